This design comes from an exercise in tuning for small area on the open sky130 flow, not from production work. RTL that was checked went through simulation tests only; none was proved equivalent to the original. Runs are listed by start time; runs that overlapped did not see each other's results, and the first one shown may already differ from the original design. The series may have gaps, and a smaller design here may also do less where the tests do not look. The RTL of runs 1 and 4 was laid out without a check of its function. Power figures rest on the tool's default switching activity, not on a simulated workload.

$ cat design/flow/config.mk
export PLATFORM = sky130hd
export DESIGN_NAME = Tetris_top
export DESIGN_NICKNAME = Tetris_top
export VERILOG_FILES = /design/flow/design.v
export SDC_FILE = /design/flow/constraint.sdc
export NUM_CORES = 8
export LEC_CHECK = 0
export CAP_MARGIN = 20
export CORE_MARGIN = 2
export CORE_UTILIZATION = 40
export PLACE_DENSITY = 0.6
export SLEW_MARGIN = 20
$ cat design/flow/constraint.sdc
create_clock -name core_clock -period 12.0 [get_ports {clk}]
set_input_delay 2.4000 -clock core_clock [delete_from_list [all_inputs] [get_ports {clk}]]
set_output_delay 2.4000 -clock core_clock [all_outputs]
set_load 0.01 [all_outputs]
$ cat design/flow/design.v
module tetris_main(clk, rst, Btn_Left, Btn_Right, Btn_Down, Btn_Spin, GridS, GridA, Score);
	reg [199:0] Grid_Settled;
	reg [229:0] Grid_Active;
	input clk, rst, Btn_Left, Btn_Right, Btn_Down, Btn_Spin;
	output wire [199:0] GridS;
	output wire [199:0] GridA;
	output reg [12:0] Score;
	assign GridS = Grid_Settled[199:0];
	assign GridA = Grid_Active[229:30];
	parameter START_SCREEN_SETTLED = 200'b0;
	parameter GAMEOVER_SCREEN_SETTLED = 200'b0;
	parameter ROW_MASK = 10'b11111_11111;
	parameter BEGINNING_SA = 8'd213;
	parameter PS_None = 0,
			  PS_O_1 =  1,
			  PS_I_1 =  2,
			  PS_I_2 =  3,
			  PS_S_1 =  4,
			  PS_S_2 =  5,
			  PS_Z_1 =  6,
			  PS_Z_2 =  7,
			  PS_L_1 =  8,
			  PS_L_2 =  9,
			  PS_L_3 = 10,
			  PS_L_4 = 11,
			  PS_J_1 = 12,
			  PS_J_2 = 13,
			  PS_J_3 = 14,
			  PS_J_4 = 15,
			  PS_T_1 = 16,
			  PS_T_2 = 17,
			  PS_T_3 = 18,
			  PS_T_4 = 19;
	parameter PSd_O_1 = 16'b0110_0110_0000_0000,
			  PSd_I_1 = 16'b0100_0100_0100_0100,
			  PSd_I_2 = 16'b0000_1111_0000_0000,
			  PSd_S_1 = 16'b0000_0110_1100_0000,
			  PSd_S_2 = 16'b0100_0110_0010_0000,
			  PSd_Z_1 = 16'b0000_1100_0110_0000,
			  PSd_Z_2 = 16'b0100_1100_1000_0000,
			  PSd_L_1 = 16'b0100_0100_0110_0000,
			  PSd_L_2 = 16'b0000_1110_1000_0000,
			  PSd_L_3 = 16'b0110_0010_0010_0000,
			  PSd_L_4 = 16'b0010_1110_0000_0000,
			  PSd_J_1 = 16'b0100_0100_1100_0000,
			  PSd_J_2 = 16'b1000_1110_0000_0000,
			  PSd_J_3 = 16'b0110_0100_0100_0000,
			  PSd_J_4 = 16'b0000_1110_0010_0000,
			  PSd_T_1 = 16'b0100_1110_0000_0000,
			  PSd_T_2 = 16'b0100_1100_0100_0000,
			  PSd_T_3 = 16'b0000_1110_0100_0000,
			  PSd_T_4 = 16'b0100_0110_0100_0000;
	parameter S_Start = 0, 				 
			  S_Initialize = 1,			 
			  S_GenerateNewPiece = 2,	 
			  S_Idle = 3,				 
			  S_MoveLeft = 4,			 
			  S_MoveRight = 5,			 
			  S_Spin = 6,				 
			  S_SpinCorrection = 7,		 
			  S_Wait = 8,				 
			  S_Tick = 9,				 
			  S_CleanFullRows = 10,		 
			  S_CleanEmptyRows = 11,	 
			  S_CheckLoss = 12,			 
			  S_GameOver = 13;			 
	reg [199:0] Grid_Mask;
	wire Column_Left = Grid_Active[229] | Grid_Active[219] | Grid_Active[209] | Grid_Active[199] | Grid_Active[189]
					 | Grid_Active[179] | Grid_Active[169] | Grid_Active[159] | Grid_Active[149] | Grid_Active[139]
					 | Grid_Active[129] | Grid_Active[119] | Grid_Active[109] | Grid_Active[099] | Grid_Active[089]
					 | Grid_Active[079] | Grid_Active[069] | Grid_Active[059] | Grid_Active[049] | Grid_Active[039]
					 | Grid_Active[029] | Grid_Active[019] | Grid_Active[009];
	wire Column_Left2 = Grid_Active[228] | Grid_Active[218] | Grid_Active[208] | Grid_Active[198] | Grid_Active[188]
					  | Grid_Active[178] | Grid_Active[168] | Grid_Active[158] | Grid_Active[148] | Grid_Active[138]
					  | Grid_Active[128] | Grid_Active[118] | Grid_Active[108] | Grid_Active[098] | Grid_Active[088]
					  | Grid_Active[078] | Grid_Active[068] | Grid_Active[058] | Grid_Active[048] | Grid_Active[038]
					  | Grid_Active[028] | Grid_Active[018] | Grid_Active[008];
	wire Column_Right = Grid_Active[220] | Grid_Active[210] | Grid_Active[200] | Grid_Active[190] | Grid_Active[180]
					  | Grid_Active[170] | Grid_Active[160] | Grid_Active[150] | Grid_Active[140] | Grid_Active[130]
					  | Grid_Active[120] | Grid_Active[110] | Grid_Active[100] | Grid_Active[090] | Grid_Active[080]
					  | Grid_Active[070] | Grid_Active[060] | Grid_Active[050] | Grid_Active[040] | Grid_Active[030]
					  | Grid_Active[020] | Grid_Active[010] | Grid_Active[000];
	wire Column_Right2 = Grid_Active[221] | Grid_Active[211] | Grid_Active[201] | Grid_Active[191] | Grid_Active[181]
					   | Grid_Active[171] | Grid_Active[161] | Grid_Active[151] | Grid_Active[141] | Grid_Active[131]
					   | Grid_Active[121] | Grid_Active[111] | Grid_Active[101] | Grid_Active[091] | Grid_Active[081]
					   | Grid_Active[071] | Grid_Active[061] | Grid_Active[051] | Grid_Active[041] | Grid_Active[031]
					   | Grid_Active[021] | Grid_Active[011] | Grid_Active[001];
	reg [4:0] AP_State_PS;  
	reg [15:0] AP_State_PSd;  
	reg [7:0] AP_State_SA;  
	reg [4:0] Game_State;
	reg [6:0] Game_State_Counter;
	reg [2:0] Row_Elim_Counter;
	reg [11:0] Game_Clock_Counter;
	reg [13:0] Game_Clock_Acc;
	wire Game_Tick = Game_Clock_Counter[11];
	reg [1:0] clk2_Counter;
	wire clk2_ce = (clk2_Counter == 2'd1);
	reg [2:0] Random_Counter;
	always @(posedge clk) begin
		if (rst) clk2_Counter <= 2'd0;
		else clk2_Counter <= clk2_Counter + 1'b1;
	end
	always @(posedge clk) begin
		if (rst)
			Random_Counter <= 3'b0;
		else if (!clk2_ce)
			Random_Counter <= Random_Counter;
		else if (Random_Counter == 3'b110)
			Random_Counter <= 3'b0;
		else
			Random_Counter <= Random_Counter + 1'b1;
	end
	 always @(posedge clk) begin
		if (rst) Game_Clock_Acc <= 5;
		else if (clk2_ce) Game_Clock_Acc <= 5;
	end
	always @(posedge clk) begin
		if (rst)
			AP_State_PSd <= 16'b0;
		else if (clk2_ce)
		case (AP_State_PS)
			PS_O_1: AP_State_PSd <= PSd_O_1;
			PS_I_1: AP_State_PSd <= PSd_I_1;
			PS_I_2: AP_State_PSd <= PSd_I_2;
			PS_S_1: AP_State_PSd <= PSd_S_1;
			PS_S_2: AP_State_PSd <= PSd_S_2;
			PS_Z_1: AP_State_PSd <= PSd_Z_1;
			PS_Z_2: AP_State_PSd <= PSd_Z_2;
			PS_L_1: AP_State_PSd <= PSd_L_1;
			PS_L_2: AP_State_PSd <= PSd_L_2;
			PS_L_3: AP_State_PSd <= PSd_L_3;
			PS_L_4: AP_State_PSd <= PSd_L_4;
			PS_J_1: AP_State_PSd <= PSd_J_1;
			PS_J_2: AP_State_PSd <= PSd_J_2;
			PS_J_3: AP_State_PSd <= PSd_J_3;
			PS_J_4: AP_State_PSd <= PSd_J_4;
			PS_T_1: AP_State_PSd <= PSd_T_1;
			PS_T_2: AP_State_PSd <= PSd_T_2;
			PS_T_3: AP_State_PSd <= PSd_T_3;
			PS_T_4: AP_State_PSd <= PSd_T_4;
			default: AP_State_PSd <= 16'b0;
		endcase
	end
	always @(posedge clk) begin
		if (rst)
			Grid_Active <= 230'b0;
		else if (clk2_ce)
		Grid_Active <= 230'b0 + (AP_State_PSd[15:12] << (AP_State_SA + 30))
					+ (AP_State_PSd[11:8] << (AP_State_SA + 20))
					+ (AP_State_PSd[7:4] << (AP_State_SA + 10))
					+ (AP_State_PSd[3:0] << (AP_State_SA));
	end
	always @(posedge clk) begin
		if (rst)
			Game_Clock_Counter <= 0;
		else if (!clk2_ce)
			Game_Clock_Counter <= Game_Clock_Counter;
		else if (Game_State == S_Idle)
			Game_Clock_Counter <= Game_Clock_Counter[10:0] + Game_Clock_Acc;
		else if (Game_State == S_Spin)
			Game_Clock_Counter <= 0;
	end
	always @(posedge clk) begin
		if (rst) begin
			Game_State <= S_Start;
			Game_State_Counter <= 0;
			Grid_Settled <= 200'b0;
			Score <= 13'd0;
			AP_State_PS <= PS_None;
			AP_State_SA <= 8'd0;
		end
		else if (clk2_ce)
		case (Game_State)
			S_Start: begin
				Grid_Settled <= START_SCREEN_SETTLED;
				if (Btn_Spin) begin
					Game_State_Counter <= 1'b0;
					Game_State <= S_Initialize;
				end
			end
			S_Initialize: begin
				Score <= 13'd0;
				Grid_Settled <= 200'b0;
				Game_State_Counter <= 1'b0;
				Game_State <= S_GenerateNewPiece;
			end
			S_GenerateNewPiece: begin
				if (Game_State_Counter == 0) begin
					case (Random_Counter)
						0: AP_State_PS <= PS_O_1;
						1: AP_State_PS <= PS_I_1;
						2: AP_State_PS <= PS_S_1;
						3: AP_State_PS <= PS_Z_1;
						4: AP_State_PS <= PS_L_1;
						5: AP_State_PS <= PS_J_1;
						default: AP_State_PS <= PS_T_1;
					endcase
					AP_State_SA <= BEGINNING_SA;
				end
				if (Game_State_Counter < 2)  
					Game_State_Counter <= Game_State_Counter + 1'b1;
				else begin
					Game_State_Counter <= 1'b0;
					Game_State <= S_Idle;
				end
			end
			S_Idle: begin
				if (Btn_Spin) begin
					Game_State_Counter <= 1'b0;
					Game_State <= S_Spin;
				end
				else if (Btn_Left) begin
					if ((Column_Left == 0) && (({1'b0,Grid_Settled[199:1]} & Grid_Active[229:30]) == 0))
						Game_State <= S_MoveLeft;
				end
				else if (Btn_Right) begin
					if ((Column_Right == 0) && (({Grid_Settled[198:0],1'b0} & Grid_Active[229:30]) == 0))
						Game_State <= S_MoveRight;
				end
				else if (Game_Tick || Btn_Down) begin
					Game_State_Counter <= 1'b0;
					Game_State <= S_Tick;
				end
			end
			S_MoveLeft: begin
				AP_State_SA <= AP_State_SA + 1'b1;
				Game_State_Counter <= 1;
				Game_State <= S_Wait;
			end
			S_MoveRight: begin
				AP_State_SA <= AP_State_SA - 1'b1;
				Game_State_Counter <= 1;
				Game_State <= S_Wait;
			end
			S_Spin: begin
				if (Game_State_Counter == 0) begin
					case (AP_State_PS)
						PS_O_1: AP_State_PS <= PS_O_1;
						PS_I_1: AP_State_PS <= PS_I_2;
						PS_I_2: AP_State_PS <= PS_I_1;
						PS_S_1: AP_State_PS <= PS_S_2;
						PS_S_2: AP_State_PS <= PS_S_1;
						PS_Z_1: AP_State_PS <= PS_Z_2;
						PS_Z_2: AP_State_PS <= PS_Z_1;
						PS_L_1: AP_State_PS <= PS_L_2;
						PS_L_2: AP_State_PS <= PS_L_3;
						PS_L_3: AP_State_PS <= PS_L_4;
						PS_L_4: AP_State_PS <= PS_L_1;
						PS_J_1: AP_State_PS <= PS_J_2;
						PS_J_2: AP_State_PS <= PS_J_3;
						PS_J_3: AP_State_PS <= PS_J_4;
						PS_J_4: AP_State_PS <= PS_J_1;
						PS_T_1: AP_State_PS <= PS_T_2;
						PS_T_2: AP_State_PS <= PS_T_3;
						PS_T_3: AP_State_PS <= PS_T_4;
						PS_T_4: AP_State_PS <= PS_T_1;
						default: AP_State_PS <= PS_None;
					endcase
				end
				if (Game_State_Counter < 3)
					Game_State_Counter <= Game_State_Counter + 1'b1;
				else begin
					Game_State_Counter <= 1'b0;
					Game_State <= S_SpinCorrection;
				end
			end
			S_SpinCorrection: begin
				Game_State_Counter <= Game_State_Counter + 1'b1;
				if (Game_State_Counter[0] == 0) begin
					if (Column_Left && Column_Right) begin
						if (Column_Left2 && Column_Right2)  
							AP_State_SA <= AP_State_SA + 2'd2;
						else if (Column_Left2 == 0)
							AP_State_SA <= AP_State_SA + 1'b1;
						else if (Column_Right2 == 0)
							AP_State_SA <= AP_State_SA - 1'b1;
					end
					else if ((Grid_Active[229:30] & Grid_Settled) != 0) begin
						AP_State_SA <= AP_State_SA + 4'd10;
					end
					else begin
						Game_State_Counter <= 1;
						Game_State <= S_Wait;
					end
				end				
			end
			S_Wait: begin
				if (Game_State_Counter != 0)
					Game_State_Counter <= Game_State_Counter + 1'b1;
				else Game_State <= S_Idle;
			end
			S_Tick: begin
				if (Grid_Active[39:30] > 0 || (Grid_Settled[189:0] & Grid_Active[229:40]) > 0) begin
					Grid_Settled <= Grid_Settled | Grid_Active[229:30];
					Game_State <= S_CleanFullRows;
					Game_State_Counter <= 16'b0;
				end
				else begin
					AP_State_SA <= AP_State_SA - 4'd10;
					Game_State_Counter <= 1'b1;
					Game_State <= S_Wait;
				end
			end
			S_CleanFullRows: begin
				if (Game_State_Counter == 0) begin
					Grid_Mask <= {ROW_MASK,190'b0};
					Row_Elim_Counter <= 3'b0;
				end
				else begin
					if ( Grid_Mask != 0 &&(Grid_Mask & Grid_Settled) == Grid_Mask) begin
						Grid_Settled <= Grid_Settled ^ Grid_Mask;
						Row_Elim_Counter <= Row_Elim_Counter + 1'b1;
					end
					Grid_Mask <= Grid_Mask >> 10;
				end
				if (Game_State_Counter > 21) begin
					case (Row_Elim_Counter)
						3'b000: Score <= Score;
						3'b001: Score <= Score + 13'd5;
						3'b010: Score <= Score + 13'd15;
						3'b011: Score <= Score + 13'd25;
						3'b100: Score <= Score + 13'd40;
						default: Score <= Score;
					endcase
					Game_State_Counter <= 16'b0;
					Game_State <= S_CleanEmptyRows;
				end
				else
					Game_State_Counter <= Game_State_Counter + 1'b1;
			end
			S_CleanEmptyRows: begin
				Game_State_Counter <= Game_State_Counter + 1'b1;
				case (Game_State_Counter)
					 0: if (Grid_Settled[189:180] == 0) Grid_Settled <= (Grid_Settled[199:190] << 180) + Grid_Settled[179:0];
					 1: if (Grid_Settled[179:170] == 0) Grid_Settled <= (Grid_Settled[199:180] << 170) + Grid_Settled[169:0];
					 2: if (Grid_Settled[169:160] == 0) Grid_Settled <= (Grid_Settled[199:170] << 160) + Grid_Settled[159:0];
					 3: if (Grid_Settled[159:150] == 0) Grid_Settled <= (Grid_Settled[199:160] << 150) + Grid_Settled[149:0];
					 4: if (Grid_Settled[149:140] == 0) Grid_Settled <= (Grid_Settled[199:150] << 140) + Grid_Settled[139:0];
					 5: if (Grid_Settled[139:130] == 0) Grid_Settled <= (Grid_Settled[199:140] << 130) + Grid_Settled[129:0];
					 6: if (Grid_Settled[129:120] == 0) Grid_Settled <= (Grid_Settled[199:130] << 120) + Grid_Settled[119:0];
					 7: if (Grid_Settled[119:110] == 0) Grid_Settled <= (Grid_Settled[199:120] << 110) + Grid_Settled[109:0];
					 8: if (Grid_Settled[109:100] == 0) Grid_Settled <= (Grid_Settled[199:110] << 100) + Grid_Settled[099:0];
					 9: if (Grid_Settled[099:090] == 0) Grid_Settled <= (Grid_Settled[199:100] <<  90) + Grid_Settled[089:0];
					10: if (Grid_Settled[089:080] == 0) Grid_Settled <= (Grid_Settled[199:090] <<  80) + Grid_Settled[079:0];
					11: if (Grid_Settled[079:070] == 0) Grid_Settled <= (Grid_Settled[199:080] <<  70) + Grid_Settled[069:0];
					12: if (Grid_Settled[069:060] == 0) Grid_Settled <= (Grid_Settled[199:070] <<  60) + Grid_Settled[059:0];
					13: if (Grid_Settled[059:050] == 0) Grid_Settled <= (Grid_Settled[199:060] <<  50) + Grid_Settled[049:0];
					14: if (Grid_Settled[049:040] == 0) Grid_Settled <= (Grid_Settled[199:050] <<  40) + Grid_Settled[039:0];
					15: if (Grid_Settled[039:030] == 0) Grid_Settled <= (Grid_Settled[199:040] <<  30) + Grid_Settled[029:0];
					16: if (Grid_Settled[029:020] == 0) Grid_Settled <= (Grid_Settled[199:030] <<  20) + Grid_Settled[019:0];
					17: if (Grid_Settled[019:010] == 0) Grid_Settled <= (Grid_Settled[199:020] <<  10) + Grid_Settled[009:0];
					18: if (Grid_Settled[009:000] == 0) Grid_Settled <= (Grid_Settled[199:010]);
				endcase
				if (Game_State_Counter < 18)
					Game_State_Counter <= Game_State_Counter + 1'b1;
				else begin
					Game_State_Counter <= 16'b0;
					Game_State <= S_CheckLoss;
				end
			end
			S_CheckLoss: begin
				if (Grid_Settled[199:190] > 0)
					Game_State <= S_GameOver;
				else begin
					Game_State <= S_GenerateNewPiece;
					Game_State_Counter <= 0;
				end
			end
			S_GameOver: begin
				if (Game_State_Counter != 0)
					Game_State_Counter <= Game_State_Counter + 1'b1;
				else if (Btn_Spin)
					Game_State <= S_Initialize;
			end
			default: Game_State <= S_Start;
		endcase
	end
endmodule
`timescale 1ns / 1ps
module tetris_vga2(
	clk, rst,
	GridA, GridB,
	HSync, VSync,
	R, G, B
    );
	input clk;  
	input rst;  
	input [199:0] GridA;  
	input [199:0] GridB;  
	output reg HSync;
	output reg VSync;
	output wire [2:0] R;
	output wire [2:0] G;
	output wire [1:0] B;
	reg [7:0] RGB;
	assign R = RGB[7:5];
	assign G = RGB[4:2];
	assign B = RGB[1:0];
	parameter COLOR_BACKGROUND = 8'b000_000_00,
			  COLOR_BORDER     = 8'b111_111_11,
			  COLOR_GRIDA      = 8'b000_111_11,
			  COLOR_GRIDB      = 8'b011_001_11,
			  COLOR_BOTH       = 8'b111_000_00;
	parameter HPULSE_END  = 96 ,
			  LMARGIN_END = 336,
			  LBORDER_END = 352,
			  RGAME_END   = 512,
			  RBORDER_END = 528;
	parameter VPULSE_END  = 2,
			  TMARGIN_END = 76,
			  TBORDER_END = 92,
			  BGAME_END   = 412,
			  BBORDER_END = 428;
	reg [9:0] HorizontalCounter;
	reg [9:0] VerticalCounter;
	wire [5:0] ShiftedHorizontalCounter = HorizontalCounter[9:4];
	parameter SHIFTED_HGAME_START = 22;  
	reg [199:0] GridA_Buff;
	reg [199:0] GridB_Buff;
	wire [9:0] a = GridA_Buff[199:190];
	wire [9:0] b = GridB_Buff[199:190];
	reg [1:0] clock_divider;
	wire pxl_ce = (clock_divider == 2'd1);
	wire hsync_fall = pxl_ce && (HorizontalCounter < 96) && HSync;
	always @(posedge clk) begin
		if (rst) clock_divider <= 2'd0;
		else clock_divider <= clock_divider + 1'b1;
	end
	always @(posedge clk) begin
		if (rst)
			HorizontalCounter <= 0;
		else if (!pxl_ce)
			HorizontalCounter <= HorizontalCounter;
		else if (HorizontalCounter < 799)
			HorizontalCounter <= HorizontalCounter + 1'b1;
		else
			HorizontalCounter <= 0;
	end
	always @(posedge clk) begin
		if (rst)
			HSync <= 1'b1;
		else if (!pxl_ce)
			HSync <= HSync;
		else if (HorizontalCounter < 96)
			HSync <= 1'b0;
		else
			HSync <= 1'b1;
	end
	always @(posedge clk) begin
		if (rst)
			VerticalCounter <= 0;
		else if (!hsync_fall)
			VerticalCounter <= VerticalCounter;
		else if (VerticalCounter < 524)
			VerticalCounter <= VerticalCounter + 1'b1;
		else
			VerticalCounter <= 0;
	end
	always @(posedge clk) begin
		if (rst)
			VSync <= 1'b0;
		else if (!pxl_ce)
			VSync <= VSync;
		else if (VerticalCounter < 2)
			VSync <= 1'b0;
		else
			VSync <= 1'b1;
	end
	always @(posedge clk) begin
		if (rst)
			RGB <= COLOR_BACKGROUND;
		else if (!pxl_ce)
			RGB <= RGB;
		else if (VerticalCounter < TMARGIN_END)
			RGB <= COLOR_BACKGROUND;
		else if (VerticalCounter < TBORDER_END) begin
			if (HorizontalCounter >= LMARGIN_END && HorizontalCounter < RBORDER_END)
				RGB <= COLOR_BORDER;
			else
				RGB <= COLOR_BACKGROUND;
		end
		else if (VerticalCounter < BGAME_END) begin
			if (HorizontalCounter < LMARGIN_END)
				RGB <= COLOR_BACKGROUND;
			else if (HorizontalCounter < LBORDER_END)
				RGB <= COLOR_BORDER;
			else if (HorizontalCounter < RGAME_END) begin
				case (ShiftedHorizontalCounter)
					SHIFTED_HGAME_START:     RGB <= (a[9] & b[9]) ? COLOR_BOTH : (a[9]) ? COLOR_GRIDA : (b[9]) ? COLOR_GRIDB : COLOR_BACKGROUND;
					SHIFTED_HGAME_START + 1: RGB <= (a[8] & b[8]) ? COLOR_BOTH : (a[8]) ? COLOR_GRIDA : (b[8]) ? COLOR_GRIDB : COLOR_BACKGROUND;
					SHIFTED_HGAME_START + 2: RGB <= (a[7] & b[7]) ? COLOR_BOTH : (a[7]) ? COLOR_GRIDA : (b[7]) ? COLOR_GRIDB : COLOR_BACKGROUND;
					SHIFTED_HGAME_START + 3: RGB <= (a[6] & b[6]) ? COLOR_BOTH : (a[6]) ? COLOR_GRIDA : (b[6]) ? COLOR_GRIDB : COLOR_BACKGROUND;
					SHIFTED_HGAME_START + 4: RGB <= (a[5] & b[5]) ? COLOR_BOTH : (a[5]) ? COLOR_GRIDA : (b[5]) ? COLOR_GRIDB : COLOR_BACKGROUND;
					SHIFTED_HGAME_START + 5: RGB <= (a[4] & b[4]) ? COLOR_BOTH : (a[4]) ? COLOR_GRIDA : (b[4]) ? COLOR_GRIDB : COLOR_BACKGROUND;
					SHIFTED_HGAME_START + 6: RGB <= (a[3] & b[3]) ? COLOR_BOTH : (a[3]) ? COLOR_GRIDA : (b[3]) ? COLOR_GRIDB : COLOR_BACKGROUND;
					SHIFTED_HGAME_START + 7: RGB <= (a[2] & b[2]) ? COLOR_BOTH : (a[2]) ? COLOR_GRIDA : (b[2]) ? COLOR_GRIDB : COLOR_BACKGROUND;
					SHIFTED_HGAME_START + 8: RGB <= (a[1] & b[1]) ? COLOR_BOTH : (a[1]) ? COLOR_GRIDA : (b[1]) ? COLOR_GRIDB : COLOR_BACKGROUND;
					SHIFTED_HGAME_START + 9: RGB <= (a[0] & b[0]) ? COLOR_BOTH : (a[0]) ? COLOR_GRIDA : (b[0]) ? COLOR_GRIDB : COLOR_BACKGROUND;
					default:		         RGB <= COLOR_BACKGROUND;
				endcase
			end
			else if (HorizontalCounter < RBORDER_END)
				RGB <= COLOR_BORDER;
			else
				RGB <= COLOR_BACKGROUND;
		end
		else if (VerticalCounter < BBORDER_END) begin
			if (HorizontalCounter >= LMARGIN_END && HorizontalCounter < RBORDER_END)
				RGB <= COLOR_BORDER;
			else
				RGB <= COLOR_BACKGROUND;
		end
		else
			RGB <= COLOR_BACKGROUND;
	end
	always @(posedge clk) begin
		if (!hsync_fall) begin
			GridA_Buff <= GridA_Buff;
			GridB_Buff <= GridB_Buff;
		end
		else if (VerticalCounter == 0) begin
			GridA_Buff <= GridA;
			GridB_Buff <= GridB;
		end
		else if (VerticalCounter > TBORDER_END 
				&& VerticalCounter[3:0] == TBORDER_END % 16) begin  
			GridA_Buff <= GridA_Buff << 10;
			GridB_Buff <= GridB_Buff << 10;
		end
	end
endmodule
`timescale 1ns / 1ps
module tetris_seg(clk, rst, num, seg, an);
	input clk, rst;
	input [12:0] num;
	output reg [7:0] seg;
	output reg [3:0] an;
	reg [12:0] divider;
	wire scan_ce = (divider == 13'h0FFF);
	reg [15:0] bcd;
	reg [3:0] dec_bcd;
	always @(posedge clk)
		if (rst) divider <= 13'd0;
		else divider <= divider + 1'b1;
	always @(posedge clk) begin
		if (rst) bcd <= 16'd0;
		else if (scan_ce) begin
		bcd[3:0] <= num % 10;
		bcd[7:4] <= (num / 10) % 10;
		bcd[11:8] <= (num / 100) % 10;
		bcd[15:12] <= (num / 1000) % 10;
		end
	end
	always @(posedge clk) begin
		if (rst) begin
			an <= 4'b1111;
			dec_bcd <= 4'd0;
		end
		else if (scan_ce)
		case (an)
			4'b1110: begin
				an <= 4'b1101;
				dec_bcd <= bcd[7:4];
			end
			4'b1101: begin
				an <= 4'b1011;
				dec_bcd <= bcd[11:8];
			end
			4'b1011: begin
				an <= 4'b0111;
				dec_bcd <= bcd[15:12];
			end
			default: begin
				an <= 4'b1110;
				dec_bcd <= bcd[3:0];
			end
		endcase
	end
	always @(dec_bcd) begin
		case (dec_bcd)
			4'h0 : seg = {1'b1,7'b1000000};
			4'h1 : seg = {1'b1,7'b1111001};
			4'h2 : seg = {1'b1,7'b0100100};
			4'h3 : seg = {1'b1,7'b0110000};
			4'h4 : seg = {1'b1,7'b0011001};
			4'h5 : seg = {1'b1,7'b0010010};
			4'h6 : seg = {1'b1,7'b0000010};
			4'h7 : seg = {1'b1,7'b1111000};
			4'h8 : seg = {1'b1,7'b0000000};
			4'h9 : seg = {1'b1,7'b0010000};
			default : seg = {1'b1,7'b1111111};
		endcase
	end
endmodule
`timescale 1ns / 1ps
module Tetris_top(
	clk,
	rst,
	btnL,
	btnR,
	btnD,
	btnS,
	HSync,
	VSync,
	R,
	G,
	B,
	Seg,
	An
    );
	input clk, rst, btnL, btnR, btnD, btnS;
	output HSync, VSync;
	output [2:0] R;
	output [2:0] G;
	output [1:0] B;
	output [7:0] Seg;
	output [3:0] An;
	wire [199:0] gridA;
	wire [199:0] gridB;
	wire [12:0] score;
	tetris_main M_TET(clk, rst, btnL, btnR, btnD, btnS, gridA, gridB, score);
	tetris_vga2 M_VGA(clk, rst, gridA, gridB, HSync, VSync, R, G, B);
	tetris_seg  M_SEG(clk, rst, score, Seg, An);
endmodule
$ cat design/flow/run.sh
#!/bin/bash
# synth_recipe.tcl (not shown) runs the flow's synth.tcl, then flattens the netlist and writes it again
# the make line also repeats each setting of config.mk as NAME=value (left out here)
make -C /OpenROAD-flow-scripts/flow DESIGN_CONFIG=/design/flow/config.mk WORK_HOME=/design/flow/orfs CLKGATE_MAP_FILE= SYNTH_SCRIPT=/design/flow/synth_recipe.tcl finish
==> run_results.csv, run 1 <==
group,metric,value,unit
outcome,outcome,"timing/DRC/antenna clean",
cells_and_area,layout.cells.non_filler,13200,
power_and_ir_drop,leakagePower,38.7,nW
clocking,numCtsBuffers,112,
setup_path,endpoint_kind,"register",
floorplan,start_util,40.3,%
power_and_ir_drop,power.density,90.7,nW/um^2
drt,viasPerCell,6.85,
synthesis,ys_ff_latch,977,
setup_path,cp_slowest_cell,"a2111oi_0",
clocking,cts.clk_slew.worst_paths,60,ps
drt,drt_first_pass_iters,6,
synthesis,ys_seq_area_share,28.1,%
grt,grt_max_degree,191,
cells_and_area,multi_input_area,55800,um^2
synthesis,synth_top_cell_area_share,15.0,%
place,post-dp-hpwl,413000,um
synthesis,synth_largest_area_cell,"edfxtp_1",
cells_and_area,syn2layout_area_growth,11.7,%
setup_path,start_kind,"register",
floorplan,die_h,464,um
drt,ant_nets,0,
sta,fin_crit,11130,ps
grt,track_usage,49.1,%
floorplan,coreArea,210000,um^2
grt,grt_pass1_vias,82900,
setup_path,slowest_delay,790,ps
synthesis,syn_area,84700,um^2
clocking,cts_setup_buffers,0,
power_and_ir_drop,peakVddDrop,0.130,mV
drt,vias,90700,
place,place_inst,12900,
setup_path,cp.required,12750,ps
drt,drt_drc_violations_left,0,
cells_and_area,regArea,23800,um^2
synthesis,ys_types,114,
synthesis,synth-main-ff-cell,"dfxtp_1",
synthesis,async_flop_share,0,%
cells_and_area,fin_util,45.0,%
synthesis,ys_top_cells_by_area,"edfxtp_1, dfxtp_1, fa_1",
sta,max_freq,89.8,MHz
cells_and_area,final_cell_mix,"nor2_1, nand2_1, inv_1",
sta,fin_crit_sh,92.8,%
grt,grt_overflow,0,
clocking,cts_hold_buffers,0,
place,portBuffers,26,
clocking,clock-root-buffer,"clkbuf_16",
place,gp_congestion,1.24,
synthesis,synthCells,10200,
setup_path,worstPathArrival,11880,ps
sta,skew,66.4,ps
synthesis,synth_edf_count,423,
floorplan,dieWidth,464,um
cells_and_area,num-nets-final,11200,
clocking,cts.repair.resized,0,
sta,rsz0062_at_grt,"false",
synthesis,avgSynthCellArea,8.31,um^2
clocking,insertion_delay,820,ps
setup_path,crit_path_frequent_cell,"buf_4",
sta,setup_viol,0,
cells_and_area,mostFrequentLayoutCell,"nor2_1",
floorplan,boundaryPins,28,
drt,drtIter0Drc,14300,
hold_path,hold_class,"register to register",
setup_path,path_max_fanout,33,
clocking,clock_sinks,977,
sta,finalMaxSlewViolations,0,
drt,wl,544000,um
clocking,htree_levels,3,
sta,hold_violations,0,
cells_and_area,drive_gt1_share,10.1,%
floorplan,rows,168,
cells_and_area,nFillCells,20700,
synthesis,synth_warnings,3,
drt,post_drt_wl_per_cell,41.1,um
grt,antenna_found_initial,106,
flow_run,cap_viol_max_count,0,
sta,relSlewSlack,10.1,%
clocking,cts_tree,"built",
floorplan,dieArea,215000,um^2
clocking,clock_path_buffers,3,
sta,tns,0,ps
setup_path,critPathKind,"register to register",
sta,tightest_slew,1350,ps
grt,grt_pass1_wl,726000,um
[Yosys cell counts, types with 70 or more instances]
cell type and number:
nand3_1 297, nor4_1 169, ha_1 515, clkbuf_1 504
a21oi_1 462, nand4_1 170, o21ai_0 632, nor3_1 115
xnor2_1 225, and3_1 77, a221oi_1 87, mux2_2 200
xor2_1 81, nor2_1 1184, dfxtp_1 554, a21o_1 181
a22o_1 70, a22oi_1 286, nand2_1 1141, fa_1 455
edfxtp_1 423, o22ai_1 254, mux2i_1 177, a211oi_1 216
nor2b_1 107, inv_1 801
[through the flow]
stage	hold slack [ps]	worst slack, ps	power, mW	area [um^2]
global placement	407	1180	4.79	90100
global route	461	289	8.75	94300
CTS	421	1140	8.53	94200
detailed placement	413	1170	4.80	90200
floorplan	399	2020	4.44	84700
finish	418	869	8.57	94500
[final cells by class]
type	count	share of cell area [%]
flip-flops and latches	977	25.2
clock buffers	145	3.27
diodes	86	0.228
inverters	811	3.22
well taps	2805	3.71
repair buffers	533	4.43
multi-input cells	7818	59.0
clock inverters	68	0.934
[layer usage]
layer  vias up  track usage [%]  routed length (um)
met4        53             42.2               57700
met1     44500             59.0              199000
met2      7278             68.8              220000
met5         -            0.401                 507
li1      36500                -                   -
met3      2299             17.8               67800
[power by group]
part | leakage [nW] | internal [mW] | total (mW) | switching (mW)
sequential | 8.50 | 3.65 | 3.72 | 0.0720
clock | 1.94 | 2.16 | 3.80 | 1.64
combinational | 28.2 | 0.277 | 1.06 | 0.781
total | 38.7 | 6.08 | 8.57 | 2.49
[registers in the layout, indices dropped and copies added, names as in the netlist, 5 cells and up, named ones only]
| name | flops |
|---|---|
| M_SEG.bcd | 16 |
| M_SEG.divider | 13 |
| M_TET.AP_State_PS | 5 |
| M_TET.AP_State_PSd | 11 |
| M_TET.AP_State_SA | 8 |
| M_TET.Game_Clock_Counter | 12 |
| M_TET.Game_State_Counter | 7 |
| M_TET.Grid_Active | 212 |
| M_TET.Grid_Mask | 20 |
| M_TET.Grid_Settled | 200 |
| M_TET.Score | 13 |
| M_VGA.GridA_Buff | 200 |
| M_VGA.GridB_Buff | 200 |
| M_VGA.HorizontalCounter | 10 |
| M_VGA.VerticalCounter | 10 |
| Seg | 7 |
[worst paths after layout]
check             slack, ps  cells after the start                      to                   start
setup / recovery        870                     39  M_TET.Grid_Active[192]    M_TET.AP_State_SA[1]
hold / removal          420                      1  M_VGA.clock_divider[0]  M_VGA.clock_divider[0]
setup reg to reg        870                     39  M_TET.Grid_Active[192]    M_TET.AP_State_SA[1]
hold reg to reg         420                      1  M_VGA.clock_divider[0]  M_VGA.clock_divider[0]
[cell families (layout without fill, tap and decap cells)]
family | after synthesis | after routing | share of synthesized area [%]
compound gates | 2625 | 2625 | 20.3
xor+xnor | 306 | 306 | 3.17
fa+ha+maj | 978 | 978 | 18.5
buf+inv | 1401 | 1557 | 6.46
flops | 977 | 977 | 28.1
mux | 377 | 377 | 4.75
other cells | 2 | 95 | 0.00887
simple gates | 3523 | 3523 | 18.7
[critical path, delay by kind of cell, from the launching register on]
| kind | cells | cell delay (ps) |
|---|---|---|
| XOR/XNOR | 1 | 460 |
| buffers and inverters | 7 | 1460 |
| AND/OR/NAND/NOR | 4 | 730 |
| AO/OA/AOI/OAI | 23 | 5950 |
| adder cells (fa/ha/maj) | 4 | 1800 |
| flip-flops | 1 | 610 |
==> inputs of run 2 (changes only) <==
==> design/flow/design.v (replaced) <==
module tetris_main(clk, rst, c, Btn_Left, Btn_Right, Btn_Down, Btn_Spin,
                   gs_ent, dirty, g_ps, g_q, g_p, Score);
	input clk, rst;
	input [1:0] c;
	input Btn_Left, Btn_Right, Btn_Down, Btn_Spin;
	output [49:0] gs_ent;      
	output reg dirty;          
	output [4:0] g_ps;         
	output [4:0] g_q;          
	output [3:0] g_p;          
	output reg [15:0] Score;   
	localparam S_Start = 4'd0, S_Initialize = 4'd1, S_GenerateNewPiece = 4'd2, S_Idle = 4'd3,
	           S_MoveLeft = 4'd4, S_MoveRight = 4'd5, S_Spin = 4'd6, S_SpinCorrection = 4'd7,
	           S_Wait = 4'd8, S_Tick = 4'd9, S_CleanFullRows = 4'd10, S_CleanEmptyRows = 4'd11,
	           S_CheckLoss = 4'd12, S_GameOver = 4'd13;
	localparam OP_NONE = 3'd0, OP_CLR = 3'd1, OP_SETTLE = 3'd2, OP_CLRROW = 3'd3, OP_SHIFT = 3'd4;
	wire ce = (c == 2'd1);
	wire [1:0] ge = c ^ 2'd2;    
	reg [3:0] Game_State;
	reg [6:0] Game_State_Counter;
	reg [2:0] Row_Elim_Counter;
	reg [11:0] Game_Clock_Counter;
	reg [2:0] Random_Counter;
	reg [4:0] PS, PS_d2;
	reg [4:0] SA_q, SAd_q;
	reg [3:0] SA_p, SAd_p;
	reg [2:0] op_r;
	reg accL, accR, accT, accS, accF, accE;
	reg [49:0] gW, gA, gB, gC;
	assign gs_ent = gC;
	assign g_ps = PS_d2;
	assign g_q = SAd_q;
	assign g_p = SAd_p;
	wire [15:0] psd;
	assign psd[0] = 1'b0;
	assign psd[1] = 1'b0;
	assign psd[2] = (PS_d2 == 5'd2);
	assign psd[3] = 1'b0;
	assign psd[4] = 1'b0;
	assign psd[5] = (PS_d2 == 5'd5) | (PS_d2 == 5'd6) | (PS_d2 == 5'd8) | (PS_d2 == 5'd10) | (PS_d2 == 5'd15);
	assign psd[6] = (PS_d2 == 5'd2) | (PS_d2 == 5'd4) | (PS_d2 == 5'd6) | (PS_d2 == 5'd8) | (PS_d2 == 5'd12) | (PS_d2 == 5'd14) | (PS_d2 == 5'd17) | (PS_d2 == 5'd18) | (PS_d2 == 5'd19);
	assign psd[7] = (PS_d2 == 5'd4) | (PS_d2 == 5'd7) | (PS_d2 == 5'd9) | (PS_d2 == 5'd12);
	assign psd[8] = (PS_d2 == 5'd3);
	assign psd[9] = (PS_d2 == 5'd1) | (PS_d2 == 5'd3) | (PS_d2 == 5'd4) | (PS_d2 == 5'd5) | (PS_d2 == 5'd9) | (PS_d2 == 5'd10) | (PS_d2 == 5'd11) | (PS_d2 == 5'd13) | (PS_d2 == 5'd15) | (PS_d2 == 5'd16) | (PS_d2 == 5'd18) | (PS_d2 == 5'd19);
	assign psd[10] = (PS_d2 == 5'd1) | (PS_d2 == 5'd2) | (PS_d2 == 5'd3) | (PS_d2 == 5'd4) | (PS_d2 == 5'd5) | (PS_d2 == 5'd6) | (PS_d2 == 5'd7) | (PS_d2 == 5'd8) | (PS_d2 == 5'd9) | (PS_d2 == 5'd11) | (PS_d2 == 5'd12) | (PS_d2 == 5'd13) | (PS_d2 == 5'd14) | (PS_d2 == 5'd15) | (PS_d2 == 5'd16) | (PS_d2 == 5'd17) | (PS_d2 == 5'd18) | (PS_d2 == 5'd19);
	assign psd[11] = (PS_d2 == 5'd3) | (PS_d2 == 5'd6) | (PS_d2 == 5'd7) | (PS_d2 == 5'd9) | (PS_d2 == 5'd11) | (PS_d2 == 5'd13) | (PS_d2 == 5'd15) | (PS_d2 == 5'd16) | (PS_d2 == 5'd17) | (PS_d2 == 5'd18);
	assign psd[12] = 1'b0;
	assign psd[13] = (PS_d2 == 5'd1) | (PS_d2 == 5'd10) | (PS_d2 == 5'd11) | (PS_d2 == 5'd14);
	assign psd[14] = (PS_d2 == 5'd1) | (PS_d2 == 5'd2) | (PS_d2 == 5'd5) | (PS_d2 == 5'd7) | (PS_d2 == 5'd8) | (PS_d2 == 5'd10) | (PS_d2 == 5'd12) | (PS_d2 == 5'd14) | (PS_d2 == 5'd16) | (PS_d2 == 5'd17) | (PS_d2 == 5'd19);
	assign psd[15] = (PS_d2 == 5'd13);
	wire [4:0] ps_spin;
	assign ps_spin[0] = (PS == 5'd1) | (PS == 5'd2) | (PS == 5'd4) | (PS == 5'd6) | (PS == 5'd8) | (PS == 5'd10) | (PS == 5'd12) | (PS == 5'd14) | (PS == 5'd16) | (PS == 5'd18);
	assign ps_spin[1] = (PS == 5'd2) | (PS == 5'd3) | (PS == 5'd6) | (PS == 5'd7) | (PS == 5'd9) | (PS == 5'd10) | (PS == 5'd13) | (PS == 5'd14) | (PS == 5'd17) | (PS == 5'd18);
	assign ps_spin[2] = (PS == 5'd4) | (PS == 5'd5) | (PS == 5'd6) | (PS == 5'd7) | (PS == 5'd12) | (PS == 5'd13) | (PS == 5'd14) | (PS == 5'd15);
	assign ps_spin[3] = (PS == 5'd8) | (PS == 5'd9) | (PS == 5'd10) | (PS == 5'd11) | (PS == 5'd12) | (PS == 5'd13) | (PS == 5'd14) | (PS == 5'd15);
	assign ps_spin[4] = (PS == 5'd16) | (PS == 5'd17) | (PS == 5'd18) | (PS == 5'd19);
	wire [4:0] ps_new;
	assign ps_new[0] = (Random_Counter == 3'd0);
	assign ps_new[1] = (Random_Counter == 3'd1) || (Random_Counter == 3'd3);
	assign ps_new[2] = (Random_Counter == 3'd2) || (Random_Counter == 3'd3) || (Random_Counter == 3'd5);
	assign ps_new[3] = (Random_Counter == 3'd4) || (Random_Counter == 3'd5);
	assign ps_new[4] = (Random_Counter == 3'd6) || (Random_Counter == 3'd7);
	reg [8:0] tdec;
	always @(*) begin : tdecode
		integer i;
		for (i = -4; i <= 4; i = i + 1)
			tdec[i + 4] = (ge == 2'd0 && SAd_q == 3 - i) || (ge == 2'd1 && SAd_q == 8 - i) ||
			              (ge == 2'd2 && SAd_q == 13 - i) || (ge == 2'd3 && SAd_q == 18 - i);
	end
	reg [9:0] pdec;
	always @(*) begin : pdecode
		integer i;
		for (i = 0; i < 10; i = i + 1) pdec[i] = (SAd_p == i);
	end
	reg [3:0] N [0:5];
	always @(*) begin : nibsel
		integer w, m;
		for (w = -1; w <= 4; w = w + 1) begin
			N[w + 1] = 4'b0;
			for (m = 0; m < 4; m = m + 1)
				if (tdec[m - w + 4]) N[w + 1] = N[w + 1] | psd[4 * m +: 4];
		end
	end
	reg [9:0] M [0:4];
	always @(*) begin : geom
		integer w, col, j;
		for (w = 0; w < 5; w = w + 1)
			for (col = 0; col < 10; col = col + 1) begin
				M[w][col] = 1'b0;
				for (j = 0; j < 4; j = j + 1) begin
					if (col - j >= 0) M[w][col] = M[w][col] | (N[w + 1][j] & pdec[col - j]);
					if (col + 10 - j <= 9) M[w][col] = M[w][col] | (N[w][j] & pdec[col + 10 - j]);
				end
			end
	end
	reg [3:0] ok1, ok2;
	always @(*) begin : colprof
		integer m, j;
		for (j = 0; j < 4; j = j + 1) begin
			ok1[j] = 1'b0; ok2[j] = 1'b0;
			for (m = 0; m < 4; m = m + 1) begin
				if (SAd_q <= 22 - m) ok1[j] = ok1[j] | psd[4 * m + j];
				if (SAd_q <= 21 - m) ok2[j] = ok2[j] | psd[4 * m + j];
			end
		end
	end
	wire colL  = (ok1[0] & pdec[9]) | (ok1[1] & pdec[8]) | (ok1[2] & pdec[7]) | (ok1[3] & pdec[6]);
	wire colL2 = (ok1[0] & pdec[8]) | (ok1[1] & pdec[7]) | (ok1[2] & pdec[6]) | (ok1[3] & pdec[5]);
	wire colR  = (ok1[0] & pdec[0]) | (ok2[1] & pdec[9]) | (ok2[2] & pdec[8]) | (ok2[3] & pdec[7]);
	wire colR2 = (ok1[0] & pdec[1]) | (ok1[1] & pdec[0]) | (ok2[2] & pdec[9]) | (ok2[3] & pdec[8]);
	reg [4:0] bsel;
	always @(*) begin
		case (Game_State)
			S_CleanFullRows:  bsel = 5'd21 - Game_State_Counter[4:0];
			S_CleanEmptyRows: bsel = 5'd19 - Game_State_Counter[4:0];
			default:          bsel = 5'd0;
		endcase
	end
	reg [1:0] bg; reg [2:0] bw;
	always @(*) begin
		if (bsel >= 20) begin bg = 2'd0; bw = 3'd5; end    
		else if (bsel >= 15) begin bg = 2'd3; bw = bsel - 5'd15; end
		else if (bsel >= 10) begin bg = 2'd2; bw = bsel - 5'd10; end
		else if (bsel >= 5) begin bg = 2'd1; bw = bsel - 5'd5; end
		else begin bg = 2'd0; bw = bsel[2:0]; end
	end
	wire bsel_top = (bsel >= 20);
	reg [4:0] r_eq, r_ge, r_chk;
	always @(*) begin : rowcmp
		integer w;
		for (w = 0; w < 5; w = w + 1) begin
			r_eq[w] = !bsel_top && (ge == bg) && (bw == w);
			r_ge[w] = !bsel_top && ((ge > bg) || ((ge == bg) && (w >= bw)));
			if (w < 4) r_chk[w] = !bsel_top && (ge == bg) && (bw == w + 1);
			else r_chk[w] = (bsel_top && bsel == 5'd20 && ge == 2'd3) || (!bsel_top && (bg == ge + 2'd1) && (ge != 2'd3) && (bw == 3'd0));
		end
	end
	wire clr_all = rst | dirty | (op_r == OP_CLR);
	wire op_set = !clr_all && (op_r == OP_SETTLE);
	wire op_crow = !clr_all && (op_r == OP_CLRROW);
	wire op_shf = !clr_all && (op_r == OP_SHIFT);
	reg [49:0] T;
	always @(*) begin : xform
		integer w;
		reg [9:0] above;
		reg keep, sh;
		for (w = 0; w < 5; w = w + 1) begin
			if (w < 4) above = gC[10 * (w + 1) +: 10];
			else above = (ge == 2'd3) ? 10'b0 : gB[9:0];
			sh = op_shf & r_ge[w];
			keep = !clr_all & !(op_crow & r_eq[w]) & !sh;
			T[10 * w +: 10] = (gC[10 * w +: 10] & {10{keep}}) | (above & {10{sh}}) | (M[w] & {10{op_set}});
		end
	end
	reg hitL, hitR, hitT, hitS, hitF, hitE;
	always @(*) begin : checks
		integer w;
		reg [9:0] below, tr, pr;
		hitL = 1'b0; hitR = 1'b0; hitT = 1'b0; hitS = 1'b0; hitF = 1'b0; hitE = 1'b0;
		for (w = 0; w < 5; w = w + 1) begin
			tr = T[10 * w +: 10];
			pr = M[w];
			if (w > 0) below = T[10 * (w - 1) +: 10];
			else below = (ge == 2'd0) ? 10'h3ff : gW[49:40];
			hitS = hitS | (|(tr & pr));
			hitT = hitT | (|(below & pr));
			hitL = hitL | (|(tr[9:1] & pr[8:0]));
			hitR = hitR | (|(tr[8:0] & pr[9:1]));
			hitF = hitF | (r_chk[w] & (&tr));
			hitE = hitE | (r_chk[w] & ~(|tr));
		end
	end
	wire row19_ne = |T[49:40];    
	wire fL = accL | hitL, fR = accR | hitR, fT = accT | hitT, fS = accS | hitS;
	wire fF = accF | hitF, fE = accE | hitE;
	always @(posedge clk) begin
		accL <= ((c == 2'd2) ? 1'b0 : accL) | hitL;
		accR <= ((c == 2'd2) ? 1'b0 : accR) | hitR;
		accT <= ((c == 2'd2) ? 1'b0 : accT) | hitT;
		accS <= ((c == 2'd2) ? 1'b0 : accS) | hitS;
		accF <= ((c == 2'd2) ? 1'b0 : accF) | hitF;
		accE <= ((c == 2'd2) ? 1'b0 : accE) | hitE;
	end
	always @(posedge clk) begin
		gW <= T;
		gA <= gW;
		gB <= gA;
		gC <= gB;
	end
	always @(posedge clk)
		if (rst) dirty <= 1'b1;
		else if (c == 2'd2) dirty <= 1'b0;
	reg [15:0] score_next;
	always @(*) begin : bcd
		reg [3:0] o, t, h, th, o2, t2;
		reg c0, c1, c2, wrap;
		reg [4:0] ts;
		reg [2:0] d;
		o = Score[3:0]; t = Score[7:4]; h = Score[11:8]; th = Score[15:12];
		c0 = 1'b0;
		if (Row_Elim_Counter == 3'd1 || Row_Elim_Counter == 3'd2 || Row_Elim_Counter == 3'd3) begin
			c0 = (o >= 4'd5);
			o = c0 ? o - 4'd5 : o + 4'd5;
		end
		d[0] = (Row_Elim_Counter == 3'd2);
		d[1] = (Row_Elim_Counter == 3'd3);
		d[2] = (Row_Elim_Counter == 3'd4);
		ts = t + d + c0;
		c1 = (ts >= 5'd10);
		t = c1 ? ts - 5'd10 : ts[3:0];
		c2 = c1 && (h == 4'd9);
		h = c1 ? ((h == 4'd9) ? 4'd0 : h + 4'd1) : h;
		th = th + c2;
		wrap = (th == 4'd8) && (h[1] || (h[0] && t == 4'd9 && o >= 4'd2));
		if (wrap) begin
			o2 = (o >= 4'd2) ? o - 4'd2 : o + 4'd8;
			t2 = (o >= 4'd2) ? ((t == 4'd9) ? 4'd0 : t + 4'd1) : t;
			score_next = {8'd0, t2, o2};
		end
		else score_next = {th, h, t, o};
	end
	reg [2:0] sa_op;
	reg [3:0] pn; reg [1:0] qop; reg [4:0] qc;
	always @(*) begin
		pn = SA_p; qop = 2'd0; qc = 5'd0;
		case (sa_op)
			3'd1: begin pn = 4'd3; qop = 2'd3; qc = 5'd21; end
			3'd2: if (SA_p == 4'd9) begin pn = 4'd0; qop = 2'd1; end
			      else if (SA_q == 5'd25 && SA_p == 4'd5) begin pn = 4'd0; qop = 2'd3; qc = 5'd0; end
			      else pn = SA_p + 4'd1;
			3'd3: if (SA_p == 4'd0) begin
			          if (SA_q == 5'd0) begin pn = 4'd5; qop = 2'd3; qc = 5'd25; end
			          else begin pn = 4'd9; qop = 2'd2; end
			      end
			      else pn = SA_p - 4'd1;
			3'd4: if (SA_p >= 4'd8) begin pn = SA_p - 4'd8; qop = 2'd1; end
			      else pn = SA_p + 4'd2;
			3'd5: qop = 2'd1;
			3'd6: if (SA_q == 5'd0) begin
			          qop = 2'd3;
			          if (SA_p <= 4'd3) begin pn = SA_p + 4'd6; qc = 5'd24; end
			          else begin pn = SA_p - 4'd4; qc = 5'd25; end
			      end
			      else qop = 2'd2;
			default: ;
		endcase
	end
	reg [2:0] op_n;
	wire ps_hold = ((Game_State == S_GenerateNewPiece) || (Game_State == S_Spin)) && (Game_State_Counter == 7'd1);
	always @(*) begin
		sa_op = 3'd0;
		case (Game_State)
			S_GenerateNewPiece: if (Game_State_Counter == 0) sa_op = 3'd1;
			S_MoveLeft: sa_op = 3'd2;
			S_MoveRight: sa_op = 3'd3;
			S_SpinCorrection:
				if (Game_State_Counter[0] == 0) begin
					if (colL && colR) begin
						if (colL2 && colR2) sa_op = 3'd4;
						else if (!colL2) sa_op = 3'd2;
						else if (!colR2) sa_op = 3'd3;
					end
					else if (fS) sa_op = 3'd5;
				end
			S_Tick: if (!fT) sa_op = 3'd6;
			default: ;
		endcase
	end
	always @(posedge clk) begin
		if (ce) begin
			SA_p <= pn;
			case (qop)
				2'd1: SA_q <= SA_q + 5'd1;
				2'd2: SA_q <= SA_q - 5'd1;
				2'd3: SA_q <= qc;
				default: ;
			endcase
			SAd_q <= SA_q; SAd_p <= SA_p;
			if (!ps_hold) PS_d2 <= PS;
		end
	end
	always @(posedge clk) begin
		if (rst) begin
			Game_State <= S_Start;
			Score <= 16'd0;
			PS <= 5'd0;
			Random_Counter <= 3'd0;
			Game_Clock_Counter <= 12'd0;
		end
		else if (ce) begin
			Random_Counter <= (Random_Counter == 3'b110) ? 3'b0 : Random_Counter + 1'b1;
			if (Game_State == S_Idle)
				Game_Clock_Counter <= Game_Clock_Counter[10:0] + 12'd5;
			else if (Game_State == S_Spin)
				Game_Clock_Counter <= 12'd0;
			case (Game_State)
				S_Start: begin
					if (Btn_Spin) Game_State <= S_Initialize;
				end
				S_Initialize: begin
					Score <= 16'd0;
					Game_State <= S_GenerateNewPiece;
				end
				S_GenerateNewPiece: begin
					if (Game_State_Counter == 0) PS <= ps_new;
					if (Game_State_Counter >= 2) Game_State <= S_Idle;
				end
				S_Idle: begin
					if (Btn_Spin) Game_State <= S_Spin;
					else if (Btn_Left) begin
						if (!colL && !fL) Game_State <= S_MoveLeft;
					end
					else if (Btn_Right) begin
						if (!colR && !fR) Game_State <= S_MoveRight;
					end
					else if (Game_Clock_Counter[11] || Btn_Down) Game_State <= S_Tick;
				end
				S_MoveLeft: Game_State <= S_Wait;
				S_MoveRight: Game_State <= S_Wait;
				S_Spin: begin
					if (Game_State_Counter == 0) PS <= ps_spin;
					if (Game_State_Counter >= 3) Game_State <= S_SpinCorrection;
				end
				S_SpinCorrection: begin
					if (Game_State_Counter[0] == 0 && !(colL && colR) && !fS) Game_State <= S_Wait;
				end
				S_Wait: begin
					if (Game_State_Counter == 0) Game_State <= S_Idle;
				end
				S_Tick: begin
					if (fT) Game_State <= S_CleanFullRows;
					else Game_State <= S_Wait;
				end
				S_CleanFullRows: begin
					if (Game_State_Counter > 21) begin
						Score <= score_next;
						Game_State <= S_CleanEmptyRows;
					end
				end
				S_CleanEmptyRows: begin
					if (Game_State_Counter >= 18) Game_State <= S_CheckLoss;
				end
				S_CheckLoss: begin
					if (row19_ne) Game_State <= S_GameOver;
					else Game_State <= S_GenerateNewPiece;
				end
				S_GameOver: begin
					if (Game_State_Counter == 0 && Btn_Spin) Game_State <= S_Initialize;
				end
				default: Game_State <= S_Start;
			endcase
		end
	end
	always @(posedge clk) begin
		if (ce) begin
			op_n = OP_NONE;
			case (Game_State)
				S_Start: begin
					op_n = OP_CLR;
					if (Btn_Spin) Game_State_Counter <= 7'd0;
				end
				S_Initialize: begin
					op_n = OP_CLR;
					Game_State_Counter <= 7'd0;
				end
				S_GenerateNewPiece: begin
					if (Game_State_Counter < 2) Game_State_Counter <= Game_State_Counter + 1'b1;
					else Game_State_Counter <= 7'd0;
				end
				S_Idle: begin
					if (Btn_Spin || (!Btn_Left && !Btn_Right && (Game_Clock_Counter[11] || Btn_Down)))
						Game_State_Counter <= 7'd0;
				end
				S_MoveLeft, S_MoveRight: Game_State_Counter <= 7'd1;
				S_Spin: begin
					if (Game_State_Counter < 3) Game_State_Counter <= Game_State_Counter + 1'b1;
					else Game_State_Counter <= 7'd0;
				end
				S_SpinCorrection: begin
					if (Game_State_Counter[0] == 0 && !(colL && colR) && !fS) Game_State_Counter <= 7'd1;
					else Game_State_Counter <= Game_State_Counter + 1'b1;
				end
				S_Wait: begin
					if (Game_State_Counter != 0) Game_State_Counter <= Game_State_Counter + 1'b1;
				end
				S_Tick: begin
					if (fT) begin
						op_n = OP_SETTLE;
						Game_State_Counter <= 7'd0;
					end
					else Game_State_Counter <= 7'd1;
				end
				S_CleanFullRows: begin
					if (Game_State_Counter == 0)
						Row_Elim_Counter <= 3'd0;
					else if (Game_State_Counter <= 20 && fF) begin
						op_n = OP_CLRROW;
						Row_Elim_Counter <= Row_Elim_Counter + 1'b1;
					end
					if (Game_State_Counter > 21) Game_State_Counter <= 7'd0;
					else Game_State_Counter <= Game_State_Counter + 1'b1;
				end
				S_CleanEmptyRows: begin
					if (Game_State_Counter <= 18 && fE) op_n = OP_SHIFT;
					if (Game_State_Counter < 18) Game_State_Counter <= Game_State_Counter + 1'b1;
					else Game_State_Counter <= 7'd0;
				end
				S_CheckLoss: begin
					if (!row19_ne) Game_State_Counter <= 7'd0;
				end
				S_GameOver: begin
					if (Game_State_Counter != 0) Game_State_Counter <= Game_State_Counter + 1'b1;
				end
				default: ;
			endcase
			op_r <= op_n;
		end
	end
endmodule
`timescale 1ns / 1ps
module tetris_vga2(
	clk, rst, c, dirty,
	gs_ent, g_ps, g_q, g_p,
	HSync, VSync,
	R, G, B
    );
	input clk;
	input rst;
	input [1:0] c;
	input dirty;
	input [49:0] gs_ent;
	input [4:0] g_ps;
	input [4:0] g_q;
	input [3:0] g_p;
	output reg HSync;
	output reg VSync;
	output wire [2:0] R;
	output wire [2:0] G;
	output wire [1:0] B;
	reg r2, r1, g2, g0;
	assign R = {r2, r1, r1};
	assign G = {g2, g2, g0};
	assign B = {g0, g0};
	reg [9:0] HorizontalCounter;
	reg [9:0] VerticalCounter;
	wire pxl_ce = (c == 2'd1);
	wire hsync_fall = pxl_ce && (HorizontalCounter < 96) && HSync;
	wire frame_start = hsync_fall && (VerticalCounter == 0);
	always @(posedge clk) begin
		if (rst)
			HorizontalCounter <= 0;
		else if (pxl_ce) begin
			if (HorizontalCounter < 799)
				HorizontalCounter <= HorizontalCounter + 1'b1;
			else
				HorizontalCounter <= 0;
		end
	end
	always @(posedge clk) begin
		if (rst)
			HSync <= 1'b1;
		else if (pxl_ce)
			HSync <= !(HorizontalCounter < 96);
	end
	always @(posedge clk) begin
		if (rst)
			VerticalCounter <= 0;
		else if (hsync_fall) begin
			if (VerticalCounter < 524)
				VerticalCounter <= VerticalCounter + 1'b1;
			else
				VerticalCounter <= 0;
		end
	end
	always @(posedge clk) begin
		if (rst)
			VSync <= 1'b0;
		else if (pxl_ce)
			VSync <= !(VerticalCounter < 2);
	end
	reg [49:0] vW, vA, vB, vC;
	reg ld;
	reg blank;
	reg [4:0] s_ps;
	reg [4:0] s_q;
	reg [3:0] s_p;
	always @(posedge clk) begin
		vW <= ld ? gs_ent : vC;
		vA <= vW;
		vB <= vA;
		vC <= vB;
	end
	always @(posedge clk)
		if (pxl_ce) ld <= frame_start;
	always @(posedge clk) begin
		if (rst) blank <= 1'b1;
		else if (frame_start && !dirty) blank <= 1'b0;
	end
	always @(posedge clk)
		if (frame_start) begin
			s_ps <= g_ps;
			s_q <= g_q;
			s_p <= g_p;
		end
	wire [9:0] H = HorizontalCounter;
	wire [9:0] V = VerticalCounter;
	wire [4:0] vq = V[8:4] + (V[3:0] >= 4'd13);
	wire [4:0] drow = (V <= 10'd108) ? 5'd19 : 5'd25 - vq;
	reg [1:0] dgrp; reg [2:0] dw;
	always @(*) begin
		if (drow >= 15) begin dgrp = 2'd3; dw = drow - 5'd15; end
		else if (drow >= 10) begin dgrp = 2'd2; dw = drow - 5'd10; end
		else if (drow >= 5) begin dgrp = 2'd1; dw = drow - 5'd5; end
		else begin dgrp = 2'd0; dw = drow[2:0]; end
	end
	wire [3:0] dcol = ~H[7:4];    
	wire [1:0] wgrp = (c - 2'd1) ^ 2'd2;    
	reg [9:0] vrow;
	always @(*)
		case (dw)
			3'd0: vrow = vW[9:0];
			3'd1: vrow = vW[19:10];
			3'd2: vrow = vW[29:20];
			3'd3: vrow = vW[39:30];
			default: vrow = vW[49:40];
		endcase
	wire vbit = vrow[dcol];
	reg cap;
	always @(posedge clk)
		if (wgrp == dgrp) cap <= vbit;
	wire abit = ((dgrp == 2'd2) ? vbit : cap) & !blank;
	wire [15:0] sd;
	assign sd[0] = 1'b0;
	assign sd[1] = 1'b0;
	assign sd[2] = (s_ps == 5'd2);
	assign sd[3] = 1'b0;
	assign sd[4] = 1'b0;
	assign sd[5] = (s_ps == 5'd5) | (s_ps == 5'd6) | (s_ps == 5'd8) | (s_ps == 5'd10) | (s_ps == 5'd15);
	assign sd[6] = (s_ps == 5'd2) | (s_ps == 5'd4) | (s_ps == 5'd6) | (s_ps == 5'd8) | (s_ps == 5'd12) | (s_ps == 5'd14) | (s_ps == 5'd17) | (s_ps == 5'd18) | (s_ps == 5'd19);
	assign sd[7] = (s_ps == 5'd4) | (s_ps == 5'd7) | (s_ps == 5'd9) | (s_ps == 5'd12);
	assign sd[8] = (s_ps == 5'd3);
	assign sd[9] = (s_ps == 5'd1) | (s_ps == 5'd3) | (s_ps == 5'd4) | (s_ps == 5'd5) | (s_ps == 5'd9) | (s_ps == 5'd10) | (s_ps == 5'd11) | (s_ps == 5'd13) | (s_ps == 5'd15) | (s_ps == 5'd16) | (s_ps == 5'd18) | (s_ps == 5'd19);
	assign sd[10] = (s_ps == 5'd1) | (s_ps == 5'd2) | (s_ps == 5'd3) | (s_ps == 5'd4) | (s_ps == 5'd5) | (s_ps == 5'd6) | (s_ps == 5'd7) | (s_ps == 5'd8) | (s_ps == 5'd9) | (s_ps == 5'd11) | (s_ps == 5'd12) | (s_ps == 5'd13) | (s_ps == 5'd14) | (s_ps == 5'd15) | (s_ps == 5'd16) | (s_ps == 5'd17) | (s_ps == 5'd18) | (s_ps == 5'd19);
	assign sd[11] = (s_ps == 5'd3) | (s_ps == 5'd6) | (s_ps == 5'd7) | (s_ps == 5'd9) | (s_ps == 5'd11) | (s_ps == 5'd13) | (s_ps == 5'd15) | (s_ps == 5'd16) | (s_ps == 5'd17) | (s_ps == 5'd18);
	assign sd[12] = 1'b0;
	assign sd[13] = (s_ps == 5'd1) | (s_ps == 5'd10) | (s_ps == 5'd11) | (s_ps == 5'd14);
	assign sd[14] = (s_ps == 5'd1) | (s_ps == 5'd2) | (s_ps == 5'd5) | (s_ps == 5'd7) | (s_ps == 5'd8) | (s_ps == 5'd10) | (s_ps == 5'd12) | (s_ps == 5'd14) | (s_ps == 5'd16) | (s_ps == 5'd17) | (s_ps == 5'd19);
	assign sd[15] = (s_ps == 5'd13);
	wire [5:0] k = {1'b0, drow} + 6'd3 - {1'b0, s_q};
	reg [3:0] nmain, nwrap;
	always @(*) begin
		case (k)
			6'd0: begin nmain = sd[3:0]; nwrap = 4'b0; end
			6'd1: begin nmain = sd[7:4]; nwrap = sd[3:0]; end
			6'd2: begin nmain = sd[11:8]; nwrap = sd[7:4]; end
			6'd3: begin nmain = sd[15:12]; nwrap = sd[11:8]; end
			6'd4: begin nmain = 4'b0; nwrap = sd[15:12]; end
			default: begin nmain = 4'b0; nwrap = 4'b0; end
		endcase
	end
	wire [4:0] jd = {1'b0, dcol} - {1'b0, s_p};    
	reg bbit0;
	wire bbit = bbit0 & !blank;
	always @(*) begin
		case (jd)
			5'd0: bbit0 = nmain[0];
			5'd1: bbit0 = nmain[1];
			5'd2: bbit0 = nmain[2];
			5'd3: bbit0 = nmain[3];
			5'd22: bbit0 = nwrap[0];    
			5'd23: bbit0 = nwrap[1];    
			5'd24: bbit0 = nwrap[2];    
			5'd25: bbit0 = nwrap[3];    
			default: bbit0 = 1'b0;
		endcase
	end
	always @(posedge clk) begin
		if (rst) begin
			r2 <= 1'b0; r1 <= 1'b0; g2 <= 1'b0; g0 <= 1'b0;
		end
		else if (pxl_ce) begin
			if (V < 76) begin
				r2 <= 1'b0; r1 <= 1'b0; g2 <= 1'b0; g0 <= 1'b0;
			end
			else if (V < 92 || (V >= 412 && V < 428)) begin
				if (H >= 336 && H < 528) begin
					r2 <= 1'b1; r1 <= 1'b1; g2 <= 1'b1; g0 <= 1'b1;
				end
				else begin
					r2 <= 1'b0; r1 <= 1'b0; g2 <= 1'b0; g0 <= 1'b0;
				end
			end
			else if (V < 412) begin
				if (H < 336 || H >= 528) begin
					r2 <= 1'b0; r1 <= 1'b0; g2 <= 1'b0; g0 <= 1'b0;
				end
				else if (H < 352 || H >= 512) begin
					r2 <= 1'b1; r1 <= 1'b1; g2 <= 1'b1; g0 <= 1'b1;
				end
				else begin
					r2 <= abit & bbit;
					r1 <= bbit;
					g2 <= abit & !bbit;
					g0 <= abit ^ bbit;
				end
			end
			else begin
				r2 <= 1'b0; r1 <= 1'b0; g2 <= 1'b0; g0 <= 1'b0;
			end
		end
	end
endmodule
`timescale 1ns / 1ps
module tetris_seg(clk, rst, num, c, seg, an);
	input clk, rst;
	input [15:0] num;        
	output [1:0] c;          
	output [7:0] seg;
	output reg [3:0] an;
	reg [12:0] divider;
	assign c = divider[1:0];
	wire scan_ce = (divider == 13'h0FFF);
	reg [3:0] dec_bcd;
	reg [3:0] pend;
	always @(posedge clk)
		if (rst) divider <= 13'd0;
		else divider <= divider + 1'b1;
	wire [3:0] an_next = {an[2:0], an[3] & ~(&an[2:0])};
	reg [3:0] digit;
	always @(*)
		case (an_next)
			4'b1110: digit = num[7:4];
			4'b1101: digit = num[11:8];
			4'b1011: digit = num[15:12];
			default: digit = num[3:0];
		endcase
	always @(posedge clk) begin
		if (rst) begin
			an <= 4'b1111;
			dec_bcd <= 4'd0;
			pend <= 4'd0;
		end
		else if (scan_ce) begin
			an <= an_next;
			dec_bcd <= pend;
			pend <= digit;
		end
	end
	assign seg[7] = 1'b1;
	assign seg[0] = !((dec_bcd == 4'd0) | (dec_bcd == 4'd2) | (dec_bcd == 4'd3) | (dec_bcd == 4'd5) | (dec_bcd == 4'd6) | (dec_bcd == 4'd7) | (dec_bcd == 4'd8) | (dec_bcd == 4'd9));
	assign seg[1] = !((dec_bcd == 4'd0) | (dec_bcd == 4'd1) | (dec_bcd == 4'd2) | (dec_bcd == 4'd3) | (dec_bcd == 4'd4) | (dec_bcd == 4'd7) | (dec_bcd == 4'd8) | (dec_bcd == 4'd9));
	assign seg[2] = !((dec_bcd == 4'd0) | (dec_bcd == 4'd1) | (dec_bcd == 4'd3) | (dec_bcd == 4'd4) | (dec_bcd == 4'd5) | (dec_bcd == 4'd6) | (dec_bcd == 4'd7) | (dec_bcd == 4'd8) | (dec_bcd == 4'd9));
	assign seg[3] = !((dec_bcd == 4'd0) | (dec_bcd == 4'd2) | (dec_bcd == 4'd3) | (dec_bcd == 4'd5) | (dec_bcd == 4'd6) | (dec_bcd == 4'd8) | (dec_bcd == 4'd9));
	assign seg[4] = !((dec_bcd == 4'd0) | (dec_bcd == 4'd2) | (dec_bcd == 4'd6) | (dec_bcd == 4'd8));
	assign seg[5] = !((dec_bcd == 4'd0) | (dec_bcd == 4'd4) | (dec_bcd == 4'd5) | (dec_bcd == 4'd6) | (dec_bcd == 4'd8) | (dec_bcd == 4'd9));
	assign seg[6] = !((dec_bcd == 4'd2) | (dec_bcd == 4'd3) | (dec_bcd == 4'd4) | (dec_bcd == 4'd5) | (dec_bcd == 4'd6) | (dec_bcd == 4'd8) | (dec_bcd == 4'd9));
endmodule
`timescale 1ns / 1ps
module Tetris_top(
	clk,
	rst,
	btnL,
	btnR,
	btnD,
	btnS,
	HSync,
	VSync,
	R,
	G,
	B,
	Seg,
	An
    );
	input clk, rst, btnL, btnR, btnD, btnS;
	output HSync, VSync;
	output [2:0] R;
	output [2:0] G;
	output [1:0] B;
	output [7:0] Seg;
	output [3:0] An;
	wire [1:0] c;
	wire dirty;
	wire [49:0] gs_ent;
	wire [4:0] g_ps, g_q;
	wire [3:0] g_p;
	wire [15:0] score;
	tetris_main M_TET(.clk(clk), .rst(rst), .c(c), .Btn_Left(btnL), .Btn_Right(btnR), .Btn_Down(btnD),
		.Btn_Spin(btnS), .gs_ent(gs_ent), .dirty(dirty), .g_ps(g_ps), .g_q(g_q), .g_p(g_p), .Score(score));
	tetris_vga2 M_VGA(.clk(clk), .rst(rst), .c(c), .dirty(dirty), .gs_ent(gs_ent), .g_ps(g_ps), .g_q(g_q),
		.g_p(g_p), .HSync(HSync), .VSync(VSync), .R(R), .G(G), .B(B));
	tetris_seg  M_SEG(.clk(clk), .rst(rst), .num(score), .c(c), .seg(Seg), .an(An));
endmodule
--- a/design/flow/config.mk
+++ b/design/flow/config.mk
@@ -5,6 +5,7 @@
 export SDC_FILE = /design/flow/constraint.sdc
 export NUM_CORES = 8
 export LEC_CHECK = 0
+export ABC_AREA = 1
 export CAP_MARGIN = 20
 export CORE_MARGIN = 2
 export CORE_UTILIZATION = 40
==> run_results.csv, run 2 <==
group,metric,value,unit
setup_path,start_kind,"register",
setup_path,cp.required,12430,ps
synthesis,synth_edf_count,52,
place,portBuffers,26,
sta,finalMaxSlewViolations,0,
cells_and_area,syn2layout_area_growth,12.3,%
drt,viasPerCell,5.20,
sta,tns,0,ps
place,gp_congestion,0.996,
cells_and_area,diodes,0,
drt,wl,77100,um
synthesis,synthCells,3358,
setup_path,endpoint_kind,"register",
sta,relSlewSlack,17.3,%
synthesis,ys_seq_area_share,44.3,%
sta,setup_viol,0,
power_and_ir_drop,peakVddDrop,0.127,mV
synthesis,synth_top_cell_area_share,38.3,%
synthesis,synth-main-ff-cell,"dfxtp_1",
cells_and_area,regArea,11600,um^2
cells_and_area,mostFrequentLayoutCell,"nand2_1",
floorplan,die_h,259,um
synthesis,ys_top_cells_by_area,"dfxtp_1, nand2_1, edfxtp_1",
drt,vias,22300,
synthesis,syn_area,26100,um^2
floorplan,dieArea,67200,um^2
synthesis,ys_ff_latch,551,
synthesis,synth_largest_area_cell,"dfxtp_1",
clocking,cts.clk_slew.worst_paths,60,ps
setup_path,slowest_delay,500,ps
drt,ant_nets,0,
cells_and_area,drive_gt1_share,10.9,%
synthesis,avgSynthCellArea,7.76,um^2
grt,grt_max_degree,52,
setup_path,path_max_fanout,10,
grt,antenna_found_initial,2,
synthesis,synth_compound_area_share,9.83,%
floorplan,boundaryPins,28,
sta,fin_crit,7540,ps
drt,drtIter0Drc,1916,
clocking,clock_sinks,551,
synthesis,synth_most_common_cell,"nand2_1",
power_and_ir_drop,swShare,24.5,%
floorplan,start_util,40.4,%
cells_and_area,multi_input_area,12700,um^2
clocking,htree_levels,2,
power_and_ir_drop,power_frac_comb,6.3,%
setup_path,worstPathArrival,7970,ps
clocking,cts_tree,"built",
synthesis,yosys.area_share.simple,30.5,%
sta,timing.hold.ws,272,ps
drt,drt_first_pass_iters,6,
clocking,cts_hold_buffers,0,
sta,tightest_slew,1220,ps
flow_run,cap_viol_max_count,0,
sta,max_freq,133,MHz
power_and_ir_drop,p_int,3.06,mW
power_and_ir_drop,power.density,138,nW/um^2
drt,post_drt_wl_per_cell,18.0,um
power_and_ir_drop,seqPwrFrac,47.0,%
outcome,outcome,"timing/DRC/antenna clean",
setup_path,critPathKind,"register to register",
cells_and_area,num-nets-final,3491,
setup_path,cp_num_buf_inv,5,
grt,grt_overflow,0,
clocking,insertion_delay,680,ps
synthesis,muxShareOfSynthArea,2.16,%
grt,track_usage,22.7,%
synthesis,synth_top_family_by_area,"simple AND/OR/NAND/NOR gates",
grt,grt_pass1_wl,120000,um
hold_path,min-delay-start,"M_TET.gA[23]",
sta,fin_crit_sh,62.8,%
synthesis,synth_xor_area_share,1.14,%
clocking,clock_path_buffers,3,
setup_path,r2r-start,"M_TET.Game_State[1]",
drt,drt_drc_violations_left,0,
cells_and_area,nFillCells,6484,
power_and_ir_drop,p_switching,994,uW
setup_path,crit_path_frequent_cell,"nand2_1",
power_and_ir_drop,clkPwrFrac,46.7,%
setup_path,path_delay_family,"simple AND/OR/NAND/NOR gates",
floorplan,rows,93,
clocking,cts_setup_buffers,0,
hold_path,hold_class,"register to register",
power_and_ir_drop,leakagePower,12.7,nW
clocking,clock-root-buffer,"clkbuf_16",
setup_path,cp_slowest_cell,"dfxtp_1",
power_and_ir_drop,total_power,4.05,mW
setup_path,startpoint,"M_TET.Game_State[1]",
sta,rsz0062_at_grt,"false",
floorplan,coreArea,64500,um^2
sta,skew,89.8,ps
synthesis,synth_common_cells,"nand2_1, dfxtp_1, inv_1",
cells_and_area,final_cell_mix,"nand2_1, dfxtp_1, inv_1",
grt,grt_pass1_vias,20500,
sta,hold_violations,0,
synthesis,synth-adder-area-share,4.90,%
synthesis,synth_warnings,5,
place,post-dp-hpwl,58000,um
synthesis,async_flop_share,0,%
synthesis,ys_types,74,
clocking,cts.repair.resized,0,
floorplan,dieWidth,259,um
clocking,numCtsBuffers,58,
run 2: changes by cell type in the layout (fill, tap and decap cells not counted), sizes merged, moves of 371 or more:
cell    before  now
nor2      1188  338
edfxtp     423   52
o21ai      647  107
buf        507   21
ha         515   94
fa         455    5
inv        817  398
run 2: final timing paths:
kind / depth (start not counted) / to / slack [ps]
max: 39 / M_TET.SA_q[4] / 4460
min: 0 / M_TET.gB[23] / 270
max reg2reg: 39 / M_TET.SA_q[4] / 4460
min reg2reg: 0 / M_TET.gB[23] / 270
run 2: power by group through the flow:
stage          Sequential, mW  Clock, mW  Combinational [mW]
2_1_floorplan            1.93          0               0.183
3_3_place_gp             1.94          0               0.249
3_5_place_dp             1.94          0               0.249
4_1_cts                  1.90       1.93               0.250
5_1_grt                  1.91       2.01               0.282
6_report                 1.90       1.89               0.254
run 2: layout make-up:
class	instances	area share [%]
Inverter	398	5.10
Multi-Input combinational cell	2331	43.3
Clock inverter	30	1.31
Timing Repair Buffer	46	1.38
Tap cell	855	3.65
Clock buffer	79	5.75
Sequential cell	551	39.5
run 2: through the flow:
step           std cells  util [%]  area (um^2)  setup slack [ps]
2_1_floorplan       3358         -        26100              6040
5_1_grt             4290      45.4        29300              3870
3_3_place_gp        4181      42.2        27200              4050
6_report            4290      45.4        29300              4460
4_1_cts             4290      45.4        29300              4600
3_5_place_dp        4181      42.2        27200              3920
run 2: logic make-up (layout without fill, tap and decap cells):
| kind of cell | count (synthesis) | in the layout |
|---|---|---|
| compound gates | 414 | 414 |
| xor+xnor | 34 | 34 |
| fa+ha+maj | 99 | 99 |
| buf+inv | 476 | 553 |
| flops | 551 | 551 |
| mux | 50 | 50 |
| other cells | 1 | 1 |
| simple gates | 1733 | 1733 |
run 2: routing by layer:
layer	wire, um	vias up	global-route usage, %
met5	9	-	0
met4	2290	2	7.52
met3	4210	137	2.85
met2	34800	716	36.0
met1	35900	10400	32.0
li1	-	11100	-
run 2: worst register-to-register path: cells and delay by family (launching register included):
family          cells  cell delay [ps]
buf+inv             5              670
compound gates      5             1070
xor+xnor            1              150
fa+ha+maj           3              970
flops               1              500
simple gates       25             3930
==> inputs of run 3 (changes only) <==
--- a/design/flow/config.mk
+++ b/design/flow/config.mk
@@ -9,5 +9,7 @@
 export CAP_MARGIN = 20
 export CORE_MARGIN = 2
 export CORE_UTILIZATION = 40
+export CTS_BUF_LIST = sky130_fd_sc_hd__clkbuf_4
+export HOLD_SLACK_MARGIN = 0
 export PLACE_DENSITY = 0.6
 export SLEW_MARGIN = 20
==> run_results.csv, run 3 <==
group,metric,value,unit
sta,fin_crit_sh,62.9,%
outcome,outcome,"timing/DRC/antenna clean",
floorplan,rows,93,
drt,drt_drc_violations_left,0,
drt,post_drt_wl_per_cell,17.6,um
clocking,numCtsBuffers,145,
hold_path,min_path_cells,0,
cells_and_area,drive_gt1_share,14.1,%
setup_path,crit_path_frequent_cell,"nand2_1",
floorplan,dieArea,67200,um^2
setup_path,start_kind,"register",
flow_run,cap_viol_max_count,0,
setup_path,cp.required,12750,ps
sta,hold_violations,0,
synthesis,synth_common_cells,"nand2_1, dfxtp_1, inv_1",
sta,tns,0,ps
hold_path,min-delay-start,"M_TET.gW[23]",
setup_path,path_max_fanout,10,
synthesis,syn_area,26100,um^2
power_and_ir_drop,peakVddDrop,0.0770,mV
setup_path,endpoint_kind,"register",
setup_path,slowest_delay,490,ps
setup_path,r2r_cells,39,
cells_and_area,syn2layout_area_growth,11.5,%
floorplan,start_util,40.4,%
floorplan,die_h,259,um
setup_path,cp_slowest_cell,"dfxtp_1",
drt,drtIter0Drc,1855,
drt,ant_nets,0,
synthesis,synth_most_common_cell,"nand2_1",
cells_and_area,mostFrequentLayoutCell,"nand2_1",
setup_path,critPathKind,"register to register",
synthesis,synth_largest_area_cell,"dfxtp_1",
sta,setup_viol,0,
setup_path,r2r-start,"M_TET.Game_State[1]",
sta,skew,89.5,ps
clocking,cts.clk_slew.worst_paths,70,ps
grt,grt_max_degree,52,
synthesis,ys_seq_area_share,44.3,%
power_and_ir_drop,leakagePower,12.8,nW
clocking,cts.repair.resized,0,
drt,vias,22900,
clocking,clock-root-buffer,"clkbuf_4",
synthesis,ys_top_cells_by_area,"dfxtp_1, nand2_1, edfxtp_1",
clocking,insertion_delay,1050,ps
grt,track_usage,23.3,%
grt,grt_pass1_wl,121000,um
synthesis,synth_edf_count,52,
place,post-dp-hpwl,58000,um
grt,grt_pass1_vias,21300,
cells_and_area,num-nets-final,3578,
sta,tightest_slew,1160,ps
synthesis,avgSynthCellArea,7.76,um^2
clocking,cts_tree,"built",
synthesis,async_flop_share,0,%
synthesis,ys_ff_latch,551,
sta,fin_crit,7550,ps
drt,drt_first_pass_iters,6,
sta,max_freq,132,MHz
place,portBuffers,26,
clocking,clock_path_buffers,3,
synthesis,synth_warnings,5,
power_and_ir_drop,total_power,3.79,mW
grt,antenna_found_initial,4,
setup_path,ff2ff_setup_slack,4450,ps
cells_and_area,nFillCells,6570,
drt,viasPerCell,5.16,
drt,wl,78000,um
clocking,htree_levels,4,
hold_path,hold_class,"register to register",
sta,relSlewSlack,21.4,%
floorplan,coreArea,64500,um^2
hold_path,min_to,"M_TET.gA[23]",
clocking,clock_sinks,551,
floorplan,dieWidth,259,um
setup_path,reg2reg_to,"M_TET.SA_q[4]",
grt,grt_overflow,0,
clocking,cts_setup_buffers,0,
place,gp_congestion,0.996,
synthesis,ys_types,74,
clocking,cts_hold_buffers,0,
floorplan,boundaryPins,28,
synthesis,synthCells,3358,
sta,finalMaxSlewViolations,0,
cells_and_area,final_cell_mix,"nand2_1, dfxtp_1, inv_1",
synthesis,synth_top_cell_area_share,38.3,%
setup_path,worstPathArrival,8300,ps
power_and_ir_drop,power.density,130,nW/um^2
sta,rsz0062_at_grt,"false",
synthesis,synth-main-ff-cell,"dfxtp_1",
## run 3: power breakdown
| group | switching [mW] | internal, mW | total, mW |
|---|---|---|---|
| sequential | 0.0241 | 1.88 | 1.90 |
| combinational | 0.180 | 0.0737 | 0.254 |
| clock | 0.811 | 0.820 | 1.63 |
| total | 1.02 | 2.77 | 3.79 |
## run 3: worst max path at each step
| stage | endpoint | slack [ps] | start | depth (start not counted) |
|---|---|---|---|---|
| after floorplan | M_TET.SA_q[4] | 6040 | rst | 28 |
| after global placement | M_TET.SA_q[4] | 4050 | rst | 30 |
| after detailed placement | M_TET.SA_q[4] | 3920 | rst | 30 |
| after CTS | M_TET.SA_q[4] | 4630 | M_TET.Game_State[1] | 39 |
| after global routing | M_TET.SA_q[4] | 3880 | M_TET.Game_State[1] | 39 |
| final | M_TET.SA_q[4] | 4450 | M_TET.Game_State[1] | 39 |
## run 3: cell families (layout without fill, tap and decap cells)
kind of cell	after synthesis	count (layout)	share of synthesized area, %
and+or+nand+nor	1733	1733	30.5
DFF	551	551	44.3
buffers and inverters	476	692	7.18
AOI/OAI and AO/OA	414	414	9.83
adders and majority gates	99	99	4.90
muxes	50	50	2.16
xor gates and xnor gates	34	34	1.14
other	1	7	0.0144
## run 3: area by class of cell
class / instances / area, um^2 / share of cell area, %
antenna: 6 / 15.0 / 0.0517
clock buffer: 210 / 1580 / 5.42
clock inverter: 38 / 262 / 0.900
inverter: 398 / 1490 / 5.14
multi-input combinational: 2331 / 12700 / 43.7
sequential: 551 / 11600 / 39.7
tap: 855 / 1070 / 3.68
timing repair buffer: 46 / 405 / 1.39
## run 3: critical path: cells and delay by family, from the launching register on
kind	cells	cell delay [ps]
AO/OA/AOI/OAI	5	1050
XOR/XNOR	1	150
AND/OR/NAND/NOR	25	3970
adder cells (fa/ha/maj)	3	970
buffers and inverters	5	670
flip-flops	1	490
## run 3: routing by layer
metal | vias up | track usage, % | share of wire, %
met5 | - | 0 | 0.012
met4 | 2 | 9.56 | 3.2
met3 | 160 | 4.95 | 6.2
met2 | 774 | 36.1 | 45
met1 | 10600 | 31.4 | 46
li1 | 11400 | - | -
## run 3: per-stage QoR
| stage | util (%) | instances | setup WS (ps) | hold slack [ps] | area (um^2) |
|---|---|---|---|---|---|
| after CTS | 45.1 | 4429 | 4630 | 256 | 29000 |
| after detailed placement | 42.2 | 4181 | 3920 | 312 | 27200 |
| after global placement | 42.2 | 4181 | 4050 | 310 | 27200 |
| after global routing | 45.1 | 4432 | 3880 | 273 | 29100 |
| final | 45.1 | 4435 | 4450 | 246 | 29100 |
| after floorplan | - | 3358 | 6040 | 310 | 26100 |
==> inputs of run 4 (changes only) <==
--- a/design/flow/design.v
+++ b/design/flow/design.v
@@ -1,5 +1,5 @@
 module tetris_main(clk, rst, c, Btn_Left, Btn_Right, Btn_Down, Btn_Spin,
-                   gs_ent, dirty, g_ps, g_q, g_p, Score);
+                   gs_ent, dirty, g_ps, g_q, g_p, g_o, Score);
 	input clk, rst;
 	input [1:0] c;
 	input Btn_Left, Btn_Right, Btn_Down, Btn_Spin;
@@ -8,6 +8,7 @@
 	output [4:0] g_ps;         
 	output [4:0] g_q;          
 	output [3:0] g_p;          
+	output [3:0] g_o;          
 	output reg [15:0] Score;   
 	localparam S_Start = 4'd0, S_Initialize = 4'd1, S_GenerateNewPiece = 4'd2, S_Idle = 4'd3,
 	           S_MoveLeft = 4'd4, S_MoveRight = 4'd5, S_Spin = 4'd6, S_SpinCorrection = 4'd7,
@@ -25,6 +26,9 @@
 	reg [4:0] SA_q, SAd_q;
 	reg [3:0] SA_p, SAd_p;
 	reg [2:0] op_r;
+	reg [3:0] o;               
+	reg [1:0] dl_r;            
+	assign g_o = o;
 	reg accL, accR, accT, accS, accF, accE;
 	reg [49:0] gW, gA, gB, gC;
 	assign gs_ent = gC;
@@ -81,17 +85,13 @@
 				if (tdec[m - w + 4]) N[w + 1] = N[w + 1] | psd[4 * m +: 4];
 		end
 	end
-	reg [9:0] M [0:4];
+	wire [3:0] wr = {SAd_p >= 4'd7, SAd_p >= 4'd8, SAd_p >= 4'd9, 1'b0};
+	reg [3:0] M [0:4];
 	always @(*) begin : geom
-		integer w, col, j;
+		integer w, j;
 		for (w = 0; w < 5; w = w + 1)
-			for (col = 0; col < 10; col = col + 1) begin
-				M[w][col] = 1'b0;
-				for (j = 0; j < 4; j = j + 1) begin
-					if (col - j >= 0) M[w][col] = M[w][col] | (N[w + 1][j] & pdec[col - j]);
-					if (col + 10 - j <= 9) M[w][col] = M[w][col] | (N[w][j] & pdec[col + 10 - j]);
-				end
-			end
+			for (j = 0; j < 4; j = j + 1)
+				M[w][j] = wr[j] ? N[w][j] : N[w + 1][j];
 	end
 	reg [3:0] ok1, ok2;
 	always @(*) begin : colprof
@@ -142,30 +142,37 @@
 	reg [49:0] T;
 	always @(*) begin : xform
 		integer w;
-		reg [9:0] above;
+		reg [9:0] above, cr, rc;
 		reg keep, sh;
 		for (w = 0; w < 5; w = w + 1) begin
 			if (w < 4) above = gC[10 * (w + 1) +: 10];
 			else above = (ge == 2'd3) ? 10'b0 : gB[9:0];
+			cr = gC[10 * w +: 10];
+			case (dl_r)
+				2'b01: rc = {cr[0], cr[9:1]};
+				2'b10: rc = {cr[8:0], cr[9]};
+				default: rc = cr;
+			endcase
 			sh = op_shf & r_ge[w];
 			keep = !clr_all & !(op_crow & r_eq[w]) & !sh;
-			T[10 * w +: 10] = (gC[10 * w +: 10] & {10{keep}}) | (above & {10{sh}}) | (M[w] & {10{op_set}});
+			T[10 * w +: 10] = (rc & {10{keep}}) | (above & {10{sh}}) | ({6'b0, M[w]} & {10{op_set}});
 		end
 	end
 	reg hitL, hitR, hitT, hitS, hitF, hitE;
 	always @(*) begin : checks
 		integer w;
-		reg [9:0] below, tr, pr;
+		reg [9:0] below, tr;
+		reg [3:0] pr;
 		hitL = 1'b0; hitR = 1'b0; hitT = 1'b0; hitS = 1'b0; hitF = 1'b0; hitE = 1'b0;
 		for (w = 0; w < 5; w = w + 1) begin
 			tr = T[10 * w +: 10];
 			pr = M[w];
 			if (w > 0) below = T[10 * (w - 1) +: 10];
 			else below = (ge == 2'd0) ? 10'h3ff : gW[49:40];
-			hitS = hitS | (|(tr & pr));
-			hitT = hitT | (|(below & pr));
-			hitL = hitL | (|(tr[9:1] & pr[8:0]));
-			hitR = hitR | (|(tr[8:0] & pr[9:1]));
+			hitS = hitS | (|(tr[3:0] & pr));
+			hitT = hitT | (|(below[3:0] & pr));
+			hitL = hitL | (|(tr[4:1] & pr));
+			hitR = hitR | (|({tr[2:0], tr[9]} & pr));
 			hitF = hitF | (r_chk[w] & (&tr));
 			hitE = hitE | (r_chk[w] & ~(|tr));
 		end
@@ -414,13 +421,21 @@
 				default: ;
 			endcase
 			op_r <= op_n;
+			if (op_n == OP_CLR) begin o <= 4'd3; dl_r <= 2'b00; end
+			else if (op_n != OP_NONE) dl_r <= 2'b00;
+			else if (sa_op == 3'd3) begin dl_r <= 2'b10; o <= (o == 4'd0) ? 4'd9 : o - 4'd1; end
+			else if (sa_op == 3'd2 || sa_op == 3'd4 || rot_t != o) begin dl_r <= 2'b01; o <= (o == 4'd9) ? 4'd0 : o + 4'd1; end
+			else dl_r <= 2'b00;
 		end
 	end
+	wire post_settle = (Game_State == S_CleanFullRows) || (Game_State == S_CleanEmptyRows) ||
+	                   (Game_State == S_CheckLoss) || (Game_State == S_GameOver) || (Game_State == S_GenerateNewPiece);
+	wire [3:0] rot_t = post_settle ? 4'd3 : SA_p;
 endmodule
 `timescale 1ns / 1ps
 module tetris_vga2(
 	clk, rst, c, dirty,
-	gs_ent, g_ps, g_q, g_p,
+	gs_ent, g_ps, g_q, g_p, g_o,
 	HSync, VSync,
 	R, G, B
     );
@@ -432,6 +447,7 @@
 	input [4:0] g_ps;
 	input [4:0] g_q;
 	input [3:0] g_p;
+	input [3:0] g_o;
 	output reg HSync;
 	output reg VSync;
 	output wire [2:0] R;
@@ -484,6 +500,7 @@
 	reg [4:0] s_ps;
 	reg [4:0] s_q;
 	reg [3:0] s_p;
+	reg [3:0] s_o;
 	always @(posedge clk) begin
 		vW <= ld ? gs_ent : vC;
 		vA <= vW;
@@ -501,6 +518,7 @@
 			s_ps <= g_ps;
 			s_q <= g_q;
 			s_p <= g_p;
+			s_o <= g_o;
 		end
 	wire [9:0] H = HorizontalCounter;
 	wire [9:0] V = VerticalCounter;
@@ -524,7 +542,8 @@
 			3'd3: vrow = vW[39:30];
 			default: vrow = vW[49:40];
 		endcase
-	wire vbit = vrow[dcol];
+	wire [3:0] scol = (dcol >= s_o) ? dcol - s_o : dcol + 4'd10 - s_o;
+	wire vbit = vrow[scol];
 	reg cap;
 	always @(posedge clk)
 		if (wgrp == dgrp) cap <= vbit;
@@ -682,11 +701,11 @@
 	wire dirty;
 	wire [49:0] gs_ent;
 	wire [4:0] g_ps, g_q;
-	wire [3:0] g_p;
+	wire [3:0] g_p, g_o;
 	wire [15:0] score;
 	tetris_main M_TET(.clk(clk), .rst(rst), .c(c), .Btn_Left(btnL), .Btn_Right(btnR), .Btn_Down(btnD),
-		.Btn_Spin(btnS), .gs_ent(gs_ent), .dirty(dirty), .g_ps(g_ps), .g_q(g_q), .g_p(g_p), .Score(score));
+		.Btn_Spin(btnS), .gs_ent(gs_ent), .dirty(dirty), .g_ps(g_ps), .g_q(g_q), .g_p(g_p), .g_o(g_o), .Score(score));
 	tetris_vga2 M_VGA(.clk(clk), .rst(rst), .c(c), .dirty(dirty), .gs_ent(gs_ent), .g_ps(g_ps), .g_q(g_q),
-		.g_p(g_p), .HSync(HSync), .VSync(VSync), .R(R), .G(G), .B(B));
+		.g_p(g_p), .g_o(g_o), .HSync(HSync), .VSync(VSync), .R(R), .G(G), .B(B));
 	tetris_seg  M_SEG(.clk(clk), .rst(rst), .num(score), .c(c), .seg(Seg), .an(An));
 endmodule
--- a/design/flow/config.mk
+++ b/design/flow/config.mk
@@ -9,7 +9,9 @@
 export CAP_MARGIN = 20
 export CORE_MARGIN = 2
 export CORE_UTILIZATION = 40
-export CTS_BUF_LIST = sky130_fd_sc_hd__clkbuf_4
+export CTS_BUF_LIST = sky130_fd_sc_hd__clkbuf_8 sky130_fd_sc_hd__clkbuf_16
+export CTS_CLUSTER_DIAMETER = 100
+export CTS_CLUSTER_SIZE = 20
 export HOLD_SLACK_MARGIN = 0
 export PLACE_DENSITY = 0.6
 export SLEW_MARGIN = 20
==> run_results.csv, run 4 <==
group,metric,value,unit
setup_path,startpoint,"M_TET.Game_State[1]",
drt,drt_drc_violations_left,0,
synthesis,ys_top_cells_by_area,"dfxtp_1, nand2_1, edfxtp_1",
synthesis,async_flop_share,0,%
sta,relSlewSlack,25.8,%
sta,tns,0,ps
setup_path,reg2reg_to,"M_TET.SA_q[4]",
cells_and_area,mostFrequentLayoutCell,"nand2_1",
sta,setup_viol,0,
clocking,cts_hold_buffers,0,
setup_path,endpoint_kind,"register",
synthesis,synthCells,3165,
clocking,clock-root-buffer,"clkbuf_16",
power_and_ir_drop,peakVddDrop,0.0867,mV
place,post-dp-hpwl,50200,um
floorplan,coreArea,61900,um^2
place,portBuffers,26,
cells_and_area,final_cell_mix,"nand2_1, dfxtp_1, inv_1",
clocking,insertion_delay,590,ps
clocking,cts.repair.resized,0,
cells_and_area,drive_gt1_share,5.12,%
grt,grt_pass1_vias,18900,
hold_path,hold_class,"register to register",
synthesis,synth_largest_area_cell,"dfxtp_1",
synthesis,syn_area,25100,um^2
synthesis,ys_ff_latch,561,
clocking,cts_tree,"built",
place,gp_congestion,0.940,
setup_path,crit_path_frequent_cell,"nand2_1",
floorplan,dieWidth,255,um
grt,track_usage,20.5,%
flow_run,cap_viol_max_count,0,
cells_and_area,nFillCells,6283,
hold_path,min_path_cells,0,
drt,ant_nets,0,
clocking,cts_setup_buffers,0,
cells_and_area,num-nets-final,3283,
floorplan,die_h,255,um
hold_path,min_to,"M_TET.gC[14]",
setup_path,path_max_fanout,14,
sta,skew,33.2,ps
grt,antenna_found_initial,1,
sta,rsz0062_at_grt,"false",
outcome,outcome,"timing/DRC/antenna clean",
hold_path,min-delay-start,"M_TET.gB[14]",
synthesis,synth_warnings,5,
setup_path,ff2ff_setup_slack,4520,ps
clocking,clock_sinks,561,
grt,grt_max_degree,85,
drt,post_drt_wl_per_cell,16.6,um
drt,drtIter0Drc,1850,
drt,viasPerCell,5.13,
grt,grt_pass1_wl,105000,um
floorplan,start_util,40.6,%
synthesis,synth_top_cell_area_share,39.8,%
power_and_ir_drop,total_power,3.70,mW
sta,finalMaxSlewViolations,0,
synthesis,synth_common_cells,"nand2_1, dfxtp_1, inv_1",
sta,tightest_slew,1100,ps
floorplan,dieArea,64800,um^2
sta,fin_crit,7480,ps
setup_path,slowest_delay,510,ps
synthesis,ys_types,67,
sta,fin_crit_sh,62.3,%
clocking,numCtsBuffers,36,
floorplan,rows,91,
setup_path,cp.required,12350,ps
power_and_ir_drop,power.density,136,nW/um^2
setup_path,r2r-start,"M_TET.Game_State[1]",
drt,vias,20600,
grt,grt_overflow,0,
cells_and_area,syn2layout_area_growth,8.53,%
drt,wl,66800,um
setup_path,r2r_cells,45,
setup_path,cp_slowest_cell,"dfxtp_1",
sta,hold_violations,0,
setup_path,critPathKind,"register to register",
drt,drt_first_pass_iters,8,
cells_and_area,diodes,0,
clocking,htree_levels,2,
synthesis,synth_most_common_cell,"nand2_1",
setup_path,start_kind,"register",
synthesis,ys_seq_area_share,47.2,%
power_and_ir_drop,leakagePower,11.3,nW
floorplan,boundaryPins,28,
synthesis,synth_edf_count,62,
sta,max_freq,134,MHz
clocking,clock_path_buffers,3,
synthesis,avgSynthCellArea,7.94,um^2
clocking,cts.clk_slew.worst_paths,80,ps
cells_and_area,fin_util,44.0,%
synthesis,synth-main-ff-cell,"dfxtp_1",
setup_path,worstPathArrival,7830,ps
## run 4: cell types whose count changed in the layout (fill, tap and decap cells not counted), moves of 18 or more
cell	before	now
a21oi_1	151	183
clkbuf_16	0	36
clkbuf_4	210	0
clkinv_1	23	3
inv_1	365	430
mux2_2	50	0
nand2_1	855	606
nand3_1	234	172
nand3_2	38	14
nor2_1	313	331
o211ai_1	18	47
o21ai_0	96	169
o22ai_1	13	56
## run 4: layout make-up
type	instances	area, um^2	area share, %
Multi-Input combinational cell	2089	11300	41.3
Clock inverter	15	165	0.606
Timing Repair Buffer	41	368	1.35
Inverter	439	1650	6.04
Sequential cell	561	11900	43.5
Tap cell	837	1050	3.84
Clock buffer	37	915	3.35
## run 4: worst max-delay path by stage
stage          depth (start not counted)  slack, ps       endpoint
6_report                              45       4520  M_TET.SA_q[4]
5_1_grt                               45       3720  M_TET.SA_q[4]
4_1_cts                               45       4580  M_TET.SA_q[4]
3_5_place_dp                          33       4350  M_TET.SA_q[4]
3_3_place_gp                          33       4400  M_TET.SA_q[4]
2_1_floorplan                         33       5660  M_TET.SA_q[4]
## run 4: metal layers
layer	vias to the layer above	routed length, um	track usage (%)
met1	9421	31500	29.0
met4	2	2400	7.74
met2	634	28900	31.6
met5	-	11	0
li1	10400	-	-
met3	117	3990	3.01
## run 4: kinds of logic after synthesis
family | count (synthesis) | share of synthesized area, %
AOI/OAI and AO/OA | 562 | 13.2
xor gates and xnor gates | 48 | 1.67
adders and majority gates | 109 | 5.67
and+or+nand+nor | 1369 | 24.3
other | 1 | 0.0149
buffers and inverters | 515 | 7.97
DFF | 561 | 47.2
## run 4: report_power, final
| part | internal, mW | switching, mW | total [mW] |
|---|---|---|---|
| Combinational | 0.112 | 0.272 | 0.385 |
| Sequential | 2.02 | 0.0588 | 2.08 |
| Clock | 0.586 | 0.648 | 1.23 |
| Total | 2.72 | 0.979 | 3.70 |
## run 4: worst max-delay path, delay by kind of cell, from the launching register on
family | cells | cell delay (ps)
adders and majority gates | 3 | 860
and+or+nand+nor | 27 | 3620
AOI/OAI and AO/OA | 6 | 810
xor gates and xnor gates | 1 | 140
buffers and inverters | 8 | 1240
DFF | 1 | 510
## run 4: stage by stage
step	hold WS [ps]	setup slack, ps	cell area (um^2)	cells
after global routing	318	3720	27300	4019
after CTS	307	4580	27300	4019
after global placement	310	4400	26200	3967
after floorplan	310	5660	25100	3165
final	304	4520	27300	4019
after detailed placement	312	4350	26200	3967
==> inputs of run 5 (changes only) <==
--- a/design/flow/design.v
+++ b/design/flow/design.v
@@ -29,7 +29,7 @@
 	reg [3:0] o;               
 	reg [1:0] dl_r;            
 	assign g_o = o;
-	reg accL, accR, accT, accS, accF, accE;
+	reg acc1, acc2;
 	reg [49:0] gW, gA, gB, gC;
 	assign gs_ent = gC;
 	assign g_ps = PS_d2;
@@ -178,15 +178,14 @@
 		end
 	end
 	wire row19_ne = |T[49:40];    
-	wire fL = accL | hitL, fR = accR | hitR, fT = accT | hitT, fS = accS | hitS;
-	wire fF = accF | hitF, fE = accE | hitE;
+	wire hit1 = (Game_State == S_SpinCorrection) ? hitS : (Game_State == S_Tick) ? hitT :
+	            (Game_State == S_CleanFullRows) ? hitF : hitL;
+	wire hit2 = (Game_State == S_CleanEmptyRows) ? hitE : hitR;
+	wire f1 = acc1 | hit1, f2 = acc2 | hit2;
+	wire fL = f1, fS = f1, fT = f1, fF = f1, fR = f2, fE = f2;
 	always @(posedge clk) begin
-		accL <= ((c == 2'd2) ? 1'b0 : accL) | hitL;
-		accR <= ((c == 2'd2) ? 1'b0 : accR) | hitR;
-		accT <= ((c == 2'd2) ? 1'b0 : accT) | hitT;
-		accS <= ((c == 2'd2) ? 1'b0 : accS) | hitS;
-		accF <= ((c == 2'd2) ? 1'b0 : accF) | hitF;
-		accE <= ((c == 2'd2) ? 1'b0 : accE) | hitE;
+		acc1 <= ((c == 2'd2) ? 1'b0 : acc1) | hit1;
+		acc2 <= ((c == 2'd2) ? 1'b0 : acc2) | hit2;
 	end
 	always @(posedge clk) begin
 		gW <= T;
@@ -352,7 +351,7 @@
 					else Game_State <= S_GenerateNewPiece;
 				end
 				S_GameOver: begin
-					if (Game_State_Counter == 0 && Btn_Spin) Game_State <= S_Initialize;
+					if (Btn_Spin) Game_State <= S_Initialize;
 				end
 				default: Game_State <= S_Start;
 			endcase
@@ -415,9 +414,6 @@
 				S_CheckLoss: begin
 					if (!row19_ne) Game_State_Counter <= 7'd0;
 				end
-				S_GameOver: begin
-					if (Game_State_Counter != 0) Game_State_Counter <= Game_State_Counter + 1'b1;
-				end
 				default: ;
 			endcase
 			op_r <= op_n;
==> design/flow/config.mk (replaced) <==
export PLATFORM = sky130hd
export DESIGN_NAME = Tetris_top
export DESIGN_NICKNAME = Tetris_top
export VERILOG_FILES = /design/flow/design.v
export SDC_FILE = /design/flow/constraint.sdc
export NUM_CORES = 8
export LEC_CHECK = 0
export ABC_AREA = 1
export CAP_MARGIN = 20
export CORE_MARGIN = 2
export CORE_UTILIZATION = 55
export CTS_BUF_LIST = sky130_fd_sc_hd__clkbuf_8
export CTS_CLUSTER_DIAMETER = 80
export CTS_CLUSTER_SIZE = 16
export HOLD_SLACK_MARGIN = 0
export PLACE_DENSITY = 0.7
export SLEW_MARGIN = 20
==> run_results.csv, run 5 <==
group,metric,value,unit
setup_path,path_max_fanout,18,
synthesis,ys_types,67,
grt,grt_pass1_vias,20100,
sta,fin_crit,8120,ps
synthesis,synth_largest_area_cell,"dfxtp_1",
synthesis,ys_seq_area_share,47.2,%
cells_and_area,design_area,26400,um^2
cells_and_area,final_cell_mix,"nand2_1, dfxtp_1, inv_1",
cells_and_area,mostFrequentLayoutCell,"nand2_1",
setup_path,r2r-start,"M_TET.Game_State[1]",
clocking,numCtsBuffers,42,
clocking,cts_hold_buffers,0,
power_and_ir_drop,leakagePower,10.8,nW
flow_run,cap_viol_max_count,0,
clocking,cts.repair.resized,0,
sta,hold_violations,0,
setup_path,path_delay_family,"simple AND/OR/NAND/NOR gates",
hold_path,min-delay-start,"M_VGA.vB[31]",
clocking,htree_levels,2,
sta,skew,52.5,ps
power_and_ir_drop,total_power,3.34,mW
sta,relSlewSlack,32.6,%
synthesis,ys_ff_latch,557,
drt,wl,69700,um
synthesis,avgSynthCellArea,7.91,um^2
cells_and_area,diodes,0,
outcome,outcome,"timing/DRC/antenna clean",
cells_and_area,multi_input_area,11200,um^2
drt,vias,21200,
setup_path,reg2reg_to,"M_TET.SA_q[4]",
synthesis,synth_top_cell_area_share,39.7,%
floorplan,start_util,55.4,%
synthesis,synthCells,3155,
place,portBuffers,26,
setup_path,r2r_cells,45,
cells_and_area,syn2layout_area_growth,5.82,%
cells_and_area,nFillCells,4138,
hold_path,min_to,"M_VGA.vC[31]",
hold_path,hold_class,"register to register",
setup_path,slowest_delay,650,ps
sta,max_freq,123,MHz
cells_and_area,drive_gt1_share,5.23,%
sta,finalMaxSlewViolations,0,
sta,tns,0,ps
floorplan,die_h,217,um
clocking,cts_tree,"built",
setup_path,ff2ff_setup_slack,3880,ps
floorplan,dieArea,47100,um^2
drt,drtIter0Drc,1814,
clocking,clock-root-buffer,"clkbuf_8",
cells_and_area,layout.cells.non_filler,3777,
setup_path,cp.required,12420,ps
place,gp_congestion,1.00,
grt,track_usage,29.1,%
clocking,clock_path_buffers,3,
floorplan,boundaryPins,28,
cells_and_area,num-nets-final,3278,
sta,rsz0062_at_grt,"false",
cells_and_area,fin_util,58.6,%
clocking,cts.clk_slew.worst_paths,120,ps
grt,grt_max_degree,101,
place,place_inst,3718,
floorplan,coreArea,45100,um^2
drt,drt_first_pass_iters,6,
sta,setup_viol,0,
drt,post_drt_wl_per_cell,18.5,um
place,post-dp-hpwl,52700,um
sta,fin_crit_sh,67.7,%
synthesis,synth_most_common_cell,"nand2_1",
setup_path,worstPathArrival,8550,ps
grt,grt_overflow,0,
floorplan,dieWidth,217,um
power_and_ir_drop,power.density,126,nW/um^2
synthesis,synth-main-ff-cell,"dfxtp_1",
setup_path,start_kind,"register",
synthesis,async_flop_share,0,%
synthesis,ys_top_cells_by_area,"dfxtp_1, nand2_1, edfxtp_1",
synthesis,syn_area,25000,um^2
setup_path,crit_path_frequent_cell,"nand2_1",
clocking,insertion_delay,670,ps
setup_path,critPathKind,"register to register",
grt,antenna_found_initial,0,
grt,grt_pass1_wl,108000,um
place,postPlaceCellArea,25700,um^2
clocking,cts_setup_buffers,0,
sta,tightest_slew,1010,ps
floorplan,rows,78,
setup_path,cp_slowest_cell,"dfxtp_1",
hold_path,min_path_cells,0,
cells_and_area,regArea,11800,um^2
setup_path,cp_num_buf_inv,5,
drt,viasPerCell,5.62,
synthesis,synth_common_cells,"nand2_1, dfxtp_1, inv_1",
clocking,clock_sinks,557,
setup_path,endpoint_kind,"register",
power_and_ir_drop,peakVddDrop,0.128,mV
drt,drt_drc_violations_left,0,
synthesis,synth_warnings,5,
drt,ant_nets,0,
synthesis,synth_edf_count,62,
run 5: final cells by class:
type,count,share of cell area [%]
clock buffers,43,2.24
clock inverters,16,0.360
inverters,437,6.23
multi-input cells,2084,42.4
flip-flops and latches,557,44.6
well taps,600,2.84
repair buffers,40,1.38
run 5: how the worst max path moves through the flow:
stage	from	endpoint	slack (ps)	depth (start not counted)
finish	M_TET.Game_State[1]	M_TET.SA_q[4]	3880	45
global route	M_TET.Game_State[1]	M_TET.SA_q[4]	3280	45
CTS	M_TET.Game_State[1]	M_TET.SA_q[4]	4050	45
detailed placement	rst	M_TET.SA_q[4]	3690	33
global placement	rst	M_TET.SA_q[4]	3850	33
floorplan	rst	M_TET.SA_q[4]	5390	34
run 5: cells by family after synthesis:
family | count (synthesis) | share of synthesized area (%)
AOI/OAI and AO/OA | 571 | 13.5
muxes | 1 | 0.0401
xor gates and xnor gates | 43 | 1.51
buffers and inverters | 514 | 8.03
and+or+nand+nor | 1358 | 24.0
DFF | 557 | 47.2
adders and majority gates | 110 | 5.75
other | 1 | 0.0150
run 5: layer usage:
layer  global-route usage (%)  vias to the layer above  part of all wire [%]
met4                     14.7                        0                   5.4
met5                        0                        -                     0
li1                         -                    10400                     -
met2                     48.8                      794                    47
met3                     3.54                      187                   5.7
met1                     37.0                     9840                    42
run 5: power by group:
group	internal, mW	switching [mW]
registers	1.99	0.0593
logic	0.0999	0.249
clock network	0.336	0.601
run 5: through the flow:
stage | hold slack, ps | setup slack [ps]
global placement | 310 | 3850
floorplan | 310 | 5390
finish | 327 | 3880
CTS | 328 | 4050
global route | 335 | 3280
detailed placement | 312 | 3690
run 5: worst register-to-register path, delay by kind of cell, from the launching register on:
kind	cells	cell delay [ps]
buffers and inverters	5	640
AND/OR/NAND/NOR	31	4640
XOR/XNOR	1	140
adder cells (fa/ha/maj)	3	900
AO/OA/AOI/OAI	5	900
flip-flops	1	650
==> inputs of run 6 (changes only) <==
==> design/flow/flow/run.sh (new file) <==
#!/bin/bash
# Layout flow: the standard flow, with one extra step after the standard
# synthesis.  The combinational logic of the synthesized netlist is mapped a
# second time with a stronger ABC script (flow/remap.tcl, flow/remap.abc);
# the registers of the standard synthesis are kept as they are (same cells,
# same names).  Then the standard flow continues from that netlist.
# Each tool's output goes to a log file of its own in this folder.
set -euo pipefail
HERE=$PWD
RES=$HERE/orfs/results/$FLOW_PLATFORM/Tetris_top/base

# 1. standard synthesis
bash standard.sh "$RES/1_2_yosys.v" > 1_synth_standard.log 2>&1
cp "$RES/1_2_yosys.v" "$HERE/1_2_yosys_standard.v"

# 2. second mapping of the combinational logic
export REMAP_LIB=$FLOW_HOME/platforms/$FLOW_PLATFORM/lib/sky130_fd_sc_hd__tt_025C_1v80.lib
export REMAP_IN=$HERE/1_2_yosys_standard.v
export REMAP_OUT=$HERE/1_2_yosys_remap.v
export REMAP_SCRIPT=$HERE/flow/remap.abc
export REMAP_CONSTR=$HERE/flow/remap.constr
export REMAP_PERIOD_PS=$(awk "BEGIN{print int($FLOW_PERIOD_NS*1000)}")
export REMAP_STAT=$HERE/remap_stat.txt
yosys -c flow/remap.tcl > 2_remap.log 2>&1
cp "$REMAP_OUT" "$RES/1_2_yosys.v"
touch "$RES/1_2_yosys.v"

# 3. the rest of the standard flow, from the re-mapped netlist
bash standard.sh > 3_layout_standard.log 2>&1
==> design/flow/flow/remap.abc (new file) <==
strash
dc2
dch -f
&get -n
&nf -R 1000
&put
mfs
strash
dch -f
&get -n
&nf -R 1000
&put
mfs
strash
dch -f
&get -n
&nf -R 1000
&put
topo
==> design/flow/flow/remap.constr (new file) <==
set_driving_cell sky130_fd_sc_hd__buf_1
set_load 5
==> design/flow/flow/remap.tcl (new file) <==
# Second mapping of the combinational logic of the standard synthesis netlist
# with a stronger ABC script.  The sequential cells (their instances and
# names) are kept as they are; only the logic between them is re-mapped.
yosys -import
set lib $::env(REMAP_LIB)
read_liberty -ignore_miss_func $lib
read_verilog $::env(REMAP_IN)
hierarchy -top Tetris_top
# keep the sequential cells
foreach m [split [string trim [tee -q -s result.string select -list-mod =sky130_fd_sc_hd__*df* =sky130_fd_sc_hd__*dl*]] "\n"] {
  setattr -mod -set keep_hierarchy 1 $m
}
flatten
opt_clean -purge
techmap
opt -fast -purge
# the platform's don't-use cells (platforms/sky130hd/config.mk)
set dont_use {}
foreach c {sky130_fd_sc_hd__probe_p_8 sky130_fd_sc_hd__probec_p_8 sky130_fd_sc_hd__lpflow_bleeder_1
           sky130_fd_sc_hd__lpflow_clkbufkapwr_1 sky130_fd_sc_hd__lpflow_clkbufkapwr_16 sky130_fd_sc_hd__lpflow_clkbufkapwr_2
           sky130_fd_sc_hd__lpflow_clkbufkapwr_4 sky130_fd_sc_hd__lpflow_clkbufkapwr_8 sky130_fd_sc_hd__lpflow_clkinvkapwr_1
           sky130_fd_sc_hd__lpflow_clkinvkapwr_16 sky130_fd_sc_hd__lpflow_clkinvkapwr_2 sky130_fd_sc_hd__lpflow_clkinvkapwr_4
           sky130_fd_sc_hd__lpflow_clkinvkapwr_8 sky130_fd_sc_hd__lpflow_decapkapwr_12 sky130_fd_sc_hd__lpflow_decapkapwr_3
           sky130_fd_sc_hd__lpflow_decapkapwr_4 sky130_fd_sc_hd__lpflow_decapkapwr_6 sky130_fd_sc_hd__lpflow_decapkapwr_8
           sky130_fd_sc_hd__lpflow_inputiso0n_1 sky130_fd_sc_hd__lpflow_inputiso0p_1 sky130_fd_sc_hd__lpflow_inputiso1n_1
           sky130_fd_sc_hd__lpflow_inputiso1p_1 sky130_fd_sc_hd__lpflow_inputisolatch_1 sky130_fd_sc_hd__lpflow_isobufsrc_1
           sky130_fd_sc_hd__lpflow_isobufsrc_16 sky130_fd_sc_hd__lpflow_isobufsrc_2 sky130_fd_sc_hd__lpflow_isobufsrc_4
           sky130_fd_sc_hd__lpflow_isobufsrc_8 sky130_fd_sc_hd__lpflow_isobufsrckapwr_16 sky130_fd_sc_hd__lpflow_lsbuf_lh_hl_isowell_tap_1
           sky130_fd_sc_hd__lpflow_lsbuf_lh_hl_isowell_tap_2 sky130_fd_sc_hd__lpflow_lsbuf_lh_hl_isowell_tap_4
           sky130_fd_sc_hd__lpflow_lsbuf_lh_isowell_4 sky130_fd_sc_hd__lpflow_lsbuf_lh_isowell_tap_1
           sky130_fd_sc_hd__lpflow_lsbuf_lh_isowell_tap_2 sky130_fd_sc_hd__lpflow_lsbuf_lh_isowell_tap_4} {
  lappend dont_use -dont_use $c
}
abc -script $::env(REMAP_SCRIPT) -liberty $lib {*}$dont_use -constr $::env(REMAP_CONSTR) -D $::env(REMAP_PERIOD_PS)
opt_clean -purge
hilomap -singleton -hicell sky130_fd_sc_hd__conb_1 HI -locell sky130_fd_sc_hd__conb_1 LO
insbuf -buf sky130_fd_sc_hd__buf_4 A X
splitnets
opt_clean -purge
foreach m [split [string trim [tee -q -s result.string select -list-mod =sky130_fd_sc_hd__*]] "\n"] {
  blackbox $m
}
tee -o $::env(REMAP_STAT) stat -liberty $lib
write_verilog -noattr -nohex -nodec $::env(REMAP_OUT)
==> design/flow/standard.sh (new file) <==
#!/bin/bash
# synth_recipe.tcl (not shown) runs the flow's synth.tcl, then flattens the netlist and writes it again
# the make line also repeats each setting of config.mk as NAME=value (left out here)
make -C /OpenROAD-flow-scripts/flow DESIGN_CONFIG=/design/flow/config.mk WORK_HOME=/design/flow/orfs CLKGATE_MAP_FILE= SYNTH_SCRIPT=/design/flow/synth_recipe.tcl "${@:-finish}"
removed: design/flow/run.sh
==> run_results.csv, run 6 <==
group,metric,value,unit
outcome,outcome,"timing/DRC/antenna clean",
power_and_ir_drop,total_power,3.01,mW
sta,rsz0062_at_grt,"false",
sta,fin_crit_sh,84.3,%
place,dp_slack,2090,ps
cells_and_area,mostFrequentLayoutCell,"dfxtp_1",
sta,tns,0,ps
power_and_ir_drop,peakVddDrop,0.0935,mV
setup_path,start_kind,"register",
sta,tightest_slew,1090,ps
clocking,clock_path_buffers,3,
grt,antenna_found_initial,2,
place,gp_congestion,1.00,
clocking,clock_sinks,557,
setup_path,path_delay_family,"simple AND/OR/NAND/NOR gates",
sta,hold_violations,0,
setup_path,slowest_delay,740,ps
cells_and_area,num-nets-final,2277,
sta,relSlewSlack,25.6,%
cells_and_area,drive_gt1_share,3.46,%
cells_and_area,diodes,0,
drt,drt_drc_violations_left,0,
clocking,numCtsBuffers,42,
drt,drt_first_pass_iters,7,
floorplan,coreArea,38500,um^2
setup_path,critPathKind,"register to register",
drt,drtIter0Drc,1834,
clocking,cts.clk_slew.worst_paths,110,ps
floorplan,start_util,55.5,%
synthesis,avgSynthCellArea,9.73,um^2
place,post-dp-hpwl,42500,um
setup_path,path_max_fanout,14,
grt,grt_pass1_vias,16200,
setup_path,worstPathArrival,10510,ps
clocking,cts_hold_buffers,0,
clocking,cts.repair.resized,0,
cells_and_area,nFillCells,3276,
sta,layout_setup_ws,1890,ps
floorplan,rows,72,
synthesis,synthCells,2193,
sta,finalMaxSlewViolations,0,
drt,viasPerCell,6.10,
cells_and_area,final_cell_mix,"dfxtp_1, nor2_1, nand2_1",
setup_path,cp_num_buf_inv,0,
drt,post_drt_wl_per_cell,20.5,um
setup_path,cp.required,12400,ps
setup_path,crit_path_frequent_cell,"a21oi_1",
sta,skew,27.9,ps
drt,vias,17100,
setup_path,endpoint_kind,"register",
hold_path,hold_class,"register to register",
floorplan,die_h,201,um
floorplan,dieWidth,201,um
clocking,htree_levels,2,
clocking,cts_tree,"built",
clocking,cts_setup_buffers,0,
drt,ant_nets,0,
cells_and_area,fin_util,59.9,%
floorplan,dieArea,40400,um^2
grt,grt_pass1_wl,90800,um
flow_run,cap_viol_max_count,0,
drt,wl,57500,um
setup_path,cp_slowest_cell,"a21oi_1",
sta,setup_viol,0,
synthesis,syn_area,21300,um^2
power_and_ir_drop,leakagePower,8.31,nW
clocking,insertion_delay,650,ps
floorplan,boundaryPins,28,
grt,track_usage,28.4,%
grt,grt_max_degree,57,
cells_and_area,syn2layout_area_growth,7.98,%
sta,fin_crit,10110,ps
synthesis,synth_warnings,5,
power_and_ir_drop,power.density,131,nW/um^2
sta,max_freq,98.9,MHz
clocking,clock-root-buffer,"clkbuf_8",
place,portBuffers,26,
grt,grt_overflow,0,
==> run 6: area by class of cell <==
cell class / count / area [um^2] / share of cell area [%]
clock buffer: 44 / 606 / 2.63
clock inverter: 14 / 110 / 0.478
inverter: 36 / 135 / 0.586
multi-input combinational: 1587 / 9370 / 40.6
sequential: 557 / 11800 / 51.1
tap: 518 / 648 / 2.81
timing repair buffer: 47 / 413 / 1.79
==> run 6: through the flow <==
step	hold WS (ps)	instances	area [um^2]
floorplan	310	2193	21300
global placement	310	2745	22300
detailed placement	312	2745	22300
CTS	297	2803	23100
global route	316	2803	23100
finish	311	2803	23100
==> run 6: worst paths after layout <==
check	end	startpoint	depth (start not counted)	slack, ps
max	M_TET.SA_q[3]	M_TET.Game_State[3]	31	1890
min	M_TET.gC[20]	M_TET.gB[20]	0	310
max reg2reg	M_TET.SA_q[3]	M_TET.Game_State[3]	31	1890
min reg2reg	M_TET.gC[20]	M_TET.gB[20]	0	310
==> run 6: power by group <==
part / total (mW) / leakage, nW / internal [mW] / switching [mW]
clock: 0.938 / 0.394 / 0.347 / 0.590
sequential: 1.92 / 4.57 / 1.90 / 0.0258
combinational: 0.149 / 3.34 / 0.0464 / 0.103
total: 3.01 / 8.31 / 2.29 / 0.719
==> run 6: routing by layer <==
layer | vias up | global-route usage [%] | share of wire [%]
li1 | 8270 | - | -
met1 | 8010 | 39.6 | 45
met3 | 129 | 5.03 | 7.1
met4 | 0 | 9.21 | 3.2
met2 | 677 | 44.8 | 44
met5 | - | 0 | 0
==> inputs of run 7 (changes only) <==
--- a/design/flow/design.v
+++ b/design/flow/design.v
@@ -22,9 +22,9 @@
 	reg [2:0] Row_Elim_Counter;
 	reg [11:0] Game_Clock_Counter;
 	reg [2:0] Random_Counter;
-	reg [4:0] PS, PS_d2;
-	reg [4:0] SA_q, SAd_q;
-	reg [3:0] SA_p, SAd_p;
+	reg [4:0] PS;
+	reg [4:0] SA_q;
+	reg [3:0] SA_p;
 	reg [2:0] op_r;
 	reg [3:0] o;               
 	reg [1:0] dl_r;            
@@ -32,26 +32,26 @@
 	reg acc1, acc2;
 	reg [49:0] gW, gA, gB, gC;
 	assign gs_ent = gC;
-	assign g_ps = PS_d2;
-	assign g_q = SAd_q;
-	assign g_p = SAd_p;
+	assign g_ps = PS;
+	assign g_q = SA_q;
+	assign g_p = SA_p;
 	wire [15:0] psd;
 	assign psd[0] = 1'b0;
 	assign psd[1] = 1'b0;
-	assign psd[2] = (PS_d2 == 5'd2);
+	assign psd[2] = (PS == 5'd2);
 	assign psd[3] = 1'b0;
 	assign psd[4] = 1'b0;
-	assign psd[5] = (PS_d2 == 5'd5) | (PS_d2 == 5'd6) | (PS_d2 == 5'd8) | (PS_d2 == 5'd10) | (PS_d2 == 5'd15);
-	assign psd[6] = (PS_d2 == 5'd2) | (PS_d2 == 5'd4) | (PS_d2 == 5'd6) | (PS_d2 == 5'd8) | (PS_d2 == 5'd12) | (PS_d2 == 5'd14) | (PS_d2 == 5'd17) | (PS_d2 == 5'd18) | (PS_d2 == 5'd19);
-	assign psd[7] = (PS_d2 == 5'd4) | (PS_d2 == 5'd7) | (PS_d2 == 5'd9) | (PS_d2 == 5'd12);
-	assign psd[8] = (PS_d2 == 5'd3);
-	assign psd[9] = (PS_d2 == 5'd1) | (PS_d2 == 5'd3) | (PS_d2 == 5'd4) | (PS_d2 == 5'd5) | (PS_d2 == 5'd9) | (PS_d2 == 5'd10) | (PS_d2 == 5'd11) | (PS_d2 == 5'd13) | (PS_d2 == 5'd15) | (PS_d2 == 5'd16) | (PS_d2 == 5'd18) | (PS_d2 == 5'd19);
-	assign psd[10] = (PS_d2 == 5'd1) | (PS_d2 == 5'd2) | (PS_d2 == 5'd3) | (PS_d2 == 5'd4) | (PS_d2 == 5'd5) | (PS_d2 == 5'd6) | (PS_d2 == 5'd7) | (PS_d2 == 5'd8) | (PS_d2 == 5'd9) | (PS_d2 == 5'd11) | (PS_d2 == 5'd12) | (PS_d2 == 5'd13) | (PS_d2 == 5'd14) | (PS_d2 == 5'd15) | (PS_d2 == 5'd16) | (PS_d2 == 5'd17) | (PS_d2 == 5'd18) | (PS_d2 == 5'd19);
-	assign psd[11] = (PS_d2 == 5'd3) | (PS_d2 == 5'd6) | (PS_d2 == 5'd7) | (PS_d2 == 5'd9) | (PS_d2 == 5'd11) | (PS_d2 == 5'd13) | (PS_d2 == 5'd15) | (PS_d2 == 5'd16) | (PS_d2 == 5'd17) | (PS_d2 == 5'd18);
+	assign psd[5] = (PS == 5'd5) | (PS == 5'd6) | (PS == 5'd8) | (PS == 5'd10) | (PS == 5'd15);
+	assign psd[6] = (PS == 5'd2) | (PS == 5'd4) | (PS == 5'd6) | (PS == 5'd8) | (PS == 5'd12) | (PS == 5'd14) | (PS == 5'd17) | (PS == 5'd18) | (PS == 5'd19);
+	assign psd[7] = (PS == 5'd4) | (PS == 5'd7) | (PS == 5'd9) | (PS == 5'd12);
+	assign psd[8] = (PS == 5'd3);
+	assign psd[9] = (PS == 5'd1) | (PS == 5'd3) | (PS == 5'd4) | (PS == 5'd5) | (PS == 5'd9) | (PS == 5'd10) | (PS == 5'd11) | (PS == 5'd13) | (PS == 5'd15) | (PS == 5'd16) | (PS == 5'd18) | (PS == 5'd19);
+	assign psd[10] = (PS == 5'd1) | (PS == 5'd2) | (PS == 5'd3) | (PS == 5'd4) | (PS == 5'd5) | (PS == 5'd6) | (PS == 5'd7) | (PS == 5'd8) | (PS == 5'd9) | (PS == 5'd11) | (PS == 5'd12) | (PS == 5'd13) | (PS == 5'd14) | (PS == 5'd15) | (PS == 5'd16) | (PS == 5'd17) | (PS == 5'd18) | (PS == 5'd19);
+	assign psd[11] = (PS == 5'd3) | (PS == 5'd6) | (PS == 5'd7) | (PS == 5'd9) | (PS == 5'd11) | (PS == 5'd13) | (PS == 5'd15) | (PS == 5'd16) | (PS == 5'd17) | (PS == 5'd18);
 	assign psd[12] = 1'b0;
-	assign psd[13] = (PS_d2 == 5'd1) | (PS_d2 == 5'd10) | (PS_d2 == 5'd11) | (PS_d2 == 5'd14);
-	assign psd[14] = (PS_d2 == 5'd1) | (PS_d2 == 5'd2) | (PS_d2 == 5'd5) | (PS_d2 == 5'd7) | (PS_d2 == 5'd8) | (PS_d2 == 5'd10) | (PS_d2 == 5'd12) | (PS_d2 == 5'd14) | (PS_d2 == 5'd16) | (PS_d2 == 5'd17) | (PS_d2 == 5'd19);
-	assign psd[15] = (PS_d2 == 5'd13);
+	assign psd[13] = (PS == 5'd1) | (PS == 5'd10) | (PS == 5'd11) | (PS == 5'd14);
+	assign psd[14] = (PS == 5'd1) | (PS == 5'd2) | (PS == 5'd5) | (PS == 5'd7) | (PS == 5'd8) | (PS == 5'd10) | (PS == 5'd12) | (PS == 5'd14) | (PS == 5'd16) | (PS == 5'd17) | (PS == 5'd19);
+	assign psd[15] = (PS == 5'd13);
 	wire [4:0] ps_spin;
 	assign ps_spin[0] = (PS == 5'd1) | (PS == 5'd2) | (PS == 5'd4) | (PS == 5'd6) | (PS == 5'd8) | (PS == 5'd10) | (PS == 5'd12) | (PS == 5'd14) | (PS == 5'd16) | (PS == 5'd18);
 	assign ps_spin[1] = (PS == 5'd2) | (PS == 5'd3) | (PS == 5'd6) | (PS == 5'd7) | (PS == 5'd9) | (PS == 5'd10) | (PS == 5'd13) | (PS == 5'd14) | (PS == 5'd17) | (PS == 5'd18);
@@ -68,13 +68,13 @@
 	always @(*) begin : tdecode
 		integer i;
 		for (i = -4; i <= 4; i = i + 1)
-			tdec[i + 4] = (ge == 2'd0 && SAd_q == 3 - i) || (ge == 2'd1 && SAd_q == 8 - i) ||
-			              (ge == 2'd2 && SAd_q == 13 - i) || (ge == 2'd3 && SAd_q == 18 - i);
+			tdec[i + 4] = (ge == 2'd0 && SA_q == 3 - i) || (ge == 2'd1 && SA_q == 8 - i) ||
+			              (ge == 2'd2 && SA_q == 13 - i) || (ge == 2'd3 && SA_q == 18 - i);
 	end
 	reg [9:0] pdec;
 	always @(*) begin : pdecode
 		integer i;
-		for (i = 0; i < 10; i = i + 1) pdec[i] = (SAd_p == i);
+		for (i = 0; i < 10; i = i + 1) pdec[i] = (SA_p == i);
 	end
 	reg [3:0] N [0:5];
 	always @(*) begin : nibsel
@@ -85,7 +85,7 @@
 				if (tdec[m - w + 4]) N[w + 1] = N[w + 1] | psd[4 * m +: 4];
 		end
 	end
-	wire [3:0] wr = {SAd_p >= 4'd7, SAd_p >= 4'd8, SAd_p >= 4'd9, 1'b0};
+	wire [3:0] wr = {SA_p >= 4'd7, SA_p >= 4'd8, SA_p >= 4'd9, 1'b0};
 	reg [3:0] M [0:4];
 	always @(*) begin : geom
 		integer w, j;
@@ -99,8 +99,8 @@
 		for (j = 0; j < 4; j = j + 1) begin
 			ok1[j] = 1'b0; ok2[j] = 1'b0;
 			for (m = 0; m < 4; m = m + 1) begin
-				if (SAd_q <= 22 - m) ok1[j] = ok1[j] | psd[4 * m + j];
-				if (SAd_q <= 21 - m) ok2[j] = ok2[j] | psd[4 * m + j];
+				if (SA_q <= 22 - m) ok1[j] = ok1[j] | psd[4 * m + j];
+				if (SA_q <= 21 - m) ok2[j] = ok2[j] | psd[4 * m + j];
 			end
 		end
 	end
@@ -252,7 +252,6 @@
 		endcase
 	end
 	reg [2:0] op_n;
-	wire ps_hold = ((Game_State == S_GenerateNewPiece) || (Game_State == S_Spin)) && (Game_State_Counter == 7'd1);
 	always @(*) begin
 		sa_op = 3'd0;
 		case (Game_State)
@@ -281,8 +280,6 @@
 				2'd3: SA_q <= qc;
 				default: ;
 			endcase
-			SAd_q <= SA_q; SAd_p <= SA_p;
-			if (!ps_hold) PS_d2 <= PS;
 		end
 	end
 	always @(posedge clk) begin
@@ -509,13 +506,16 @@
 		if (rst) blank <= 1'b1;
 		else if (frame_start && !dirty) blank <= 1'b0;
 	end
-	always @(posedge clk)
-		if (frame_start) begin
-			s_ps <= g_ps;
+	wire pre2 = pxl_ce && (VerticalCounter == 10'd0) && (HorizontalCounter == 10'd798);
+	wire pre1 = pxl_ce && (VerticalCounter == 10'd0) && (HorizontalCounter == 10'd799);
+	always @(posedge clk) begin
+		if (pre2) s_ps <= g_ps;
+		if (pre1) begin
 			s_q <= g_q;
 			s_p <= g_p;
-			s_o <= g_o;
 		end
+		if (frame_start) s_o <= g_o;
+	end
 	wire [9:0] H = HorizontalCounter;
 	wire [9:0] V = VerticalCounter;
 	wire [4:0] vq = V[8:4] + (V[3:0] >= 4'd13);
==> run_results.csv, run 7 <==
group,metric,value,unit
clocking,cts_tree,"built",
drt,drtIter0Drc,1724,
place,dp_slack,2680,ps
hold_path,hold_class,"register to register",
clocking,clock-root-buffer,"clkbuf_8",
setup_path,path_delay_family,"simple AND/OR/NAND/NOR gates",
place,postPlaceCellArea,21900,um^2
synthesis,synth_warnings,5,
power_and_ir_drop,leakagePower,8.13,nW
sta,fin_crit_sh,76.9,%
setup_path,critPathKind,"register to register",
drt,viasPerCell,6.21,
setup_path,cp.required,12470,ps
flow_run,cap_viol_max_count,0,
cells_and_area,num-nets-final,2270,
cells_and_area,design_area,22600,um^2
grt,antenna_found_initial,1,
grt,track_usage,29.5,%
floorplan,dieWidth,199,um
setup_path,endpoint_kind,"register",
drt,vias,17300,
grt,grt_max_degree,51,
clocking,numCtsBuffers,41,
sta,tightest_slew,1080,ps
sta,relSlewSlack,27.5,%
power_and_ir_drop,p_switching,664,uW
grt,met1_usage,41.3,%
power_and_ir_drop,power.density,128,nW/um^2
cells_and_area,drive_gt1_share,3.34,%
floorplan,rows,71,
floorplan,start_util,55.6,%
setup_path,start_kind,"register",
clocking,cts.repair.resized,0,
sta,hold_violations,0,
drt,ant_nets,0,
power_and_ir_drop,power_frac_comb,3.4,%
place,gp_congestion,1.03,
grt,grt_use_met2,46.0,%
sta,rsz0062_at_grt,"false",
drt,drt_first_pass_iters,6,
outcome,outcome,"timing/DRC/antenna clean",
drt,post_drt_wl_per_cell,20.9,um
power_and_ir_drop,swShare,22.9,%
setup_path,path_max_fanout,19,
sta,layout_setup_ws,2780,ps
floorplan,die_h,199,um
clocking,cts.clk_slew.worst_paths,110,ps
sta,finalMaxSlewViolations,0,
sta,fin_crit,9220,ps
sta,timing.hold.ws,324,ps
clocking,cts_setup_buffers,0,
synthesis,syn_area,20900,um^2
grt,grt_overflow,0,
place,place_inst,2732,
power_and_ir_drop,seqPwrFrac,64.1,%
floorplan,coreArea,37600,um^2
place,portBuffers,26,
cells_and_area,final_cell_mix,"dfxtp_1, nor2_1, nand2_1",
setup_path,worstPathArrival,9690,ps
sta,setup_viol,0,
clocking,htree_levels,2,
drt,drt_drc_violations_left,0,
clocking,clock_sinks,543,
place,post-dp-hpwl,43400,um
setup_path,cp_slowest_cell,"a211oi_1",
cells_and_area,syn2layout_area_growth,7.98,%
floorplan,boundaryPins,28,
synthesis,avgSynthCellArea,9.55,um^2
cells_and_area,layout.cells.non_filler,2789,
drt,wl,58300,um
clocking,clock_path_buffers,3,
setup_path,cp_num_buf_inv,1,
power_and_ir_drop,p_int,2.23,mW
floorplan,dieArea,39600,um^2
power_and_ir_drop,clkPwrFrac,32.5,%
cells_and_area,nFillCells,3236,
setup_path,crit_path_frequent_cell,"nand2_1",
grt,grt_pass1_vias,15900,
setup_path,slowest_delay,890,ps
grt,met3_usage,5.53,%
synthesis,synthCells,2188,
sta,tns,0,ps
grt,grt_busiest_layer,"met2",
sta,max_freq,108,MHz
clocking,cts_hold_buffers,0,
cells_and_area,mostFrequentLayoutCell,"dfxtp_1",
power_and_ir_drop,peakVddDrop,0.113,mV
clocking,insertion_delay,670,ps
grt,grt_pass1_wl,89600,um
sta,skew,41.3,ps
[run 7: power by group through the flow]
stage               Clock [mW]  Sequential, mW  Combinational, mW
finish                   0.942            1.86             0.0978
detailed placement           0            1.90             0.0965
global placement             0            1.90             0.0947
floorplan                    0            1.90             0.0613
global route              1.03            1.86              0.107
CTS                      0.964            1.86             0.0966
[run 7: path summary, 6_finish.rpt]
| path | startpoint | to | slack (ps) | cells after the start |
|---|---|---|---|---|
| worst max-delay path | M_TET.Game_State[2] | M_TET.SA_q[3] | 2780 | 36 |
| worst min register to register | M_TET.gW[6] | M_TET.gA[6] | 320 | 0 |
| worst min-delay path | M_TET.gW[6] | M_TET.gA[6] | 320 | 0 |
| worst max register to register | M_TET.Game_State[2] | M_TET.SA_q[3] | 2780 | 36 |
[run 7: final cells by class]
cell class                      count  area [um^2]  share of cell area (%)
Timing Repair Buffer               46          405                    1.80
Antenna cell                        1         2.50                  0.0111
Sequential cell                   543        11400                    50.3
Inverter                           56          210                   0.931
Clock buffer                       44          606                    2.68
Clock inverter                     12          100                   0.443
Tap cell                          511          639                    2.83
Multi-Input combinational cell   1576         9260                    41.0
[run 7: metrics by stage]
stage | total power [mW] | util, %
4_1_cts | 2.92 | 60.0
2_1_floorplan | 1.96 | -
6_report | 2.90 | 60.1
3_3_place_gp | 1.99 | 58.2
5_1_grt | 3.00 | 60.1
3_5_place_dp | 2.00 | 58.2
[run 7: metal layers]
layer  vias up  part of all wire [%]
met5         -                     0
met4         0                   3.2
met3       139                   8.6
met2       779                    44
met1      8195                    44
li1       8203                     -
==> inputs of run 8 (changes only) <==
--- a/design/flow/flow/run.sh
+++ b/design/flow/flow/run.sh
@@ -25,5 +25,9 @@
 cp "$REMAP_OUT" "$RES/1_2_yosys.v"
 touch "$RES/1_2_yosys.v"
 
-# 3. the rest of the standard flow, from the re-mapped netlist
+# 3. the rest of the standard flow, from the re-mapped netlist (with the
+#    clock tree options of flow/cts_args.txt, if there is one)
+if [[ -f flow/cts_args.txt ]]; then
+  export CTS_ARGS="$(cat flow/cts_args.txt)"
+fi
 bash standard.sh > 3_layout_standard.log 2>&1
==> design/flow/flow/cts_args.txt (new file) <==
-sink_clustering_enable -repair_clock_nets -sink_clustering_size 30 -sink_clustering_max_diameter 100 -buf_list sky130_fd_sc_hd__clkbuf_16 -dont_use_dummy_load
==> run_results.csv, run 8 <==
group,metric,value,unit
outcome,outcome,"timing/DRC/antenna clean",
place,post-dp-hpwl,43400,um
power_and_ir_drop,peakVddDrop,0.104,mV
drt,post_drt_wl_per_cell,21.0,um
power_and_ir_drop,power.density,126,nW/um^2
setup_path,critPathKind,"register to register",
grt,antenna_found_initial,2,
floorplan,dieArea,39600,um^2
clocking,numCtsBuffers,22,
setup_path,cp.required,12350,ps
place,postPlaceCellArea,21900,um^2
sta,max_freq,109,MHz
sta,layout_setup_ws,2830,ps
cells_and_area,design_area,22400,um^2
setup_path,worstPathArrival,9510,ps
power_and_ir_drop,leakagePower,8.02,nW
grt,grt_pass1_vias,15700,
hold_path,hold_class,"register to register",
grt,grt_max_degree,51,
clocking,cts.repair.resized,0,
clocking,insertion_delay,590,ps
setup_path,slowest_delay,840,ps
sta,rsz0062_at_grt,"false",
setup_path,path_max_fanout,19,
cells_and_area,diodes,0,
sta,tightest_slew,1060,ps
cells_and_area,mostFrequentLayoutCell,"dfxtp_1",
flow_run,cap_viol_max_count,0,
cells_and_area,num-nets-final,2252,
drt,ant_nets,0,
sta,setup_viol,0,
sta,hold_violations,0,
sta,skew,39.5,ps
drt,maxUsedRoutingLayer,"met5",
cells_and_area,syn2layout_area_growth,7.22,%
setup_path,cp_slowest_cell,"a211oi_1",
drt,vias,17100,
setup_path,start_kind,"register",
cells_and_area,drive_gt1_share,2.09,%
floorplan,start_util,55.6,%
floorplan,coreArea,37600,um^2
sta,fin_crit,9170,ps
floorplan,rows,71,
floorplan,boundaryPins,28,
clocking,htree_levels,1,
sta,fin_crit_sh,76.4,%
setup_path,crit_path_frequent_cell,"nand2_1",
cells_and_area,layout.cells.non_filler,2755,
setup_path,path_delay_family,"simple AND/OR/NAND/NOR gates",
clocking,clock_path_buffers,3,
place,dp_slack,2680,ps
grt,grt_pass1_wl,88900,um
sta,timing.hold.ws,310,ps
synthesis,synth_warnings,5,
setup_path,endpoint_kind,"register",
setup_path,cp_num_buf_inv,1,
grt,track_usage,29.1,%
clocking,cts_hold_buffers,0,
drt,dr_wl_met3,4760,um
grt,grt_overflow,0,
synthesis,synthCells,2188,
sta,tns,0,ps
clocking,cts_tree,"built",
drt,drtIter0Drc,1748,
synthesis,avgSynthCellArea,9.55,um^2
clocking,cts.clk_slew.worst_paths,120,ps
sta,relSlewSlack,28.5,%
drt,drt_first_pass_iters,6,
drt,viasPerCell,6.21,
place,gp_congestion,1.03,
floorplan,die_h,199,um
clocking,cts_setup_buffers,0,
cells_and_area,final_cell_mix,"dfxtp_1, nor2_1, nand2_1",
drt,wl_met1,25800,um
clocking,clock-root-buffer,"clkbuf_16",
synthesis,syn_area,20900,um^2
place,portBuffers,26,
place,place_inst,2732,
sta,finalMaxSlewViolations,0,
floorplan,dieWidth,199,um
drt,wl_met2,25700,um
drt,drt_drc_violations_left,0,
drt,wl,58000,um
clocking,clock_sinks,543,
## run 8: path summary, 6_finish.rpt
check                                         start            end  slack, ps  cells after the start
worst max register to register  M_TET.Game_State[2]  M_TET.SA_q[3]       2830                     36
worst min-delay path                   M_TET.gB[33]   M_TET.gC[33]        310                      0
worst max-delay path            M_TET.Game_State[2]  M_TET.SA_q[3]       2830                     36
worst min register to register         M_TET.gB[33]   M_TET.gC[33]        310                      0
## run 8: report_power, final
| group | total [mW] | internal, mW | switching, mW | leakage [nW] |
|---|---|---|---|---|
| Combinational | 0.0976 | 0.0330 | 0.0646 | 3.33 |
| Clock | 0.858 | 0.331 | 0.527 | 0.271 |
| Sequential | 1.86 | 1.84 | 0.0190 | 4.42 |
| Total | 2.81 | 2.20 | 0.610 | 8.02 |
## run 8: area by class of cell
cell class,instances,area (um^2)
fill,3263,15200
sequential,543,11400
multi-input combinational,1576,9250
tap,511,639
clock buffer,22,551
timing repair buffer,47,410
inverter,56,210
## run 8: metal layers
layer,vias to the layer above,global-route usage [%]
met5,-,0
met4,2,8.73
met3,117,4.95
met2,712,46.0
met1,8114,40.8
li1,8161,-
## run 8: stage by stage
step	utilization (%)	power (mW)
after CTS	59.6	2.83
final	59.6	2.81
after floorplan	-	1.96
after global placement	58.2	1.99
after global routing	59.6	2.90
after detailed placement	58.2	2.00
==> inputs of run 9 (changes only) <==
==> design/flow/flow/cts_args.txt (replaced) <==
-sink_clustering_enable -repair_clock_nets -sink_clustering_size 16 -sink_clustering_max_diameter 80 -buf_list sky130_fd_sc_hd__clkbuf_8 -dont_use_dummy_load
==> run_results.csv, run 9 <==
group,metric,value,unit
hold_path,min_path_cells,0,
drt,ant_nets,0,
setup_path,cp.depth,36,
sta,setup_viol,0,
setup_path,r2r_cells,36,
sta,finalMaxSlewViolations,0,
floorplan,boundaryPins,28,
power_and_ir_drop,seqPwrFrac,66.1,%
setup_path,worstPathArrival,9570,ps
clocking,numCtsBuffers,41,
drt,drt_first_pass_iters,7,
cells_and_area,num-nets-final,2271,
clocking,clock-root-buffer,"clkbuf_8",
setup_path,crit_path_frequent_cell,"nand2_1",
setup_path,start_kind,"register",
setup_path,reg2reg_to,"M_TET.SA_q[3]",
setup_path,endpoint_kind,"register",
cells_and_area,mostFrequentLayoutCell,"dfxtp_1",
floorplan,rows,71,
cells_and_area,nFillCells,3247,
setup_path,r2r-start,"M_TET.Game_State[2]",
floorplan,die_h,199,um
cells_and_area,multi_input_area,9250,um^2
grt,grt_overflow,0,
setup_path,ff2ff_setup_slack,2860,ps
power_and_ir_drop,p_switching,632,uW
drt,post_drt_wl_per_cell,21.0,um
cells_and_area,design_area,22400,um^2
place,dp_slack,2680,ps
sta,max_freq,109,MHz
hold_path,hold_class,"register to register",
cells_and_area,drive_gt1_share,2.92,%
synthesis,avgSynthCellArea,9.55,um^2
cells_and_area,syn2layout_area_growth,7.30,%
hold_path,min_to,"M_TET.gA[15]",
setup_path,path_delay_family,"simple AND/OR/NAND/NOR gates",
floorplan,dieArea,39600,um^2
power_and_ir_drop,power.density,125,nW/um^2
grt,grt_max_degree,51,
grt,track_usage,29.5,%
place,postPlaceCellArea,21900,um^2
clocking,cts_setup_buffers,0,
clocking,htree_levels,2,
clocking,cts_tree,"built",
drt,drt_drc_violations_left,0,
cells_and_area,final_cell_mix,"dfxtp_1, nor2_1, nand2_1",
floorplan,dieWidth,199,um
clocking,cts.clk_slew.worst_paths,110,ps
grt,grt_pass1_wl,89600,um
place,post-dp-hpwl,43400,um
sta,fin_crit_sh,76.2,%
sta,hold_violations,0,
drt,drtIter0Drc,1692,
power_and_ir_drop,p_int,2.18,mW
sta,layout_setup_ws,2860,ps
power_and_ir_drop,clkPwrFrac,30.4,%
power_and_ir_drop,peakVddDrop,0.0944,mV
drt,wl,58200,um
clocking,cts.repair.resized,0,
setup_path,cp.required,12430,ps
sta,skew,48.3,ps
setup_path,critPathKind,"register to register",
sta,fin_crit,9140,ps
clocking,cts_hold_buffers,0,
cells_and_area,regArea,11400,um^2
grt,antenna_found_initial,1,
power_and_ir_drop,total_power,2.81,mW
floorplan,coreArea,37600,um^2
synthesis,syn_area,20900,um^2
clocking,clock_sinks,543,
power_and_ir_drop,power_frac_comb,3.5,%
power_and_ir_drop,leakagePower,8.04,nW
place,gp_congestion,1.03,
sta,relSlewSlack,27.2,%
setup_path,slowest_delay,870,ps
clocking,clock_path_buffers,3,
floorplan,start_util,55.6,%
setup_path,path_max_fanout,19,
clocking,insertion_delay,630,ps
drt,viasPerCell,6.20,
grt,grt_pass1_vias,15900,
sta,tns,0,ps
sta,tightest_slew,1080,ps
drt,vias,17200,
place,portBuffers,26,
synthesis,synthCells,2188,
outcome,outcome,"timing/DRC/antenna clean",
setup_path,cp_slowest_cell,"a211oi_1",
flow_run,cap_viol_max_count,0,
synthesis,synth_warnings,5,
hold_path,min-delay-start,"M_TET.gW[15]",
setup_path,cp_num_buf_inv,1,
power_and_ir_drop,swShare,22.5,%
sta,rsz0062_at_grt,"false",
## run 9: area by class of cell
class,count,area share [%]
Timing Repair Buffer,47,1.83
Tap cell,511,2.85
Multi-Input combinational cell,1576,41.2
Clock buffer,41,2.52
Sequential cell,543,50.6
Antenna cell,1,0.0112
Inverter,56,0.937
## run 9: worst max-delay path by stage
stage	startpoint	end	slack, ps
finish	M_TET.Game_State[2]	M_TET.SA_q[3]	2860
floorplan	rst	M_TET.SA_q[3]	4410
global route	M_TET.Game_State[2]	M_TET.o[0]	1940
CTS	M_TET.Game_State[2]	M_TET.SA_q[3]	3100
detailed placement	rst	M_TET.SA_q[3]	2680
global placement	rst	M_TET.o[0]	2960
## run 9: routing by layer
metal  vias to the layer above  wire length, um  share of wire, %  track usage (%)
li1                       8172                -                 -                -
met1                      8158            26200                45             41.3
met2                       746            25700                44             46.0
met3                       123             4650               8.0             5.58
met4                         0             1680               2.9             9.29
met5                         -                0                 0                0
## run 9: stage by stage
stage | hold WS, ps | utilization [%] | cells
after global routing | 295 | 59.7 | 2774
after global placement | 309 | 58.2 | 2732
final | 293 | 59.7 | 2775
after detailed placement | 312 | 58.2 | 2732
after CTS | 291 | 59.7 | 2773
after floorplan | 310 | - | 2188
## run 9: power by group through the flow
stage | sequential [mW] | clock (mW) | combinational [mW]
after floorplan | 1.90 | 0 | 0.0613
after global placement | 1.90 | 0 | 0.0947
after detailed placement | 1.90 | 0 | 0.0965
after CTS | 1.86 | 0.878 | 0.0966
after global routing | 1.86 | 0.942 | 0.107
final | 1.86 | 0.855 | 0.0980
==> inputs of run 10 (changes only) <==
--- a/design/flow/flow/run.sh
+++ b/design/flow/flow/run.sh
@@ -13,16 +13,28 @@
 bash standard.sh "$RES/1_2_yosys.v" > 1_synth_standard.log 2>&1
 cp "$RES/1_2_yosys.v" "$HERE/1_2_yosys_standard.v"
 
-# 2. second mapping of the combinational logic
+# 2. second mapping of the combinational logic, repeated a few times on its
+#    own result; the smallest netlist is kept
 export REMAP_LIB=$FLOW_HOME/platforms/$FLOW_PLATFORM/lib/sky130_fd_sc_hd__tt_025C_1v80.lib
-export REMAP_IN=$HERE/1_2_yosys_standard.v
-export REMAP_OUT=$HERE/1_2_yosys_remap.v
 export REMAP_SCRIPT=$HERE/flow/remap.abc
 export REMAP_CONSTR=$HERE/flow/remap.constr
 export REMAP_PERIOD_PS=$(awk "BEGIN{print int($FLOW_PERIOD_NS*1000)}")
-export REMAP_STAT=$HERE/remap_stat.txt
-yosys -c flow/remap.tcl > 2_remap.log 2>&1
-cp "$REMAP_OUT" "$RES/1_2_yosys.v"
+prev=$HERE/1_2_yosys_standard.v
+best=""; best_area=""
+for i in 1 2 3 4 5 6; do
+  export REMAP_IN=$prev
+  export REMAP_OUT=$HERE/1_2_yosys_remap$i.v
+  export REMAP_STAT=$HERE/remap_stat$i.txt
+  yosys -c flow/remap.tcl > 2_remap$i.log 2>&1
+  area=$(awk '/Chip area for module/ {print $NF}' "$REMAP_STAT")
+  echo "pass $i: area $area" >> 2_remap_summary.log
+  if [[ -z "$best" ]] || awk "BEGIN{exit !($area < $best_area)}"; then
+    best=$REMAP_OUT; best_area=$area
+  fi
+  prev=$REMAP_OUT
+done
+echo "kept $best ($best_area)" >> 2_remap_summary.log
+cp "$best" "$RES/1_2_yosys.v"
 touch "$RES/1_2_yosys.v"
 
 # 3. the rest of the standard flow, from the re-mapped netlist (with the
==> design/flow/flow/remap.abc (replaced) <==
strash
dc2
dch -f
&get -n
&nf -R 1000 -p -F 8 -C 32
&put
mfs -a
strash
dc2
dch -f
&get -n
&nf -R 1000 -p -F 8 -C 32
&put
mfs -a
strash
dc2
dch -f
&get -n
&nf -R 1000 -p -F 8 -C 32
&put
mfs -a
strash
dch -f
&get -n
&nf -R 1000 -p -F 8 -C 32
&put
topo
==> run_results.csv, run 10 <==
group,metric,value,unit
outcome,outcome,"timing/DRC/antenna clean",
synthesis,synth_warnings,5,
drt,drtIter0Drc,1566,
floorplan,die_h,197,um
sta,finalMaxSlewViolations,0,
sta,hold_violations,0,
power_and_ir_drop,power.density,127,nW/um^2
floorplan,coreArea,36700,um^2
grt,track_usage,29.5,%
clocking,cts_tree,"built",
setup_path,reg2reg_to,"M_TET.SA_q[2]",
clocking,clock_path_buffers,3,
clocking,cts.clk_slew.worst_paths,120,ps
synthesis,avgSynthCellArea,9.71,um^2
clocking,clock-root-buffer,"clkbuf_8",
sta,tightest_slew,1090,ps
place,dp_slack,2470,ps
clocking,cts_hold_buffers,0,
drt,viasPerCell,6.28,
clocking,numCtsBuffers,40,
place,gp_congestion,0.952,
clocking,cts_setup_buffers,0,
clocking,cts.repair.resized,0,
grt,grt_pass1_vias,15500,
grt,antenna_found_initial,1,
place,post-dp-hpwl,42400,um
drt,drt_drc_violations_left,0,
cells_and_area,regArea,11400,um^2
floorplan,rows,70,
synthesis,syn_area,20500,um^2
sta,fin_crit_sh,75.9,%
flow_run,cap_viol_max_count,0,
setup_path,path_max_fanout,13,
drt,post_drt_wl_per_cell,21.5,um
floorplan,boundaryPins,28,
cells_and_area,num-nets-final,2207,
floorplan,start_util,56.0,%
cells_and_area,diodes,0,
sta,rsz0062_at_grt,"false",
place,portBuffers,26,
drt,wl,57400,um
clocking,clock_sinks,543,
grt,grt_use_met2,46.5,%
cells_and_area,drive_gt1_share,3.46,%
setup_path,crit_path_frequent_cell,"nand2_1",
grt,grt_pass1_wl,89200,um
cells_and_area,mostFrequentLayoutCell,"dfxtp_1",
clocking,htree_levels,2,
hold_path,min_path_cells,0,
sta,tns,0,ps
cells_and_area,syn2layout_area_growth,7.47,%
sta,layout_setup_ws,2890,ps
setup_path,ff2ff_setup_slack,2890,ps
sta,max_freq,110,MHz
grt,grt_max_degree,51,
cells_and_area,multi_input_area,8960,um^2
setup_path,r2r-start,"M_TET.Game_State[3]",
synthesis,synthCells,2116,
setup_path,endpoint_kind,"register",
drt,drt_first_pass_iters,6,
setup_path,critPathKind,"register to register",
drt,vias,16800,
sta,fin_crit,9110,ps
hold_path,hold_class,"register to register",
grt,grt_overflow,0,
setup_path,slowest_delay,810,ps
power_and_ir_drop,peakVddDrop,0.0960,mV
sta,skew,88.1,ps
cells_and_area,nFillCells,3243,
setup_path,cp_slowest_cell,"a21oi_1",
power_and_ir_drop,leakagePower,8.08,nW
setup_path,r2r_cells,32,
setup_path,cp.required,12450,ps
hold_path,min-delay-start,"M_TET.gA[15]",
floorplan,dieWidth,197,um
grt,met1_usage,41.3,%
sta,relSlewSlack,26.5,%
clocking,insertion_delay,660,ps
setup_path,worstPathArrival,9560,ps
sta,setup_viol,0,
grt,met3_usage,5.11,%
grt,grt_busiest_layer,"met2",
floorplan,dieArea,38900,um^2
drt,ant_nets,0,
cells_and_area,final_cell_mix,"dfxtp_1, nand2_1, nor2_1",
setup_path,start_kind,"register",
hold_path,min_to,"M_TET.gB[15]",
[run 10: how the worst max path moves through the flow]
stage                             start             to  cells after the start
global placement                    rst  M_TET.SA_q[1]                     28
detailed placement                  rst  M_TET.SA_q[3]                     27
finish              M_TET.Game_State[3]  M_TET.SA_q[2]                     32
floorplan                           rst  M_TET.SA_q[0]                     27
CTS                 M_TET.Game_State[3]  M_TET.SA_q[2]                     32
global route        M_TET.Game_State[3]  M_TET.SA_q[4]                     33
[run 10: per-stage QoR]
step                cells  total power, mW  hold slack, ps  area [um^2]  utilization [%]
floorplan            2116             1.95             310        20500                -
global placement     2626             1.99             310        21500             58.6
detailed placement   2627             1.99             312        21500             58.7
CTS                  2667             2.81             266        22100             60.2
global route         2667             2.89             276        22100             60.2
finish               2667             2.80             264        22100             60.2
[run 10: metal layers]
| metal | vias to the layer above | wire [um] |
|---|---|---|
| met2 | 682 | 25900 |
| met4 | 0 | 1530 |
| met3 | 125 | 4090 |
| met1 | 7979 | 25900 |
| li1 | 7965 | - |
| met5 | - | 0 |
[run 10: worst max-delay path, delay by kind of cell, from the launching register on]
| kind | cells | cell delay (ps) |
|---|---|---|
| DFF | 1 | 570 |
| AOI/OAI and AO/OA | 12 | 3880 |
| and+or+nand+nor | 19 | 4250 |
| buffers and inverters | 1 | 250 |
[run 10: final cells by class]
cell class / count / share of cell area (%)
multi-input combinational: 1520 / 40.6
clock buffer: 40 / 2.49
tap: 468 / 2.65
sequential: 543 / 51.4
timing repair buffer: 56 / 2.16
inverter: 40 / 0.680
[run 10: power by group]
group | switching [mW] | internal, mW | leakage (nW)
Combinational | 0.0658 | 0.0305 | 3.38
Clock | 0.543 | 0.300 | 0.288
Sequential | 0.0179 | 1.84 | 4.42
==> inputs of run 11 (changes only) <==
==> design/flow/flow/cts_args.txt (replaced) <==
-sink_clustering_enable -repair_clock_nets -sink_clustering_size 10 -sink_clustering_max_diameter 60 -buf_list sky130_fd_sc_hd__clkbuf_4 -dont_use_dummy_load
==> run_results.csv, run 11 <==
group,metric,value,unit
setup_path,worstPathArrival,9790,ps
floorplan,die_h,197,um
setup_path,cp_slowest_cell,"a21oi_1",
power_and_ir_drop,total_power,2.73,mW
sta,skew,88.6,ps
cells_and_area,fin_util,59.9,%
floorplan,start_util,56.0,%
cells_and_area,num-nets-final,2228,
sta,finalMaxSlewViolations,0,
cells_and_area,drive_gt1_share,4.37,%
setup_path,slowest_delay,850,ps
sta,tns,0,ps
sta,relSlewSlack,26.5,%
setup_path,critPathKind,"register to register",
hold_path,min-delay-start,"M_TET.gB[34]",
clocking,clock_path_buffers,3,
flow_run,cap_viol_max_count,0,
floorplan,boundaryPins,28,
hold_path,hold_class,"register to register",
cells_and_area,syn2layout_area_growth,7.05,%
drt,vias,17000,
setup_path,start_kind,"register",
sta,fin_crit,9110,ps
setup_path,cp.required,12680,ps
floorplan,dieWidth,197,um
synthesis,synthCells,2116,
clocking,cts.repair.resized,0,
grt,track_usage,29.6,%
power_and_ir_drop,leakagePower,8.08,nW
clocking,cts.clk_slew.worst_paths,110,ps
drt,drt_drc_violations_left,0,
power_and_ir_drop,power.density,124,nW/um^2
sta,setup_viol,0,
synthesis,syn_area,20500,um^2
synthesis,synth_warnings,5,
floorplan,dieArea,38900,um^2
drt,viasPerCell,6.30,
grt,grt_max_degree,51,
clocking,clock-root-buffer,"clkbuf_4",
drt,drtIter0Drc,1649,
floorplan,coreArea,36700,um^2
clocking,cts_hold_buffers,0,
clocking,numCtsBuffers,61,
floorplan,rows,70,
sta,fin_crit_sh,75.9,%
outcome,outcome,"timing/DRC/antenna clean",
sta,rsz0062_at_grt,"false",
grt,grt_pass1_vias,15600,
sta,hold_violations,0,
setup_path,path_delay_family,"simple AND/OR/NAND/NOR gates",
grt,grt_pass1_wl,89700,um
sta,layout_setup_ws,2890,ps
drt,drt_first_pass_iters,7,
setup_path,endpoint_kind,"register",
drt,post_drt_wl_per_cell,21.4,um
clocking,cts_tree,"built",
cells_and_area,design_area,22000,um^2
place,postPlaceCellArea,21500,um^2
setup_path,r2r-start,"M_TET.Game_State[3]",
grt,grt_overflow,0,
drt,ant_nets,0,
setup_path,startpoint,"M_TET.Game_State[3]",
place,dp_slack,2470,ps
cells_and_area,final_cell_mix,"dfxtp_1, nand2_1, nor2_1",
sta,max_freq,110,MHz
grt,antenna_found_initial,4,
place,post-dp-hpwl,42400,um
place,portBuffers,26,
place,gp_congestion,0.952,
synthesis,avgSynthCellArea,9.71,um^2
cells_and_area,mostFrequentLayoutCell,"dfxtp_1",
power_and_ir_drop,peakVddDrop,0.0720,mV
setup_path,cp_num_buf_inv,1,
clocking,htree_levels,2,
clocking,cts_setup_buffers,0,
sta,tightest_slew,1090,ps
setup_path,path_max_fanout,13,
drt,wl,57600,um
setup_path,crit_path_frequent_cell,"nand2_1",
clocking,insertion_delay,850,ps
clocking,clock_sinks,543,
[run 11: power by group]
group          switching [mW]  internal, mW  total [mW]
sequential             0.0178          1.84        1.86
combinational          0.0656        0.0305      0.0961
clock                   0.544         0.232       0.775
total                   0.627          2.10        2.73
[run 11: per-stage QoR]
step | instances | hold WS, ps
after floorplan | 2116 | 310
after global placement | 2626 | 310
after detailed placement | 2627 | 312
after CTS | 2688 | 242
after global routing | 2690 | 278
final | 2690 | 252
[run 11: per-layer routing]
metal	track usage, %	routed length [um]	share of wire [%]	up-vias
li1	-	-	-	8033
met1	41.2	25700	45	8069
met2	46.7	25800	45	715
met3	4.78	4200	7.3	139
met4	10.7	1870	3.2	2
met5	0	13	0.023	-
[run 11: final cells by class]
| class | count | area, um^2 |
|---|---|---|
| fill | 3270 | 14700 |
| sequential | 543 | 11400 |
| multi-input combinational | 1520 | 8960 |
| tap | 468 | 586 |
| timing repair buffer | 56 | 478 |
| clock buffer | 61 | 458 |
| inverter | 40 | 150 |
| antenna | 2 | 5.00 |
[run 11: final timing paths]
path	slack (ps)	cells past startpoint	endpoint
setup / recovery	2890	32	M_TET.SA_q[2]
setup reg to reg	2890	32	M_TET.SA_q[2]
hold reg to reg	250	0	M_TET.gC[34]
hold / removal	250	0	M_TET.gC[34]
==> inputs of run 12 (changes only) <==
--- a/design/flow/design.v
+++ b/design/flow/design.v
@@ -14,7 +14,7 @@
 	           S_MoveLeft = 4'd4, S_MoveRight = 4'd5, S_Spin = 4'd6, S_SpinCorrection = 4'd7,
 	           S_Wait = 4'd8, S_Tick = 4'd9, S_CleanFullRows = 4'd10, S_CleanEmptyRows = 4'd11,
 	           S_CheckLoss = 4'd12, S_GameOver = 4'd13;
-	localparam OP_NONE = 3'd0, OP_CLR = 3'd1, OP_SETTLE = 3'd2, OP_CLRROW = 3'd3, OP_SHIFT = 3'd4;
+	localparam OP_NONE = 3'd0, OP_CLR = 3'd1, OP_SETTLE = 3'd2, OP_CLRROW = 3'd3, OP_SHIFT = 3'd4, OP_ROTP = 3'd5, OP_ROTM = 3'd6;
 	wire ce = (c == 2'd1);
 	wire [1:0] ge = c ^ 2'd2;    
 	reg [3:0] Game_State;
@@ -27,7 +27,6 @@
 	reg [3:0] SA_p;
 	reg [2:0] op_r;
 	reg [3:0] o;               
-	reg [1:0] dl_r;            
 	assign g_o = o;
 	reg acc1, acc2;
 	reg [49:0] gW, gA, gB, gC;
@@ -148,9 +147,9 @@
 			if (w < 4) above = gC[10 * (w + 1) +: 10];
 			else above = (ge == 2'd3) ? 10'b0 : gB[9:0];
 			cr = gC[10 * w +: 10];
-			case (dl_r)
-				2'b01: rc = {cr[0], cr[9:1]};
-				2'b10: rc = {cr[8:0], cr[9]};
+			case (op_r)
+				OP_ROTP: rc = {cr[0], cr[9:1]};
+				OP_ROTM: rc = {cr[8:0], cr[9]};
 				default: rc = cr;
 			endcase
 			sh = op_shf & r_ge[w];
@@ -414,11 +413,10 @@
 				default: ;
 			endcase
 			op_r <= op_n;
-			if (op_n == OP_CLR) begin o <= 4'd3; dl_r <= 2'b00; end
-			else if (op_n != OP_NONE) dl_r <= 2'b00;
-			else if (sa_op == 3'd3) begin dl_r <= 2'b10; o <= (o == 4'd0) ? 4'd9 : o - 4'd1; end
-			else if (sa_op == 3'd2 || sa_op == 3'd4 || rot_t != o) begin dl_r <= 2'b01; o <= (o == 4'd9) ? 4'd0 : o + 4'd1; end
-			else dl_r <= 2'b00;
+			if (op_n == OP_CLR) o <= 4'd3;
+			else if (op_n != OP_NONE) ;
+			else if (sa_op == 3'd3) begin op_r <= OP_ROTM; o <= (o == 4'd0) ? 4'd9 : o - 4'd1; end
+			else if (sa_op == 3'd2 || sa_op == 3'd4 || rot_t != o) begin op_r <= OP_ROTP; o <= (o == 4'd9) ? 4'd0 : o + 4'd1; end
 		end
 	end
 	wire post_settle = (Game_State == S_CleanFullRows) || (Game_State == S_CleanEmptyRows) ||
@@ -427,7 +425,7 @@
 endmodule
 `timescale 1ns / 1ps
 module tetris_vga2(
-	clk, rst, c, dirty,
+	clk, rst, c, hlo, dirty,
 	gs_ent, g_ps, g_q, g_p, g_o,
 	HSync, VSync,
 	R, G, B
@@ -435,6 +433,7 @@
 	input clk;
 	input rst;
 	input [1:0] c;
+	input [3:0] hlo;           
 	input dirty;
 	input [49:0] gs_ent;
 	input [4:0] g_ps;
@@ -450,19 +449,20 @@
 	assign R = {r2, r1, r1};
 	assign G = {g2, g2, g0};
 	assign B = {g0, g0};
-	reg [9:0] HorizontalCounter;
+	reg [5:0] HorizontalCounterHi;
+	wire [9:0] HorizontalCounter = {HorizontalCounterHi, hlo};
 	reg [9:0] VerticalCounter;
 	wire pxl_ce = (c == 2'd1);
-	wire hsync_fall = pxl_ce && (HorizontalCounter < 96) && HSync;
+	wire hsync_fall = pxl_ce && (HorizontalCounter == 10'd0);
 	wire frame_start = hsync_fall && (VerticalCounter == 0);
 	always @(posedge clk) begin
 		if (rst)
-			HorizontalCounter <= 0;
-		else if (pxl_ce) begin
-			if (HorizontalCounter < 799)
-				HorizontalCounter <= HorizontalCounter + 1'b1;
+			HorizontalCounterHi <= 0;
+		else if (pxl_ce && hlo == 4'd15) begin
+			if (HorizontalCounterHi < 6'd49)
+				HorizontalCounterHi <= HorizontalCounterHi + 1'b1;
 			else
-				HorizontalCounter <= 0;
+				HorizontalCounterHi <= 0;
 		end
 	end
 	always @(posedge clk) begin
@@ -626,14 +626,16 @@
 	end
 endmodule
 `timescale 1ns / 1ps
-module tetris_seg(clk, rst, num, c, seg, an);
+module tetris_seg(clk, rst, num, c, hlo, seg, an);
 	input clk, rst;
 	input [15:0] num;        
 	output [1:0] c;          
+	output [3:0] hlo;        
 	output [7:0] seg;
 	output reg [3:0] an;
 	reg [12:0] divider;
 	assign c = divider[1:0];
+	assign hlo = divider[5:2];
 	wire scan_ce = (divider == 13'h0FFF);
 	reg [3:0] dec_bcd;
 	reg [3:0] pend;
@@ -694,6 +696,7 @@
 	output [7:0] Seg;
 	output [3:0] An;
 	wire [1:0] c;
+	wire [3:0] hlo;
 	wire dirty;
 	wire [49:0] gs_ent;
 	wire [4:0] g_ps, g_q;
@@ -701,7 +704,7 @@
 	wire [15:0] score;
 	tetris_main M_TET(.clk(clk), .rst(rst), .c(c), .Btn_Left(btnL), .Btn_Right(btnR), .Btn_Down(btnD),
 		.Btn_Spin(btnS), .gs_ent(gs_ent), .dirty(dirty), .g_ps(g_ps), .g_q(g_q), .g_p(g_p), .g_o(g_o), .Score(score));
-	tetris_vga2 M_VGA(.clk(clk), .rst(rst), .c(c), .dirty(dirty), .gs_ent(gs_ent), .g_ps(g_ps), .g_q(g_q),
+	tetris_vga2 M_VGA(.clk(clk), .rst(rst), .c(c), .hlo(hlo), .dirty(dirty), .gs_ent(gs_ent), .g_ps(g_ps), .g_q(g_q),
 		.g_p(g_p), .g_o(g_o), .HSync(HSync), .VSync(VSync), .R(R), .G(G), .B(B));
-	tetris_seg  M_SEG(.clk(clk), .rst(rst), .num(score), .c(c), .seg(Seg), .an(An));
+	tetris_seg  M_SEG(.clk(clk), .rst(rst), .num(score), .c(c), .hlo(hlo), .seg(Seg), .an(An));
 endmodule
==> design/flow/flow/cts_args.txt (replaced) <==
-sink_clustering_enable -repair_clock_nets -sink_clustering_size 20 -sink_clustering_max_diameter 70 -buf_list sky130_fd_sc_hd__clkbuf_8 -dont_use_dummy_load
==> run_results.csv, run 12 <==
group,metric,value,unit
outcome,outcome,"timing/DRC/antenna clean",
cells_and_area,nFillCells,3123,
drt,wl,55200,um
clocking,cts.repair.resized,0,
floorplan,die_h,196,um
clocking,clock_path_buffers,3,
clocking,clock-root-buffer,"clkbuf_8",
sta,hold_violations,0,
flow_run,cap_viol_max_count,0,
setup_path,path_max_fanout,12,
setup_path,startpoint,"M_TET.Game_State[3]",
cells_and_area,mostFrequentLayoutCell,"dfxtp_1",
grt,grt_pass1_wl,85900,um
clocking,cts_hold_buffers,0,
sta,tns,0,ps
sta,fin_crit_sh,79.9,%
place,gp_congestion,0.964,
power_and_ir_drop,peakVddDrop,0.0904,mV
grt,antenna_found_initial,1,
sta,relSlewSlack,23.7,%
clocking,clock_sinks,537,
clocking,insertion_delay,650,ps
cells_and_area,layout.cells.non_filler,2612,
sta,skew,70.6,ps
drt,vias,16400,
floorplan,dieArea,38500,um^2
hold_path,min-delay-start,"M_TET.gW[34]",
sta,tightest_slew,1150,ps
sta,setup_viol,0,
floorplan,boundaryPins,28,
floorplan,coreArea,36500,um^2
cells_and_area,multi_input_area,8930,um^2
sta,rsz0062_at_grt,"false",
clocking,cts_tree,"built",
place,place_inst,2575,
place,postPlaceCellArea,21200,um^2
cells_and_area,num-nets-final,2152,
synthesis,synth_warnings,5,
cells_and_area,fin_util,59.6,%
power_and_ir_drop,power.density,124,nW/um^2
setup_path,crit_path_frequent_cell,"o21ai_0",
setup_path,slowest_delay,830,ps
setup_path,start_kind,"register",
sta,max_freq,104,MHz
synthesis,syn_area,20300,um^2
place,post-dp-hpwl,41000,um
setup_path,worstPathArrival,9910,ps
sta,finalMaxSlewViolations,0,
drt,drtIter0Drc,1681,
clocking,cts.clk_slew.worst_paths,120,ps
clocking,htree_levels,2,
setup_path,critPathKind,"register to register",
cells_and_area,diodes,0,
power_and_ir_drop,leakagePower,7.90,nW
hold_path,hold_class,"register to register",
drt,ant_nets,0,
setup_path,cp.required,12330,ps
drt,post_drt_wl_per_cell,21.1,um
sta,fin_crit,9590,ps
cells_and_area,drive_gt1_share,3.17,%
grt,grt_max_degree,52,
floorplan,rows,70,
clocking,numCtsBuffers,37,
synthesis,synthCells,2072,
grt,track_usage,28.6,%
drt,drt_first_pass_iters,7,
grt,grt_pass1_vias,15300,
floorplan,dieWidth,196,um
cells_and_area,regArea,11200,um^2
synthesis,avgSynthCellArea,9.80,um^2
place,portBuffers,26,
setup_path,r2r-start,"M_TET.Game_State[3]",
cells_and_area,syn2layout_area_growth,7.10,%
cells_and_area,final_cell_mix,"dfxtp_1, nand2_1, nor2_1",
cells_and_area,design_area,21800,um^2
grt,grt_overflow,0,
floorplan,start_util,55.6,%
setup_path,cp_slowest_cell,"o21ai_0",
drt,viasPerCell,6.27,
drt,drt_drc_violations_left,0,
sta,timing.hold.ws,277,ps
setup_path,endpoint_kind,"register",
clocking,cts_setup_buffers,0,
==> run 12: metal layers <==
metal  GRT usage, %  share of wire [%]  vias to the layer above
met4           7.74                2.1                        2
met3           4.38                6.8                       91
met1           40.0                 46                     7775
li1               -                  -                     7833
met2           46.3                 45                      682
met5              0              0.024                        -
==> run 12: path summary, 6_finish.rpt <==
path	to	slack [ps]	cells past startpoint
hold reg to reg	M_TET.gA[34]	280	0
setup / recovery	M_TET.SA_q[3]	2410	31
hold / removal	M_TET.gA[34]	280	0
setup reg to reg	M_TET.SA_q[3]	2410	31
==> run 12: worst max-delay path: cells and delay by family (launching register included) <==
kind,cells,cell delay (ps)
flip-flops,1,520
AO/OA/AOI/OAI,15,4490
AND/OR/NAND/NOR,14,3800
XOR/XNOR,2,470
==> run 12: cell type report <==
type	instances	area share, %
Multi-Input combinational cell	1495	41.0
Clock buffer	37	2.34
Timing Repair Buffer	48	1.92
Tap cell	468	2.69
Sequential cell	537	51.5
Inverter	27	0.466
==> run 12: power by group <==
| part | switching [mW] | internal [mW] | total [mW] |
|---|---|---|---|
| registers | 0.0110 | 1.81 | 1.82 |
| logic | 0.0476 | 0.0217 | 0.0693 |
| clock network | 0.532 | 0.279 | 0.811 |
==> run 12: metrics by stage <==
stage          setup WS [ps]  total power, mW
6_report                2410             2.70
5_1_grt                 1490             2.79
4_1_cts                 2610             2.72
3_5_place_dp            2640             1.93
3_3_place_gp            2840             1.93
2_1_floorplan           4400             1.90
==> inputs of run 13 (changes only) <==
==> design/flow/flow/cts_args.txt (replaced) <==
-sink_clustering_enable -repair_clock_nets -buf_list sky130_fd_sc_hd__clkbuf_8 -dont_use_dummy_load
==> run_results.csv, run 13 <==
group,metric,value,unit
place,gp_congestion,0.964,
cells_and_area,final_cell_mix,"dfxtp_1, nand2_1, nor2_1",
setup_path,ff2ff_setup_slack,2400,ps
place,post-dp-hpwl,41000,um
floorplan,die_h,196,um
floorplan,rows,70,
clocking,clock_sinks,537,
power_and_ir_drop,total_power,3.12,mW
clocking,numCtsBuffers,83,
floorplan,start_util,55.6,%
drt,wl,56300,um
setup_path,slowest_delay,810,ps
drt,drt_first_pass_iters,8,
clocking,cts_tree,"built",
grt,grt_overflow,0,
place,portBuffers,26,
synthesis,syn_area,20300,um^2
setup_path,crit_path_frequent_cell,"o21ai_0",
cells_and_area,nFillCells,3079,
clocking,clock-root-buffer,"clkbuf_8",
floorplan,boundaryPins,28,
hold_path,min_to,"M_TET.gC[48]",
setup_path,worstPathArrival,9930,ps
power_and_ir_drop,power.density,139,nW/um^2
setup_path,path_max_fanout,12,
setup_path,cp.required,12330,ps
clocking,cts_setup_buffers,0,
sta,tightest_slew,1070,ps
cells_and_area,design_area,22400,um^2
flow_run,cap_viol_max_count,0,
synthesis,synthCells,2072,
sta,finalMaxSlewViolations,0,
hold_path,min-delay-start,"M_TET.gB[48]",
clocking,cts.clk_slew.worst_paths,60,ps
outcome,outcome,"timing/DRC/antenna clean",
floorplan,coreArea,36500,um^2
setup_path,cp_slowest_cell,"o21ai_0",
grt,grt_max_degree,52,
power_and_ir_drop,leakagePower,8.23,nW
grt,grt_pass1_wl,87900,um
grt,grt_pass1_vias,15900,
sta,fin_crit,9600,ps
cells_and_area,mostFrequentLayoutCell,"dfxtp_1",
cells_and_area,num-nets-final,2198,
floorplan,dieArea,38500,um^2
cells_and_area,syn2layout_area_growth,10.2,%
sta,tns,0,ps
synthesis,avgSynthCellArea,9.80,um^2
floorplan,dieWidth,196,um
setup_path,r2r-start,"M_TET.Game_State[3]",
hold_path,hold_class,"register to register",
clocking,cts.repair.resized,0,
setup_path,reg2reg_to,"M_TET.SA_q[3]",
setup_path,critPathKind,"register to register",
drt,drt_drc_violations_left,0,
setup_path,r2r_cells,31,
drt,viasPerCell,6.30,
place,postPlaceCellArea,21200,um^2
setup_path,endpoint_kind,"register",
sta,relSlewSlack,28.5,%
clocking,cts_hold_buffers,0,
clocking,clock_path_buffers,3,
sta,rsz0062_at_grt,"false",
synthesis,synth_warnings,5,
sta,skew,71.9,ps
setup_path,start_kind,"register",
clocking,insertion_delay,640,ps
clocking,htree_levels,3,
power_and_ir_drop,peakVddDrop,0.0938,mV
sta,max_freq,104,MHz
drt,post_drt_wl_per_cell,21.2,um
cells_and_area,drive_gt1_share,5.21,%
hold_path,min_path_cells,0,
drt,ant_nets,0,
grt,track_usage,29.2,%
grt,antenna_found_initial,2,
sta,hold_violations,0,
drt,drtIter0Drc,1686,
drt,vias,16700,
sta,fin_crit_sh,80.0,%
sta,setup_viol,0,
cells_and_area,diodes,0,
## run 13: final cells by class
cell class                 count  area (um^2)  share of cell area (%)
clock buffer                  83         1140                    5.10
inverter                      27          101                   0.453
sequential                   537        11200                    50.1
timing repair buffer          48          418                    1.87
multi-input combinational   1495         8930                    39.9
tap                          468          586                    2.62
## run 13: metal layers
layer | vias to the layer above | part of all wire [%] | GRT usage, %
met5 | - | 0.027 | 0
met4 | 2 | 2.6 | 10.0
met3 | 118 | 7.2 | 5.52
met2 | 727 | 45 | 47.1
met1 | 7954 | 45 | 39.7
li1 | 7938 | - | -
## run 13: metrics by stage
| step | cells | hold WS [ps] | setup slack (ps) | utilization, % |
|---|---|---|---|---|
| after global routing | 2658 | 279 | 1560 | 61.3 |
| final | 2658 | 272 | 2400 | 61.3 |
| after floorplan | 2072 | 310 | 4400 | - |
| after detailed placement | 2575 | 312 | 2640 | 58.1 |
| after CTS | 2658 | 270 | 2650 | 61.3 |
| after global placement | 2574 | 310 | 2840 | 58.1 |
## run 13: critical path: cells and delay by family, from the launching register on
kind | cells | cell delay (ps)
XOR/XNOR | 2 | 490
AND/OR/NAND/NOR | 14 | 3850
AO/OA/AOI/OAI | 15 | 4480
flip-flops | 1 | 490
## run 13: worst max path at each step
stage,startpoint,slack (ps),cells after the start,end
floorplan,rst,4400,23,M_TET.SA_q[3]
global placement,rst,2840,24,M_TET.SA_q[3]
detailed placement,rst,2640,23,M_TET.SA_q[3]
CTS,M_TET.Game_State[3],2650,31,M_TET.SA_q[3]
global route,M_TET.Game_State[3],1560,31,M_TET.SA_q[3]
finish,M_TET.Game_State[3],2400,31,M_TET.SA_q[3]
## run 13: power by group
| group | switching, mW | total, mW | leakage, nW | internal, mW |
|---|---|---|---|---|
| combinational | 0.0477 | 0.0694 | 3.26 | 0.0217 |
| clock | 0.614 | 1.22 | 0.597 | 0.609 |
| sequential | 0.0110 | 1.82 | 4.38 | 1.81 |
| total | 0.673 | 3.12 | 8.23 | 2.44 |
==> inputs of run 14 (changes only) <==
==> design/flow/flow/cts_args.txt (replaced) <==
-sink_clustering_enable -repair_clock_nets -sink_clustering_size 16 -sink_clustering_max_diameter 80 -buf_list sky130_fd_sc_hd__clkbuf_8 -dont_use_dummy_load
==> run_results.csv, run 14 <==
group,metric,value,unit
place,place_inst,2575,
sta,finalMaxSlewViolations,0,
cells_and_area,layout.cells.non_filler,2615,
clocking,clock_sinks,537,
floorplan,die_h,196,um
floorplan,rows,70,
sta,timing.hold.ws,289,ps
power_and_ir_drop,swShare,21.8,%
power_and_ir_drop,power.density,125,nW/um^2
grt,grt_max_degree,52,
grt,antenna_found_initial,1,
power_and_ir_drop,p_int,2.13,mW
clocking,insertion_delay,640,ps
hold_path,min-delay-start,"M_TET.gA[2]",
setup_path,r2r-start,"M_TET.Game_State[3]",
cells_and_area,nFillCells,3136,
sta,hold_violations,0,
drt,drt_drc_violations_left,0,
hold_path,min_to,"M_TET.gB[2]",
grt,track_usage,28.7,%
place,post-dp-hpwl,41000,um
synthesis,synthCells,2072,
cells_and_area,num-nets-final,2155,
setup_path,worstPathArrival,9880,ps
sta,rsz0062_at_grt,"false",
power_and_ir_drop,peakVddDrop,0.0868,mV
synthesis,syn_area,20300,um^2
setup_path,cp_num_buf_inv,0,
hold_path,hold_class,"register to register",
clocking,cts_tree,"built",
sta,tightest_slew,1050,ps
drt,viasPerCell,6.28,
setup_path,slowest_delay,830,ps
flow_run,cap_viol_max_count,0,
power_and_ir_drop,p_switching,595,uW
setup_path,path_delay_family,"compound AO/OA/AOI/OAI gates",
cells_and_area,diodes,0,
cells_and_area,mostFrequentLayoutCell,"dfxtp_1",
outcome,outcome,"timing/DRC/antenna clean",
sta,max_freq,105,MHz
power_and_ir_drop,leakagePower,7.92,nW
place,portBuffers,26,
synthesis,avgSynthCellArea,9.80,um^2
setup_path,cp.required,12370,ps
setup_path,ff2ff_setup_slack,2480,ps
clocking,clock-root-buffer,"clkbuf_8",
sta,fin_crit_sh,79.3,%
clocking,cts_hold_buffers,0,
drt,wl,55300,um
floorplan,boundaryPins,28,
floorplan,dieWidth,196,um
clocking,htree_levels,2,
clocking,cts.clk_slew.worst_paths,110,ps
synthesis,synth_warnings,5,
floorplan,dieArea,38500,um^2
power_and_ir_drop,power_frac_comb,2.5,%
grt,grt_overflow,0,
floorplan,start_util,55.6,%
sta,fin_crit,9520,ps
clocking,cts_setup_buffers,0,
drt,ant_nets,0,
place,postPlaceCellArea,21200,um^2
setup_path,path_max_fanout,12,
setup_path,r2r_cells,29,
sta,relSlewSlack,28.0,%
cells_and_area,syn2layout_area_growth,7.30,%
clocking,numCtsBuffers,40,
setup_path,start_kind,"register",
clocking,cts.repair.resized,0,
place,gp_congestion,0.964,
power_and_ir_drop,seqPwrFrac,66.8,%
power_and_ir_drop,clkPwrFrac,30.7,%
sta,tns,0,ps
drt,drtIter0Drc,1640,
setup_path,endpoint_kind,"register",
setup_path,reg2reg_to,"M_TET.SA_q[3]",
sta,setup_viol,0,
cells_and_area,drive_gt1_share,3.31,%
drt,drt_first_pass_iters,6,
sta,skew,62.3,ps
setup_path,cp_slowest_cell,"o21ai_0",
clocking,clock_path_buffers,3,
setup_path,critPathKind,"register to register",
hold_path,min_path_cells,0,
cells_and_area,final_cell_mix,"dfxtp_1, nand2_1, nor2_1",
drt,post_drt_wl_per_cell,21.1,um
drt,vias,16400,
grt,grt_pass1_wl,86500,um
cells_and_area,design_area,21800,um^2
grt,grt_pass1_vias,15500,
floorplan,coreArea,36500,um^2
[run 14: metal layers]
metal	track usage (%)	part of all wire, %	wire [um]
met1	39.9	45	25000
met2	46.2	45	25000
met3	4.28	7.0	3850
met4	9.46	2.6	1450
met5	0	0.024	13
[run 14: worst max-delay path by stage]
stage	from	to	slack (ps)	cells past startpoint
after global routing	M_TET.Game_State[3]	M_TET.SA_q[3]	1590	31
after global placement	rst	M_TET.SA_q[3]	2840	24
after floorplan	rst	M_TET.SA_q[3]	4400	23
after CTS	M_TET.Game_State[3]	M_TET.SA_q[3]	2690	31
final	M_TET.Game_State[3]	M_TET.SA_q[3]	2480	29
after detailed placement	rst	M_TET.SA_q[3]	2640	23
[run 14: layout make-up]
cell class                 count  area (um^2)  area share [%]
clock buffer                  40          551            2.53
timing repair buffer          48          418            1.92
inverter                      27          101           0.465
sequential                   537        11200            51.4
multi-input combinational   1495         8930            41.0
tap                          468          586            2.69
[run 14: per-stage QoR]
stage | power, mW | utilization [%] | setup WS (ps)
5_1_grt | 2.82 | 59.7 | 1590
4_1_cts | 2.74 | 59.6 | 2690
2_1_floorplan | 1.90 | - | 4400
3_5_place_dp | 1.93 | 58.1 | 2640
3_3_place_gp | 1.93 | 58.1 | 2840
6_report | 2.73 | 59.7 | 2480
[run 14: worst register-to-register path, delay by kind of cell, from the launching register on]
family	cells	cell delay (ps)
AOI/OAI and AO/OA	13	4430
xor gates and xnor gates	2	490
DFF	1	500
and+or+nand+nor	14	3850
[run 14: power groups by stage]
stage	logic, mW	clock network [mW]	registers (mW)
after global routing	0.0750	0.923	1.82
final	0.0691	0.837	1.82
after CTS	0.0686	0.856	1.82
after detailed placement	0.0683	0	1.86
after global placement	0.0674	0	1.86
after floorplan	0.0395	0	1.86
==> inputs of run 15 (changes only) <==
--- a/design/flow/flow/run.sh
+++ b/design/flow/flow/run.sh
@@ -13,26 +13,42 @@
 bash standard.sh "$RES/1_2_yosys.v" > 1_synth_standard.log 2>&1
 cp "$RES/1_2_yosys.v" "$HERE/1_2_yosys_standard.v"
 
-# 2. second mapping of the combinational logic, repeated a few times on its
-#    own result; the smallest netlist is kept
+# 2. second mapping of the combinational logic, repeated on its own result
+#    (every third pass with a second script, flow/remap_b.abc); the smallest
+#    netlist is kept.  A pass whose result is implausibly small (under 70% of
+#    the standard synthesis) is not kept.
 export REMAP_LIB=$FLOW_HOME/platforms/$FLOW_PLATFORM/lib/sky130_fd_sc_hd__tt_025C_1v80.lib
 export REMAP_SCRIPT=$HERE/flow/remap.abc
 export REMAP_CONSTR=$HERE/flow/remap.constr
 export REMAP_PERIOD_PS=$(awk "BEGIN{print int($FLOW_PERIOD_NS*1000)}")
 prev=$HERE/1_2_yosys_standard.v
 best=""; best_area=""
-for i in 1 2 3 4 5 6; do
+std_area=$(awk '/Chip area for module/ {print $NF}' "$HERE/orfs/reports/$FLOW_PLATFORM/Tetris_top/base/synth_stat.txt" 2>/dev/null || true)
+for i in $(seq 1 12); do
+  if (( i % 3 == 0 )); then export REMAP_SCRIPT=$HERE/flow/remap_b.abc; else export REMAP_SCRIPT=$HERE/flow/remap.abc; fi
   export REMAP_IN=$prev
   export REMAP_OUT=$HERE/1_2_yosys_remap$i.v
   export REMAP_STAT=$HERE/remap_stat$i.txt
-  yosys -c flow/remap.tcl > 2_remap$i.log 2>&1
-  area=$(awk '/Chip area for module/ {print $NF}' "$REMAP_STAT")
+  if ! yosys -c flow/remap.tcl > 2_remap$i.log 2>&1; then
+    echo "pass $i: failed" >> 2_remap_summary.log
+    continue
+  fi
+  area=$(awk '/Chip area for module/ {print $NF}' "$REMAP_STAT" 2>/dev/null || true)
+  if [[ -z "$area" ]]; then
+    echo "pass $i: no area" >> 2_remap_summary.log
+    continue
+  fi
   echo "pass $i: area $area" >> 2_remap_summary.log
+  if [[ -n "$std_area" ]] && awk "BEGIN{exit !($area < 0.7 * $std_area)}"; then
+    echo "pass $i: result rejected (standard synthesis $std_area)" >> 2_remap_summary.log
+    continue
+  fi
   if [[ -z "$best" ]] || awk "BEGIN{exit !($area < $best_area)}"; then
     best=$REMAP_OUT; best_area=$area
   fi
   prev=$REMAP_OUT
 done
+if [[ -z "$best" ]]; then best=$HERE/1_2_yosys_standard.v; best_area=$std_area; fi
 echo "kept $best ($best_area)" >> 2_remap_summary.log
 cp "$best" "$RES/1_2_yosys.v"
 touch "$RES/1_2_yosys.v"
==> design/flow/flow/remap_b.abc (new file) <==
strash
dc2
dch -f
&get -n
&nf -R 1000
&put
mfs
strash
dch -f
&get -n
&nf -R 1000
&put
mfs
strash
dch -f
&get -n
&nf -R 1000
&put
topo
==> run_results.csv, run 15 <==
group,metric,value,unit
place,postPlaceCellArea,21100,um^2
drt,viasPerCell,6.32,
setup_path,endpoint_kind,"register",
sta,setup_viol,0,
cells_and_area,mostFrequentLayoutCell,"dfxtp_1",
floorplan,dieArea,38300,um^2
setup_path,r2r_cells,28,
power_and_ir_drop,clkPwrFrac,30.2,%
power_and_ir_drop,seqPwrFrac,65.7,%
power_and_ir_drop,swShare,22.7,%
sta,fin_crit_sh,74.7,%
synthesis,avgSynthCellArea,9.80,um^2
place,post-dp-hpwl,40000,um
sta,finalMaxSlewViolations,0,
drt,drtIter0Drc,1852,
synthesis,synthCells,2064,
grt,grt_max_degree,52,
synthesis,syn_area,20200,um^2
drt,post_drt_wl_per_cell,21.0,um
clocking,clock_path_buffers,3,
power_and_ir_drop,leakagePower,7.97,nW
hold_path,hold_class,"register to register",
clocking,htree_levels,2,
place,portBuffers,26,
cells_and_area,syn2layout_area_growth,7.26,%
setup_path,critPathKind,"register to register",
sta,rsz0062_at_grt,"false",
grt,track_usage,28.4,%
clocking,numCtsBuffers,41,
clocking,clock_sinks,537,
sta,tightest_slew,1090,ps
setup_path,r2r-start,"M_TET.Game_State[3]",
sta,fin_crit,8960,ps
cells_and_area,drive_gt1_share,2.99,%
clocking,cts.clk_slew.worst_paths,100,ps
clocking,cts_tree,"built",
floorplan,rows,70,
drt,dr_wl_met3,4570,um
setup_path,ff2ff_setup_slack,3040,ps
drt,maxUsedRoutingLayer,"met4",
sta,tns,0,ps
power_and_ir_drop,p_int,2.16,mW
setup_path,path_max_fanout,12,
drt,ant_nets,0,
power_and_ir_drop,p_switching,634,uW
cells_and_area,design_area,21700,um^2
sta,max_freq,112,MHz
hold_path,min-delay-start,"M_TET.gW[43]",
grt,grt_overflow,0,
hold_path,min_path_cells,0,
synthesis,synth_warnings,5,
setup_path,reg2reg_to,"M_TET.SA_q[2]",
grt,grt_pass1_vias,15300,
drt,wl_met2,23300,um
cells_and_area,num-nets-final,2145,
drt,vias,16500,
grt,grt_pass1_wl,85900,um
grt,antenna_found_initial,1,
place,gp_congestion,1.02,
drt,wl_met1,25500,um
sta,hold_violations,0,
floorplan,boundaryPins,28,
drt,drt_first_pass_iters,8,
setup_path,cp.required,12270,ps
flow_run,cap_viol_max_count,0,
clocking,insertion_delay,640,ps
floorplan,start_util,55.5,%
power_and_ir_drop,power.density,129,nW/um^2
power_and_ir_drop,peakVddDrop,0.120,mV
setup_path,cp_slowest_cell,"o21ai_0",
cells_and_area,final_cell_mix,"dfxtp_1, nand2_1, a21oi_1, nor2_1, o21ai_0",
setup_path,worstPathArrival,9230,ps
sta,relSlewSlack,26.5,%
floorplan,dieWidth,196,um
clocking,cts_hold_buffers,0,
outcome,outcome,"timing/DRC/antenna clean",
setup_path,slowest_delay,740,ps
floorplan,die_h,196,um
setup_path,crit_path_frequent_cell,"a21oi_1",
drt,wl,54800,um
clocking,cts_setup_buffers,0,
drt,drt_drc_violations_left,0,
floorplan,coreArea,36400,um^2
sta,skew,85.0,ps
clocking,clock-root-buffer,"clkbuf_8",
power_and_ir_drop,power_frac_comb,4.1,%
hold_path,min_to,"M_TET.gA[43]",
setup_path,start_kind,"register",
clocking,cts.repair.resized,0,
power_and_ir_drop,total_power,2.79,mW
run 15: area by class of cell:
class | count | area, um^2
Fill cell | 3155 | 14700
Sequential cell | 537 | 11200
Multi-Input combinational cell | 1471 | 8770
Tap cell | 468 | 586
Clock buffer | 41 | 564
Timing Repair Buffer | 45 | 398
Inverter | 43 | 161
Antenna cell | 1 | 2.50
run 15: stage by stage:
stage / cells / worst slack, ps / utilization, % / hold slack [ps]
floorplan: 2064 / 4930 / - / 310
global placement: 2564 / 3440 / 58.0 / 310
detailed placement: 2564 / 3240 / 58.0 / 312
CTS: 2605 / 3240 / 59.5 / 259
global route: 2605 / 2230 / 59.5 / 271
finish: 2606 / 3040 / 59.5 / 274
run 15: worst max path at each step:
stage / from / end / slack (ps)
after global routing: M_TET.Game_State[3] / M_TET.SA_q[0] / 2230
after CTS: M_TET.Game_State[3] / M_TET.SA_q[0] / 3240
after floorplan: rst / M_TET.SA_q[2] / 4930
after global placement: rst / M_TET.SA_q[0] / 3440
final: M_TET.Game_State[3] / M_TET.SA_q[2] / 3040
after detailed placement: M_TET.Game_State[3] / M_TET.SA_q[2] / 3240
run 15: routing by layer:
metal	up-vias	GRT usage [%]
met5	-	0
met1	7852	41.6
met3	107	5.66
met4	0	8.08
met2	712	42.9
li1	7809	-
run 15: power by group through the flow:
stage	logic, mW	clock network [mW]	registers, mW
final	0.115	0.843	1.84
after CTS	0.113	0.869	1.83
after floorplan	0.0728	0	1.87
after global placement	0.112	0	1.88
after detailed placement	0.112	0	1.88
after global routing	0.126	0.922	1.84
run 15: critical path, delay by kind of cell (launching register included):
family / cells / cell delay, ps
AO/OA/AOI/OAI: 14 / 5050
AND/OR/NAND/NOR: 13 / 2880
flip-flops: 1 / 550
XOR/XNOR: 1 / 150
==> inputs of run 16 (changes only) <==
--- a/design/flow/design.v
+++ b/design/flow/design.v
@@ -70,11 +70,17 @@
 			tdec[i + 4] = (ge == 2'd0 && SA_q == 3 - i) || (ge == 2'd1 && SA_q == 8 - i) ||
 			              (ge == 2'd2 && SA_q == 13 - i) || (ge == 2'd3 && SA_q == 18 - i);
 	end
-	reg [9:0] pdec;
-	always @(*) begin : pdecode
-		integer i;
-		for (i = 0; i < 10; i = i + 1) pdec[i] = (SA_p == i);
-	end
+	wire [9:0] pdec;
+	assign pdec[0] = !SA_p[3] && SA_p[2:0] == 3'd0;
+	assign pdec[1] = !SA_p[3] && SA_p[2:0] == 3'd1;
+	assign pdec[2] = SA_p[2:0] == 3'd2;
+	assign pdec[3] = SA_p[2:0] == 3'd3;
+	assign pdec[4] = SA_p[2:0] == 3'd4;
+	assign pdec[5] = SA_p[2:0] == 3'd5;
+	assign pdec[6] = SA_p[2:0] == 3'd6;
+	assign pdec[7] = SA_p[2:0] == 3'd7;
+	assign pdec[8] = SA_p[3] && !SA_p[0];
+	assign pdec[9] = SA_p[3] && SA_p[0];
 	reg [3:0] N [0:5];
 	always @(*) begin : nibsel
 		integer w, m;
@@ -84,7 +90,7 @@
 				if (tdec[m - w + 4]) N[w + 1] = N[w + 1] | psd[4 * m +: 4];
 		end
 	end
-	wire [3:0] wr = {SA_p >= 4'd7, SA_p >= 4'd8, SA_p >= 4'd9, 1'b0};
+	wire [3:0] wr = {SA_p[3] || SA_p[2:0] == 3'd7, SA_p[3], SA_p[3] && SA_p[0], 1'b0};    
 	reg [3:0] M [0:4];
 	always @(*) begin : geom
 		integer w, j;
@@ -238,8 +244,7 @@
 			          else begin pn = 4'd9; qop = 2'd2; end
 			      end
 			      else pn = SA_p - 4'd1;
-			3'd4: if (SA_p >= 4'd8) begin pn = SA_p - 4'd8; qop = 2'd1; end
-			      else pn = SA_p + 4'd2;
+			3'd4: begin pn = 4'd0; qop = 2'd1; end
 			3'd5: qop = 2'd1;
 			3'd6: if (SA_q == 5'd0) begin
 			          qop = 2'd3;
@@ -416,7 +421,7 @@
 			if (op_n == OP_CLR) o <= 4'd3;
 			else if (op_n != OP_NONE) ;
 			else if (sa_op == 3'd3) begin op_r <= OP_ROTM; o <= (o == 4'd0) ? 4'd9 : o - 4'd1; end
-			else if (sa_op == 3'd2 || sa_op == 3'd4 || rot_t != o) begin op_r <= OP_ROTP; o <= (o == 4'd9) ? 4'd0 : o + 4'd1; end
+			else if (sa_op == 3'd2 || sa_op == 3'd4 || rot_t != o) begin op_r <= OP_ROTP; o <= (o[3] && o[0]) ? 4'd0 : o + 4'd1; end
 		end
 	end
 	wire post_settle = (Game_State == S_CleanFullRows) || (Game_State == S_CleanEmptyRows) ||
==> run_results.csv, run 16 <==
group,metric,value,unit
sta,tns,0,ps
drt,drt_first_pass_iters,8,
sta,relSlewSlack,23.0,%
sta,max_freq,114,MHz
cells_and_area,mostFrequentLayoutCell,"dfxtp_1",
place,gp_congestion,0.985,
floorplan,dieWidth,196,um
drt,ant_nets,0,
power_and_ir_drop,peakVddDrop,0.0980,mV
hold_path,hold_class,"register to register",
clocking,cts_hold_buffers,0,
sta,finalMaxSlewViolations,0,
floorplan,start_util,55.8,%
setup_path,endpoint_kind,"register",
clocking,cts_tree,"built",
grt,grt_max_degree,51,
synthesis,avgSynthCellArea,9.74,um^2
floorplan,die_h,196,um
grt,track_usage,28.2,%
sta,fin_crit,8810,ps
power_and_ir_drop,total_power,2.72,mW
setup_path,cp_slowest_cell,"nor2_1",
sta,skew,77.2,ps
cells_and_area,final_cell_mix,"dfxtp_1, nor2_1, a21oi_1",
cells_and_area,syn2layout_area_growth,7.20,%
drt,wl,54700,um
clocking,cts.clk_slew.worst_paths,100,ps
synthesis,syn_area,20400,um^2
cells_and_area,nFillCells,3129,
floorplan,dieArea,38600,um^2
cells_and_area,drive_gt1_share,3.09,%
grt,grt_overflow,0,
sta,fin_crit_sh,73.4,%
drt,drt_drc_violations_left,0,
clocking,clock_sinks,537,
floorplan,rows,70,
drt,post_drt_wl_per_cell,20.8,um
sta,rsz0062_at_grt,"false",
setup_path,critPathKind,"register to register",
synthesis,synthCells,2092,
clocking,cts_setup_buffers,0,
setup_path,worstPathArrival,9160,ps
floorplan,boundaryPins,28,
drt,viasPerCell,6.29,
flow_run,cap_viol_max_count,0,
clocking,htree_levels,2,
sta,tightest_slew,1150,ps
cells_and_area,num-nets-final,2174,
clocking,clock_path_buffers,3,
sta,hold_violations,0,
floorplan,coreArea,36500,um^2
power_and_ir_drop,power.density,124,nW/um^2
synthesis,synth_warnings,5,
drt,drtIter0Drc,1639,
clocking,clock-root-buffer,"clkbuf_8",
place,post-dp-hpwl,40400,um
clocking,insertion_delay,620,ps
setup_path,cp.required,12350,ps
grt,grt_pass1_vias,15600,
sta,setup_viol,0,
clocking,cts.repair.resized,0,
cells_and_area,fin_util,59.8,%
outcome,outcome,"timing/DRC/antenna clean",
power_and_ir_drop,leakagePower,7.90,nW
setup_path,slowest_delay,680,ps
setup_path,start_kind,"register",
drt,vias,16600,
grt,grt_pass1_wl,85500,um
place,portBuffers,26,
setup_path,path_max_fanout,13,
clocking,numCtsBuffers,40,
grt,antenna_found_initial,4,
## run 16: cell types whose count changed in the layout (fill, tap and decap cells not counted), sizes merged, moves of 6 or more
cell | before | now
nand2b | 21 | 32
a221oi | 18 | 7
nor2 | 190 | 197
a21oi | 188 | 194
or3 | 8 | 16
o211ai | 3 | 10
clkinv | 43 | 30
nor4 | 20 | 27
a221o | 14 | 6
nand3 | 42 | 54
a22o | 65 | 56
## run 16: path summary, 6_finish.rpt
path | startpoint | end | slack (ps) | cells past startpoint
worst max register to register | M_TET.Game_State_Counter[1] | M_TET.SA_q[3] | 3190 | 30
worst min-delay path | M_VGA.vB[8] | M_VGA.vC[8] | 280 | 0
worst max-delay path | M_TET.Game_State_Counter[1] | M_TET.SA_q[3] | 3190 | 30
worst min register to register | M_VGA.vB[8] | M_VGA.vC[8] | 280 | 0
## run 16: cell type report
type / instances / area, um^2 / area share (%)
Antenna cell: 1 / 2.50 / 0.0115
Clock buffer: 40 / 551 / 2.52
Inverter: 30 / 113 / 0.515
Multi-Input combinational cell: 1512 / 8970 / 41.1
Sequential cell: 537 / 11200 / 51.3
Tap cell: 468 / 586 / 2.68
Timing Repair Buffer: 47 / 413 / 1.89
## run 16: critical path: cells and delay by family, from the launching register on
kind	cells	cell delay, ps
and+or+nand+nor	19	4830
AOI/OAI and AO/OA	10	2740
DFF	1	590
muxes	1	360
## run 16: where the power goes
part	internal [mW]	total, mW	switching [mW]	leakage, nW
clock network	0.300	0.822	0.522	0.288
registers	1.81	1.82	0.0116	4.38
logic	0.0228	0.0750	0.0521	3.23
total	2.13	2.72	0.586	7.90
## run 16: metrics by stage
step	hold slack (ps)	instance area [um^2]	setup WS, ps	instances
3_3_place_gp	310	21300	3350	2594
3_5_place_dp	312	21300	3020	2594
5_1_grt	288	21800	2660	2634
4_1_cts	284	21800	3460	2634
6_report	279	21800	3190	2635
2_1_floorplan	310	20400	4050	2092
## run 16: routing by layer
metal | wire (um) | global-route usage [%]
met2 | 25000 | 45.4
met3 | 4270 | 5.15
met5 | 0 | 0
met1 | 24300 | 38.6
met4 | 1130 | 8.87
==> inputs of run 17 (changes only) <==
--- a/design/flow/design.v
+++ b/design/flow/design.v
@@ -14,7 +14,7 @@
 	           S_MoveLeft = 4'd4, S_MoveRight = 4'd5, S_Spin = 4'd6, S_SpinCorrection = 4'd7,
 	           S_Wait = 4'd8, S_Tick = 4'd9, S_CleanFullRows = 4'd10, S_CleanEmptyRows = 4'd11,
 	           S_CheckLoss = 4'd12, S_GameOver = 4'd13;
-	localparam OP_NONE = 3'd0, OP_CLR = 3'd1, OP_SETTLE = 3'd2, OP_CLRROW = 3'd3, OP_SHIFT = 3'd4, OP_ROTP = 3'd5, OP_ROTM = 3'd6;
+	localparam OP_NONE = 3'd0, OP_CLR = 3'd1, OP_SETTLE = 3'd2, OP_CLRROW = 3'd3, OP_SHIFT = 3'd4, OP_ROTP = 3'd5;
 	wire ce = (c == 2'd1);
 	wire [1:0] ge = c ^ 2'd2;    
 	reg [3:0] Game_State;
@@ -155,7 +155,6 @@
 			cr = gC[10 * w +: 10];
 			case (op_r)
 				OP_ROTP: rc = {cr[0], cr[9:1]};
-				OP_ROTM: rc = {cr[8:0], cr[9]};
 				default: rc = cr;
 			endcase
 			sh = op_shf & r_ge[w];
@@ -183,7 +182,8 @@
 		end
 	end
 	wire row19_ne = |T[49:40];    
-	wire hit1 = (Game_State == S_SpinCorrection) ? hitS : (Game_State == S_Tick) ? hitT :
+	wire spin_off = (o != SA_p);
+	wire hit1 = (Game_State == S_SpinCorrection) ? (spin_off ? hitR : hitS) : (Game_State == S_Tick) ? hitT :
 	            (Game_State == S_CleanFullRows) ? hitF : hitL;
 	wire hit2 = (Game_State == S_CleanEmptyRows) ? hitE : hitR;
 	wire f1 = acc1 | hit1, f2 = acc2 | hit2;
@@ -419,11 +419,14 @@
 			endcase
 			op_r <= op_n;
 			if (op_n == OP_CLR) o <= 4'd3;
-			else if (op_n != OP_NONE) ;
-			else if (sa_op == 3'd3) begin op_r <= OP_ROTM; o <= (o == 4'd0) ? 4'd9 : o - 4'd1; end
-			else if (sa_op == 3'd2 || sa_op == 3'd4 || rot_t != o) begin op_r <= OP_ROTP; o <= (o[3] && o[0]) ? 4'd0 : o + 4'd1; end
+			else if (op_n == OP_NONE && (sa_op == 3'd2 || sa_op == 3'd4 ||
+			         (Game_State == S_SpinCorrection ? (SA_p == o_inc) : (rot_t != o)))) begin
+				op_r <= OP_ROTP;
+				o <= o_inc;
+			end
 		end
 	end
+	wire [3:0] o_inc = (o[3] && o[0]) ? 4'd0 : o + 4'd1;
 	wire post_settle = (Game_State == S_CleanFullRows) || (Game_State == S_CleanEmptyRows) ||
 	                   (Game_State == S_CheckLoss) || (Game_State == S_GameOver) || (Game_State == S_GenerateNewPiece);
 	wire [3:0] rot_t = post_settle ? 4'd3 : SA_p;
--- a/design/flow/flow/remap.tcl
+++ b/design/flow/flow/remap.tcl
@@ -34,7 +34,7 @@
 abc -script $::env(REMAP_SCRIPT) -liberty $lib {*}$dont_use -constr $::env(REMAP_CONSTR) -D $::env(REMAP_PERIOD_PS)
 opt_clean -purge
 hilomap -singleton -hicell sky130_fd_sc_hd__conb_1 HI -locell sky130_fd_sc_hd__conb_1 LO
-insbuf -buf sky130_fd_sc_hd__buf_4 A X
+# (no insbuf: the floorplan step buffers every port anyway)
 splitnets
 opt_clean -purge
 foreach m [split [string trim [tee -q -s result.string select -list-mod =sky130_fd_sc_hd__*]] "\n"] {
==> run_results.csv, run 17 <==
group,metric,value,unit
cells_and_area,mostFrequentLayoutCell,"dfxtp_1",
place,place_inst,2541,
power_and_ir_drop,peakVddDrop,0.106,mV
clocking,cts_setup_buffers,0,
synthesis,synthCells,2030,
floorplan,die_h,195,um
synthesis,synth_warnings,5,
sta,tightest_slew,1060,ps
cells_and_area,final_cell_mix,"dfxtp_1, nand2_1, nor2_1",
hold_path,hold_class,"register to register",
cells_and_area,syn2layout_area_growth,7.66,%
setup_path,crit_path_frequent_cell,"nor2b_1",
sta,max_freq,106,MHz
floorplan,start_util,55.3,%
drt,vias,16000,
hold_path,min_path_cells,0,
place,post-dp-hpwl,39800,um
setup_path,critPathKind,"register to register",
sta,skew,69.5,ps
power_and_ir_drop,leakagePower,7.99,nW
cells_and_area,num-nets-final,2122,
place,portBuffers,26,
sta,fin_crit,9400,ps
grt,grt_max_degree,51,
setup_path,worstPathArrival,9630,ps
sta,relSlewSlack,28.8,%
clocking,clock_path_buffers,3,
clocking,cts_hold_buffers,0,
place,postPlaceCellArea,21100,um^2
sta,rsz0062_at_grt,"false",
sta,hold_violations,0,
drt,drt_first_pass_iters,9,
clocking,clock-root-buffer,"clkbuf_8",
synthesis,avgSynthCellArea,9.91,um^2
setup_path,cp.depth,33,
grt,track_usage,28.2,%
grt,grt_pass1_wl,84300,um
setup_path,cp.required,12230,ps
cells_and_area,design_area,21700,um^2
floorplan,boundaryPins,28,
sta,fin_crit_sh,78.3,%
sta,finalMaxSlewViolations,0,
place,dp_slack,2890,ps
drt,drt_drc_violations_left,0,
setup_path,slowest_delay,750,ps
cells_and_area,multi_input_area,8790,um^2
grt,grt_pass1_vias,14900,
grt,antenna_found_initial,3,
cells_and_area,regArea,11200,um^2
setup_path,start_kind,"register",
drt,wl,53900,um
grt,grt_overflow,0,
clocking,cts.clk_slew.worst_paths,100,ps
cells_and_area,drive_gt1_share,2.89,%
setup_path,cp_num_buf_inv,0,
setup_path,cp_slowest_cell,"o21ai_0",
sta,layout_setup_ws,2600,ps
sta,tns,0,ps
clocking,insertion_delay,640,ps
floorplan,dieWidth,195,um
cells_and_area,fin_util,59.6,%
power_and_ir_drop,power.density,129,nW/um^2
drt,post_drt_wl_per_cell,20.9,um
synthesis,syn_area,20100,um^2
clocking,htree_levels,2,
drt,viasPerCell,6.21,
drt,drtIter0Drc,1696,
clocking,cts_tree,"built",
setup_path,path_max_fanout,17,
cells_and_area,nFillCells,3169,
clocking,cts.repair.resized,0,
cells_and_area,layout.cells.non_filler,2582,
flow_run,cap_viol_max_count,0,
drt,ant_nets,0,
sta,setup_viol,0,
clocking,clock_sinks,537,
setup_path,r2r_cells,33,
outcome,outcome,"timing/DRC/antenna clean",
place,gp_congestion,0.945,
floorplan,coreArea,36300,um^2
setup_path,path_delay_family,"simple AND/OR/NAND/NOR gates",
floorplan,dieArea,38100,um^2
cells_and_area,diodes,0,
clocking,numCtsBuffers,41,
setup_path,endpoint_kind,"register",
floorplan,rows,70,
[run 17: routing by layer]
| metal | up-vias | part of all wire (%) | GRT usage, % |
|---|---|---|---|
| met1 | 7627 | 45 | 39.3 |
| met2 | 627 | 46 | 45.2 |
| met3 | 108 | 6.4 | 4.82 |
| met4 | 0 | 2.6 | 8.23 |
| met5 | - | 0 | 0 |
| li1 | 7679 | - | - |
[run 17: worst reg2reg max path, delay by kind of cell (launching register included)]
family / cells / cell delay (ps)
AND/OR/NAND/NOR: 20 / 5150
AO/OA/AOI/OAI: 12 / 3090
flip-flops: 1 / 640
XOR/XNOR: 1 / 150
[run 17: final timing paths]
path / startpoint / to / slack, ps
max reg2reg: M_TET.Game_State[3] / M_TET.SA_q[4] / 2600
max: M_TET.Game_State[3] / M_TET.SA_q[4] / 2600
min reg2reg: M_TET.gA[42] / M_TET.gB[42] / 300
min: M_TET.gA[42] / M_TET.gB[42] / 300
[run 17: cell type report]
cell class	count	share of cell area [%]
flip-flops and latches	537	51.8
multi-input cells	1460	40.6
well taps	468	2.70
clock buffers	41	2.61
repair buffers	43	1.77
inverters	33	0.572
[run 17: power breakdown]
part           internal, mW  total (mW)  switching (mW)
Combinational        0.0395       0.119          0.0794
Clock                 0.307       0.844           0.537
Sequential             1.82        1.84          0.0201
[run 17: stage by stage]
step | power [mW] | hold slack (ps)
2_1_floorplan | 1.95 | 310
3_5_place_dp | 2.00 | 312
6_report | 2.80 | 299
3_3_place_gp | 1.99 | 310
5_1_grt | 2.90 | 295
4_1_cts | 2.82 | 298
==> inputs of run 18 (changes only) <==
--- a/design/flow/config.mk
+++ b/design/flow/config.mk
@@ -12,6 +12,7 @@
 export CTS_BUF_LIST = sky130_fd_sc_hd__clkbuf_8
 export CTS_CLUSTER_DIAMETER = 80
 export CTS_CLUSTER_SIZE = 16
+export GPL_TIMING_DRIVEN = 0
 export HOLD_SLACK_MARGIN = 0
 export PLACE_DENSITY = 0.7
 export SLEW_MARGIN = 20
==> run_results.csv, run 18 <==
group,metric,value,unit
cells_and_area,regArea,11200,um^2
setup_path,ff2ff_setup_slack,2150,ps
drt,post_drt_wl_per_cell,20.2,um
sta,max_freq,102,MHz
cells_and_area,syn2layout_area_growth,7.65,%
drt,ant_nets,0,
drt,viasPerCell,6.26,
hold_path,hold_class,"register to register",
drt,wl,52000,um
setup_path,critPathKind,"register to register",
sta,finalMaxSlewViolations,0,
sta,fin_crit,9850,ps
synthesis,synthCells,2030,
setup_path,r2r-start,"M_TET.Game_State[3]",
sta,hold_violations,0,
setup_path,path_delay_family,"simple AND/OR/NAND/NOR gates",
sta,tns,0,ps
sta,skew,59.9,ps
drt,drt_first_pass_iters,8,
setup_path,cp.depth,31,
drt,wl_met1,23800,um
setup_path,cp_slowest_cell,"o21ai_0",
sta,tightest_slew,1110,ps
drt,maxUsedRoutingLayer,"met4",
cells_and_area,multi_input_area,8790,um^2
power_and_ir_drop,power.density,129,nW/um^2
cells_and_area,num-nets-final,2111,
setup_path,worstPathArrival,10100,ps
clocking,clock_path_buffers,3,
grt,grt_overflow,0,
grt,antenna_found_initial,1,
setup_path,critical_path.endpoint,"M_TET.SA_q[3]",
place,post-dp-hpwl,37800,um
cells_and_area,nFillCells,3107,
setup_path,r2r_cells,31,
clocking,insertion_delay,640,ps
floorplan,dieArea,38100,um^2
sta,rsz0062_at_grt,"false",
cells_and_area,fin_util,59.6,%
clocking,cts_setup_buffers,0,
floorplan,rows,70,
grt,track_usage,26.7,%
floorplan,boundaryPins,28,
setup_path,cp.required,12250,ps
grt,grt_max_degree,36,
setup_path,endpoint_kind,"register",
setup_path,start_kind,"register",
grt,grt_pass1_vias,14900,
cells_and_area,final_cell_mix,"dfxtp_1, nand2_1, nor2_1",
setup_path,slowest_delay,900,ps
sta,relSlewSlack,25.4,%
cells_and_area,drive_gt1_share,2.47,%
setup_path,cp_num_buf_inv,0,
floorplan,die_h,195,um
setup_path,startpoint,"M_TET.Game_State[3]",
drt,dr_wl_met3,3560,um
floorplan,start_util,55.3,%
floorplan,coreArea,36300,um^2
setup_path,reg2reg_to,"M_TET.SA_q[3]",
synthesis,synth_warnings,5,
clocking,cts_tree,"built",
floorplan,dieWidth,195,um
sta,setup_viol,0,
power_and_ir_drop,leakagePower,7.96,nW
cells_and_area,design_area,21700,um^2
drt,drtIter0Drc,1665,
setup_path,path_max_fanout,17,
sta,fin_crit_sh,82.1,%
place,portBuffers,26,
clocking,numCtsBuffers,40,
clocking,htree_levels,2,
grt,grt_pass1_wl,80800,um
flow_run,cap_viol_max_count,0,
place,postPlaceCellArea,21100,um^2
outcome,outcome,"timing/DRC/antenna clean",
clocking,clock_sinks,537,
cells_and_area,mostFrequentLayoutCell,"dfxtp_1",
clocking,clock-root-buffer,"clkbuf_8",
clocking,cts.repair.resized,0,
synthesis,syn_area,20100,um^2
power_and_ir_drop,peakVddDrop,0.0950,mV
synthesis,avgSynthCellArea,9.91,um^2
drt,drt_drc_violations_left,0,
drt,wl_met2,23200,um
clocking,cts_hold_buffers,0,
setup_path,crit_path_frequent_cell,"nor2b_1",
place,gp_congestion,0.934,
drt,vias,16100,
clocking,cts.clk_slew.worst_paths,100,ps
run 18: how the worst min path moves through the flow:
stage                       startpoint           end  slack, ps  cells past startpoint
after floorplan            M_TET.gW[0]   M_TET.gA[0]        310                      0
after global placement    M_TET.gB[35]  M_TET.gC[35]        310                      0
after detailed placement  M_VGA.vB[48]  M_VGA.vC[48]        310                      0
after CTS                  M_TET.gA[6]   M_TET.gB[6]        300                      0
after global routing       M_TET.gA[6]   M_TET.gB[6]        300                      0
final                      M_TET.gA[6]   M_TET.gB[6]        290                      0
run 18: where the power goes:
part	leakage, nW	switching, mW	total, mW	internal [mW]
clock	0.288	0.529	0.829	0.300
combinational	3.30	0.0751	0.118	0.0429
sequential	4.37	0.0217	1.84	1.82
run 18: worst reg2reg max path: cells and delay by family (launching register included):
| kind | cells | cell delay, ps |
|---|---|---|
| flip-flops | 1 | 680 |
| XOR/XNOR | 1 | 150 |
| AO/OA/AOI/OAI | 11 | 3360 |
| AND/OR/NAND/NOR | 19 | 5330 |
run 18: area by class of cell:
class,instances,area share [%]
flip-flops and latches,537,51.8
repair buffers,33,1.77
inverters,33,0.572
diodes,1,0.0116
multi-input cells,1460,40.6
clock buffers,40,2.54
well taps,468,2.70
run 18: metal layers:
layer | GRT usage, % | up-vias
met1 | 37.8 | 7682
met2 | 42.2 | 671
met3 | 3.64 | 125
met4 | 8.91 | 0
li1 | - | 7628
met5 | 0 | -
run 18: stage by stage:
step | hold slack [ps] | worst slack, ps | power (mW) | std cells
2_1_floorplan | 310 | 4700 | 1.95 | 2030
3_3_place_gp | 310 | 1050 | 1.99 | 2524
3_5_place_dp | 312 | 2420 | 2.00 | 2531
4_1_cts | 299 | 2450 | 2.81 | 2571
5_1_grt | 303 | 1700 | 2.88 | 2571
6_report | 293 | 2150 | 2.79 | 2572
==> inputs of run 19 (changes only) <==
--- a/design/flow/flow/run.sh
+++ b/design/flow/flow/run.sh
@@ -14,8 +14,8 @@
 cp "$RES/1_2_yosys.v" "$HERE/1_2_yosys_standard.v"
 
 # 2. second mapping of the combinational logic, repeated on its own result
-#    (every third pass with a second script, flow/remap_b.abc); the smallest
-#    netlist is kept.  A pass whose result is implausibly small (under 70% of
+#    (passes cycle through flow/remap.abc, remap_c.abc and remap_b.abc); the
+#    smallest netlist is kept.  A pass whose result is implausibly small (under 70% of
 #    the standard synthesis) is not kept.
 export REMAP_LIB=$FLOW_HOME/platforms/$FLOW_PLATFORM/lib/sky130_fd_sc_hd__tt_025C_1v80.lib
 export REMAP_SCRIPT=$HERE/flow/remap.abc
@@ -24,8 +24,12 @@
 prev=$HERE/1_2_yosys_standard.v
 best=""; best_area=""
 std_area=$(awk '/Chip area for module/ {print $NF}' "$HERE/orfs/reports/$FLOW_PLATFORM/Tetris_top/base/synth_stat.txt" 2>/dev/null || true)
-for i in $(seq 1 12); do
-  if (( i % 3 == 0 )); then export REMAP_SCRIPT=$HERE/flow/remap_b.abc; else export REMAP_SCRIPT=$HERE/flow/remap.abc; fi
+for i in $(seq 1 20); do
+  case $(( i % 4 )) in
+    0) export REMAP_SCRIPT=$HERE/flow/remap_b.abc ;;
+    2) export REMAP_SCRIPT=$HERE/flow/remap_c.abc ;;
+    *) export REMAP_SCRIPT=$HERE/flow/remap.abc ;;
+  esac
   export REMAP_IN=$prev
   export REMAP_OUT=$HERE/1_2_yosys_remap$i.v
   export REMAP_STAT=$HERE/remap_stat$i.txt
==> design/flow/flow/remap_c.abc (new file) <==
strash
dc2
dch -f
&get -n
&nf -R 1000 -p -F 8 -C 32
&put
mfs -a
strash
dc2
dch -f
&get -n
&nf -R 1000 -p -F 8 -C 32
&put
mfs -a
strash
dch -f
&get -n
&nf -R 1000 -p -F 8 -C 32
&put
topo
--- a/design/flow/config.mk
+++ b/design/flow/config.mk
@@ -12,7 +12,6 @@
 export CTS_BUF_LIST = sky130_fd_sc_hd__clkbuf_8
 export CTS_CLUSTER_DIAMETER = 80
 export CTS_CLUSTER_SIZE = 16
-export GPL_TIMING_DRIVEN = 0
 export HOLD_SLACK_MARGIN = 0
 export PLACE_DENSITY = 0.7
 export SLEW_MARGIN = 20
==> run_results.csv, run 19 <==
group,metric,value,unit
outcome,outcome,"timing/DRC/antenna clean",
drt,wl,55500,um
setup_path,cp.required,12450,ps
clocking,cts_tree,"built",
power_and_ir_drop,leakagePower,7.89,nW
synthesis,synth_warnings,5,
grt,grt_max_degree,51,
cells_and_area,num-nets-final,2136,
power_and_ir_drop,total_power,2.76,mW
cells_and_area,final_cell_mix,"dfxtp_1, nand2_1, nor2_1",
power_and_ir_drop,p_int,2.15,mW
floorplan,die_h,195,um
hold_path,min-delay-start,"M_TET.gW[3]",
sta,rsz0062_at_grt,"false",
drt,vias,16400,
setup_path,critPathKind,"register to register",
grt,antenna_found_initial,3,
clocking,clock-root-buffer,"clkbuf_8",
drt,wl_met1,24900,um
grt,grt_pass1_wl,86000,um
power_and_ir_drop,power.density,128,nW/um^2
setup_path,endpoint_kind,"register",
sta,max_freq,115,MHz
place,post-dp-hpwl,41200,um
place,portBuffers,26,
synthesis,syn_area,20100,um^2
sta,tightest_slew,1190,ps
setup_path,r2r-start,"M_TET.Game_State_Counter[1]",
drt,drtIter0Drc,1497,
drt,viasPerCell,6.33,
power_and_ir_drop,swShare,22.2,%
power_and_ir_drop,clkPwrFrac,30.0,%
drt,dr_wl_met3,3830,um
cells_and_area,syn2layout_area_growth,7.38,%
sta,relSlewSlack,19.6,%
sta,tns,0,ps
clocking,cts.repair.resized,0,
clocking,insertion_delay,630,ps
floorplan,dieArea,38000,um^2
drt,wl_met2,24600,um
sta,fin_crit,8730,ps
clocking,cts_setup_buffers,0,
flow_run,cap_viol_max_count,0,
grt,grt_overflow,0,
drt,drt_drc_violations_left,0,
sta,hold_violations,0,
floorplan,rows,69,
sta,fin_crit_sh,72.7,%
synthesis,avgSynthCellArea,9.79,um^2
clocking,clock_path_buffers,3,
grt,track_usage,28.9,%
drt,post_drt_wl_per_cell,21.4,um
setup_path,ff2ff_setup_slack,3270,ps
floorplan,start_util,56.1,%
setup_path,reg2reg_to,"M_TET.SA_q[2]",
setup_path,path_max_fanout,11,
grt,grt_pass1_vias,15300,
power_and_ir_drop,power_frac_comb,3.6,%
setup_path,cp_num_buf_inv,2,
setup_path,cp_slowest_cell,"nor2_1",
setup_path,crit_path_frequent_cell,"o21ai_0",
hold_path,min_to,"M_TET.gA[3]",
place,gp_congestion,0.956,
drt,maxUsedRoutingLayer,"met5",
sta,skew,74.8,ps
clocking,cts.clk_slew.worst_paths,90,ps
setup_path,path_delay_family,"compound AO/OA/AOI/OAI gates",
power_and_ir_drop,p_switching,613,uW
hold_path,hold_class,"register to register",
clocking,clock_sinks,537,
clocking,numCtsBuffers,40,
clocking,htree_levels,2,
floorplan,coreArea,35700,um^2
power_and_ir_drop,peakVddDrop,0.108,mV
cells_and_area,mostFrequentLayoutCell,"dfxtp_1",
setup_path,start_kind,"register",
sta,finalMaxSlewViolations,0,
setup_path,worstPathArrival,9170,ps
clocking,cts_hold_buffers,0,
drt,ant_nets,0,
drt,drt_first_pass_iters,8,
floorplan,boundaryPins,28,
floorplan,dieWidth,195,um
setup_path,slowest_delay,670,ps
synthesis,synthCells,2050,
hold_path,min_path_cells,0,
cells_and_area,drive_gt1_share,2.54,%
power_and_ir_drop,seqPwrFrac,66.4,%
setup_path,r2r_cells,31,
sta,setup_viol,0,
## run 19: layout make-up
type | instances | area [um^2]
fillers | 3075 | 14200
repair buffers | 38 | 345
inverters | 41 | 154
diodes | 1 | 2.50
multi-input cells | 1472 | 8710
well taps | 461 | 577
clock buffers | 40 | 551
flip-flops and latches | 537 | 11200
## run 19: per-layer routing
metal	vias to the layer above	GRT usage (%)
met4	2	11.9
met1	7896	40.0
met2	652	45.1
met5	-	0
li1	7715	-
met3	128	4.77
## run 19: stage by stage
stage | setup slack [ps] | instance area (um^2) | hold WS (ps) | utilization [%] | cells
after global routing | 2210 | 21500 | 243 | 60.3 | 2589
after detailed placement | 3010 | 21000 | 312 | 58.7 | 2549
after CTS | 3470 | 21500 | 247 | 60.3 | 2589
final | 3270 | 21500 | 250 | 60.3 | 2590
after global placement | 3180 | 21000 | 310 | 58.7 | 2549
after floorplan | 4640 | 20100 | 310 | - | 2050
## run 19: power by group through the flow
stage / Clock [mW] / Sequential, mW / Combinational, mW
5_1_grt: 0.911 / 1.83 / 0.108
3_5_place_dp: 0 / 1.87 / 0.0969
3_3_place_gp: 0 / 1.87 / 0.0960
2_1_floorplan: 0 / 1.87 / 0.0634
4_1_cts: 0.848 / 1.83 / 0.0973
6_report: 0.828 / 1.83 / 0.0992
## run 19: worst max-delay path by stage
stage | startpoint | endpoint | cells past startpoint
finish | M_TET.Game_State_Counter[1] | M_TET.SA_q[2] | 31
global placement | rst | M_TET.SA_q[3] | 24
global route | M_TET.Game_State_Counter[1] | M_TET.SA_q[2] | 31
floorplan | rst | M_TET.SA_q[0] | 23
detailed placement | rst | M_TET.SA_q[2] | 25
CTS | M_TET.Game_State_Counter[1] | M_TET.SA_q[2] | 31
## run 19: worst reg2reg max path, delay by kind of cell (launching register included)
kind | cells | cell delay (ps)
compound gates | 15 | 4330
simple gates | 12 | 2720
xor+xnor | 2 | 560
flops | 1 | 510
buf+inv | 2 | 440
==> inputs of run 20 (changes only) <==
--- a/design/flow/flow/run.sh
+++ b/design/flow/flow/run.sh
@@ -52,6 +52,36 @@
   fi
   prev=$REMAP_OUT
 done
+# 2b. from the smallest netlist so far, a few passes of ABC's &deepsyn
+#     (flow/remap_ds.abc.in) with different random seeds; again the smallest
+#     netlist is kept
+if [[ -n "$best" ]]; then
+  base=$best
+  for seed in 3 11 5 0 7 13 19 23; do
+    sed "s/SEED/$seed/" flow/remap_ds.abc.in > remap_ds_$seed.abc
+    export REMAP_SCRIPT=$HERE/remap_ds_$seed.abc
+    export REMAP_IN=$base
+    export REMAP_OUT=$HERE/1_2_yosys_remap_ds$seed.v
+    export REMAP_STAT=$HERE/remap_stat_ds$seed.txt
+    if ! timeout 600 yosys -c flow/remap.tcl > 2_remap_ds$seed.log 2>&1; then
+      echo "deepsyn seed $seed: failed" >> 2_remap_summary.log
+      continue
+    fi
+    area=$(awk '/Chip area for module/ {print $NF}' "$REMAP_STAT" 2>/dev/null || true)
+    if [[ -z "$area" ]]; then
+      echo "deepsyn seed $seed: no area" >> 2_remap_summary.log
+      continue
+    fi
+    echo "deepsyn seed $seed: area $area" >> 2_remap_summary.log
+    if [[ -n "$std_area" ]] && awk "BEGIN{exit !($area < 0.7 * $std_area)}"; then
+      echo "deepsyn seed $seed: result rejected (standard synthesis $std_area)" >> 2_remap_summary.log
+      continue
+    fi
+    if awk "BEGIN{exit !($area < $best_area)}"; then
+      best=$REMAP_OUT; best_area=$area
+    fi
+  done
+fi
 if [[ -z "$best" ]]; then best=$HERE/1_2_yosys_standard.v; best_area=$std_area; fi
 echo "kept $best ($best_area)" >> 2_remap_summary.log
 cp "$best" "$RES/1_2_yosys.v"
==> design/flow/flow/remap_ds.abc.in (new file) <==
strash
&get -n
&deepsyn -T 30 -S SEED
&put
strash
dch -f
&get -n
&nf -R 1000 -p -F 8 -C 32
&put
topo
==> run_results.csv, run 20 <==
group,metric,value,unit
drt,wl,53800,um
setup_path,reg2reg_to,"M_TET.SA_p[2]",
clocking,insertion_delay,610,ps
drt,ant_nets,0,
synthesis,synth_warnings,5,
grt,grt_max_degree,51,
drt,drt_first_pass_iters,8,
power_and_ir_drop,power_frac_comb,3.2,%
clocking,cts_setup_buffers,0,
clocking,cts_hold_buffers,0,
synthesis,synthCells,1973,
setup_path,critPathKind,"input port to register",
sta,setup_viol,0,
grt,track_usage,28.2,%
floorplan,dieArea,37400,um^2
sta,relSlewSlack,25.2,%
drt,post_drt_wl_per_cell,21.3,um
cells_and_area,mostFrequentLayoutCell,"dfxtp_1",
sta,max_freq,107,MHz
sta,finalMaxSlewViolations,0,
place,portBuffers,26,
clocking,cts.repair.resized,0,
clocking,htree_levels,2,
setup_path,cp.required,12350,ps
sta,skew,98.9,ps
drt,vias,15900,
cells_and_area,nFillCells,3032,
power_and_ir_drop,swShare,21.9,%
power_and_ir_drop,p_int,2.14,mW
sta,fin_crit,9390,ps
cells_and_area,fin_util,60.2,%
clocking,clock_sinks,537,
hold_path,hold_class,"register to register",
floorplan,dieWidth,193,um
floorplan,coreArea,35400,um^2
clocking,numCtsBuffers,40,
grt,grt_pass1_wl,83600,um
synthesis,syn_area,19700,um^2
grt,grt_pass1_vias,14600,
drt,drtIter0Drc,1718,
flow_run,cap_viol_max_count,0,
grt,grt_overflow,0,
drt,drt_drc_violations_left,0,
floorplan,boundaryPins,28,
clocking,clock-root-buffer,"clkbuf_8",
power_and_ir_drop,total_power,2.74,mW
hold_path,min-delay-start,"M_TET.gA[44]",
drt,viasPerCell,6.31,
floorplan,start_util,55.7,%
power_and_ir_drop,p_switching,602,uW
sta,fin_crit_sh,78.2,%
setup_path,ff2ff_setup_slack,3030,ps
setup_path,worstPathArrival,9740,ps
place,gp_congestion,0.943,
floorplan,die_h,193,um
cells_and_area,diodes,0,
place,postPlaceCellArea,20700,um^2
clocking,clock_path_buffers,3,
synthesis,avgSynthCellArea,9.99,um^2
hold_path,min_to,"M_TET.gB[44]",
cells_and_area,syn2layout_area_growth,8.14,%
hold_path,min_path_cells,0,
setup_path,r2r_cells,32,
grt,antenna_found_initial,1,
sta,rsz0062_at_grt,"false",
cells_and_area,num-nets-final,2069,
power_and_ir_drop,clkPwrFrac,30.2,%
sta,tns,0,ps
setup_path,start_kind,"input port",
place,post-dp-hpwl,39300,um
cells_and_area,design_area,21300,um^2
cells_and_area,final_cell_mix,"dfxtp_1, nand2_1, nor2_1",
power_and_ir_drop,peakVddDrop,0.119,mV
clocking,cts.clk_slew.worst_paths,120,ps
power_and_ir_drop,seqPwrFrac,66.7,%
clocking,cts_tree,"built",
sta,hold_violations,0,
power_and_ir_drop,power.density,129,nW/um^2
cells_and_area,drive_gt1_share,3.49,%
outcome,outcome,"timing/DRC/antenna clean",
setup_path,startpoint,"rst",
power_and_ir_drop,leakagePower,7.97,nW
setup_path,path_max_fanout,15,
floorplan,rows,69,
sta,tightest_slew,1110,ps
setup_path,endpoint_kind,"register",
setup_path,r2r-start,"M_TET.Game_State[0]",
[run 20: cell types whose count changed in the layout (fill, tap and decap cells not counted), moves of 21 or more]
cell,change
a221o_1,-21
nand2_1,+27
mux2i_1,-30
a222oi_1,+33
o21ai_0,-45
a22oi_1,+22
nor2_1,-52
[run 20: metrics by stage]
| stage | cells | setup slack, ps | hold WS (ps) |
|---|---|---|---|
| 6_report | 2522 | 2610 | 255 |
| 5_1_grt | 2522 | 1900 | 257 |
| 4_1_cts | 2522 | 2880 | 255 |
| 3_5_place_dp | 2482 | 2320 | 312 |
| 3_3_place_gp | 2482 | 2520 | 309 |
| 2_1_floorplan | 1973 | 2320 | 310 |
[run 20: how the worst max path moves through the flow]
stage	to
2_1_floorplan	M_TET.SA_p[2]
3_3_place_gp	M_TET.SA_p[2]
3_5_place_dp	M_TET.SA_p[2]
4_1_cts	M_TET.SA_p[2]
5_1_grt	M_TET.SA_p[2]
6_report	M_TET.SA_p[2]
[run 20: power groups by stage]
stage | combinational (mW) | clock (mW) | sequential, mW
3_5_place_dp | 0.0857 | 0 | 1.87
6_report | 0.0870 | 0.828 | 1.83
2_1_floorplan | 0.0537 | 0 | 1.87
5_1_grt | 0.0956 | 0.910 | 1.83
3_3_place_gp | 0.0848 | 0 | 1.87
4_1_cts | 0.0859 | 0.849 | 1.83
[run 20: critical path, cell delays in order]
cell	delay, ps
clkdlybuf4s50_1	580
nor3_1	340
nand4_1	220
a21oi_1	170
buf_4	230
and2_0	580
nor2b_1	720
a311oi_1	120
buf_4	220
a222oi_1	250
clkinv_1	180
a222oi_1	400
nand3_1	130
a2111oi_0	540
a21oi_1	270
nor2_1	140
nand2_1	120
a31oi_1	370
nor2b_1	140
a21oi_1	210
o21ai_0	170
nor3b_1	270
nor2b_1	330
nor4_1	100
nor3b_1	260
a221o_1	180
o21ai_0	80
[run 20: area by class of cell]
type | instances | area [um^2] | area share, %
inverters | 53 | 199 | 0.933
flip-flops and latches | 537 | 11200 | 52.6
clock buffers | 40 | 551 | 2.58
repair buffers | 48 | 425 | 1.99
multi-input cells | 1383 | 8360 | 39.2
well taps | 461 | 577 | 2.70
[run 20: routing by layer]
layer	part of all wire, %	track usage (%)
met4	2.8	9.64
met3	7.9	4.46
met1	46	41.9
met2	43	41.7
met5	0	0
==> inputs of run 21 (changes only) <==
--- a/design/flow/flow/run.sh
+++ b/design/flow/flow/run.sh
@@ -57,7 +57,7 @@
 #     netlist is kept
 if [[ -n "$best" ]]; then
   base=$best
-  for seed in 3 11 5 0 7 13 19 23; do
+  for seed in 3 11 5 0 7 13 19 23 29 31 37 41 43 47 53 59; do
     sed "s/SEED/$seed/" flow/remap_ds.abc.in > remap_ds_$seed.abc
     export REMAP_SCRIPT=$HERE/remap_ds_$seed.abc
     export REMAP_IN=$base
==> design/flow/flow/cts_args.txt (replaced) <==
-sink_clustering_enable -repair_clock_nets -sink_clustering_size 18 -sink_clustering_max_diameter 80 -buf_list sky130_fd_sc_hd__clkbuf_8 -dont_use_dummy_load
==> run_results.csv, run 21 <==
group,metric,value,unit
outcome,outcome,"timing/DRC/antenna clean",
power_and_ir_drop,power_frac_comb,3.1,%
drt,dr_wl_met3,4190,um
hold_path,min_path_cells,0,
clocking,clock-root-buffer,"clkbuf_8",
floorplan,dieArea,37400,um^2
power_and_ir_drop,swShare,22.2,%
cells_and_area,fin_util,60.1,%
power_and_ir_drop,p_switching,605,uW
grt,grt_overflow,0,
drt,wl_met1,23100,um
synthesis,avgSynthCellArea,9.89,um^2
setup_path,endpoint_kind,"register",
clocking,insertion_delay,650,ps
drt,drt_drc_violations_left,0,
hold_path,hold_class,"register to register",
power_and_ir_drop,p_int,2.12,mW
setup_path,path_delay_family,"simple AND/OR/NAND/NOR gates",
synthesis,syn_area,19700,um^2
sta,setup_viol,0,
clocking,cts_setup_buffers,0,
drt,vias,15900,
setup_path,critPathKind,"register to register",
sta,relSlewSlack,25.1,%
sta,fin_crit,9200,ps
grt,grt_max_degree,51,
floorplan,rows,69,
sta,rsz0062_at_grt,"false",
drt,maxUsedRoutingLayer,"met4",
place,place_inst,2504,
cells_and_area,drive_gt1_share,3.17,%
floorplan,dieWidth,193,um
drt,ant_nets,0,
power_and_ir_drop,power.density,128,nW/um^2
power_and_ir_drop,seqPwrFrac,67.2,%
setup_path,crit_path_frequent_cell,"nand2_1",
clocking,cts.repair.resized,0,
sta,finalMaxSlewViolations,0,
setup_path,cp_num_buf_inv,1,
setup_path,slowest_delay,880,ps
setup_path,path_max_fanout,16,
cells_and_area,num-nets-final,2088,
grt,grt_pass1_vias,14900,
sta,tns,0,ps
drt,drtIter0Drc,1745,
drt,post_drt_wl_per_cell,21.3,um
grt,antenna_found_initial,0,
drt,viasPerCell,6.27,
clocking,clock_sinks,537,
clocking,cts.clk_slew.worst_paths,120,ps
power_and_ir_drop,leakagePower,7.80,nW
cells_and_area,layout.cells.non_filler,2541,
setup_path,cp.required,12400,ps
clocking,cts_tree,"built",
power_and_ir_drop,peakVddDrop,0.145,mV
drt,wl_met2,24300,um
drt,wl,54200,um
clocking,numCtsBuffers,37,
clocking,htree_levels,2,
cells_and_area,multi_input_area,8290,um^2
sta,fin_crit_sh,76.7,%
setup_path,start_kind,"register",
power_and_ir_drop,clkPwrFrac,29.8,%
place,gp_congestion,1.04,
grt,grt_pass1_wl,84000,um
floorplan,die_h,193,um
place,portBuffers,26,
floorplan,boundaryPins,28,
clocking,cts_hold_buffers,0,
sta,skew,94.6,ps
sta,hold_violations,0,
setup_path,worstPathArrival,9600,ps
cells_and_area,syn2layout_area_growth,7.88,%
sta,max_freq,109,MHz
place,post-dp-hpwl,40000,um
grt,track_usage,28.5,%
synthesis,synthCells,1992,
floorplan,coreArea,35400,um^2
cells_and_area,regArea,11200,um^2
floorplan,start_util,55.7,%
synthesis,synth_warnings,5,
cells_and_area,mostFrequentLayoutCell,"dfxtp_1",
cells_and_area,nFillCells,3064,
flow_run,cap_viol_max_count,0,
cells_and_area,diodes,0,
sta,tightest_slew,1110,ps
clocking,clock_path_buffers,3,
setup_path,cp_slowest_cell,"nor3_1",
setup_path,cp.depth,34,
drt,drt_first_pass_iters,12,
cells_and_area,final_cell_mix,"dfxtp_1, nand2_1, nor2_1",
setup_path,r2r_cells,34,
-- run 21: worst reg2reg max path: cells and delay by family, from the launching register on --
| kind | cells | cell delay [ps] |
|---|---|---|
| and+or+nand+nor | 21 | 5700 |
| AOI/OAI and AO/OA | 11 | 2400 |
| DFF | 1 | 640 |
| buffers and inverters | 1 | 180 |
| xor gates and xnor gates | 1 | 100 |
-- run 21: final cells by class --
cell class / instances / share of cell area [%]
clock buffer: 37 / 2.40
inverter: 60 / 1.06
multi-input combinational: 1395 / 39.0
sequential: 537 / 52.7
tap: 461 / 2.71
timing repair buffer: 51 / 2.11
-- run 21: stage by stage --
stage          power (mW)  hold WS [ps]  worst slack (ps)  cell area (um^2)
5_1_grt              2.81           265              1910             21300
3_3_place_gp         1.95           310              2880             20700
6_report             2.73           256              2800             21300
2_1_floorplan        1.92           310              4120             19700
4_1_cts              2.74           259              3080             21300
3_5_place_dp         1.95           312              2700             20700
-- run 21: metal layers --
metal | GRT usage (%) | vias to the layer above
met5 | 0 | -
met4 | 14.0 | 0
met3 | 4.79 | 152
met2 | 45.5 | 747
met1 | 37.6 | 7503
li1 | - | 7524
-- run 21: path summary, 6_finish.rpt --
check | start | slack (ps) | end
hold / removal | M_TET.gA[22] | 260 | M_TET.gB[22]
setup / recovery | M_TET.Game_State[1] | 2800 | M_TET.SA_q[2]
hold reg to reg | M_TET.gA[22] | 260 | M_TET.gB[22]
setup reg to reg | M_TET.Game_State[1] | 2800 | M_TET.SA_q[2]
-- run 21: power groups by stage --
| stage | combinational, mW | sequential, mW | clock [mW] |
|---|---|---|---|
| after floorplan | 0.0497 | 1.87 | 0 |
| after global placement | 0.0814 | 1.87 | 0 |
| after detailed placement | 0.0825 | 1.87 | 0 |
| after CTS | 0.0829 | 1.83 | 0.827 |
| after global routing | 0.0922 | 1.83 | 0.887 |
| final | 0.0838 | 1.83 | 0.811 |
==> inputs of run 22 (changes only) <==
==> design/flow/flow/cts_args.txt (replaced) <==
-sink_clustering_enable -repair_clock_nets -sink_clustering_size 16 -sink_clustering_max_diameter 80 -buf_list sky130_fd_sc_hd__clkbuf_8 -dont_use_dummy_load
==> run_results.csv, run 22 <==
group,metric,value,unit
outcome,outcome,"timing/DRC/antenna clean",
drt,viasPerCell,6.26,
drt,drt_first_pass_iters,10,
setup_path,worstPathArrival,9640,ps
floorplan,start_util,55.7,%
grt,grt_pass1_wl,83900,um
sta,tightest_slew,1220,ps
power_and_ir_drop,peakVddDrop,0.138,mV
power_and_ir_drop,power_frac_comb,3.1,%
grt,antenna_found_initial,0,
cells_and_area,mostFrequentLayoutCell,"dfxtp_1",
drt,post_drt_wl_per_cell,21.3,um
sta,hold_violations,0,
floorplan,coreArea,35400,um^2
grt,grt_pass1_vias,15000,
clocking,cts_setup_buffers,0,
clocking,cts_tree,"built",
setup_path,cp.required,12370,ps
grt,grt_overflow,0,
sta,max_freq,108,MHz
cells_and_area,num-nets-final,2090,
clocking,numCtsBuffers,39,
power_and_ir_drop,p_int,2.13,mW
setup_path,path_max_fanout,16,
power_and_ir_drop,seqPwrFrac,66.8,%
sta,timing.hold.ws,313,ps
clocking,cts.clk_slew.worst_paths,110,ps
cells_and_area,final_cell_mix,"dfxtp_1, nand2_1, nor2_1",
grt,track_usage,28.4,%
floorplan,dieWidth,193,um
floorplan,rows,69,
clocking,clock-root-buffer,"clkbuf_8",
drt,vias,15900,
cells_and_area,syn2layout_area_growth,8.02,%
place,gp_congestion,1.04,
cells_and_area,fin_util,60.1,%
setup_path,start_kind,"register",
sta,finalMaxSlewViolations,0,
cells_and_area,drive_gt1_share,3.27,%
flow_run,cap_viol_max_count,0,
floorplan,boundaryPins,28,
sta,setup_viol,0,
hold_path,hold_class,"register to register",
floorplan,dieArea,37400,um^2
setup_path,ff2ff_setup_slack,2730,ps
setup_path,cp_slowest_cell,"nor3_1",
sta,relSlewSlack,17.9,%
clocking,cts_hold_buffers,0,
power_and_ir_drop,p_switching,604,uW
synthesis,synthCells,1992,
drt,drtIter0Drc,1715,
synthesis,synth_warnings,5,
sta,skew,27.5,ps
power_and_ir_drop,power.density,129,nW/um^2
power_and_ir_drop,swShare,22.1,%
power_and_ir_drop,leakagePower,7.81,nW
clocking,insertion_delay,610,ps
drt,wl,54200,um
sta,tns,0,ps
synthesis,avgSynthCellArea,9.89,um^2
sta,fin_crit,9270,ps
setup_path,crit_path_frequent_cell,"nand2_1",
setup_path,critPathKind,"register to register",
place,post-dp-hpwl,40000,um
clocking,cts.repair.resized,0,
setup_path,endpoint_kind,"register",
place,portBuffers,26,
drt,ant_nets,0,
sta,fin_crit_sh,77.3,%
drt,drt_drc_violations_left,0,
clocking,clock_sinks,537,
clocking,htree_levels,2,
clocking,clock_path_buffers,3,
grt,grt_max_degree,51,
sta,rsz0062_at_grt,"false",
power_and_ir_drop,clkPwrFrac,30.1,%
setup_path,slowest_delay,890,ps
floorplan,die_h,193,um
cells_and_area,diodes,0,
synthesis,syn_area,19700,um^2
==> run 22: cell type report <==
class / instances / area [um^2]
sequential: 537 / 11200
fill: 3061 / 14100
inverter: 60 / 225
timing repair buffer: 51 / 448
clock buffer: 39 / 537
multi-input combinational: 1395 / 8290
tap: 461 / 577
==> run 22: worst max-delay path: cells and delay by family (launching register included) <==
kind	cells	cell delay, ps
flip-flops	1	640
AND/OR/NAND/NOR	21	5710
XOR/XNOR	1	100
buffers and inverters	1	180
AO/OA/AOI/OAI	11	2410
==> run 22: through the flow <==
stage                     total power, mW  setup WS (ps)  std cells  cell area (um^2)
after global routing                 2.83           1850       2543             21300
after floorplan                      1.92           4120       1992             19700
after CTS                            2.76           3020       2543             21300
after detailed placement             1.95           2700       2504             20700
after global placement               1.95           2880       2504             20700
final                                2.74           2730       2543             21300
==> run 22: power groups by stage <==
stage | Clock (mW) | Combinational, mW | Sequential [mW]
finish | 0.825 | 0.0841 | 1.83
global route | 0.906 | 0.0922 | 1.83
CTS | 0.847 | 0.0829 | 1.83
detailed placement | 0 | 0.0825 | 1.87
global placement | 0 | 0.0814 | 1.87
floorplan | 0 | 0.0497 | 1.87
==> run 22: worst paths after layout <==
check	start	cells after the start	end
worst max register to register	M_TET.Game_State[1]	34	M_TET.SA_q[2]
worst min register to register	M_TET.gA[22]	0	M_TET.gB[22]
worst min-delay path	M_TET.gA[22]	0	M_TET.gB[22]
worst max-delay path	M_TET.Game_State[1]	34	M_TET.SA_q[2]
==> run 22: per-layer routing <==
metal | share of wire [%] | up-vias | routed length (um) | GRT usage [%]
li1 | - | 7530 | - | -
met1 | 43 | 7532 | 23400 | 38.0
met2 | 45 | 714 | 24200 | 45.0
met3 | 7.1 | 142 | 3840 | 4.15
met4 | 5.1 | 0 | 2740 | 15.1
met5 | 0 | - | 0 | 0
==> inputs of run 23 (changes only) <==
--- a/design/flow/flow/run.sh
+++ b/design/flow/flow/run.sh
@@ -88,8 +88,13 @@
 touch "$RES/1_2_yosys.v"
 
 # 3. the rest of the standard flow, from the re-mapped netlist (with the
-#    clock tree options of flow/cts_args.txt, if there is one)
+#    clock tree options of flow/cts_args.txt and the port buffer options of
+#    flow/buffer_ports_args.txt, if there are)
 if [[ -f flow/cts_args.txt ]]; then
   export CTS_ARGS="$(cat flow/cts_args.txt)"
 fi
+# every port still gets its buffer (buffer_ports), of the smallest buffer cell
+if [[ -f flow/buffer_ports_args.txt ]]; then
+  export BUFFER_PORTS_ARGS="$(cat flow/buffer_ports_args.txt)"
+fi
 bash standard.sh > 3_layout_standard.log 2>&1
==> design/flow/flow/buffer_ports_args.txt (new file) <==
-buffer_cell sky130_fd_sc_hd__buf_1
==> run_results.csv, run 23 <==
group,metric,value,unit
outcome,outcome,"timing/DRC/antenna clean",
sta,timing.hold.ws,313,ps
drt,ant_nets,0,
setup_path,worstPathArrival,9380,ps
synthesis,syn_area,19700,um^2
setup_path,r2r-start,"M_TET.Game_State[1]",
clocking,insertion_delay,620,ps
place,portBuffers,26,
place,place_inst,2500,
floorplan,dieWidth,193,um
place,postPlaceCellArea,20600,um^2
setup_path,crit_path_frequent_cell,"nand2_1",
grt,grt_max_degree,51,
synthesis,avgSynthCellArea,9.89,um^2
drt,drt_first_pass_iters,7,
cells_and_area,final_cell_mix,"dfxtp_1, nand2_1, nor2_1",
cells_and_area,num-nets-final,2088,
setup_path,start_kind,"register",
clocking,cts.repair.resized,0,
drt,post_drt_wl_per_cell,21.0,um
synthesis,synth_warnings,5,
setup_path,critPathKind,"register to register",
cells_and_area,layout.cells.non_filler,2542,
power_and_ir_drop,power.density,130,nW/um^2
place,post-dp-hpwl,39300,um
floorplan,dieArea,37400,um^2
cells_and_area,fin_util,59.7,%
hold_path,hold_class,"register to register",
clocking,cts_hold_buffers,0,
clocking,clock-root-buffer,"clkbuf_8",
cells_and_area,mostFrequentLayoutCell,"dfxtp_1",
sta,finalMaxSlewViolations,0,
grt,grt_overflow,0,
setup_path,endpoint_kind,"register",
sta,tns,0,ps
place,dp_slack,3080,ps
power_and_ir_drop,leakagePower,7.74,nW
setup_path,slowest_delay,710,ps
power_and_ir_drop,peakVddDrop,0.122,mV
drt,vias,15900,
clocking,cts.clk_slew.worst_paths,100,ps
floorplan,coreArea,35400,um^2
clocking,cts_tree,"built",
sta,max_freq,110,MHz
cells_and_area,design_area,21100,um^2
floorplan,die_h,193,um
grt,antenna_found_initial,2,
drt,drt_drc_violations_left,0,
power_and_ir_drop,total_power,2.75,mW
floorplan,boundaryPins,28,
sta,tightest_slew,1160,ps
sta,fin_crit_sh,75.6,%
clocking,clock_sinks,537,
place,gp_congestion,0.957,
hold_path,min-delay-start,"M_VGA.vA[31]",
sta,rsz0062_at_grt,"false",
setup_path,cp.required,12310,ps
setup_path,startpoint,"M_TET.Game_State[1]",
clocking,clock_path_buffers,3,
synthesis,synthCells,1992,
grt,track_usage,28.1,%
setup_path,cp_slowest_cell,"nor3_1",
setup_path,path_max_fanout,16,
drt,wl,53400,um
drt,drtIter0Drc,1864,
sta,skew,58.2,ps
sta,setup_viol,0,
cells_and_area,drive_gt1_share,3.22,%
sta,hold_violations,0,
flow_run,cap_viol_max_count,0,
drt,viasPerCell,6.26,
clocking,numCtsBuffers,41,
clocking,htree_levels,2,
cells_and_area,syn2layout_area_growth,7.22,%
grt,grt_pass1_vias,14800,
floorplan,start_util,55.7,%
grt,grt_pass1_wl,83400,um
floorplan,rows,69,
sta,layout_setup_ws,2930,ps
sta,fin_crit,9070,ps
clocking,cts_setup_buffers,0,
sta,relSlewSlack,22.8,%
## run 23: path summary, 6_finish.rpt
check / to / slack, ps / cells after the start
hold / removal: M_VGA.vB[31] / 310 / 0
setup reg to reg: M_TET.SA_q[2] / 2930 / 35
setup / recovery: M_TET.SA_q[2] / 2930 / 35
hold reg to reg: M_VGA.vB[31] / 310 / 0
## run 23: cell type report
cell class                 count  area (um^2)
fill                        3094        14300
sequential                   537        11200
multi-input combinational   1395         8290
tap                          461          577
clock buffer                  41          564
timing repair buffer          47          255
inverter                      60          225
antenna                        1         2.50
## run 23: report_power, final
part,internal (mW),total [mW],leakage [nW],switching (mW)
clock,0.307,0.835,0.295,0.527
combinational,0.0255,0.0802,3.08,0.0546
sequential,1.81,1.83,4.36,0.0172
## run 23: layer usage
| layer | wire, um | vias up | global-route usage [%] |
|---|---|---|---|
| li1 | - | 7550 | - |
| met1 | 23000 | 7576 | 38.2 |
| met2 | 24400 | 673 | 44.9 |
| met3 | 3990 | 122 | 4.74 |
| met4 | 2060 | 2 | 11.2 |
| met5 | 39 | - | 0 |
## run 23: worst max-delay path: cells and delay by family, from the launching register on
family,cells,cell delay (ps)
simple gates,21,5300
buf+inv,2,390
compound gates,11,2340
xor+xnor,1,100
flops,1,620
==> inputs of run 24 (changes only) <==
--- a/design/flow/config.mk
+++ b/design/flow/config.mk
@@ -6,7 +6,7 @@
 export NUM_CORES = 8
 export LEC_CHECK = 0
 export ABC_AREA = 1
-export CAP_MARGIN = 20
+export CAP_MARGIN = 10
 export CORE_MARGIN = 2
 export CORE_UTILIZATION = 55
 export CTS_BUF_LIST = sky130_fd_sc_hd__clkbuf_8
@@ -14,4 +14,4 @@
 export CTS_CLUSTER_SIZE = 16
 export HOLD_SLACK_MARGIN = 0
 export PLACE_DENSITY = 0.7
-export SLEW_MARGIN = 20
+export SLEW_MARGIN = 10
==> run_results.csv, run 24 <==
group,metric,value,unit
cells_and_area,mostFrequentLayoutCell,"dfxtp_1",
drt,wl,53400,um
setup_path,worstPathArrival,9420,ps
sta,finalMaxSlewViolations,0,
setup_path,cp_slowest_cell,"nor3_1",
sta,rsz0062_at_grt,"false",
place,post-dp-hpwl,39300,um
cells_and_area,multi_input_area,8280,um^2
sta,tightest_slew,1270,ps
place,gp_congestion,0.957,
floorplan,dieArea,37400,um^2
place,portBuffers,26,
clocking,cts_setup_buffers,0,
cells_and_area,num-nets-final,2089,
sta,skew,83.1,ps
clocking,htree_levels,2,
cells_and_area,regArea,11200,um^2
synthesis,synth_warnings,5,
power_and_ir_drop,leakagePower,7.74,nW
sta,setup_viol,0,
cells_and_area,nFillCells,3098,
setup_path,start_kind,"register",
clocking,clock_sinks,537,
sta,fin_crit_sh,75.5,%
grt,grt_pass1_vias,14800,
grt,grt_max_degree,51,
clocking,cts.repair.resized,0,
sta,fin_crit,9060,ps
grt,grt_overflow,0,
outcome,outcome,"timing/DRC/antenna clean",
floorplan,die_h,193,um
setup_path,critPathKind,"register to register",
grt,track_usage,28.1,%
drt,ant_nets,0,
power_and_ir_drop,peakVddDrop,0.128,mV
sta,timing.hold.ws,308,ps
synthesis,synthCells,1992,
power_and_ir_drop,power.density,130,nW/um^2
clocking,clock-root-buffer,"clkbuf_8",
clocking,numCtsBuffers,41,
clocking,insertion_delay,640,ps
sta,max_freq,110,MHz
hold_path,hold_class,"register to register",
cells_and_area,drive_gt1_share,3.17,%
grt,grt_pass1_wl,83300,um
drt,drt_first_pass_iters,8,
sta,relSlewSlack,14.1,%
flow_run,cap_viol_max_count,0,
floorplan,dieWidth,193,um
setup_path,endpoint_kind,"register",
setup_path,cp.required,12360,ps
floorplan,boundaryPins,28,
clocking,clock_path_buffers,3,
drt,drtIter0Drc,1761,
cells_and_area,syn2layout_area_growth,7.17,%
drt,vias,16000,
clocking,cts.clk_slew.worst_paths,100,ps
sta,hold_violations,0,
floorplan,start_util,55.7,%
drt,drt_drc_violations_left,0,
clocking,cts_hold_buffers,0,
drt,post_drt_wl_per_cell,21.0,um
sta,tns,0,ps
cells_and_area,final_cell_mix,"dfxtp_1, nand2_1, nor2_1",
synthesis,avgSynthCellArea,9.89,um^2
setup_path,slowest_delay,730,ps
cells_and_area,diodes,0,
floorplan,rows,69,
floorplan,coreArea,35400,um^2
clocking,cts_tree,"built",
setup_path,crit_path_frequent_cell,"nand2_1",
power_and_ir_drop,total_power,2.75,mW
grt,antenna_found_initial,1,
setup_path,path_max_fanout,16,
drt,viasPerCell,6.28,
synthesis,syn_area,19700,um^2
-- run 24: cell types whose count changed in the layout (fill, tap and decap cells not counted) --
cell,before,now
nor3_2,3,2
nor4bb_2,1,0
nor3_1,72,73
diode_2,1,0
nor4bb_1,1,2
clkbuf_2,0,1
-- run 24: final cells by class --
type	count	area share, %
Tap cell	461	2.73
Timing Repair Buffer	48	1.23
Clock buffer	41	2.67
Multi-Input combinational cell	1395	39.2
Sequential cell	537	53.1
Inverter	60	1.07
-- run 24: routing by layer --
layer	global-route usage, %	routed length, um	vias to the layer above
li1	-	-	7536
met1	38.0	23100	7571
met2	44.7	24100	696
met3	4.48	3870	150
met4	12.8	2420	0
met5	0	0	-
-- run 24: power breakdown --
| group | switching [mW] | leakage [nW] | internal [mW] |
|---|---|---|---|
| Clock | 0.532 | 0.295 | 0.307 |
| Combinational | 0.0546 | 3.09 | 0.0255 |
| Sequential | 0.0170 | 4.36 | 1.81 |
-- run 24: per-stage QoR --
stage          setup WS [ps]  cells  instance area (um^2)  utilization [%]
4_1_cts                 3160   2541                 21100             59.7
6_report                2940   2542                 21100             59.7
2_1_floorplan           4120   1992                 19700                -
5_1_grt                 1950   2542                 21100             59.7
3_3_place_gp            3310   2500                 20600             58.1
3_5_place_dp            3050   2500                 20600             58.1
-- run 24: critical path: cells and delay by family (launching register included) --
kind	cells	cell delay, ps
compound gates	11	2300
xor+xnor	1	100
buf+inv	2	390
flops	1	610
simple gates	21	5380
-- run 24: path summary, 6_finish.rpt --
kind | slack, ps | start | cells after the start | endpoint
hold / removal | 310 | M_TET.gA[42] | 0 | M_TET.gB[42]
hold reg to reg | 310 | M_TET.gA[42] | 0 | M_TET.gB[42]
setup reg to reg | 2940 | M_TET.Game_State[1] | 35 | M_TET.SA_q[2]
setup / recovery | 2940 | M_TET.Game_State[1] | 35 | M_TET.SA_q[2]
==> inputs of run 25 (changes only) <==
==> design/flow/config.mk (replaced) <==
export PLATFORM = sky130hd
export DESIGN_NAME = Tetris_top
export DESIGN_NICKNAME = Tetris_top
export VERILOG_FILES = /design/flow/design.v
export SDC_FILE = /design/flow/constraint.sdc
export NUM_CORES = 8
export LEC_CHECK = 0
export ABC_AREA = 1
export CAP_MARGIN = 20
export CORE_MARGIN = 2
export CORE_UTILIZATION = 80
export CTS_BUF_LIST = sky130_fd_sc_hd__clkbuf_8
export CTS_CLUSTER_DIAMETER = 80
export CTS_CLUSTER_SIZE = 16
export HOLD_SLACK_MARGIN = 0
export PLACE_DENSITY = 0.92
export SLEW_MARGIN = 20
==> run_results.csv, run 25 <==
group,metric,value,unit
power_and_ir_drop,leakagePower,7.70,nW
clocking,cts.clk_slew.worst_paths,110,ps
grt,grt_pass1_vias,17500,
drt,post_drt_wl_per_cell,28.7,um
setup_path,path_max_fanout,16,
cells_and_area,mostFrequentLayoutCell,"dfxtp_1",
setup_path,start_kind,"register",
grt,track_usage,52.9,%
sta,finalMaxSlewViolations,0,
place,gp_congestion,1.06,
clocking,htree_levels,2,
floorplan,dieWidth,161,um
sta,skew,117,ps
power_and_ir_drop,total_power,2.80,mW
sta,setup_viol,0,
setup_path,cp.required,12400,ps
clocking,cts_hold_buffers,0,
setup_path,slowest_delay,1010,ps
synthesis,synthCells,1992,
cells_and_area,nFillCells,1150,
cells_and_area,final_cell_mix,"dfxtp_1, nand2_1, nor2_1",
place,portBuffers,26,
cells_and_area,num-nets-final,2080,
setup_path,worstPathArrival,10170,ps
outcome,outcome,"timing/DRC/antenna clean",
setup_path,critPathKind,"register to register",
drt,vias,18700,
hold_path,hold_class,"register to register",
grt,grt_pass1_wl,104000,um
clocking,cts_tree,"built",
power_and_ir_drop,peakVddDrop,0.119,mV
sta,rsz0062_at_grt,"false",
power_and_ir_drop,power.density,134,nW/um^2
floorplan,dieArea,25900,um^2
clocking,numCtsBuffers,39,
sta,max_freq,102,MHz
clocking,clock_sinks,537,
drt,ant_nets,0,
floorplan,coreArea,24200,um^2
drt,drt_drc_violations_left,0,
drt,drt_first_pass_iters,31,
place,post-dp-hpwl,43100,um
cells_and_area,multi_input_area,8290,um^2
sta,hold_violations,0,
sta,fin_crit_sh,81.4,%
drt,drtIter0Drc,4581,
setup_path,crit_path_frequent_cell,"nand2_1",
drt,viasPerCell,7.76,
floorplan,boundaryPins,28,
clocking,clock-root-buffer,"clkbuf_8",
clocking,clock_path_buffers,3,
cells_and_area,syn2layout_area_growth,6.08,%
synthesis,synth_warnings,5,
sta,tightest_slew,1240,ps
flow_run,cap_viol_max_count,0,
clocking,cts.repair.resized,0,
floorplan,rows,57,
clocking,insertion_delay,640,ps
floorplan,die_h,161,um
floorplan,start_util,81.3,%
setup_path,endpoint_kind,"register",
cells_and_area,regArea,11200,um^2
clocking,cts_setup_buffers,0,
sta,relSlewSlack,16.3,%
synthesis,avgSynthCellArea,9.89,um^2
grt,grt_max_degree,51,
synthesis,syn_area,19700,um^2
sta,fin_crit,9770,ps
grt,grt_overflow,0,
sta,tns,0,ps
cells_and_area,drive_gt1_share,2.80,%
grt,antenna_found_initial,15,
setup_path,cp_slowest_cell,"nor3_1",
drt,wl,69200,um
[run 25: final timing paths]
kind / from / endpoint / slack [ps] / depth (start not counted)
worst min-delay path: M_TET.gB[42] / M_TET.gC[42] / 280 / 0
worst max register to register: M_TET.Game_State[1] / M_TET.SA_q[2] / 2230 / 34
worst max-delay path: M_TET.Game_State[1] / M_TET.SA_q[2] / 2230 / 34
worst min register to register: M_TET.gB[42] / M_TET.gC[42] / 280 / 0
[run 25: worst max-delay path, delay by kind of cell, from the launching register on]
kind            cells  cell delay (ps)
compound gates     11             2450
xor+xnor            1              220
buf+inv             1              180
flops               1              600
simple gates       21             6160
[run 25: stage by stage]
stage	worst slack [ps]	hold slack, ps	util (%)	area, um^2	std cells
global placement	3520	310	83.8	20300	2357
detailed placement	3020	312	83.8	20300	2357
finish	2230	278	86.2	20900	2407
CTS	2890	275	86.1	20900	2396
floorplan	4120	310	-	19700	1992
global route	2040	290	86.1	20900	2401
[run 25: final cells by class]
| class | count | share of cell area, % |
|---|---|---|
| clock buffers | 39 | 2.57 |
| flip-flops and latches | 537 | 53.6 |
| repair buffers | 41 | 1.01 |
| well taps | 324 | 1.94 |
| diodes | 11 | 0.132 |
| inverters | 60 | 1.08 |
| multi-input cells | 1395 | 39.6 |
[run 25: where the power goes]
part	switching (mW)	total [mW]	internal, mW
registers	0.0181	1.83	1.81
clock network	0.583	0.877	0.294
logic	0.0634	0.0884	0.0250
total	0.665	2.80	2.13
[run 25: routing by layer]
layer | GRT usage (%) | part of all wire [%] | vias to the layer above
li1 | - | - | 7526
met1 | 60.7 | 32 | 8317
met2 | 76.8 | 41 | 2036
met3 | 26.4 | 16 | 784
met4 | 36.1 | 10 | 20
met5 | 7.58 | 0.44 | -
==> inputs of run 26 (changes only) <==
--- a/design/flow/config.mk
+++ b/design/flow/config.mk
@@ -8,10 +8,10 @@
 export ABC_AREA = 1
 export CAP_MARGIN = 20
 export CORE_MARGIN = 2
-export CORE_UTILIZATION = 80
+export CORE_UTILIZATION = 70
 export CTS_BUF_LIST = sky130_fd_sc_hd__clkbuf_8
 export CTS_CLUSTER_DIAMETER = 80
 export CTS_CLUSTER_SIZE = 16
 export HOLD_SLACK_MARGIN = 0
-export PLACE_DENSITY = 0.92
+export PLACE_DENSITY = 0.85
 export SLEW_MARGIN = 20
==> run_results.csv, run 26 <==
group,metric,value,unit
outcome,outcome,"timing/DRC/antenna clean",
setup_path,endpoint_kind,"register",
setup_path,r2r_cells,32,
place,gp_congestion,0.972,
floorplan,coreArea,27800,um^2
sta,fin_crit_sh,76.0,%
cells_and_area,layout.cells.non_filler,2438,
cells_and_area,final_cell_mix,"dfxtp_1, nand2_1, nor2_1",
drt,ant_nets,0,
synthesis,synthCells,1973,
hold_path,min_path_cells,0,
hold_path,hold_class,"register to register",
clocking,cts_tree,"built",
drt,drt_drc_violations_left,0,
sta,layout_setup_ws,2880,ps
setup_path,path_max_fanout,25,
power_and_ir_drop,total_power,2.74,mW
setup_path,start_kind,"input port",
sta,tightest_slew,1160,ps
clocking,clock-root-buffer,"clkbuf_8",
drt,drtIter0Drc,2875,
cells_and_area,multi_input_area,8330,um^2
cells_and_area,regArea,11200,um^2
place,post-dp-hpwl,39100,um
clocking,insertion_delay,610,ps
drt,viasPerCell,6.81,
synthesis,avgSynthCellArea,9.99,um^2
clocking,cts_hold_buffers,0,
place,dp_slack,2680,ps
place,place_inst,2396,
floorplan,die_h,172,um
hold_path,min_to,"M_VGA.vB[21]",
synthesis,syn_area,19700,um^2
power_and_ir_drop,peakVddDrop,0.114,mV
floorplan,dieArea,29500,um^2
cells_and_area,mostFrequentLayoutCell,"dfxtp_1",
clocking,cts.clk_slew.worst_paths,100,ps
clocking,numCtsBuffers,39,
cells_and_area,fin_util,75.6,%
clocking,htree_levels,2,
grt,grt_overflow,0,
sta,tns,0,ps
setup_path,worstPathArrival,9420,ps
grt,antenna_found_initial,2,
grt,grt_pass1_vias,15300,
drt,post_drt_wl_per_cell,22.3,um
power_and_ir_drop,leakagePower,7.88,nW
sta,relSlewSlack,21.9,%
clocking,cts.repair.resized,0,
setup_path,ff2ff_setup_slack,3130,ps
setup_path,cp.required,12290,ps
sta,setup_viol,0,
sta,skew,76.8,ps
setup_path,r2r-start,"M_TET.Game_State[0]",
synthesis,synth_warnings,5,
cells_and_area,num-nets-final,2065,
floorplan,dieWidth,172,um
cells_and_area,syn2layout_area_growth,6.50,%
floorplan,boundaryPins,28,
cells_and_area,nFillCells,1845,
hold_path,min-delay-start,"M_VGA.vA[21]",
grt,grt_pass1_wl,83600,um
setup_path,critPathKind,"input port to register",
sta,hold_violations,0,
drt,drt_first_pass_iters,10,
clocking,clock_sinks,537,
setup_path,reg2reg_to,"M_TET.SA_p[2]",
floorplan,rows,61,
drt,wl,54300,um
grt,track_usage,36.6,%
drt,vias,16600,
sta,rsz0062_at_grt,"false",
cells_and_area,drive_gt1_share,3.06,%
place,portBuffers,26,
sta,finalMaxSlewViolations,0,
floorplan,start_util,71.0,%
sta,max_freq,110,MHz
sta,fin_crit,9120,ps
clocking,clock_path_buffers,3,
grt,grt_max_degree,51,
power_and_ir_drop,power.density,130,nW/um^2
flow_run,cap_viol_max_count,0,
clocking,cts_setup_buffers,0,
==> run 26: changes by cell type in the layout (fill, tap and decap cells not counted), sizes merged, moves of 7 or more <==
cell	previous run	this run
nor2	199	151
nand2	232	253
a22oi	31	49
a222oi	34	50
o22ai	24	10
a31oi	9	19
nand2b	29	39
diode	11	3
nand3b	13	5
a221oi	18	11
clkinv	60	53
nor2b	25	32
o311ai	10	3
==> run 26: power breakdown <==
group / internal, mW / leakage, nW / total [mW] / switching [mW]
sequential: 1.81 / 4.36 / 1.83 / 0.0180
combinational: 0.0271 / 3.24 / 0.0850 / 0.0579
clock: 0.293 / 0.280 / 0.819 / 0.526
total: 2.13 / 7.88 / 2.74 / 0.602
==> run 26: through the flow <==
stage	hold slack [ps]	instance area (um^2)
2_1_floorplan	310	19700
3_3_place_gp	310	20400
3_5_place_dp	312	20400
4_1_cts	284	21000
5_1_grt	290	21000
6_report	283	21000
==> run 26: layout make-up <==
type | instances | area share, %
Inverter | 53 | 0.947
Clock buffer | 39 | 2.56
Multi-Input combinational cell | 1383 | 39.7
Sequential cell | 537 | 53.4
Timing Repair Buffer | 45 | 1.14
Antenna cell | 3 | 0.0357
Tap cell | 378 | 2.25
==> run 26: worst max-delay path: stages <==
cell and delay, ps:
buf_1 70, buf_4 250, nor3_1 310, nand4_1 210, a21oi_1 180, buf_4 240, and2_0 540, nor2b_1 670
a311oi_1 120, buf_4 220, a222oi_1 230, clkinv_1 190, a222oi_1 480, nand3_1 130, a2111oi_0 500, a21oi_1 260
nor2_1 150, nand2_1 130, a31oi_1 420, nor2b_1 140, a21oi_1 220, o21ai_0 170, nor3b_1 280, nor2b_1 320
nor4_1 100, nand2b_1 190, a22oi_1 180, o21ai_0 100
==> run 26: routing by layer <==
metal	routed length (um)	vias up	GRT usage [%]
met5	13	-	0
met4	2170	2	13.8
met3	6000	235	6.93
met2	24300	1112	58.1
met1	21900	7753	50.0
li1	-	7501	-
==> run 26: worst max path at each step <==
stage / from / end / slack (ps) / depth (start not counted)
3_3_place_gp: rst / M_TET.SA_p[2] / 2970 / 28
5_1_grt: rst / M_TET.SA_p[2] / 2230 / 28
2_1_floorplan: rst / M_TET.SA_p[2] / 2320 / 22
4_1_cts: rst / M_TET.SA_p[2] / 3210 / 28
3_5_place_dp: rst / M_TET.SA_p[2] / 2680 / 28
6_report: rst / M_TET.SA_p[2] / 2880 / 28
==> inputs of run 27 (changes only) <==
--- a/design/flow/flow/run.sh
+++ b/design/flow/flow/run.sh
@@ -57,7 +57,7 @@
 #     netlist is kept
 if [[ -n "$best" ]]; then
   base=$best
-  for seed in 3 11 5 0 7 13 19 23 29 31 37 41 43 47 53 59; do
+  for seed in 3 11 5 0 7 13 19 23 29 31 37 41 43 47 53 59 61 67 71 73 79 83 89 97; do
     sed "s/SEED/$seed/" flow/remap_ds.abc.in > remap_ds_$seed.abc
     export REMAP_SCRIPT=$HERE/remap_ds_$seed.abc
     export REMAP_IN=$base
==> design/flow/flow/cts_args.txt (replaced) <==
-sink_clustering_enable -repair_clock_nets -sink_clustering_size 18 -sink_clustering_max_diameter 80 -buf_list sky130_fd_sc_hd__clkbuf_8 -dont_use_dummy_load
==> run_results.csv, run 27 <==
group,metric,value,unit
drt,ant_nets,0,
clocking,numCtsBuffers,35,
drt,drt_first_pass_iters,10,
floorplan,start_util,71.0,%
clocking,cts.repair.resized,0,
sta,tns,0,ps
clocking,clock_path_buffers,3,
synthesis,synthCells,1973,
cells_and_area,fin_util,75.4,%
sta,setup_viol,0,
clocking,cts_hold_buffers,0,
grt,grt_pass1_vias,15300,
clocking,clock-root-buffer,"clkbuf_8",
setup_path,cp.depth,28,
setup_path,reg2reg_to,"M_TET.SA_p[2]",
setup_path,path_delay_family,"simple AND/OR/NAND/NOR gates",
drt,drtIter0Drc,2698,
cells_and_area,drive_gt1_share,2.92,%
drt,wl,54800,um
clocking,htree_levels,2,
drt,post_drt_wl_per_cell,22.5,um
setup_path,cp.required,12350,ps
grt,grt_overflow,0,
drt,viasPerCell,6.80,
cells_and_area,num-nets-final,2061,
synthesis,syn_area,19700,um^2
sta,hold_violations,0,
sta,rsz0062_at_grt,"false",
floorplan,boundaryPins,28,
power_and_ir_drop,power.density,130,nW/um^2
outcome,outcome,"timing/DRC/antenna clean",
cells_and_area,syn2layout_area_growth,6.26,%
grt,track_usage,36.8,%
setup_path,slowest_delay,680,ps
hold_path,min-delay-start,"M_TET.gA[33]",
sta,relSlewSlack,23.6,%
floorplan,rows,61,
floorplan,dieArea,29500,um^2
grt,grt_max_degree,51,
synthesis,synth_warnings,5,
hold_path,min_to,"M_TET.gB[33]",
setup_path,cp_slowest_cell,"nor2b_1",
hold_path,min_path_cells,0,
floorplan,coreArea,27800,um^2
sta,timing.hold.ws,301,ps
sta,fin_crit_sh,75.3,%
floorplan,dieWidth,172,um
sta,fin_crit,9030,ps
setup_path,path_max_fanout,25,
grt,grt_pass1_wl,83900,um
sta,max_freq,111,MHz
clocking,insertion_delay,590,ps
cells_and_area,mostFrequentLayoutCell,"dfxtp_1",
clocking,cts_tree,"built",
drt,vias,16600,
grt,antenna_found_initial,3,
synthesis,avgSynthCellArea,9.99,um^2
sta,finalMaxSlewViolations,0,
sta,skew,57.0,ps
setup_path,cp_num_buf_inv,5,
sta,layout_setup_ws,2970,ps
floorplan,die_h,172,um
clocking,clock_sinks,537,
place,gp_congestion,0.972,
power_and_ir_drop,peakVddDrop,0.132,mV
place,dp_slack,2680,ps
place,portBuffers,26,
place,post-dp-hpwl,39100,um
clocking,cts_setup_buffers,0,
cells_and_area,final_cell_mix,"dfxtp_1, nand2_1, nor2_1",
flow_run,cap_viol_max_count,0,
setup_path,critPathKind,"input port to register",
power_and_ir_drop,leakagePower,7.85,nW
clocking,cts.clk_slew.worst_paths,120,ps
sta,tightest_slew,1140,ps
drt,drt_drc_violations_left,0,
setup_path,endpoint_kind,"register",
setup_path,r2r_cells,32,
setup_path,start_kind,"input port",
setup_path,r2r-start,"M_TET.Game_State[0]",
hold_path,hold_class,"register to register",
setup_path,worstPathArrival,9380,ps
setup_path,ff2ff_setup_slack,3220,ps
==> run 27: layer usage <==
| layer | track usage [%] | part of all wire (%) | up-vias | wire [um] |
|---|---|---|---|---|
| met1 | 50.4 | 41 | 7738 | 22500 |
| li1 | - | - | 7493 | - |
| met3 | 6.88 | 10 | 240 | 5620 |
| met5 | 0 | 0.064 | - | 35 |
| met4 | 15.6 | 4.4 | 4 | 2410 |
| met2 | 57.7 | 44 | 1086 | 24200 |
==> run 27: through the flow <==
step	cell area (um^2)	total power, mW	std cells
after floorplan	19700	1.92	1973
after global placement	20400	1.95	2396
after detailed placement	20400	1.95	2396
after CTS	20900	2.71	2431
after global routing	20900	2.78	2431
final	21000	2.71	2435
==> run 27: power by group <==
group / switching, mW / total (mW) / internal (mW) / leakage (nW)
Combinational: 0.0579 / 0.0850 / 0.0271 / 3.24
Clock: 0.532 / 0.797 / 0.265 / 0.252
Sequential: 0.0182 / 1.83 / 1.81 / 4.36
==> run 27: how the worst max path moves through the flow <==
stage,start,to,slack (ps)
final,rst,M_TET.SA_p[2],2970
after global routing,rst,M_TET.SA_p[2],2280
after CTS,rst,M_TET.SA_p[2],3260
after detailed placement,rst,M_TET.SA_p[2],2680
after global placement,rst,M_TET.SA_p[2],2970
after floorplan,rst,M_TET.SA_p[2],2320
==> run 27: area by class of cell <==
| cell class | count | area (um^2) |
|---|---|---|
| flip-flops and latches | 537 | 11200 |
| multi-input cells | 1383 | 8340 |
| fillers | 1849 | 6830 |
| clock buffers | 35 | 482 |
| well taps | 378 | 473 |
| repair buffers | 45 | 240 |
| inverters | 53 | 199 |
| diodes | 4 | 10.0 |

## re-timing with driven ports
The flow's constraints put no driver on any port. The routed layouts listed below were extracted and timed again, unchanged, in two steps. Step 1 sets driving cells, clkbuf_16 on the clock port and buf_2 on the other inputs (assumed; they add their load-dependent delay and slew). Step 2 adds t to the input delays and takes it off the output delays; t is the mean of the earliest and latest rising clock arrival at the registers after step 1. Input paths then give back, and output paths get back, about the clock's delay inside the block. a / b / c = no drivers / after step 1 / after step 2; a / b = the first two.
run	t (ns)	setup slack, ns	hold slack, ns	latest minus earliest clock arrival (ns)	worst slew at a driven data input, ns
run 1	0.887	0.869 / 0.869 / 0.869	0.418 / 0.418 / 0.418	0.067 / 0.067	0.05
run 2	0.698	4.462 / 4.462 / 3.840	0.272 / 0.272 / 0.272	0.090 / 0.090	0.03
run 3	1.062	4.452 / 4.452 / 3.777	0.246 / 0.246 / 0.246	0.094 / 0.094	0.03
run 4	0.627	4.525 / 4.525 / 4.277	0.304 / 0.304 / 0.304	0.034 / 0.034	0.04
run 5	0.697	3.876 / 3.876 / 3.571	0.327 / 0.327 / 0.327	0.054 / 0.053	0.03
run 6	0.694	1.890 / 1.890 / 1.890	0.311 / 0.311 / 0.311	0.029 / 0.029	0.04
run 7	0.698	2.776 / 2.776 / 2.343	0.324 / 0.324 / 0.324	0.041 / 0.042	0.03
run 8	0.626	2.832 / 2.832 / 2.438	0.310 / 0.310 / 0.310	0.039 / 0.040	0.03
run 9	0.663	2.859 / 2.859 / 2.394	0.293 / 0.293 / 0.293	0.052 / 0.051	0.03
run 10	0.665	2.893 / 2.893 / 2.311	0.264 / 0.264 / 0.264	0.089 / 0.089	0.04
run 11	0.855	2.886 / 2.886 / 2.267	0.252 / 0.252 / 0.252	0.089 / 0.089	0.05
run 12	0.665	2.411 / 2.411 / 2.411	0.277 / 0.277 / 0.277	0.071 / 0.071	0.06
run 13	0.658	2.397 / 2.397 / 2.397	0.272 / 0.272 / 0.272	0.072 / 0.073	0.05
run 14	0.660	2.482 / 2.482 / 2.476	0.289 / 0.289 / 0.289	0.063 / 0.063	0.05
run 15	0.656	3.042 / 3.042 / 3.042	0.274 / 0.274 / 0.274	0.088 / 0.088	0.03
run 16	0.648	3.191 / 3.191 / 2.845	0.279 / 0.279 / 0.279	0.102 / 0.102	0.03
run 17	0.645	2.598 / 2.598 / 2.598	0.299 / 0.299 / 0.299	0.107 / 0.107	0.03
run 18	0.660	2.151 / 2.151 / 2.151	0.293 / 0.293 / 0.293	0.065 / 0.065	0.03
run 19	0.651	3.275 / 3.275 / 2.798	0.250 / 0.250 / 0.250	0.076 / 0.075	0.03
run 20	0.625	2.614 / 2.637 / 2.012	0.255 / 0.255 / 0.255	0.116 / 0.116	0.04
run 21	0.653	2.800 / 2.800 / 2.516	0.256 / 0.256 / 0.256	0.095 / 0.096	0.03
run 22	0.652	2.727 / 2.727 / 2.477	0.313 / 0.313 / 0.313	0.030 / 0.030	0.03
run 23	0.651	2.927 / 2.927 / 2.927	0.313 / 0.313 / 0.313	0.059 / 0.059	0.03
run 24	0.652	2.941 / 2.941 / 2.941	0.308 / 0.308 / 0.308	0.083 / 0.083	0.04
run 25	0.629	2.229 / 2.229 / 2.229	0.278 / 0.278 / 0.278	0.123 / 0.123	0.03
run 26	0.621	2.876 / 2.908 / 2.287	0.283 / 0.283 / 0.283	0.083 / 0.083	0.03
run 27	0.621	2.969 / 3.003 / 2.382	0.301 / 0.301 / 0.301	0.064 / 0.064	0.03
After both steps every run listed still meets setup and hold. The setup slack of run 3, which loses most, moves by 0.000 ns with the drivers and by -0.675 ns with both steps.
